This design comes from an exercise in tuning for small area on the open sky130 flow, not from production work.
At most, simulation tests tie the RTL to the original design; equivalence was not proved.
The runs stand in the order in which they began. Some may have run side by side, so a run need not build on the results above it, and the first need not be the original design.
The series may have gaps, and a smaller design here may also do less where the tests do not look.
Function not checked in runs 20 and 21: the RTL went through the layout flow alone.
In runs 13 to 28 the design's own scripts or RTL, not TritonCTS, make the clock network.
The clock port is modelled as an ideal driver, which makes a skipped or thinned clock tree look cheaper than it is; a real chip needs a root buffer or a tree.
No activity file was given, so power comes from the tool's default toggle rates.

<file path="flow/config.mk">
export PLATFORM = sky130hd
export DESIGN_NAME = riscv8bit
export DESIGN_NICKNAME = riscv8bit
export VERILOG_FILES = /design/flow/design.v
export SDC_FILE = /design/flow/constraint.sdc
export NUM_CORES = 4
export LEC_CHECK = 0
export CAP_MARGIN = 20
export CORE_MARGIN = 2
export CORE_UTILIZATION = 40
export SLEW_MARGIN = 20
</file>
<file path="flow/constraint.sdc">
create_clock -name core_clock -period 5.0 [get_ports {clk}]
set_input_delay 1.0000 -clock core_clock [delete_from_list [all_inputs] [get_ports {clk}]]
set_output_delay 1.0000 -clock core_clock [all_outputs]
set_load 0.01 [all_outputs]
</file>
<file path="flow/design.v">
`timescale 1ns / 1ps
module pc(
	output reg [7:0] pc_increment_address,	 
	input wire clk,
	input wire rst
);
always@(posedge clk)begin
	if (rst) begin
		pc_increment_address <= 8'b0000_0000;
	end else begin
		pc_increment_address <= pc_increment_address + 8'b0000_0001;
	end
end
endmodule
`timescale 1ns / 1ps
module ifid(
	output reg [15:0] instruction_ifid_output,
	input wire [15:0] instruction_ifid_input,
	input wire rst,
	input wire clk
);
always@(posedge clk)begin
	if(rst)begin
		instruction_ifid_output <= 16'b0000_0000_0000_0000;
	end else begin
		instruction_ifid_output <= instruction_ifid_input;
	end
end
endmodule
`timescale 1ns / 1ps
module registerfile(
	output wire [7:0] read_data_1,	 
	output wire [7:0] read_data_2,	 
	input wire [2:0] rd,
	input wire [2:0] rs,  
	input wire [2:0] write_address,
	input wire [7:0] write_data,
	input wire regwrite,
	input wire clk,
	input wire rst
);
reg [7:0] register_memory [7:0];
assign read_data_1 = register_memory [rd];
assign read_data_2 = register_memory [rs];
always@(posedge clk)begin
	if(rst)begin
		register_memory[0] <= 8'b0000_0000;
		register_memory[1] <= 8'b0000_0000;
		register_memory[2] <= 8'b0000_0000;
		register_memory[3] <= 8'b0000_0000;
		register_memory[4] <= 8'b0000_0000;
		register_memory[5] <= 8'b0000_0000;
		register_memory[6] <= 8'b0000_0000;
		register_memory[7] <= 8'b0000_0000;
	end else if(regwrite)begin
		register_memory[write_address] <= write_data;
	end else begin
		register_memory[0] <= register_memory[0];
		register_memory[1] <= register_memory[1];
		register_memory[2] <= register_memory[2];
		register_memory[3] <= register_memory[3];
		register_memory[4] <= register_memory[4];
		register_memory[5] <= register_memory[5];
		register_memory[6] <= register_memory[6];
		register_memory[7] <= register_memory[7];
	end
end
endmodule	
`timescale 1ns / 1ps
module control(
	output reg regwrite,
	output reg mem_read,
	output reg mem_write,
	output reg mem_to_reg,
	output reg alu_src,
	input wire [4:0] instruction,
	input wire rst
);
always@(*) begin
	if(rst)begin
		{regwrite,mem_read} <= 2'b00;
		{mem_write,mem_to_reg,alu_src} <= 3'b000;
	end else begin
		case(instruction[4:3])
			2'b00:  
			if(instruction[2:0]==3'b101)begin		 
				{regwrite,mem_read} <= 2'b00;
				{mem_write,mem_to_reg,alu_src} <= 3'b000;
			end else begin
				{regwrite,mem_read} <= 2'b00;
				{mem_write,mem_to_reg,alu_src} <= 3'b001;
			end
			2'b01:  
				if(instruction[2:0]==3'b101)begin		 
					{regwrite,mem_read} <= 2'b11;
					{mem_write,mem_to_reg,alu_src} <= 3'b011;
				end else if(instruction[2:0]==3'b110) begin	 
					{regwrite,mem_read} <= 2'b00;
					{mem_write,mem_to_reg,alu_src} <= 3'b101;
				end else begin
					{regwrite,mem_read} <= 2'b10;
					{mem_write,mem_to_reg,alu_src} <= 3'b001;
				end
			2'b10:  
				begin
					{regwrite,mem_read} <= 2'b10;
					{mem_write,mem_to_reg,alu_src} <= 3'b000;
				end
			2'b11:  
				begin
					{regwrite,mem_read} <= 2'b10;
					{mem_write,mem_to_reg,alu_src} <= 3'b000;
				end
			default:  
				begin
					{regwrite,mem_read} <= 2'b00;
					{mem_write,mem_to_reg,alu_src} <= 3'b000;
				end
		endcase
	end	
end	
endmodule	
`timescale 1ns / 1ps
module idex(
	output reg regwrite_idex_output,
	output reg mem_read_idex_output,
	output reg mem_write_idex_output,
	output reg mem_to_reg_idex_output,
	output reg alu_src_idex_output,
	output reg [7:0] read_data_1_idex_output,
	output reg [7:0] read_data_2_idex_output,
	output reg [15:0] instruction_idex_output,
	input wire regwrite_idex_input,
	input wire mem_read_idex_input,
	input wire mem_write_idex_input,
	input wire mem_to_reg_idex_input,
	input wire alu_src_idex_input,
	input wire [7:0] read_data_1_idex_input,
	input wire [7:0] read_data_2_idex_input,
	input wire [15:0] instruction_idex_input,
	input wire rst,
	input wire clk
);
always@(posedge clk)begin
	if(rst)begin
		regwrite_idex_output <= 1'b0;
		mem_read_idex_output <= 1'b0;
		mem_write_idex_output <= 1'b0;
		mem_to_reg_idex_output <= 1'b0;
		alu_src_idex_output <= 1'b0;
		read_data_1_idex_output <= 8'b0000_0000;
		read_data_2_idex_output <= 8'b0000_0000;
		instruction_idex_output <= 16'b0000_0000_0000_0000;
	end else begin
		regwrite_idex_output <= regwrite_idex_input;
		mem_read_idex_output <= mem_read_idex_input;
		mem_write_idex_output <= mem_write_idex_input;
		mem_to_reg_idex_output <= mem_to_reg_idex_input;
		alu_src_idex_output <= alu_src_idex_input;
		read_data_1_idex_output <= read_data_1_idex_input;
		read_data_2_idex_output <= read_data_2_idex_input;
		instruction_idex_output <= instruction_idex_input;
	end
end
endmodule
`timescale 1ns / 1ps
module id(
	output wire regwrite_out,
	output wire mem_read,
	output wire mem_write,
	output wire mem_to_reg,
	output wire alu_src,
	output wire [7:0] rd_data,
	output wire [7:0] rs_data,
	output wire [15:0] instruction_output,
	input wire [15:0] instruction_input,
	input wire rst,
	input wire rst_registerfile,
	input wire regwrite,
	input wire [7:0] write_data,
	input wire [2:0] write_addr,
	input wire clk
);
wire [15:0] instruction_from_ifid; 
wire [7:0] rd, rs;
wire regwrite_from_control, 
	 mem_read_from_control, 
	 mem_write_from_control, 
	 mem_to_reg_from_control, 
	 alu_src_from_control;
ifid ifid1(instruction_from_ifid, 
		   instruction_input, 
		   rst,
		   clk
);
registerfile registerfile1(rd,
						   rs,
						   instruction_from_ifid [10:8],
						   instruction_from_ifid [7:5],
						   write_addr,	
						   write_data,						
						   regwrite,	
						   clk,					   
						   rst_registerfile
);
control control1(regwrite_from_control,
				 mem_read_from_control,
				 mem_write_from_control,
				 mem_to_reg_from_control,
				 alu_src_from_control,
				 instruction_from_ifid[15:11],
				 rst
);
idex idex1(regwrite_out,
		   mem_read,
		   mem_write,
		   mem_to_reg,
		   alu_src,
		   rd_data,
		   rs_data,
		   instruction_output,
		   regwrite_from_control,
		   mem_read_from_control,
		   mem_write_from_control,
		   mem_to_reg_from_control,
		   alu_src_from_control,
		   rd,
		   rs,
		   instruction_from_ifid,
		   rst,
		   clk
);
endmodule
`timescale 1ns / 1ps
module alu(
	output reg [7:0] alu_result,
	input wire [15:0] instruction,
	input wire alu_src,
	input wire [7:0] read_data_1,
	input wire [7:0] read_data_2,
	input wire rst
);
wire [7:0] alu_2nd_input;
wire [4:0] alu_op;
assign alu_op = instruction[15:11];
assign alu_2nd_input = alu_src ? instruction[7:0] : read_data_2;
parameter JMP = 5'b00000,
		  BRC = 5'b00001,
		  BRZ = 5'b00010,
		  BRV = 5'b00011,
		  JSR = 5'b00100,
		  NOP = 5'b00101,	 
		  ADDI = 5'b01000,	 
		  SUBI = 5'b01001,	 
		  ANDI = 5'b01010,	 
		  ORI = 5'b01011,	 
		  LDI = 5'b01100,	 
		  LDD = 5'b01101,	 
		  STD = 5'b01110,	 
		  ADD = 5'b10000,	 
		  SUB = 5'b10001,	 
		  AND = 5'b10010,	 
		  OR = 5'b10011,	 
		  EOR = 5'b10110,	 
		  NOT = 5'b11100,	 
		  SHL = 5'b11101,	 
		  SHR = 5'b11110;	 
always @(*) begin
	if(rst)begin
		alu_result = 8'b0000_0000;
	end else begin
		casez(alu_op)
			NOP: 
				begin
					alu_result = 8'b0000_0000;
				end
			ADDI: 
				begin	
					alu_result = read_data_1 + alu_2nd_input;
				end
			SUBI: 
				begin
					alu_result = read_data_1 - alu_2nd_input;
				end
			ANDI: 
				begin
					alu_result = read_data_1 & alu_2nd_input;
				end 
			ORI: 
				begin
					alu_result = read_data_1 | alu_2nd_input;
				end 
			LDI: 
				begin
					alu_result = alu_2nd_input;
				end
			LDD: 
				begin
					alu_result = alu_2nd_input;
				end 
			STD:
				begin
					alu_result = alu_2nd_input;
				end
			ADD: 
				begin
					alu_result = read_data_1 + alu_2nd_input;
				end
			SUB: 
				begin
					alu_result = read_data_1 - alu_2nd_input;
				end 
			AND: 
				begin
					alu_result = read_data_1 & alu_2nd_input;
				end 
			OR: 
				begin
					alu_result = read_data_1 | alu_2nd_input;
				end 
			EOR: 
				begin
					alu_result = read_data_1 ^ alu_2nd_input;
				end
			NOT: 
				begin
					alu_result = ~read_data_1;
				end
			SHL: 
				begin
					alu_result = read_data_1 << 1;
				end 
			SHR: 
				begin
					alu_result = read_data_1 >> 1;
				end
			default:	
				begin
					alu_result = 8'b0000_0000;
				end
		endcase
	end
end
endmodule
`timescale 1ns / 1ps
module exmem(
	output reg regwrite_exmem_output,
	output reg memread_exmem_output,
	output reg memwrite_exmem_output,
	output reg mem_to_reg_exmem_output,
	output reg [7:0] alu_result_exmem_output,
	output reg [7:0] write_data_exmem_output,
	output reg [2:0] rd_exmem_output,			 
	input wire regwrite_exmem_input,
	input wire memread_exmem_input,
	input wire memwrite_exmem_input,
	input wire mem_to_reg_exmem_input,
	input wire [7:0] alu_result_exmem_input,
	input wire [7:0] write_data_exmem_input,
	input wire [2:0] rd_exmem_input,			 
	input wire rst,
	input wire clk
);
always@(posedge clk)begin
	if(rst)begin
		alu_result_exmem_output <= 8'b0000_0000;
		rd_exmem_output <= 3'b000;
		write_data_exmem_output <= 8'b0000_0000;
		memwrite_exmem_output <= 1'b0;
		memread_exmem_output <= 1'b0;
		regwrite_exmem_output <= 1'b0;
		mem_to_reg_exmem_output <= 1'b0;
	end else begin
		alu_result_exmem_output <= alu_result_exmem_input;
		rd_exmem_output <= rd_exmem_input;
		write_data_exmem_output <= write_data_exmem_input;
		memwrite_exmem_output <= memwrite_exmem_input;
		memread_exmem_output <= memread_exmem_input;
		regwrite_exmem_output <= regwrite_exmem_input;
		mem_to_reg_exmem_output <= mem_to_reg_exmem_input;
	end
end
endmodule
`timescale 1ns / 1ps
module id_and_ex(
	output wire regwrite_out,
	output wire mem_read_out,
	output wire mem_write_out,
	output wire mem_to_reg_out,
	output wire [7:0] alu_result,
	output wire [7:0] write_data_to_memory,
	output wire [2:0] rd_address,	 
	input wire [15:0] instruction_input,
	input wire rst,
	input wire rst_registerfile,
	input wire regwrite,
	input wire [7:0] write_data,
	input wire [2:0] write_addr,
	input wire clk
);
wire [7:0] alu_result_from_alu;
wire regwrite_from_id;
wire mem_read_from_id;
wire mem_write_from_id;
wire mem_to_reg_from_id;
wire alu_src_from_id;
wire [7:0] rd_data_from_id;	 
wire [7:0] rs_data_from_id;
wire [15:0] instruction_from_id;
id id1(regwrite_from_id,
	   mem_read_from_id,
	   mem_write_from_id,
	   mem_to_reg_from_id,
	   alu_src_from_id,
	   rd_data_from_id,
	   rs_data_from_id,
	   instruction_from_id,
	   instruction_input,
	   rst,
	   rst_registerfile,
	   regwrite,
	   write_data,
	   write_addr,
	   clk
);
alu alu1(alu_result_from_alu,  
		 instruction_from_id, 
		 alu_src_from_id, 
		 rd_data_from_id,
		 rs_data_from_id,
		 rst
);
exmem exmem1(regwrite_out,
		   mem_read_out,
		   mem_write_out,
		   mem_to_reg_out,
		   alu_result,
		   write_data_to_memory,
		   rd_address,
		   regwrite_from_id,
		   mem_read_from_id,
		   mem_write_from_id,
		   mem_to_reg_from_id,
		   alu_result_from_alu,
		   rd_data_from_id,		 
		   instruction_from_id[10:8],
		   rst,
		   clk
);
endmodule
`timescale 1ns / 1ps
module memwb(	
	output reg regwire_memwb_output,
	output reg [2:0] rd_memwb_output,			 
	output wire [7:0] wb_data,		 
	input wire regwire_memwb_input,
	input wire mem_to_reg_memwb_input,
	input wire [7:0] read_ram_data_memwb_input,
	input wire [7:0] alu_result_memwb_input,
	input wire [2:0] rd_memwb_input,			 
	input wire rst,
	input wire clk
);
reg mem_to_reg_memwb_output;
reg [7:0] read_ram_data_memwb_output, alu_result_memwb_output;
assign wb_data =  mem_to_reg_memwb_output ? read_ram_data_memwb_output : alu_result_memwb_output;  
always@(posedge clk)begin
	if(rst)begin
		regwire_memwb_output <= 1'b0;
		read_ram_data_memwb_output <= 8'b0000_0000;
		alu_result_memwb_output <= 8'b0000_0000;
		rd_memwb_output <= 3'b000;
		mem_to_reg_memwb_output <= 1'b0;
	end else begin
		regwire_memwb_output <= regwire_memwb_input;
		read_ram_data_memwb_output <= read_ram_data_memwb_input;
		alu_result_memwb_output <= alu_result_memwb_input;
		rd_memwb_output <= rd_memwb_input;
		mem_to_reg_memwb_output <= mem_to_reg_memwb_input;
	end
end
endmodule
`timescale 1ns / 1ps
module id_to_wb(
	output wire [7:0] data_from_ram, 
	output wire mem_read_from_idandex,
	output wire mem_write_from_idandex,
	output wire [7:0] alu_result_from_idandex,		 
	output wire [7:0] write_data_to_memory,
	input wire [7:0] ram_data,
	input wire [15:0] instruction_input,
	input wire rst,
	input wire rst_registerfile,
	input wire clk
);
assign data_from_ram = ram_data;
wire regwrite_from_idandex;
wire mem_to_reg_from_idandex;
wire [2:0] instruction_from_idandex;
wire  regwrite_from_wb_mux_in;		 
wire  regwrite_from_wb;		 
wire [2:0] wb_address;		 
wire [7:0] wb_data;			 
id_and_ex id_and_ex1(regwrite_from_idandex,
					 mem_read_from_idandex,
					 mem_write_from_idandex,
					 mem_to_reg_from_idandex,
					 alu_result_from_idandex,
					 write_data_to_memory,
					 instruction_from_idandex,
					 instruction_input,
					 rst,
					 rst_registerfile,
					 regwrite_from_wb,		 
					 wb_data,				 
					 wb_address,			 
					 clk
);
memwb memwb1(regwrite_from_wb,
			 wb_address,
			 wb_data,
			 regwrite_from_idandex,
			 mem_to_reg_from_idandex,
			 ram_data,
			 alu_result_from_idandex,
			 instruction_from_idandex,
			 rst,
		     clk
);
endmodule
`timescale 1ns / 1ps
module riscv8bit(
	output wire [7:0] data_from_ram, 
	output wire mem_read_from_idandex,
	output wire mem_write_from_idandex,
	output wire [7:0] alu_result_from_idandex,		 
	output wire [7:0] write_data_to_memory,
	input wire [7:0] ram_data,
	output wire [7:0] pc_increment_address,
	input wire [15:0] instruction_input,
	input wire rst,
	input wire rst_registerfile,
	input wire clk 
);
id_to_wb id_to_wb1(data_from_ram,
				   mem_read_from_idandex,
				   mem_write_from_idandex,
				   alu_result_from_idandex,		
				   write_data_to_memory,
				   ram_data,
				   instruction_input,
				   rst,
				   rst_registerfile,
				   clk
);
pc pc1(pc_increment_address,	 
	   clk,
	   rst
);
endmodule
</file>
<file path="flow/run.sh">
#!/bin/bash
# synth_recipe.tcl (not shown) runs the flow's synth.tcl, then flattens the netlist and writes it again
# the make line also repeats each setting of config.mk as NAME=value (left out here)
make -C /OpenROAD-flow-scripts/flow DESIGN_CONFIG=/design/flow/config.mk WORK_HOME=/design/flow/orfs CLKGATE_MAP_FILE= SYNTH_SCRIPT=/design/flow/synth_recipe.tcl finish
</file>
==> flow_summary_export.csv, run 1 <==
group,metric,value,unit
detailed_routing,drt-initial-drc-count,393,
placed_design,finalWeightedCongestion,0.865,
finish,area_growth,17.4,%
detailed_routing,vias_per_cell,5.38,
finish,num-nets-final,726,
floorplanning,io_pins,61,
critical_path,cp_slowest_stage_delay,0.76,ns
floorplanning,core-area,0.0181,mm2
yosys,seq_area_frac_synth,53.6,%
critical_path,path_class,"reg -> reg",
critical_path,crit_fanout,16,
power,cellLeakagePower,3.13,nW
floorplanning,rows,49,
yosys,synthesis.area,0.00743,mm2
detailed_routing,drt-pass1-iter-count,5,
power,p_seq_share,48.9,%
run,cap_violations,0,
power,pwr-share-clk,41.1,%
global_route,first_global_vias,5023,
detailed_routing,vias,4915,
cts,cts_hold_buffers,0,
yosys,synth_top_area_share,27.8,%
yosys,synth-edff-count,64,
power,sw_frac_of_total,25.1,%
finish,drive_above_1_share,10.9,%
detailed_routing,detail-route-antenna-nets,0,
cts,cts_tree,"built",
timing,setup_tns,0,ns
yosys,synth_common_cells,"nor2_1 (107), dfxtp_1 (103), edfxtp_1 (64)",
placed_design,post-place-ws,1.85,ns
finish,postLayoutCoreUtil,48.2,%
floorplanning,die_w,140,um
global_route,track_usage,18.5,%
timing,maxSlewViolCount,0,
placed_design,hpwl,12.5,mm
yosys,synth_cell_types,56,
cts,clk_pin_slew,0.06,ns
outcome,status,"complete, no violations",
global_route,grt_pass1_wl,27.5,mm
power,power.density,357,mW/mm2
finish,fillCellCount,1587,
yosys,syn_area_per_cell,11.8,um2
yosys,yosysMostFrequentCell,"nor2_1",
cts,htreeDepth,4,
critical_path,rr_worst_depth,12,
timing,finalSetupViolations,0,
critical_path,worstPathArrival,3.57,ns
finish,n_antenna_cell,0,
cts,numCtsBuffers,17,
cts,clock_latency,0.43,ns
finish,stdcell_count,914,
global_route,antenna_found_initial,0,
floorplanning,fp.dieArea,0.0197,mm2
power,intPower,2.33,mW
worst_hold_path,min-delay-path-class,"reg -> reg",
timing,fin_skew,0.00855,ns
yosys,synth_largest_area_cell,"dfxtp_1",
yosys,yosysWarnings,8,
timing,fin_crit_sh,65.6,%
critical_path,worstSetupStartpointType,"register",
yosys,synth_seq_cells,167,
timing,worst_pin_slew,1.03,ns
detailed_routing,wire_per_inst,19.1,um
global_route,grt_max_degree,66,
critical_path,crit_cells,12,
timing,final_hold_viol_count,0,
timing,timing.final.ws_setup,1.72,ns
worst_hold_path,whs_path_depth,1,
global_route,grt_remaining_overflow,0,
yosys,netlist_instances,630,
detailed_routing,drt_wl_total,17.4,mm
critical_path,crit_required,5.29,ns
timing,fmax,305,MHz
cts,root_buffer,"clkbuf_16",
floorplanning,initial_core_util,41.1,%
timing,min_period,3.28,ns
timing,relSlewSlack,29.3,%
yosys,yosys-top-cells-area,"dfxtp_1 (28%), edfxtp_1 (26%), mux4_2 (9.7%)",
critical_path,cp-end-kind,"register",
cts,cts_setup_buffers,0,
placed_design,io_buffers,60,
cts,cts_buffer_depth,2,
yosys,ys_async_sr_fraction,0,%
cts,ctsResizeCount,0,
floorplanning,die_h,140,um
detailed_routing,drc,0,
critical_path,cp_num_buf_inv,1,
critical_path,crit_family,"compound AO/OA/AOI/OAI gates",
yosys,synthFlopType,"dfxtp_1",
timing,rsz0062_at_grt,"false",
critical_path,crit_slowest_cell,"dfxtp_1",
cts,clock-sinks,167,
power,power_switching,0.783,mW
power,p_comb_share,10.0,%
placed_design,dp_cells,882,
critical_path,crit_chain,"mux2i_1 > ha_1 > nand2_1 > o21ai_1 > inv_1 > ha_1 > nor2b_1 > o21ai_0 > o21ai_0 > o31a_1 > a31oi_1 > o41ai_1",
power,ir_drop,244,uV
-- power groups by stage --
stage                     sequential (mW)  clock (mW)  combinational [mW]
after floorplan                      1.52           0               0.236
after global placement               1.55           0               0.304
after detailed placement             1.55           0               0.306
after CTS                            1.52        1.31               0.311
after global routing                 1.53        1.36               0.338
final                                1.52        1.28               0.312
-- kinds of logic (layout without fill, tap and decap cells) --
logic type / count (synthesis) / count (layout) / share of synthesized area, %
adders and majority gates: 27 / 27 / 4.65
DFF: 167 / 167 / 53.6
xor gates and xnor gates: 19 / 19 / 2.34
buffers and inverters: 58 / 113 / 3.44
and+or+nand+nor: 235 / 235 / 16.0
AOI/OAI and AO/OA: 59 / 59 / 5.81
muxes: 65 / 65 / 14.2
-- metal layers --
metal | wire [um] | GRT usage, % | up-vias
met5 | 0 | 0 | -
met4 | 359 | 6.80 | 0
met3 | 1070 | 4.51 | 27
met2 | 8790 | 31.6 | 169
met1 | 7200 | 22.7 | 2418
li1 | - | - | 2301
-- path summary, 6_finish.rpt --
kind | to | slack, ns
max | register | 1.72
min | id_to_wb1.id_and_ex1.exmem1.memwrite_exmem_output | 0.44
max reg2reg | register | 1.72
min reg2reg | id_to_wb1.id_and_ex1.exmem1.memwrite_exmem_output | 0.44
-- through the flow --
step | power (mW) | area (um2) | hold WS [ns]
global placement | 1.86 | 8140 | 0.418
CTS | 3.15 | 8720 | 0.444
floorplan | 1.75 | 7430 | 0.401
global route | 3.23 | 8720 | 0.459
finish | 3.12 | 8720 | 0.438
detailed placement | 1.86 | 8140 | 0.425
-- sequential cells by signal, summed over array words and instances (netlist names), 3 cells and up --
signal / flops
id_to_wb1.id_and_ex1.id1.idex1.read_data_1_idex_output: 8
id_to_wb1.id_and_ex1.exmem1.alu_result_exmem_output: 8
id_to_wb1.memwb1.rd_memwb_output: 3
id_to_wb1.memwb1.alu_result_memwb_output: 8
id_to_wb1.id_and_ex1.exmem1.write_data_exmem_output: 8
id_to_wb1.id_and_ex1.id1.idex1.read_data_2_idex_output: 8
pc1.pc_increment_address: 8
id_to_wb1.id_and_ex1.exmem1.rd_exmem_output: 3
id_to_wb1.memwb1.read_ram_data_memwb_output: 8
id_to_wb1.id_and_ex1.id1.registerfile1.register_memory: 64
id_to_wb1.id_and_ex1.id1.idex1.instruction_idex_output: 16
id_to_wb1.id_and_ex1.id1.ifid1.instruction_ifid_output: 16
-- layout by cell type (no fill, tap or decap), types with 4 or more instances in the layout --
master | synthesis | routed
nor2b_1 | 63 | 63
xor2_1 | 7 | 7
clkbuf_16 | 0 | 19
nand3_1 | 7 | 7
edfxtp_1 | 64 | 64
dfxtp_1 | 103 | 101
mux2i_1 | 33 | 32
o21ai_0 | 4 | 4
nand2_1 | 19 | 19
nor3_1 | 5 | 5
mux4_2 | 32 | 32
nor2_1 | 107 | 107
inv_1 | 20 | 20
ha_1 | 26 | 26
clkdlybuf4s50_1 | 0 | 59
a31oi_1 | 8 | 8
xnor2_1 | 11 | 11
a21oi_1 | 12 | 12
nand2b_1 | 15 | 15
a221oi_1 | 5 | 5
inv_6 | 0 | 7
-- layout make-up --
class / count / area (um2) / area share [%]
clock buffers: 20 / 479 / 5.49
clock inverters: 12 / 98.8 / 1.13
inverters: 20 / 75.1 / 0.861
multi-input cells: 405 / 3190 / 36.6
flip-flops and latches: 167 / 3990 / 45.7
well taps: 229 / 287 / 3.29
repair buffers: 61 / 603 / 6.92
==> run 2, diff against run 1 <==
--- a/flow/config.mk
+++ b/flow/config.mk
@@ -5,7 +5,10 @@
 export SDC_FILE = /design/flow/constraint.sdc
 export NUM_CORES = 4
 export LEC_CHECK = 0
+export ABC_AREA = 1
 export CAP_MARGIN = 20
 export CORE_MARGIN = 2
 export CORE_UTILIZATION = 40
+export CTS_BUF_LIST = sky130_fd_sc_hd__clkbuf_2 sky130_fd_sc_hd__clkbuf_4 sky130_fd_sc_hd__clkbuf_8
+export CTS_CLUSTER_SIZE = 30
 export SLEW_MARGIN = 20
==> run 2 against run 1 <==
Core utilization shrank 1.1 points; highest routed layer unchanged; count of clock-buffer cells in the layout decreased by 2; cell count increased by 38%; still clean; synthesized cell count increased by 50%; sequential share of layout area shrank 0.83 points; worst setup slack better by 0.26 ns; synthesized area is 3.8% higher; hold slack lost 0.032 ns; register-to-register slack better by 0.49 ns.
==> flow_summary_export.csv, run 2 <==
group,metric,value,unit
critical_path,crit_slowest_cell,"clkdlybuf4s50_1",
critical_path,path_class,"in -> out",
critical_path,cp_num_buf_inv,2,
yosys,synthesis.area,0.00771,mm2
floorplanning,core-area,0.0188,mm2
cts,clk_pin_slew,0.09,ns
yosys,synth_seq_cells,167,
yosys,netlist_instances,944,
finish,fillCellCount,1813,
critical_path,crit_family,"buffers and inverters",
outcome,status,"complete, no violations",
critical_path,crit_required,4.00,ns
detailed_routing,drt_wl_total,19.1,mm
detailed_routing,vias,6194,
power,power.density,321,mW/mm2
yosys,synth_largest_area_cell,"dfxtp_1",
finish,largest_reg_flops,64,
cts,cts_tree,"built",
finish,drive_above_1_share,6.99,%
global_route,grt_max_degree,61,
cts,cts_buffer_depth,2,
placed_design,post-place-ws,1.98,ns
power,p_total,2.85,mW
yosys,yosysWarnings,8,
floorplanning,initial_core_util,40.9,%
cts,clock_latency,0.47,ns
timing,fmax,331,MHz
placed_design,hpwl,13.9,mm
yosys,synth_top_area_share,26.7,%
timing,holdWs,0.405,ns
yosys,synth_cell_types,44,
floorplanning,die_w,143,um
global_route,first_global_vias,5693,
timing,fin_skew,0.0184,ns
finish,largest_register,"id_to_wb1.id_and_ex1.id1.registerfile1.register_memory",
detailed_routing,drt-pass1-iter-count,5,
cts,clock-sinks,167,
placed_design,dp_cells,1228,
finish,design_area,0.00888,mm2
critical_path,cp_slowest_stage_delay,0.54,ns
floorplanning,rows,50,
floorplanning,fp.dieArea,0.0204,mm2
detailed_routing,wire_per_inst,15.2,um
yosys,yosys-top-cells-area,"dfxtp_1 (27%), edfxtp_1 (25%), nor2_1 (9.5%)",
yosys,synth_common_cells,"nor2_1 (196), inv_1 (128), nand2_1 (112)",
worst_hold_path,min-delay-path-class,"reg -> reg",
critical_path,cp-end-kind,"output port",
finish,stdcell_count,1261,
timing,finalSetupViolations,0,
cts,ctsResizeCount,0,
timing,worst_pin_slew,1.20,ns
finish,largestRegisters,"id_to_wb1.id_and_ex1.id1.registerfile1.register_memory (64), id_to_wb1.id_and_ex1.id1.idex1.instruction_idex_output (16), id_to_wb1.id_and_ex1.id1.ifid1.instruction_ifid_output (16)",
critical_path,crit_chain,"clkdlybuf4s50_1 > clkdlybuf4s50_1",
detailed_routing,drc,0,
floorplanning,io_pins,61,
finish,area_growth,15.1,%
detailed_routing,vias_per_cell,4.91,
finish,n_antenna_cell,0,
cts,htreeDepth,4,
power,cellLeakagePower,3.59,nW
detailed_routing,detail-route-antenna-nets,0,
yosys,syn_area_per_cell,8.17,um2
timing,setup_tns,0,ns
yosys,synth-edff-count,64,
cts,cts_hold_buffers,0,
timing,rsz0062_at_grt,"false",
global_route,grt_remaining_overflow,0,
timing,timing.final.ws_setup,1.98,ns
yosys,synthFlopType,"dfxtp_1",
cts,cts_setup_buffers,0,
floorplanning,die_h,143,um
timing,relSlewSlack,17.7,%
timing,maxSlewViolCount,0,
critical_path,worstPathArrival,2.02,ns
timing,fin_crit_sh,60.4,%
critical_path,crit_top_cell,"clkdlybuf4s50_1",
power,ir_drop,153,uV
critical_path,worstSetupStartpointType,"input port",
global_route,antenna_found_initial,0,
cts,root_buffer,"clkbuf_8",
placed_design,io_buffers,60,
critical_path,crit_fanout,2,
finish,layout_common_cells,"nor2_1 (196), inv_1 (128), nand2_1 (112)",
global_route,track_usage,19.5,%
detailed_routing,drt-initial-drc-count,474,
timing,min_period,3.02,ns
finish,mostFrequentLayoutCell,"nor2_1",
cts,numCtsBuffers,17,
yosys,yosysMostFrequentCell,"nor2_1",
timing,final_hold_viol_count,0,
critical_path,rrSetupSlack,2.21,ns
placed_design,finalWeightedCongestion,0.921,
yosys,seq_area_frac_synth,51.7,%
run,cap_violations,0,
yosys,ys_async_sr_fraction,0,%
finish,num-nets-final,1042,
finish,postLayoutCoreUtil,47.1,%
placed_design,placed_cell_area,0.00846,mm2
global_route,grt_pass1_wl,30.3,mm
## run 2: per-layer routing
metal	part of all wire, %	wire (um)	global-route usage [%]	vias to the layer above
li1	-	-	-	3110
met1	47	9040	27.2	2873
met2	46	8850	31.0	186
met3	4.9	945	3.76	25
met4	1.5	296	5.26	0
met5	0	0	0	-
## run 2: area by class of cell
class                   instances  area, um2  area share [%]
multi-input cells             598       3010            33.9
well taps                     260        325            3.67
clock buffers                  18        248            2.79
repair buffers                 64        623            7.02
clock inverters                14        156            1.76
flip-flops and latches        167       3980            44.9
inverters                     140        532            5.99
## run 2: path summary, 6_finish.rpt
path                                   from  cells after the start                                                 to
worst max-delay path            ram_data[5]                      2                                   data_from_ram[5]
worst min-delay path               register                      2  id_to_wb1.id_and_ex1.exmem1.memwrite_exmem_output
worst max register to register     register                     18                                           register
worst min register to register     register                      2  id_to_wb1.id_and_ex1.exmem1.memwrite_exmem_output
## run 2: cell families after synthesis
logic type      count (synthesis)  share of synthesized area (%)
xor+xnor                        6                          0.682
compound gates                182                           12.4
fa+ha+maj                      27                           4.48
mux                             8                           1.04
simple gates                  375                           20.3
buf+inv                       179                           9.41
flops                         167                           51.7
## run 2: where the power goes
part           switching, mW  total, mW  internal [mW]  leakage, nW
Sequential            0.0428       1.51           1.47         1.51
Clock                  0.553      0.984          0.431        0.200
Combinational          0.223      0.358          0.135         1.89
Total                  0.819       2.85           2.03         3.59
==> run 3, diff against run 2 <==
==> flow/design.v (replaced) <==
`timescale 1ns / 1ps
module riscv8bit(
	output wire [7:0] data_from_ram,
	output wire mem_read_from_idandex,
	output wire mem_write_from_idandex,
	output wire [7:0] alu_result_from_idandex,
	output wire [7:0] write_data_to_memory,
	input wire [7:0] ram_data,
	output wire [7:0] pc_increment_address,
	input wire [15:0] instruction_input,
	input wire rst,
	input wire rst_registerfile,
	input wire clk
);
assign data_from_ram = ram_data;
reg [7:0] pc;
always @(posedge clk)
	pc <= rst ? 8'd0 : pc + 8'd1;
assign pc_increment_address = pc;
reg [7:0] s1_res, s1_a;  reg [2:0] s1_rd;  reg s1_we, s1_m;
reg [7:0] s2_res, s2_a;  reg [2:0] s2_rd;  reg s2_we, s2_m;
reg       s2_v;
reg [7:0] s3_res, s3_a;  reg [2:0] s3_rd;  reg s3_we, s3_m;
wire s3_mr = s3_we & s3_m;
wire s3_mw = ~s3_we & s3_m;
reg [63:0] rf;
wire [7:0] wdata = s3_m ? ram_data : s3_res;
wire       wen   = s3_we & ~rst;
genvar gi;
generate
	for (gi = 0; gi < 8; gi = gi + 1) begin : g_rf
		wire sel  = wen & (s3_rd == gi);
		wire hold = ~sel & ~rst_registerfile;
		always @(posedge clk)
			rf[gi*8 +: 8] <= ({8{sel}} & wdata) | ({8{hold}} & rf[gi*8 +: 8]);
	end
endgenerate
wire [4:0] op = {instruction_input[15:14] & {2{~rst}}, instruction_input[13:11]};
wire [2:0] ra = instruction_input[10:8] & {3{~rst}};
wire [2:0] rb = instruction_input[7:5];
wire [7:0] k  = instruction_input[7:0];
reg [7:0] ra_q, rb_q;
integer i;
always @(*) begin
	ra_q = 8'd0;
	rb_q = 8'd0;
	for (i = 0; i < 8; i = i + 1) begin
		ra_q = ra_q | ({8{ra == i}} & rf[i*8 +: 8]);
		rb_q = rb_q | ({8{rb == i}} & rf[i*8 +: 8]);
	end
end
wire [7:0] a = ra_q & {8{~rst_registerfile}};
wire [7:0] b = op[4] ? (rb_q & {8{~rst_registerfile}}) : k;
wire is_i  = ~op[4] &  op[3];
wire is_r2 =  op[4] & ~op[3];
wire is_r1 =  op[4] &  op[3];
wire is_ir = is_i | is_r2;
wire f_arith = is_ir & (op[2:1] == 2'b00);
wire f_and   = is_ir & (op[2:0] == 3'b010);
wire f_or    = is_ir & (op[2:0] == 3'b011);
wire f_xor   = is_r2 & (op[2:0] == 3'b110);
wire f_b     = is_i  & op[2] & ~(op[1] & op[0]);
wire f_not   = is_r1 & (op[2:0] == 3'b100);
wire f_shl   = is_r1 & (op[2:0] == 3'b101);
wire f_shr   = is_r1 & (op[2:0] == 3'b110);
wire sub     = f_arith & op[0];
wire l0 = sub | f_not;                         
wire l1 = (f_arith & ~sub) | f_or | f_xor | f_b | f_not;  
wire l2 = (f_arith & ~sub) | f_or | f_xor;     
wire l3 = sub | f_and | f_or | f_b;            
wire [8:0] c;
wire [7:0] p;
assign c[0] = sub;
genvar gk;
generate
	for (gk = 0; gk < 8; gk = gk + 1) begin : g_alu
		assign p[gk]   = a[gk] ? (b[gk] ? l3 : l2) : (b[gk] ? l1 : l0);
		assign c[gk+1] = f_arith & (p[gk] ? c[gk] : a[gk]);
	end
endgenerate
wire [7:0] res = (p ^ c[7:0])
               | ({8{f_shl}} & {a[6:0], 1'b0})
               | ({8{f_shr}} & {1'b0, a[7:1]});
wire c_m  = is_i & op[2] & (op[1] ^ op[0]);    
wire c_we = (op[4] | op[3]) & ~(is_i & (op[2:0] == 3'b110));
always @(posedge clk) begin
	s1_res <= res;  s1_a <= a;  s1_rd <= ra;
	s1_we  <= c_we; s1_m <= c_m;
	s2_res <= s1_res; s2_a <= s1_a; s2_rd <= s1_rd;
	s2_we  <= s1_we;  s2_m <= s1_m;
	s2_v   <= ~rst;
	s3_rd  <= s2_rd;
	if (rst | ~s2_v) begin
		s3_res <= 8'd0; s3_a <= 8'd0;
		s3_we  <= 1'b0; s3_m <= 1'b0;
	end else begin
		s3_res <= s2_res; s3_a <= s2_a;
		s3_we  <= s2_we;  s3_m <= s2_m;
	end
end
assign alu_result_from_idandex = s3_res;
assign mem_read_from_idandex   = s3_mr;
assign mem_write_from_idandex  = s3_mw;
assign write_data_to_memory    = s3_a;
endmodule
--- a/flow/config.mk
+++ b/flow/config.mk
@@ -9,6 +9,4 @@
 export CAP_MARGIN = 20
 export CORE_MARGIN = 2
 export CORE_UTILIZATION = 40
-export CTS_BUF_LIST = sky130_fd_sc_hd__clkbuf_2 sky130_fd_sc_hd__clkbuf_4 sky130_fd_sc_hd__clkbuf_8
-export CTS_CLUSTER_SIZE = 30
 export SLEW_MARGIN = 20
==> run 3 against run 2 <==
Register-to-register slack improved by 0.45 ns; power fell by 12%; worst setup slack got worse by 1.0 ns; count of clock-buffer cells in the layout fell by 1; die area fell by 24%; critical path type is now in -> reg; global-route usage rose by 3.2 points; sequential power fell by 26%; non-clock buffer count fell by 1.
==> flow_summary_export.csv, run 3 <==
group,metric,value,unit
cts,root_buffer,"clkbuf_16",
yosys,syn_area_per_cell,7.73,um2
timing,finalSetupViolations,0,
run,cap_violations,0,
timing,final_hold_viol_count,0,
critical_path,cp_num_buf_inv,3,
detailed_routing,drt-pass1-iter-count,5,
power,power_switching,0.645,mW
cts,cts_buffer_depth,2,
global_route,grt_remaining_overflow,0,
critical_path,path_class,"in -> reg",
detailed_routing,drt_wl_total,17.2,mm
global_route,first_global_vias,5251,
finish,mostFrequentLayoutCell,"nand2_1",
power,intPower,1.87,mW
yosys,yosysWarnings,1,
cts,cts_hold_buffers,0,
finish,stdcell_count,1007,
placed_design,dp_cells,975,
yosys,synth-edff-count,0,
yosys,synth_largest_area_cell,"dfxtp_1",
detailed_routing,routed.top_layer,"met4",
critical_path,worstSetupStartpointType,"input port",
cts,clk_pin_slew,0.06,ns
floorplanning,core-area,0.0144,mm2
timing,fmax,247,MHz
detailed_routing,wl_met1,7.61,mm
finish,n_antenna_cell,0,
detailed_routing,vias_per_cell,5.36,
timing,fin_crit_sh,81.0,%
detailed_routing,drt-initial-drc-count,399,
power,power.density,353,mW/mm2
global_route,grt_pass1_wl,27.5,mm
placed_design,hpwl,12.9,mm
cts,htreeDepth,4,
detailed_routing,wire_per_inst,17.1,um
cts,clock_latency,0.43,ns
detailed_routing,wl_met3,1.11,mm
timing,fin_skew,0.00834,ns
critical_path,cp_slowest_stage_delay,0.43,ns
timing,worst_pin_slew,0.948,ns
floorplanning,io_pins,61,
cts,clock-sinks,136,
yosys,seq_area_frac_synth,46.8,%
worst_hold_path,min-delay-path-class,"reg -> reg",
placed_design,io_buffers,60,
finish,fillCellCount,1394,
yosys,synth_common_cells,"nand2_1 (139), dfxtp_1 (136), inv_1 (112)",
finish,largest_register,"rf",
power,p_seq_share,44.3,%
outcome,status,"complete, no violations",
timing,setup_tns,0,ns
global_route,track_usage,22.6,%
yosys,synth_cell_types,42,
finish,area_growth,22.3,%
floorplanning,fp.dieArea,0.0155,mm2
floorplanning,die_w,125,um
power,pwr-share-clk,49.2,%
timing,relSlewSlack,35.0,%
critical_path,crit_fanout,12,
cts,ctsResizeCount,0,
yosys,ys_async_sr_fraction,0,%
critical_path,crit_family,"simple AND/OR/NAND/NOR gates",
power,sw_frac_of_total,25.7,%
power,ir_drop,230,uV
detailed_routing,vias,5393,
detailed_routing,detail-route-antenna-nets,0,
yosys,synthesis.area,0.00582,mm2
yosys,yosysMostFrequentCell,"nand2_1",
finish,drive_above_1_share,8.63,%
cts,numCtsBuffers,17,
cts,cts_setup_buffers,0,
power,p_comb_share,6.5,%
floorplanning,rows,44,
detailed_routing,drc,0,
detailed_routing,met2_length,8.09,mm
placed_design,finalWeightedCongestion,0.959,
global_route,grt_max_degree,22,
yosys,netlist_instances,753,
finish,largest_reg_flops,64,
critical_path,worstPathArrival,4.36,ns
timing,rsz0062_at_grt,"false",
global_route,antenna_found_initial,0,
critical_path,crit_slowest_cell,"clkdlybuf4s50_1",
critical_path,crit_required,5.31,ns
yosys,synth_seq_cells,136,
floorplanning,initial_core_util,40.5,%
finish,layout_common_cells,"nand2_1 (139), dfxtp_1 (136), inv_1 (112)",
yosys,yosys-top-cells-area,"dfxtp_1 (47%), nand2_1 (9.0%), o22ai_1 (7.6%)",
critical_path,cp-end-kind,"register",
timing,min_period,4.05,ns
power,cellLeakagePower,2.82,nW
floorplanning,die_h,125,um
cts,cts_tree,"built",
timing,maxSlewViolCount,0,
yosys,synth_top_area_share,46.8,%
finish,num-nets-final,846,
yosys,synthFlopType,"dfxtp_1",
[run 3: per-layer routing]
metal | up-vias | track usage, %
li1 | 2647 | -
met1 | 2504 | 28.7
met2 | 208 | 36.6
met3 | 34 | 5.80
met4 | 0 | 9.58
met5 | - | 0
[run 3: layout make-up]
| cell class | instances | area [um2] | share of cell area (%) |
|---|---|---|---|
| Clock buffer | 17 | 425 | 5.97 |
| Multi-Input combinational cell | 473 | 2510 | 35.3 |
| Timing Repair Buffer | 63 | 623 | 8.75 |
| Inverter | 119 | 447 | 6.27 |
| Tap cell | 184 | 230 | 3.23 |
| Clock inverter | 15 | 158 | 2.21 |
| Sequential cell | 136 | 2720 | 38.2 |
[run 3: path summary, 6_finish.rpt]
kind | start | endpoint | slack, ns | depth (start not counted)
worst max-delay path | rst | s1_res[7] | 0.95 | 26
worst min-delay path | s1_res[5] | s2_res[5] | 0.33 | 0
worst max register to register | rf[14] | s1_res[7] | 2.66 | 14
worst min register to register | s1_res[5] | s2_res[5] | 0.33 | 0
[run 3: stage by stage]
stage / total power, mW / setup slack (ns) / area [um2] / hold WS (ns) / util, %
finish: 2.51 / 0.951 / 7120 / 0.325 / 49.6
global route: 2.60 / 0.606 / 7120 / 0.327 / 49.6
CTS: 2.54 / 0.966 / 7120 / 0.325 / 49.6
detailed placement: 1.30 / 0.510 / 6540 / 0.312 / 45.5
global placement: 1.30 / 0.663 / 6540 / 0.311 / 45.5
floorplan: 1.23 / 1.46 / 5820 / 0.310 / -
[run 3: power by group through the flow]
| stage | clock, mW | sequential [mW] | combinational, mW |
|---|---|---|---|
| after floorplan | 0 | 1.14 | 0.0942 |
| after global placement | 0 | 1.14 | 0.161 |
| after detailed placement | 0 | 1.14 | 0.162 |
| after CTS | 1.26 | 1.11 | 0.162 |
| after global routing | 1.30 | 1.11 | 0.181 |
| final | 1.24 | 1.11 | 0.164 |
[run 3: kinds of logic after synthesis]
| family | synth area share (%) |
|---|---|
| xor gates and xnor gates | 0.150 |
| buffers and inverters | 10.1 |
| DFF | 46.8 |
| muxes | 1.38 |
| and+or+nand+nor | 23.4 |
| AOI/OAI and AO/OA | 16.3 |
| adders and majority gates | 1.93 |
[run 3: worst reg2reg max path: stages (launching register included)]
cell and delay [ns]:
dfxtp_1 0.30, inv_1 0.10, o22ai_1 0.09, a2111oi_0 0.62
o21ai_0 0.24, nand2_1 0.13, inv_1 0.10, o211ai_1 0.11
nand2_1 0.10, inv_1 0.08, nand3_2 0.08, nand2_1 0.08
nand2_1 0.06, nand2_1 0.07, nand3_1 0.07
==> run 4, diff against run 3 <==
==> flow/flow/run.sh (new file) <==
#!/bin/bash
set -euo pipefail
W=$(pwd)
F=$W/flow

{
  echo 'proc abc {args} {'
  echo '  set i [lsearch $args -script]'
  echo "  if {\$i >= 0} { lset args [expr {\$i+1}] $F/area.abc }"
  echo '  yosys abc {*}$args'
  echo '}'
  cat "$W/synth_recipe.tcl"
} > "$W/own_synth.tcl"

export BUFFER_PORTS_ARGS="-buffer_cell sky130_fd_sc_hd__buf_1"
export CTS_ARGS="-sink_clustering_enable -repair_clock_nets -dont_use_dummy_load -buf_list {sky130_fd_sc_hd__clkbuf_2 sky130_fd_sc_hd__clkbuf_4 sky130_fd_sc_hd__clkbuf_8}"

make -C "$FLOW_HOME" DESIGN_CONFIG="$W/config.mk" WORK_HOME="$W/orfs" CLKGATE_MAP_FILE= \
  SYNTH_SCRIPT="$W/own_synth.tcl" finish > "$W/make.log" 2>&1

R=$W/orfs/results/sky130hd/riscv8bit/base
: # left out here: write the final layout as DEF
==> flow/flow/area.abc (new file) <==
strash
&get -n
&st
&dch
&nf -R 1000
&put
==> flow/standard.sh (new file) <==
#!/bin/bash
# synth_recipe.tcl (not shown) runs the flow's synth.tcl, then flattens the netlist and writes it again
# the make line also repeats each setting of config.mk as NAME=value (left out here)
make -C /OpenROAD-flow-scripts/flow DESIGN_CONFIG=/design/flow/config.mk WORK_HOME=/design/flow/orfs CLKGATE_MAP_FILE= SYNTH_SCRIPT=/design/flow/synth_recipe.tcl "${@:-finish}"
removed: flow/run.sh
==> run 4 against run 3 <==
Synthesized area decreased by 9.5%; sequential power about the same; highest routed layer unchanged; fmax decreased by 14%.
==> flow_summary_export.csv, run 4 <==
group,metric,value,unit
floorplanning,io_pins,61,
finish,layout_common_cells,"dfxtp_1 (136), nand2_1 (102), o21ai_0 (71)",
timing,final_hold_viol_count,0,
detailed_routing,detail-route-antenna-nets,0,
global_route,track_usage,23.3,%
critical_path,path_class,"in -> reg",
yosys,yosysWarnings,1,
floorplanning,fp.dieArea,0.0141,mm2
timing,fmax,212,MHz
yosys,netlist_instances,563,
finish,fillCellCount,1286,
critical_path,r2r-end,"s1_res[6]",
timing,timing.final.ws_setup,0.289,ns
finish,largest_register,"rf",
power,ir_drop,122,uV
yosys,synth_seq_cells,136,
yosys,ys_async_sr_fraction,0,%
finish,area_growth,19.7,%
worst_hold_path,whs_path_depth,0,
worst_hold_path,min_from,"s1_a[2]",
yosys,synth_top_area_share,51.6,%
finish,largest_reg_flops,64,
critical_path,cp-end-kind,"register",
finish,num-nets-final,724,
yosys,synth-edff-count,0,
finish,n_antenna_cell,0,
placed_design,io_buffers,60,
cts,clock-sinks,136,
floorplanning,die_h,119,um
placed_design,dp_cells,841,
critical_path,cp_num_buf_inv,4,
yosys,yosys-top-cells-area,"dfxtp_1 (52%), nand2_1 (7.3%), o21ai_0 (6.8%)",
timing,min_period,4.71,ns
timing,relSlewSlack,24.6,%
placed_design,post-place-ws,-0.104,ns
finish,mostFrequentLayoutCell,"dfxtp_1",
finish,stdcell_count,858,
placed_design,hpwl,12.2,mm
critical_path,rr_worst_depth,17,
timing,maxSlewViolCount,0,
power,power.density,304,mW/mm2
global_route,grt_pass1_wl,24.8,mm
finish,drive_above_1_share,11.1,%
worst_hold_path,hold_end,"s2_a[2]",
global_route,first_global_vias,4632,
yosys,synth_largest_area_cell,"dfxtp_1",
outcome,status,"complete, no violations",
detailed_routing,drt-initial-drc-count,483,
yosys,synthesis.area,0.00527,mm2
yosys,synthFlopType,"dfxtp_1",
yosys,synth_cell_types,37,
cts,clock_latency,0.46,ns
critical_path,crit_slowest_cell,"or3_1",
critical_path,crit_fanout,7,
critical_path,rrSetupSlack,1.08,ns
global_route,grt_remaining_overflow,0,
cts,cts_setup_buffers,0,
worst_hold_path,min-delay-path-class,"reg -> reg",
cts,root_buffer,"clkbuf_8",
timing,holdWs,0.316,ns
critical_path,cp_slowest_stage_delay,0.34,ns
timing,finalSetupViolations,0,
critical_path,crit_chain,"buf_1 > clkinv_1 > buf_4 > nand2_1 > ha_1 > nor2b_2 > nand2_1 > o21ai_0 > a31oi_2 > and3_1 > buf_4 > o21ai_0 > a21oi_1 > a21oi_1 > a21o_1 > o21a_1 > o31a_1 > nor3_1 > nor2b_1 > o31a_1 > or3_1 > xor2_1 > a221o_1",
timing,fin_skew,0.0346,ns
detailed_routing,vias_per_cell,5.71,
placed_design,finalWeightedCongestion,1.01,
timing,setup_tns,0,ns
cts,clk_pin_slew,0.08,ns
yosys,seq_area_frac_synth,51.6,%
floorplanning,initial_core_util,41.4,%
cts,cts_buffer_depth,2,
cts,cts_tree,"built",
critical_path,worstPathArrival,5.07,ns
cts,numCtsBuffers,17,
critical_path,crit_required,5.36,ns
critical_path,crit_family,"compound AO/OA/AOI/OAI gates",
detailed_routing,wire_per_inst,18.4,um
floorplanning,die_w,119,um
cts,htreeDepth,4,
detailed_routing,drt-pass1-iter-count,7,
yosys,syn_area_per_cell,9.36,um2
detailed_routing,drc,0,
run,cap_violations,0,
global_route,antenna_found_initial,0,
detailed_routing,vias,4903,
global_route,grt_max_degree,19,
critical_path,worstSetupStartpointType,"input port",
critical_path,r2r_start,"rf[0]",
floorplanning,core-area,0.0127,mm2
timing,worst_pin_slew,1.13,ns
detailed_routing,drt_wl_total,15.8,mm
floorplanning,rows,41,
yosys,synth_common_cells,"dfxtp_1 (136), nand2_1 (103), o21ai_0 (72)",
timing,fin_crit_sh,94.2,%
power,cellLeakagePower,2.31,nW
yosys,yosysMostFrequentCell,"dfxtp_1",
finish,postLayoutCoreUtil,49.6,%
## run 4: changes by cell type after synthesis, sizes merged, moves of 14 or more
cell    before  now
inv        119    0
o22ai       71    2
nand3       67   16
nand2      152  103
nor2        60   19
o21ai       44   72
and2         3   21
a222oi       0   14
## run 4: worst register-to-register path: stages (launching register included)
cell and delay [ns]:
dfxtp_1 0.34, a222oi_1 0.33, nand4_1 0.15, a221o_1 0.27, a22oi_1 0.30, nand2_1 0.09
o211ai_1 0.11, buf_4 0.14, o211ai_1 0.10, a21o_1 0.22, o21a_1 0.18, o31a_1 0.25
nor3_1 0.22, nor2b_1 0.10, o31a_1 0.25, or3_1 0.34, xor2_1 0.17, a221o_1 0.27
## run 4: layer usage
layer / up-vias / track usage [%] / share of wire, %
li1: 2295 / - / -
met1: 2341 / 31.9 / 46
met2: 228 / 34.6 / 44
met3: 39 / 5.45 / 7.3
met4: 0 / 10.7 / 2.7
met5: - / 0 / 0
## run 4: worst max-delay path by stage
| stage | start | endpoint | slack, ns | depth (start not counted) |
|---|---|---|---|---|
| 3_5_place_dp | rst | s1_res[6] | -0.10 | 20 |
| 5_1_grt | rst | s1_res[7] | -0.02 | 25 |
| 2_1_floorplan | rst | s1_res[6] | 0.02 | 20 |
| 3_3_place_gp | rst | s1_res[7] | -0.05 | 22 |
| 4_1_cts | rst | s1_res[6] | 0.37 | 20 |
| 6_report | rst | s1_res[6] | 0.29 | 23 |
## run 4: what timing repair did
action,CTS,global route
resized for setup,0,2
setup endpoints to repair,0,2
hold buffers,0,0
## run 4: layout make-up
class                      count  area [um2]  area share [%]
sequential                   136        2720            43.1
tap                          172         215            3.41
inverter                      10        37.5           0.595
multi-input combinational    409        2470            39.2
timing repair buffer         114         631            9.99
clock buffer                  17         234            3.71
## run 4: per-stage QoR
stage	instance area, um2	power, mW
global route	6310	2.00
global placement	6070	1.29
floorplan	5280	1.21
finish	6310	1.92
CTS	6300	1.93
detailed placement	6070	1.29
## run 4: cells by family (layout without fill, tap and decap cells)
group	Yosys count	in the layout	synth area share, %
AO/OA/AOI/OAI	171	171	21.4
buffers and inverters	18	141	1.85
AND/OR/NAND/NOR	200	200	17.6
multiplexers	18	18	3.54
adder cells (fa/ha/maj)	9	9	2.14
flip-flops	136	136	51.6
XOR/XNOR	11	11	1.83
## run 4: power by group
part	internal [mW]	switching, mW
Clock	0.298	0.347
Combinational	0.0611	0.0989
Sequential	1.10	0.00930
==> run 5, diff against run 4 <==
--- a/flow/config.mk
+++ b/flow/config.mk
@@ -9,4 +9,5 @@
 export CAP_MARGIN = 20
 export CORE_MARGIN = 2
 export CORE_UTILIZATION = 40
+export GPL_TIMING_DRIVEN = 0
 export SLEW_MARGIN = 20
==> run 5 against run 4 <==
Still clean on timing, DRC and antenna; wire length down 5.0%; combinational power down 7%; count of clock-buffer cells in the layout unchanged; power down 0.58%; synthesized cell count unchanged; global-route usage down 1.7 points; non-clock buffer count down 40; worst setup slack better by 0.0021 ns; fmax about the same; register-to-register slack worse by 0.13 ns; largest cell class unchanged; cell count down 4.7%; core utilization down 1.3 points.
==> flow_summary_export.csv, run 5 <==
group,metric,value,unit
yosys,syn_area_per_cell,9.36,um2
yosys,synth_largest_area_cell,"dfxtp_1",
floorplanning,core-area,0.0127,mm2
yosys,seq_area_frac_synth,51.6,%
detailed_routing,drt-pass1-iter-count,5,
yosys,synthesis.area,0.00527,mm2
critical_path,crit_start,"instruction_input[9]",
timing,final_hold_viol_count,0,
global_route,first_global_vias,4527,
global_route,grt_remaining_overflow,0,
power,cellLeakagePower,2.17,nW
placed_design,hpwl,10.9,mm
timing,fmax,212,MHz
power,ir_drop,135,uV
timing,rsz0062_at_grt,"false",
timing,fin_crit_sh,94.2,%
timing,worst_pin_slew,1.13,ns
critical_path,path_class,"in -> reg",
yosys,ys_async_sr_fraction,0,%
detailed_routing,drt_wl_total,15.0,mm
global_route,grt_pass1_wl,23.3,mm
critical_path,r2r_start,"rf[0]",
detailed_routing,detail-route-antenna-nets,0,
finish,layout_common_cells,"dfxtp_1 (136), nand2_1 (99), o21ai_0 (71)",
yosys,synth_common_cells,"dfxtp_1 (136), nand2_1 (103), o21ai_0 (72)",
outcome,status,"complete, no violations",
finish,largest_reg_flops,64,
cts,clock-sinks,136,
yosys,yosysMostFrequentCell,"dfxtp_1",
cts,numCtsBuffers,17,
global_route,met3_usage,5.50,%
critical_path,worstPathArrival,5.05,ns
critical_path,crit_required,5.34,ns
power,sw_frac_of_total,23.9,%
yosys,synth-edff-count,0,
finish,mostFrequentLayoutCell,"dfxtp_1",
placed_design,finalWeightedCongestion,0.931,
timing,holdWs,0.324,ns
cts,root_buffer,"clkbuf_8",
finish,drive_above_1_share,9.44,%
detailed_routing,drc,0,
yosys,synth_cell_types,37,
power,intPower,1.45,mW
finish,largest_register,"rf",
placed_design,io_buffers,60,
floorplanning,io_pins,61,
yosys,yosys-top-cells-area,"dfxtp_1 (52%), nand2_1 (7.3%), o21ai_0 (6.8%)",
floorplanning,initial_core_util,41.4,%
timing,fin_skew,0.0289,ns
global_route,track_usage,21.5,%
critical_path,crit_slowest_cell,"or3_1",
finish,multi_input_area,0.00259,mm2
power,p_seq_share,58.4,%
critical_path,crit_chain,"buf_1 > nor2b_4 > nor3_4 > a22o_1 > a221o_1 > a221oi_2 > a31o_1 > o211ai_1 > o21ai_1 > o211ai_1 > a21o_1 > o21a_1 > o31a_1 > nor3_2 > nor2b_1 > o31a_1 > or3_1 > xor2_1 > a221o_1",
finish,regArea,0.00272,mm2
timing,setup_tns,0,ns
worst_hold_path,min_from,"s1_a[2]",
finish,design_area,0.00614,mm2
timing,maxSlewViolCount,0,
timing,relSlewSlack,24.5,%
power,p_comb_share,7.8,%
power,p_total,1.91,mW
detailed_routing,vias_per_cell,5.76,
worst_hold_path,min-delay-path-class,"reg -> reg",
power,power_switching,0.455,mW
critical_path,crit_family,"compound AO/OA/AOI/OAI gates",
global_route,grt.busiest_layer,"met2",
critical_path,worstSetupStartpointType,"input port",
placed_design,placed_cell_area,0.00573,mm2
global_route,grt_util_met2,32.6,%
critical_path,crit_fanout,7,
cts,cts_tree,"built",
yosys,synth_top_area_share,51.6,%
finish,area_growth,16.6,%
finish,fillCellCount,1269,
floorplanning,fp.dieArea,0.0141,mm2
yosys,netlist_instances,563,
detailed_routing,wire_per_inst,18.4,um
finish,n_antenna_cell,0,
global_route,grt_max_degree,19,
placed_design,post-place-ws,-1.60,ns
yosys,synthFlopType,"dfxtp_1",
power,power.density,310,mW/mm2
timing,timing.final.ws_setup,0.291,ns
finish,num-nets-final,684,
critical_path,cp_num_buf_inv,1,
cts,cts_buffer_depth,2,
floorplanning,die_h,119,um
global_route,use_met1,28.9,%
cts,clock_latency,0.45,ns
run,cap_violations,0,
critical_path,cp_slowest_stage_delay,0.36,ns
critical_path,cp-end-kind,"register",
power,pwr-share-clk,33.8,%
cts,clk_pin_slew,0.07,ns
timing,finalSetupViolations,0,
yosys,yosysWarnings,1,
floorplanning,die_w,119,um
timing,min_period,4.71,ns
floorplanning,rows,41,
detailed_routing,drt-initial-drc-count,587,
yosys,synth_seq_cells,136,
global_route,antenna_found_initial,0,
cts,htreeDepth,4,
detailed_routing,vias,4714,
## run 5: cell count changes in the layout (fill, tap and decap cells not counted), sizes merged
cell	before	now
clkinv	10	9
clkbuf	17	20
inv	0	1
buf	114	71
## run 5: area by class of cell
class,count,area share [%]
Clock buffer,17,3.81
Tap cell,172,3.50
Inverter,10,0.692
Multi-Input combinational cell,409,42.1
Buffer,8,0.977
Sequential cell,136,44.3
Timing Repair Buffer,66,4.58
## run 5: layer usage
| layer | part of all wire [%] | routed length [um] |
|---|---|---|
| met3 | 8.3 | 1250 |
| met1 | 44 | 6670 |
| met2 | 45 | 6750 |
| met4 | 2.4 | 360 |
| met5 | 0 | 0 |
## run 5: cell families (layout without fill, tap and decap cells)
| logic type | after synthesis | in the layout | synth area share [%] |
|---|---|---|---|
| muxes | 18 | 18 | 3.54 |
| buffers and inverters | 18 | 101 | 1.85 |
| adders and majority gates | 9 | 9 | 2.14 |
| xor gates and xnor gates | 11 | 11 | 1.83 |
| AOI/OAI and AO/OA | 171 | 171 | 21.4 |
| DFF | 136 | 136 | 51.6 |
| and+or+nand+nor | 200 | 200 | 17.6 |
## run 5: timing repair
item                       in CTS  in global routing
setup buffers                   1                  5
pin swaps                       0                  4
gates resized for setup        15                 22
setup endpoints to repair       4                  2
hold buffers                    0                  0
## run 5: per-stage QoR
| stage | util [%] | instances |
|---|---|---|
| after floorplan | - | 563 |
| after global placement | 45.0 | 795 |
| after detailed placement | 45.0 | 795 |
| after CTS | 47.4 | 813 |
| after global routing | 48.3 | 818 |
| final | 48.3 | 818 |
## run 5: worst paths after layout
check / endpoint / slack, ns / depth (start not counted)
setup / recovery: s1_res[6] / 0.29 / 19
setup reg to reg: s1_res[6] / 0.95 / 16
hold / removal: s2_a[2] / 0.32 / 0
hold reg to reg: s2_a[2] / 0.32 / 0
## run 5: power groups by stage
stage / clock, mW / sequential, mW / combinational, mW
after global routing: 0.702 / 1.12 / 0.161
after detailed placement: 0 / 1.14 / 0.130
after CTS: 0.661 / 1.11 / 0.136
after global placement: 0 / 1.14 / 0.127
after floorplan: 0 / 1.14 / 0.0771
final: 0.644 / 1.11 / 0.149
==> run 6, diff against run 5 <==
--- a/flow/design.v
+++ b/flow/design.v
@@ -17,8 +17,8 @@
 always @(posedge clk)
 	pc <= rst ? 8'd0 : pc + 8'd1;
 assign pc_increment_address = pc;
-reg [7:0] s1_res, s1_a;  reg [2:0] s1_rd;  reg s1_we, s1_m;
-reg [7:0] s2_res, s2_a;  reg [2:0] s2_rd;  reg s2_we, s2_m;
+reg [7:0] s1_res_n, s1_a_n;  reg [2:0] s1_rd;  reg s1_we, s1_m;
+reg [7:0] s2_res_n, s2_a_n;  reg [2:0] s2_rd;  reg s2_we, s2_m;
 reg       s2_v;
 reg [7:0] s3_res, s3_a;  reg [2:0] s3_rd;  reg s3_we, s3_m;
 wire s3_mr = s3_we & s3_m;
@@ -75,7 +75,7 @@
 generate
 	for (gk = 0; gk < 8; gk = gk + 1) begin : g_alu
 		assign p[gk]   = a[gk] ? (b[gk] ? l3 : l2) : (b[gk] ? l1 : l0);
-		assign c[gk+1] = f_arith & (p[gk] ? c[gk] : a[gk]);
+		assign c[gk+1] = p[gk] ? c[gk] : (a[gk] & f_arith);
 	end
 endgenerate
 wire [7:0] res = (p ^ c[7:0])
@@ -84,9 +84,9 @@
 wire c_m  = is_i & op[2] & (op[1] ^ op[0]);    
 wire c_we = (op[4] | op[3]) & ~(is_i & (op[2:0] == 3'b110));
 always @(posedge clk) begin
-	s1_res <= res;  s1_a <= a;  s1_rd <= ra;
+	s1_res_n <= ~res;  s1_a_n <= ~a;  s1_rd <= ra;
 	s1_we  <= c_we; s1_m <= c_m;
-	s2_res <= s1_res; s2_a <= s1_a; s2_rd <= s1_rd;
+	s2_res_n <= s1_res_n; s2_a_n <= s1_a_n; s2_rd <= s1_rd;
 	s2_we  <= s1_we;  s2_m <= s1_m;
 	s2_v   <= ~rst;
 	s3_rd  <= s2_rd;
@@ -94,7 +94,7 @@
 		s3_res <= 8'd0; s3_a <= 8'd0;
 		s3_we  <= 1'b0; s3_m <= 1'b0;
 	end else begin
-		s3_res <= s2_res; s3_a <= s2_a;
+		s3_res <= ~s2_res_n; s3_a <= ~s2_a_n;
 		s3_we  <= s2_we;  s3_m <= s2_m;
 	end
 end
--- a/flow/flow/run.sh
+++ b/flow/flow/run.sh
@@ -13,7 +13,7 @@
 } > "$W/own_synth.tcl"
 
 export BUFFER_PORTS_ARGS="-buffer_cell sky130_fd_sc_hd__buf_1"
-export CTS_ARGS="-sink_clustering_enable -repair_clock_nets -dont_use_dummy_load -buf_list {sky130_fd_sc_hd__clkbuf_2 sky130_fd_sc_hd__clkbuf_4 sky130_fd_sc_hd__clkbuf_8}"
+export CTS_ARGS="-sink_clustering_enable -repair_clock_nets -dont_use_dummy_load -buf_list {sky130_fd_sc_hd__clkbuf_4}"
 
 make -C "$FLOW_HOME" DESIGN_CONFIG="$W/config.mk" WORK_HOME="$W/orfs" CLKGATE_MAP_FILE= \
   SYNTH_SCRIPT="$W/own_synth.tcl" finish > "$W/make.log" 2>&1
==> run 6 against run 5 <==
Still clean on timing, DRC and antenna; clock power decreased by 25%; power shrank 8.0%; first-iteration DRC count is 2.2% lower; register-to-register slack better by 0.21 ns; non-clock buffer count is 5 lower; largest cell class unchanged; highest routed layer unchanged.
==> flow_summary_export.csv, run 6 <==
group,metric,value,unit
outcome,status,"complete, no violations",
placed_design,io_buffers,60,
global_route,grt_remaining_overflow,0,
cts,numCtsBuffers,17,
critical_path,worstSetupStartpointType,"input port",
placed_design,finalWeightedCongestion,0.852,
critical_path,crit_required,5.50,ns
detailed_routing,wire_per_inst,18.4,um
critical_path,crit_slowest_cell,"nor3_2",
critical_path,worstPathArrival,5.11,ns
timing,fmax,217,MHz
detailed_routing,drt_wl_total,14.9,mm
finish,mostFrequentLayoutCell,"dfxtp_1",
power,pwr-share-clk,27.4,%
cts,root_buffer,"clkbuf_4",
cts,clock_latency,0.55,ns
yosys,synth-edff-count,0,
cts,cts_buffer_depth,2,
yosys,synth_top_area_share,52.0,%
floorplanning,die_w,118,um
timing,fin_skew,0.0326,ns
critical_path,cp-end-kind,"register",
floorplanning,initial_core_util,41.2,%
yosys,yosys-top-cells-area,"dfxtp_1 (52%), o21ai_0 (7.2%), nand2_1 (6.7%)",
timing,holdWs,0.319,ns
global_route,grt_pass1_wl,23.3,mm
finish,n_antenna_cell,0,
yosys,syn_area_per_cell,9.39,um2
power,cellLeakagePower,2.12,nW
finish,num-nets-final,674,
placed_design,placed_cell_area,0.00569,mm2
run,cap_violations,0,
worst_hold_path,min-delay-path-class,"reg -> reg",
floorplanning,die_h,118,um
yosys,synthesis.area,0.00524,mm2
cts,clock-sinks,136,
critical_path,cp_num_buf_inv,3,
power,power.density,298,mW/mm2
timing,setup_tns,0,ns
detailed_routing,drt-pass1-iter-count,6,
timing,maxSlewViolCount,0,
yosys,netlist_instances,558,
yosys,yosysMostFrequentCell,"dfxtp_1",
global_route,track_usage,21.7,%
critical_path,crit_family,"simple AND/OR/NAND/NOR gates",
timing,final_hold_viol_count,0,
power,intPower,1.31,mW
yosys,seq_area_frac_synth,52.0,%
global_route,first_global_vias,4220,
floorplanning,fp.dieArea,0.0140,mm2
critical_path,crit_fanout,11,
floorplanning,rows,41,
yosys,synth_seq_cells,136,
detailed_routing,drc,0,
power,sw_frac_of_total,25.1,%
yosys,synth_common_cells,"dfxtp_1 (136), nand2_1 (94), o21ai_0 (75)",
detailed_routing,wl_met1,6.60,mm
cts,htreeDepth,4,
global_route,antenna_found_initial,0,
detailed_routing,met2_length,6.67,mm
yosys,synth_cell_types,32,
global_route,grt_max_degree,18,
timing,min_period,4.61,ns
finish,area_growth,12.3,%
detailed_routing,drt-initial-drc-count,574,
finish,design_area,0.00589,mm2
finish,largest_register,"rf",
timing,finalSetupViolations,0,
timing,rsz0062_at_grt,"false",
timing,worst_pin_slew,1.09,ns
yosys,yosysWarnings,1,
critical_path,path_class,"in -> reg",
finish,layout_common_cells,"dfxtp_1 (136), nand2_1 (92), o21ai_0 (74)",
critical_path,cp_slowest_stage_delay,0.63,ns
power,p_seq_share,64.0,%
power,p_comb_share,8.6,%
yosys,synthFlopType,"dfxtp_1",
detailed_routing,vias,4604,
cts,cts_tree,"built",
cts,clk_pin_slew,0.11,ns
yosys,synth_largest_area_cell,"dfxtp_1",
floorplanning,core-area,0.0127,mm2
power,power_switching,0.441,mW
detailed_routing,routed.top_layer,"met4",
detailed_routing,wl_met3,1.33,mm
yosys,ys_async_sr_fraction,0,%
finish,drive_above_1_share,6.60,%
critical_path,crit_top_cell,"nand2_1",
power,ir_drop,121,uV
detailed_routing,vias_per_cell,5.70,
floorplanning,io_pins,61,
critical_path,crit_chain,"buf_2 > inv_4 > nand2_1 > clkinv_1 > nor3_2 > a221oi_1 > a21o_1 > o22ai_2 > nand2_1 > o21ai_1 > nor2_1 > nor2_1 > nand2_1 > o21ai_0 > nand2b_1 > o31a_1 > nand2_1 > o21ai_0 > nand2b_1 > o31a_1 > nand2_1 > o21a_1 > xor2_1 > nor2_1",
finish,largest_reg_flops,64,
placed_design,hpwl,11.0,mm
timing,fin_crit_sh,92.2,%
detailed_routing,detail-route-antenna-nets,0,
timing,relSlewSlack,27.1,%
## run 6: cell count changes in the layout (fill, tap and decap cells not counted), sizes merged, moves of 5 or more
cell / change
nor2: +25
and2: -20
a21oi: -12
mux2i: +11
nand2: -9
mux2: -5
o22ai: +5
## run 6: layout make-up
cell class	count	area [um2]
Fill cell	1273	6840
Sequential cell	136	2720
Multi-Input combinational cell	407	2500
Timing Repair Buffer	61	235
Tap cell	172	215
Clock buffer	17	128
Buffer	8	60.1
Inverter	7	28.8
## run 6: per-stage QoR
stage	worst slack, ns	total power [mW]	util [%]	std cells
CTS	0.00951	1.76	45.8	807
global route	0.0392	1.83	46.3	808
global placement	-1.06	1.29	44.6	790
finish	0.388	1.75	46.3	808
floorplan	0.358	1.23	-	558
detailed placement	-1.28	1.29	44.7	790
## run 6: cells by family (layout without fill, tap and decap cells)
logic type	Yosys count	count (layout)	share of synthesized area [%]
and+or+nand+nor	195	195	16.3
AOI/OAI and AO/OA	168	168	21.5
DFF	136	136	52.0
muxes	24	24	4.58
buffers and inverters	15	93	1.65
xor gates and xnor gates	11	11	1.84
adders and majority gates	9	9	2.15
## run 6: repair_timing
item	4_1_cts	5_1_grt
setup endpoints to repair	3	3
gates resized for setup	4	12
hold buffers	0	0
hold endpoints to repair	0	0
setup buffers	0	1
## run 6: path summary, 6_finish.rpt
path              startpoint     endpoint  slack [ns]  depth (start not counted)
hold reg to reg        s1_we        s2_we        0.32                          0
setup reg to reg      rf[16]  s1_res_n[7]        1.16                         21
hold / removal         s1_we        s2_we        0.32                          0
setup / recovery         rst  s1_res_n[7]        0.39                         24
## run 6: power groups by stage
stage          clock (mW)  combinational (mW)  sequential [mW]
6_report            0.481               0.151             1.12
2_1_floorplan           0              0.0854             1.15
4_1_cts             0.496               0.144             1.12
5_1_grt             0.543               0.164             1.13
3_5_place_dp            0               0.142             1.15
3_3_place_gp            0               0.139             1.15
## run 6: routing by layer
metal | GRT usage, % | up-vias
met2 | 31.8 | 239
li1 | - | 2199
met3 | 6.76 | 23
met5 | 0 | -
met4 | 9.08 | 0
met1 | 29.4 | 2143
==> run 7, diff against run 6 <==
--- a/flow/flow/run.sh
+++ b/flow/flow/run.sh
@@ -12,7 +12,9 @@
   cat "$W/synth_recipe.tcl"
 } > "$W/own_synth.tcl"
 
+export REMOVE_ABC_BUFFERS=1
 export BUFFER_PORTS_ARGS="-buffer_cell sky130_fd_sc_hd__buf_1"
+export POST_CTS_TCL="$F/post_cts.tcl"
 export CTS_ARGS="-sink_clustering_enable -repair_clock_nets -dont_use_dummy_load -buf_list {sky130_fd_sc_hd__clkbuf_4}"
 
 make -C "$FLOW_HOME" DESIGN_CONFIG="$W/config.mk" WORK_HOME="$W/orfs" CLKGATE_MAP_FILE= \
==> flow/flow/area.abc (replaced) <==
strash
dc2
&get -n
&st
&dch -f
&nf -R 1000
&put
==> flow/flow/post_cts.tcl (new file) <==
set target [expr {[info exists ::env(MY_CLK_SLEW_TARGET)] ? $::env(MY_CLK_SLEW_TARGET) : 0.105}]
set_propagated_clock [all_clocks]
estimate_parasitics -placement
set changed 0
foreach inst [get_cells clkbuf_*] {
  set cell [get_name [get_lib_cells -of_objects $inst]]
  set bigger [dict create sky130_fd_sc_hd__clkbuf_1 sky130_fd_sc_hd__clkbuf_2 sky130_fd_sc_hd__clkbuf_2 sky130_fd_sc_hd__clkbuf_4 sky130_fd_sc_hd__clkbuf_4 sky130_fd_sc_hd__clkbuf_8 sky130_fd_sc_hd__clkbuf_8 sky130_fd_sc_hd__clkbuf_16]
  if {![dict exists $bigger $cell]} { continue }
  set worst 0
  foreach out [get_pins -of_objects $inst -filter "direction==output"] {
    foreach p [get_pins -of_objects [get_nets -of_objects $out] -filter "direction==input"] {
      set s [get_property $p slew_max]
      if {$s > $worst} { set worst $s }
    }
  }
  if {$worst > $target} {
    puts "clock buffer [get_name $inst]: load slew $worst > $target, $cell -> [dict get $bigger $cell]"
    replace_cell $inst [dict get $bigger $cell]
    incr changed
  }
}
if {$changed > 0} {
  detailed_placement
  estimate_parasitics -placement
}
==> run 7 against run 6 <==
Still clean; fmax fell by 0.70%; sequential power hardly changed; global-route usage up 2.3 points; via count increased by 6.5%; hold slack got worse by 0.020 ns; clock skew barely moved; critical endpoint unchanged; largest cell class unchanged; largest power group unchanged.
==> flow_summary_export.csv, run 7 <==
group,metric,value,unit
finish,mostFrequentLayoutCell,"dfxtp_1",
timing,holdWs,0.299,ns
yosys,synth-edff-count,0,
global_route,antenna_found_initial,0,
detailed_routing,drc,0,
floorplanning,die_h,118,um
global_route,grt.busiest_layer,"met2",
floorplanning,rows,41,
finish,largest_register,"rf",
floorplanning,core-area,0.0126,mm2
timing,relSlewSlack,18.5,%
detailed_routing,drt_wl_total,16.5,mm
placed_design,post-place-ws,-1.66,ns
detailed_routing,drt-pass1-iter-count,6,
run,cap_violations,0,
worst_hold_path,min-delay-path-class,"reg -> reg",
global_route,use_met1,33.0,%
critical_path,worstPathArrival,4.98,ns
finish,area_growth,16.7,%
finish,layout_common_cells,"dfxtp_1 (136), nand2_1 (99), o21ai_0 (77)",
yosys,ys_async_sr_fraction,0,%
timing,fin_crit_sh,92.9,%
yosys,syn_area_per_cell,9.28,um2
yosys,synth_largest_area_cell,"dfxtp_1",
yosys,synth_cell_types,34,
timing,fin_skew,0.0330,ns
power,cellLeakagePower,2.11,nW
placed_design,io_buffers,60,
yosys,yosys-top-cells-area,"dfxtp_1 (53%), o21ai_0 (7.5%), nand2_1 (7.3%)",
timing,finalSetupViolations,0,
yosys,netlist_instances,557,
detailed_routing,wire_per_inst,20.3,um
yosys,synth_seq_cells,136,
floorplanning,initial_core_util,41.0,%
floorplanning,fp.dieArea,0.0139,mm2
cts,clk_pin_slew,0.10,ns
global_route,grt_util_met2,33.8,%
global_route,first_global_vias,4467,
cts,clock_latency,0.42,ns
detailed_routing,vias_per_cell,6.01,
yosys,synthFlopType,"dfxtp_1",
finish,n_antenna_cell,0,
placed_design,finalWeightedCongestion,0.913,
timing,final_hold_viol_count,0,
outcome,status,"complete, no violations",
yosys,synth_top_area_share,52.6,%
yosys,yosysMostFrequentCell,"dfxtp_1",
placed_design,hpwl,10.9,mm
power,power.density,293,mW/mm2
finish,fillCellCount,1275,
critical_path,worstSetupStartpointType,"input port",
timing,rsz0062_at_grt,"false",
critical_path,crit_required,5.34,ns
placed_design,dp_cells,781,
floorplanning,die_w,118,um
detailed_routing,detail-route-antenna-nets,0,
global_route,grt_remaining_overflow,0,
yosys,synthesis.area,0.00517,mm2
detailed_routing,drt-initial-drc-count,816,
yosys,yosysWarnings,1,
global_route,track_usage,23.9,%
finish,stdcell_count,815,
finish,drive_above_1_share,11.0,%
power,ir_drop,150,uV
timing,maxSlewViolCount,0,
floorplanning,io_pins,61,
yosys,seq_area_frac_synth,52.6,%
critical_path,cp-end-kind,"register",
global_route,met3_usage,7.46,%
critical_path,path_class,"in -> reg",
critical_path,crit_fanout,13,
timing,worst_pin_slew,1.22,ns
global_route,grt_pass1_wl,25.1,mm
finish,largest_reg_flops,64,
cts,cts_tree,"built",
cts,clock-sinks,136,
detailed_routing,vias,4901,
timing,timing.final.ws_setup,0.356,ns
global_route,grt_max_degree,18,
finish,postLayoutCoreUtil,47.8,%
finish,num-nets-final,681,
timing,setup_tns,0,ns
timing,min_period,4.64,ns
timing,fmax,215,MHz
yosys,synth_common_cells,"dfxtp_1 (136), nand2_1 (101), o21ai_0 (78)",
run 7: cell types whose count changed in the layout (fill, tap and decap cells not counted), sizes merged, moves of 5 or more:
cell    before  now
a22o        17    6
a31oi        6   18
nor2        44   30
nand2       94  101
o22ai        7    1
clkbuf      18   23
mux2i       24   11
a21oi        7   30
a222oi      13   25
xnor2        7    1
clkinv       6   12
a31o         6    0
nand3       18    5
run 7: report_power, final:
group,total (mW),switching [mW],internal [mW]
combinational,0.160,0.112,0.0477
sequential,1.12,0.0103,1.10
clock,0.492,0.318,0.175
run 7: area by class of cell:
class / count / area (um2) / area share [%]
Timing Repair Buffer: 77 / 363 / 6.01
Clock buffer: 17 / 140 / 2.32
Inverter: 13 / 51.3 / 0.850
Sequential cell: 136 / 2720 / 45.1
Tap cell: 172 / 215 / 3.57
Multi-Input combinational cell: 400 / 2540 / 42.1
run 7: final timing paths:
kind | from | end | slack [ns] | depth (start not counted)
worst max-delay path | rst | s1_res_n[7] | 0.36 | 22
worst min-delay path | s1_res_n[4] | s2_res_n[4] | 0.30 | 0
worst max register to register | rf[16] | s1_res_n[7] | 1.24 | 18
worst min register to register | s1_res_n[4] | s2_res_n[4] | 0.30 | 0
run 7: metal layers:
metal  wire length (um)  up-vias
li1                   -     2234
met1               6890     2280
met2               6950      332
met3               2050       55
met4                637        0
met5                  0        -
run 7: critical path, cell delays in order:
cell and delay (ns):
clkbuf_4 0.23, inv_4 0.10, nand2_4 0.18, clkinv_1 0.13, ha_1 0.36, nor2_1 0.11
o21ai_0 0.15, nand3_1 0.21, mux2_1 0.36, a21oi_2 0.21, nor2_1 0.06, a31oi_1 0.22
nor2b_1 0.08, a21o_1 0.18, a22oi_1 0.24, o22ai_1 0.16, a22o_1 0.24, nor2b_1 0.14
a31oi_2 0.20, mux2i_1 0.12, xor2_1 0.17, a21oi_1 0.11
run 7: cells by family after synthesis:
family                   Yosys count  synth area share, %
flip-flops                       136                 52.6
adder cells (fa/ha/maj)            9                 2.18
AND/OR/NAND/NOR                  181                 15.8
multiplexers                      12                 2.35
buffers and inverters             21                 2.11
XOR/XNOR                           8                 1.36
AO/OA/AOI/OAI                    190                 23.6
run 7: metrics by stage:
step	instance area (um2)	power (mW)
5_1_grt	6040	1.85
6_report	6040	1.77
3_3_place_gp	5550	1.27
3_5_place_dp	5590	1.27
2_1_floorplan	5110	1.21
==> run 8, diff against run 7 <==
--- a/flow/design.v
+++ b/flow/design.v
@@ -17,7 +17,7 @@
 always @(posedge clk)
 	pc <= rst ? 8'd0 : pc + 8'd1;
 assign pc_increment_address = pc;
-reg [7:0] s1_res_n, s1_a_n;  reg [2:0] s1_rd;  reg s1_we, s1_m;
+reg [7:0] s1_p, s1_a_n;  reg s1_c1, s1_ar;  reg [2:0] s1_rd;  reg s1_we, s1_m;
 reg [7:0] s2_res_n, s2_a_n;  reg [2:0] s2_rd;  reg s2_we, s2_m;
 reg       s2_v;
 reg [7:0] s3_res, s3_a;  reg [2:0] s3_rd;  reg s3_we, s3_m;
@@ -68,25 +68,32 @@
 wire l1 = (f_arith & ~sub) | f_or | f_xor | f_b | f_not;  
 wire l2 = (f_arith & ~sub) | f_or | f_xor;     
 wire l3 = sub | f_and | f_or | f_b;            
-wire [8:0] c;
 wire [7:0] p;
-assign c[0] = sub;
 genvar gk;
 generate
 	for (gk = 0; gk < 8; gk = gk + 1) begin : g_alu
-		assign p[gk]   = a[gk] ? (b[gk] ? l3 : l2) : (b[gk] ? l1 : l0);
-		assign c[gk+1] = p[gk] ? c[gk] : (a[gk] & f_arith);
+		assign p[gk] = a[gk] ? (b[gk] ? l3 : l2) : (b[gk] ? l1 : l0);
 	end
 endgenerate
-wire [7:0] res = (p ^ c[7:0])
-               | ({8{f_shl}} & {a[6:0], 1'b0})
-               | ({8{f_shr}} & {1'b0, a[7:1]});
+wire [7:0] pp = p | ({8{f_shl}} & {a[6:0], 1'b0})
+                  | ({8{f_shr}} & {1'b0, a[7:1]});
+wire       c1 = p[0] ? sub : (a[0] & f_arith);
+wire [7:0] s1_a = ~s1_a_n;
+wire [8:1] c;
+assign c[1] = s1_c1;
+generate
+	for (gk = 1; gk < 8; gk = gk + 1) begin : g_carry
+		assign c[gk+1] = s1_p[gk] ? c[gk] : (s1_a[gk] & s1_ar);
+	end
+endgenerate
+wire [7:0] res = {s1_p[7:1] ^ c[7:1], s1_p[0]};
 wire c_m  = is_i & op[2] & (op[1] ^ op[0]);    
 wire c_we = (op[4] | op[3]) & ~(is_i & (op[2:0] == 3'b110));
 always @(posedge clk) begin
-	s1_res_n <= ~res;  s1_a_n <= ~a;  s1_rd <= ra;
+	s1_p <= {pp[7:1], pp[0] ^ sub};  s1_c1 <= c1;  s1_ar <= f_arith;
+	s1_a_n <= ~a;  s1_rd <= ra;
 	s1_we  <= c_we; s1_m <= c_m;
-	s2_res_n <= s1_res_n; s2_a_n <= s1_a_n; s2_rd <= s1_rd;
+	s2_res_n <= ~res; s2_a_n <= s1_a_n; s2_rd <= s1_rd;
 	s2_we  <= s1_we;  s2_m <= s1_m;
 	s2_v   <= ~rst;
 	s3_rd  <= s2_rd;
==> flow/flow/area.abc (replaced) <==
strash
&get -n
&st
&dch
&nf -R 1000
&put
--- a/flow/config.mk
+++ b/flow/config.mk
@@ -8,6 +8,6 @@
 export ABC_AREA = 1
 export CAP_MARGIN = 20
 export CORE_MARGIN = 2
-export CORE_UTILIZATION = 40
+export CORE_UTILIZATION = 65
 export GPL_TIMING_DRIVEN = 0
 export SLEW_MARGIN = 20
==> run 8 against run 7 <==
Via count fell by 2.3%; clock power grew 7.1%; die area is 36% lower; clock skew decreased by 0.0014 ns; critical endpoint is now s1_p[0]; sequential share of layout area up 2.7 points; combinational power is 22% lower; sequential cell count increased by 2; wire length is 12% lower.
==> flow_summary_export.csv, run 8 <==
group,metric,value,unit
worst_hold_path,min_from,"s1_a_n[2]",
timing,min_period,4.75,ns
global_route,track_usage,34.1,%
finish,num-nets-final,676,
yosys,synth_seq_cells,138,
timing,timing.final.ws_setup,0.254,ns
run,cap_violations,0,
timing,fin_skew,0.0315,ns
finish,regArea,0.00276,mm2
floorplanning,core-area,0.00785,mm2
placed_design,post-place-ws,-0.0407,ns
finish,fillCellCount,626,
finish,design_area,0.00578,mm2
worst_hold_path,min-delay-path-class,"reg -> reg",
power,power.density,309,mW/mm2
yosys,yosys-top-cells-area,"dfxtp_1 (52%), o21ai_0 (7.1%), nand2_1 (6.8%)",
finish,layout_common_cells,"dfxtp_1 (138), nand2_1 (97), o21ai_0 (76)",
timing,maxSlewViolCount,0,
yosys,yosysWarnings,1,
cts,cts_tree,"built",
critical_path,path_class,"in -> reg",
detailed_routing,drt-pass1-iter-count,6,
yosys,synth_cell_types,35,
floorplanning,initial_core_util,67.8,%
floorplanning,die_w,94.5,um
timing,fin_crit_sh,94.9,%
global_route,grt_remaining_overflow,0,
critical_path,crit_start,"rst",
yosys,synth_top_area_share,51.9,%
critical_path,r2r-end,"s1_p[0]",
yosys,syn_area_per_cell,9.35,um2
critical_path,worstPathArrival,5.07,ns
yosys,ys_async_sr_fraction,0,%
finish,drive_above_1_share,2.98,%
floorplanning,rows,32,
placed_design,io_buffers,60,
critical_path,rrSetupSlack,2.51,ns
detailed_routing,vias_per_cell,6.47,
floorplanning,fp.dieArea,0.00892,mm2
timing,fmax,211,MHz
placed_design,finalWeightedCongestion,0.964,
global_route,first_global_vias,4351,
detailed_routing,drc,0,
finish,multi_input_area,0.00246,mm2
yosys,netlist_instances,569,
critical_path,cp-end-kind,"register",
finish,largest_register,"rf",
power,cellLeakagePower,2.02,nW
worst_hold_path,hold_end,"s2_a_n[2]",
cts,clk_pin_slew,0.10,ns
critical_path,crit_fanout,12,
detailed_routing,wire_per_inst,19.6,um
critical_path,crit_required,5.32,ns
global_route,antenna_found_initial,0,
detailed_routing,detail-route-antenna-nets,0,
global_route,grt_max_degree,18,
timing,worst_pin_slew,1.20,ns
yosys,synth-edff-count,0,
floorplanning,io_pins,61,
cts,clock-sinks,138,
detailed_routing,vias,4789,
timing,relSlewSlack,19.8,%
yosys,synthFlopType,"dfxtp_1",
global_route,grt_pass1_wl,22.5,mm
timing,rsz0062_at_grt,"false",
critical_path,worstSetupStartpointType,"input port",
cts,clock_latency,0.42,ns
finish,largest_reg_flops,64,
detailed_routing,drt-initial-drc-count,647,
yosys,synth_largest_area_cell,"dfxtp_1",
yosys,seq_area_frac_synth,51.9,%
yosys,synthesis.area,0.00532,mm2
placed_design,placed_cell_area,0.00561,mm2
yosys,yosysMostFrequentCell,"dfxtp_1",
finish,mostFrequentLayoutCell,"dfxtp_1",
detailed_routing,drt_wl_total,14.5,mm
yosys,synth_common_cells,"dfxtp_1 (138), nand2_1 (97), o21ai_0 (76)",
floorplanning,die_h,94.5,um
power,ir_drop,186,uV
timing,finalSetupViolations,0,
timing,final_hold_viol_count,0,
finish,area_growth,8.56,%
outcome,status,"complete, no violations",
placed_design,hpwl,10.3,mm
finish,n_antenna_cell,0,
critical_path,rr_worst_depth,9,
worst_hold_path,whs_path_depth,0,
critical_path,r2r_start,"rf[16]",
## run 8: cells by family (layout without fill, tap and decap cells)
group / after synthesis / in the layout / synth area share (%)
and+or+nand+nor: 192 / 192 / 16.1
buffers and inverters: 21 / 90 / 2.05
muxes: 23 / 23 / 4.40
AOI/OAI and AO/OA: 172 / 172 / 21.1
adders and majority gates: 9 / 9 / 2.12
xor gates and xnor gates: 14 / 14 / 2.30
DFF: 138 / 138 / 51.9
## run 8: layout make-up
cell class	instances	area share, %
well taps	102	2.21
flip-flops and latches	138	47.8
inverters	13	0.845
multi-input cells	410	42.6
repair buffers	60	3.90
clock buffers	17	2.64
## run 8: critical path, cell delays in order
cell	delay (ns)
buf_1	0.40
clkinv_1	0.44
nand2_1	0.47
ha_1	0.31
nor2b_1	0.15
and2_0	0.22
clkinv_1	0.08
o21ai_0	0.34
a311oi_1	1.00
mux2_1	0.25
a21oi_1	0.07
a21oi_1	0.19
xnor2_1	0.14
## run 8: power breakdown
part | switching [mW] | internal [mW]
registers | 0.0135 | 1.12
clock network | 0.336 | 0.192
logic | 0.0879 | 0.0369
total | 0.437 | 1.35
## run 8: routing by layer
layer | track usage [%] | share of wire, % | up-vias
met3 | 8.86 | 13 | 40
met5 | 0 | 0 | -
met4 | 12.3 | 2.9 | 0
li1 | - | - | 2209
met1 | 46.9 | 40 | 2207
met2 | 52.0 | 44 | 333
## run 8: worst max path at each step
stage,slack [ns],cells past startpoint,end
after floorplan,1.47,12,s1_c1
after global placement,0.18,13,s1_c1
after detailed placement,-0.04,13,s1_c1
after global routing,0.07,13,s1_p[0]
final,0.25,13,s1_p[0]
## run 8: per-stage QoR
stage | TNS [ns] | hold slack [ns] | power (mW) | util [%] | std cells
floorplan | 0 | 0.310 | 1.22 | - | 561
detailed placement | -0.0761 | 0.313 | 1.28 | 71.5 | 723
global route | 0 | 0.314 | 1.85 | 73.6 | 740
finish | 0 | 0.312 | 1.79 | 73.6 | 740
global placement | 0 | 0.310 | 1.27 | 71.5 | 723
==> run 9, diff against run 8 <==
==> flow/flow/area.abc (replaced) <==
strash
dc2
&get -n
&st
&dch -f
&nf -R 1000
&put
==> run 9 against run 8 <==
Still clean on timing, DRC and antenna; wire length is 2.9% higher; first-iteration DRC count rose by 53%; cell count fell by 1.8%; synthesized area shrank 2.0%; count of clock-buffer cells in the layout did not move; clock power is essentially flat; global-route usage is 0.68 points higher; sequential share of layout area up 0.60 points; sequential power hardly changed; critical path type unchanged; largest cell class unchanged.
==> flow_summary_export.csv, run 9 <==
group,metric,value,unit
placed_design,placed_cell_area,0.00553,mm2
cts,clk_pin_slew,0.07,ns
yosys,ys_async_sr_fraction,0,%
timing,fin_skew,0.0306,ns
run,cap_violations,0,
power,power.density,314,mW/mm2
floorplanning,io_pins,61,
yosys,synth_cell_types,31,
timing,final_hold_viol_count,0,
critical_path,worstSetupStartpointType,"input port",
timing,timing.final.ws_setup,0.625,ns
finish,drive_above_1_share,4.00,%
yosys,synth_common_cells,"dfxtp_1 (138), nand2_1 (92), o21ai_0 (86)",
placed_design,hpwl,10.3,mm
detailed_routing,drt_wl_total,14.9,mm
critical_path,path_class,"in -> reg",
yosys,synth_largest_area_cell,"dfxtp_1",
floorplanning,fp.dieArea,0.00875,mm2
yosys,yosysWarnings,1,
finish,stdcell_count,727,
timing,rsz0062_at_grt,"false",
power,cellLeakagePower,1.92,nW
critical_path,cp-end-kind,"register",
detailed_routing,detail-route-antenna-nets,0,
finish,fillCellCount,616,
critical_path,rr_worst_depth,10,
timing,min_period,4.37,ns
floorplanning,initial_core_util,67.1,%
detailed_routing,drt-pass1-iter-count,11,
yosys,synth_seq_cells,138,
timing,worst_pin_slew,1.09,ns
yosys,synthesis.area,0.00521,mm2
floorplanning,die_w,93.6,um
power,ir_drop,201,uV
cts,clock_latency,0.42,ns
floorplanning,core-area,0.00777,mm2
timing,fin_crit_sh,87.5,%
global_route,first_global_vias,4504,
detailed_routing,drc,0,
timing,maxSlewViolCount,0,
finish,layout_common_cells,"dfxtp_1 (138), nand2_1 (92), o21ai_0 (86)",
detailed_routing,wire_per_inst,20.5,um
cts,clock-sinks,138,
finish,area_growth,9.43,%
finish,n_antenna_cell,0,
global_route,track_usage,34.7,%
yosys,yosysMostFrequentCell,"dfxtp_1",
yosys,yosys-top-cells-area,"dfxtp_1 (53%), o21ai_0 (8.3%), nand2_1 (6.6%)",
worst_hold_path,whs_path_depth,0,
critical_path,crit_required,5.28,ns
finish,num-nets-final,663,
global_route,grt_pass1_wl,23.0,mm
finish,mostFrequentLayoutCell,"dfxtp_1",
floorplanning,die_h,93.6,um
timing,finalSetupViolations,0,
critical_path,worstPathArrival,4.66,ns
yosys,seq_area_frac_synth,53.0,%
global_route,grt_max_degree,18,
global_route,antenna_found_initial,0,
timing,fmax,229,MHz
cts,cts_tree,"built",
worst_hold_path,min-delay-path-class,"reg -> reg",
yosys,syn_area_per_cell,9.37,um2
finish,design_area,0.00570,mm2
floorplanning,rows,32,
placed_design,io_buffers,60,
placed_design,finalWeightedCongestion,0.947,
detailed_routing,vias_per_cell,6.71,
detailed_routing,vias,4881,
timing,relSlewSlack,26.9,%
yosys,netlist_instances,556,
placed_design,dp_cells,710,
yosys,synthFlopType,"dfxtp_1",
yosys,synth_top_area_share,53.0,%
timing,setup_tns,0,ns
detailed_routing,drt-initial-drc-count,992,
finish,largest_reg_flops,64,
finish,largest_register,"rf",
power,p_total,1.79,mW
placed_design,post-place-ws,0.357,ns
yosys,synth-edff-count,0,
critical_path,rrSetupSlack,2.70,ns
global_route,grt_remaining_overflow,0,
critical_path,crit_fanout,13,
outcome,status,"complete, no violations",
==> run 9: worst paths after layout <==
| check | startpoint | end |
|---|---|---|
| worst max-delay path | rst | s1_p[0] |
| worst min-delay path | s2_rd[1] | s3_rd[1] |
| worst max register to register | s1_ar | s2_res_n[7] |
| worst min register to register | s2_rd[1] | s3_rd[1] |
==> run 9: power breakdown <==
part           switching (mW)  leakage, nW  internal, mW
Sequential             0.0139         1.12          1.12
Combinational          0.0926        0.708        0.0335
Clock                   0.330       0.0912         0.200
Total                   0.436         1.92          1.36
==> run 9: layout make-up <==
| class | instances | area, um2 | share of cell area [%] |
|---|---|---|---|
| tap | 102 | 128 | 2.24 |
| multi-input combinational | 395 | 2370 | 41.6 |
| clock buffer | 17 | 159 | 2.79 |
| timing repair buffer | 60 | 225 | 3.95 |
| inverter | 15 | 56.3 | 0.987 |
| sequential | 138 | 2760 | 48.4 |
==> run 9: critical path, cell delays in order <==
cell      delay [ns]
buf_1           0.51
clkinv_1        0.40
nand2_1         0.48
ha_1            0.32
nor2b_1         0.16
nand2_1         0.13
clkinv_1        0.12
a21oi_1         0.70
and3_1          0.33
mux2i_1         0.10
o21ai_0         0.18
nand2_1         0.09
xnor2_1         0.13
==> run 9: cell families after synthesis <==
group                      share of synthesized area (%)
adders and majority gates                           2.16
AOI/OAI and AO/OA                                   23.9
DFF                                                 53.0
buffers and inverters                               2.23
and+or+nand+nor                                     15.2
xor gates and xnor gates                            1.18
muxes                                               2.35
==> run 9: through the flow <==
| step | utilization, % | hold slack (ns) |
|---|---|---|
| 2_1_floorplan | - | 0.310 |
| 3_3_place_gp | 70.9 | 0.310 |
| 3_5_place_dp | 71.1 | 0.315 |
| 5_1_grt | 73.4 | 0.338 |
| 6_report | 73.4 | 0.330 |
==> run 9: layer usage <==
layer | vias up | global-route usage, % | wire [um] | part of all wire, %
met2 | 393 | 54.3 | 6720 | 45
met1 | 2206 | 44.9 | 5740 | 38
met3 | 76 | 8.30 | 1780 | 12
met5 | - | 0 | 0 | 0
met4 | 0 | 17.9 | 677 | 4.5
li1 | 2206 | - | - | -
==> run 10, diff against run 9 <==
--- a/flow/design.v
+++ b/flow/design.v
@@ -17,7 +17,7 @@
 always @(posedge clk)
 	pc <= rst ? 8'd0 : pc + 8'd1;
 assign pc_increment_address = pc;
-reg [7:0] s1_p, s1_a_n;  reg s1_c1, s1_ar;  reg [2:0] s1_rd;  reg s1_we, s1_m;
+reg [7:0] s1_res_n, s1_a_n;  reg [2:0] s1_rd;  reg s1_we, s1_m;
 reg [7:0] s2_res_n, s2_a_n;  reg [2:0] s2_rd;  reg s2_we, s2_m;
 reg       s2_v;
 reg [7:0] s3_res, s3_a;  reg [2:0] s3_rd;  reg s3_we, s3_m;
@@ -68,32 +68,25 @@
 wire l1 = (f_arith & ~sub) | f_or | f_xor | f_b | f_not;  
 wire l2 = (f_arith & ~sub) | f_or | f_xor;     
 wire l3 = sub | f_and | f_or | f_b;            
+wire [8:0] c;
 wire [7:0] p;
+assign c[0] = sub;
 genvar gk;
 generate
 	for (gk = 0; gk < 8; gk = gk + 1) begin : g_alu
-		assign p[gk] = a[gk] ? (b[gk] ? l3 : l2) : (b[gk] ? l1 : l0);
+		assign p[gk]   = a[gk] ? (b[gk] ? l3 : l2) : (b[gk] ? l1 : l0);
+		assign c[gk+1] = p[gk] ? c[gk] : (a[gk] & f_arith);
 	end
 endgenerate
-wire [7:0] pp = p | ({8{f_shl}} & {a[6:0], 1'b0})
-                  | ({8{f_shr}} & {1'b0, a[7:1]});
-wire       c1 = p[0] ? sub : (a[0] & f_arith);
-wire [7:0] s1_a = ~s1_a_n;
-wire [8:1] c;
-assign c[1] = s1_c1;
-generate
-	for (gk = 1; gk < 8; gk = gk + 1) begin : g_carry
-		assign c[gk+1] = s1_p[gk] ? c[gk] : (s1_a[gk] & s1_ar);
-	end
-endgenerate
-wire [7:0] res = {s1_p[7:1] ^ c[7:1], s1_p[0]};
+wire [7:0] res = (p ^ c[7:0])
+               | ({8{f_shl}} & {a[6:0], 1'b0})
+               | ({8{f_shr}} & {1'b0, a[7:1]});
 wire c_m  = is_i & op[2] & (op[1] ^ op[0]);    
 wire c_we = (op[4] | op[3]) & ~(is_i & (op[2:0] == 3'b110));
 always @(posedge clk) begin
-	s1_p <= {pp[7:1], pp[0] ^ sub};  s1_c1 <= c1;  s1_ar <= f_arith;
-	s1_a_n <= ~a;  s1_rd <= ra;
+	s1_res_n <= ~res;  s1_a_n <= ~a;  s1_rd <= ra;
 	s1_we  <= c_we; s1_m <= c_m;
-	s2_res_n <= ~res; s2_a_n <= s1_a_n; s2_rd <= s1_rd;
+	s2_res_n <= s1_res_n; s2_a_n <= s1_a_n; s2_rd <= s1_rd;
 	s2_we  <= s1_we;  s2_m <= s1_m;
 	s2_v   <= ~rst;
 	s3_rd  <= s2_rd;
--- a/flow/flow/run.sh
+++ b/flow/flow/run.sh
@@ -14,7 +14,6 @@
 
 export REMOVE_ABC_BUFFERS=1
 export BUFFER_PORTS_ARGS="-buffer_cell sky130_fd_sc_hd__buf_1"
-export POST_CTS_TCL="$F/post_cts.tcl"
 export CTS_ARGS="-sink_clustering_enable -repair_clock_nets -dont_use_dummy_load -buf_list {sky130_fd_sc_hd__clkbuf_4}"
 
 make -C "$FLOW_HOME" DESIGN_CONFIG="$W/config.mk" WORK_HOME="$W/orfs" CLKGATE_MAP_FILE= \
==> flow/flow/area.abc (replaced) <==
strash
&get -n
&st
&dch
&nf -R 1000
&put
removed: flow/flow/post_cts.tcl
==> run 10 against run 9 <==
Sequential power is essentially flat; register-to-register slack worse by 1.7 ns; core utilization rose by 0.43 points; critical path depth is 11 higher; design area increased by 0.59%; count of clock-buffer cells in the layout is the same; synthesized area up 0.53%; wire length fell by 4.4%; worst setup slack lost 0.40 ns; fmax shrank 8.4%; largest power group unchanged.
==> flow_summary_export.csv, run 10 <==
group,metric,value,unit
yosys,yosysWarnings,1,
timing,maxSlewViolCount,0,
power,ir_drop,240,uV
floorplanning,core-area,0.00777,mm2
floorplanning,fp.dieArea,0.00880,mm2
critical_path,cp_slowest_stage_delay,0.89,ns
power,cellLeakagePower,2.08,nW
detailed_routing,drt-pass1-iter-count,9,
cts,htreeDepth,4,
floorplanning,initial_core_util,67.5,%
power,power.density,304,mW/mm2
yosys,synth_largest_area_cell,"dfxtp_1",
detailed_routing,wire_per_inst,19.5,um
yosys,netlist_instances,558,
floorplanning,rows,32,
power,p_total,1.74,mW
global_route,track_usage,33.1,%
critical_path,cp-end-kind,"register",
detailed_routing,drc,0,
detailed_routing,vias_per_cell,6.48,
yosys,yosysMostFrequentCell,"dfxtp_1",
power,p_seq_share,64.4,%
finish,num-nets-final,666,
yosys,syn_area_per_cell,9.39,um2
global_route,grt_pass1_wl,21.9,mm
global_route,grt_max_degree,18,
finish,layout_common_cells,"dfxtp_1 (136), nand2_1 (92), o21ai_0 (74)",
timing,relSlewSlack,29.6,%
timing,finalSetupViolations,0,
floorplanning,io_pins,61,
global_route,first_global_vias,4208,
critical_path,worstPathArrival,5.16,ns
cts,clock_latency,0.52,ns
cts,cts_tree,"built",
cts,cts_hold_buffers,0,
critical_path,crit_fanout,9,
critical_path,path_class,"in -> reg",
finish,mostFrequentLayoutCell,"dfxtp_1",
timing,fmax,209,MHz
placed_design,hpwl,10.3,mm
timing,fin_crit_sh,95.5,%
outcome,status,"complete, no violations",
power,intPower,1.31,mW
timing,min_period,4.77,ns
placed_design,finalWeightedCongestion,0.993,
placed_design,io_buffers,60,
floorplanning,die_h,93.8,um
power,sw_frac_of_total,24.8,%
timing,worst_pin_slew,1.05,ns
critical_path,crit_required,5.39,ns
finish,drive_above_1_share,5.41,%
critical_path,crit_chain,"buf_1 > nor3_1 > a222oi_1 > nand4_1 > a221o_1 > a22oi_1 > mux2i_1 > o22ai_2 > nand2_1 > o21ai_1 > nor2_1 > nor2_2 > nand2_1 > o21ai_0 > nand2b_1 > o31a_1 > nand2_1 > o21ai_0 > nand2b_1 > o31a_1 > nand2_1 > o21a_1 > xor2_1 > nor2_1",
finish,largest_register,"rf",
yosys,yosys-top-cells-area,"dfxtp_1 (52%), o21ai_0 (7.2%), nand2_1 (6.7%)",
finish,n_antenna_cell,0,
yosys,ys_async_sr_fraction,0,%
cts,root_buffer,"clkbuf_4",
global_route,grt_remaining_overflow,0,
power,pwr-share-clk,27.3,%
detailed_routing,vias,4727,
critical_path,crit_top_cell,"nand2_1",
worst_hold_path,min-delay-path-class,"reg -> reg",
floorplanning,die_w,93.8,um
yosys,synth_common_cells,"dfxtp_1 (136), nand2_1 (94), o21ai_0 (75)",
critical_path,cp_num_buf_inv,1,
cts,numCtsBuffers,17,
timing,final_hold_viol_count,0,
detailed_routing,drt_wl_total,14.2,mm
global_route,antenna_found_initial,0,
power,power_switching,0.434,mW
critical_path,worstSetupStartpointType,"input port",
finish,largest_reg_flops,64,
timing,fin_skew,0.0468,ns
run,cap_violations,0,
yosys,synthesis.area,0.00524,mm2
cts,cts_buffer_depth,2,
yosys,synth_top_area_share,52.0,%
finish,postLayoutCoreUtil,73.9,%
yosys,synth-edff-count,0,
critical_path,crit_slowest_cell,"nor3_1",
critical_path,crit_family,"simple AND/OR/NAND/NOR gates",
cts,clock-sinks,136,
yosys,synth_cell_types,32,
yosys,synth_seq_cells,136,
power,p_comb_share,8.3,%
detailed_routing,drt-initial-drc-count,689,
detailed_routing,detail-route-antenna-nets,0,
yosys,seq_area_frac_synth,52.0,%
timing,setup_tns,0,ns
finish,area_growth,9.50,%
yosys,synthFlopType,"dfxtp_1",
cts,clk_pin_slew,0.12,ns
==> run 10: path summary, 6_finish.rpt <==
path / start / end / slack, ns / cells after the start
max: instruction_input[5] / s1_res_n[7] / 0.23 / 24
min: s1_a_n[5] / s2_a_n[5] / 0.30 / 0
max reg2reg: rf[16] / s1_res_n[7] / 0.98 / 21
min reg2reg: s1_a_n[5] / s2_a_n[5] / 0.30 / 0
==> run 10: kinds of logic after synthesis <==
group | share of synthesized area [%]
mux | 4.58
simple gates | 16.3
xor+xnor | 1.84
compound gates | 21.5
fa+ha+maj | 2.15
flops | 52.0
buf+inv | 1.65
==> run 10: cell type report <==
| class | count | area, um2 |
|---|---|---|
| well taps | 102 | 128 |
| fillers | 603 | 2030 |
| inverters | 7 | 28.8 |
| multi-input cells | 407 | 2500 |
| flip-flops and latches | 136 | 2720 |
| clock buffers | 17 | 128 |
| repair buffers | 61 | 234 |
==> run 10: routing by layer <==
metal / up-vias / wire length, um / track usage, %
met5: - / 0 / 0
met3: 44 / 1610 / 8.35
met1: 2191 / 5990 / 45.8
met2: 313 / 6210 / 49.9
li1: 2179 / - / -
met4: 0 / 438 / 13.0
==> run 10: what timing repair did <==
action / 4_1_cts / 5_1_grt
setup buffers: 1 / 0
setup endpoints to repair: 3 / 2
gates resized for setup: 4 / 16
==> run 10: power groups by stage <==
stage	clock network [mW]	logic, mW	registers [mW]
after floorplan	0	0.0788	1.15
after global placement	0	0.129	1.15
after detailed placement	0	0.134	1.15
after CTS	0.479	0.136	1.12
after global routing	0.523	0.158	1.13
final	0.476	0.145	1.12
==> run 10: through the flow <==
stage	hold WS [ns]	instances	area (um2)	setup WS, ns
6_report	0.301	730	5740	0.226
5_1_grt	0.300	730	5740	-0.0110
4_1_cts	0.295	730	5680	0.0882
3_5_place_dp	0.312	712	5530	-1.26
3_3_place_gp	0.310	712	5530	-0.933
2_1_floorplan	0.310	550	5180	0.358
==> run 11, diff against run 10 <==
--- a/flow/flow/run.sh
+++ b/flow/flow/run.sh
@@ -14,6 +14,7 @@
 
 export REMOVE_ABC_BUFFERS=1
 export BUFFER_PORTS_ARGS="-buffer_cell sky130_fd_sc_hd__buf_1"
+export POST_CTS_TCL="$F/post_cts.tcl"
 export CTS_ARGS="-sink_clustering_enable -repair_clock_nets -dont_use_dummy_load -buf_list {sky130_fd_sc_hd__clkbuf_4}"
 
 make -C "$FLOW_HOME" DESIGN_CONFIG="$W/config.mk" WORK_HOME="$W/orfs" CLKGATE_MAP_FILE= \
==> flow/flow/post_cts.tcl (new file) <==
set target [expr {[info exists ::env(MY_CLK_SLEW_TARGET)] ? $::env(MY_CLK_SLEW_TARGET) : 0.115}]
set_propagated_clock [all_clocks]
estimate_parasitics -placement
set changed 0
foreach inst [get_cells clkbuf_*] {
  set cell [get_name [get_lib_cells -of_objects $inst]]
  set bigger [dict create sky130_fd_sc_hd__clkbuf_1 sky130_fd_sc_hd__clkbuf_2 sky130_fd_sc_hd__clkbuf_2 sky130_fd_sc_hd__clkbuf_4 sky130_fd_sc_hd__clkbuf_4 sky130_fd_sc_hd__clkbuf_8 sky130_fd_sc_hd__clkbuf_8 sky130_fd_sc_hd__clkbuf_16]
  if {![dict exists $bigger $cell]} { continue }
  set worst 0
  foreach out [get_pins -of_objects $inst -filter "direction==output"] {
    foreach p [get_pins -of_objects [get_nets -of_objects $out] -filter "direction==input"] {
      set s [get_property $p slew_max]
      if {$s > $worst} { set worst $s }
    }
  }
  if {$worst > $target} {
    puts "clock buffer [get_name $inst]: load slew $worst > $target, $cell -> [dict get $bigger $cell]"
    replace_cell $inst [dict get $bigger $cell]
    incr changed
  }
}
if {$changed > 0} {
  detailed_placement
  estimate_parasitics -placement
}
--- a/flow/config.mk
+++ b/flow/config.mk
@@ -8,6 +8,6 @@
 export ABC_AREA = 1
 export CAP_MARGIN = 20
 export CORE_MARGIN = 2
-export CORE_UTILIZATION = 65
+export CORE_UTILIZATION = 55
 export GPL_TIMING_DRIVEN = 0
 export SLEW_MARGIN = 20
==> run 11 against run 10 <==
Still clean on timing, DRC and antenna; worst setup slack better by 0.065 ns; clock skew down 0.010 ns; combinational power about the same; sequential share of layout area down 0.57 points; count of clock-buffer cells in the layout unchanged; critical path type unchanged; largest power group unchanged.
==> flow_summary_export.csv, run 11 <==
group,metric,value,unit
cts,clock_latency,0.41,ns
yosys,synth-simple-area-share,16.3,%
finish,regArea,0.00272,mm2
finish,layout_common_cells,"dfxtp_1 (136), nand2_1 (92), o21ai_0 (74)",
critical_path,r2r_start,"rf[8]",
global_route,grt_max_degree,18,
yosys,synth-edff-count,0,
floorplanning,die_h,102,um
floorplanning,die_w,102,um
critical_path,crit_cells,23,
yosys,synthFlopType,"dfxtp_1",
power,ir_drop,183,uV
detailed_routing,wire_per_inst,18.6,um
timing,maxSlewViolCount,0,
yosys,synth_common_cells,"dfxtp_1 (136), nand2_1 (94), o21ai_0 (75)",
timing,relSlewSlack,29.3,%
outcome,status,"complete, no violations",
yosys,yosys-top-cells-area,"dfxtp_1 (52%), o21ai_0 (7.2%), nand2_1 (6.7%)",
timing,holdWs,0.296,ns
finish,n_antenna_cell,0,
timing,finalSetupViolations,0,
finish,multi_input_area,0.00251,mm2
yosys,yosysMostFrequentCell,"dfxtp_1",
global_route,track_usage,28.4,%
power,pwr-share-clk,28.9,%
detailed_routing,drt-pass1-iter-count,8,
yosys,synth_cell_types,32,
detailed_routing,vias,4599,
power,p_comb_share,8.1,%
floorplanning,core-area,0.00924,mm2
yosys,synthMuxAreaShare,4.58,%
global_route,antenna_found_initial,0,
placed_design,dp_cells,739,
finish,area_growth,10.8,%
critical_path,cp_slowest_stage_delay,0.43,ns
power,power_switching,0.437,mW
finish,fillCellCount,847,
critical_path,rr_worst_depth,21,
critical_path,cp-end-kind,"register",
yosys,synth_largest_area_cell,"dfxtp_1",
worst_hold_path,min-delay-path-class,"reg -> reg",
floorplanning,fp.dieArea,0.0103,mm2
timing,fin_crit_sh,94.2,%
finish,largest_reg_flops,64,
power,sw_frac_of_total,24.5,%
timing,fin_skew,0.0366,ns
global_route,grt_remaining_overflow,0,
critical_path,worstSetupStartpointType,"input port",
finish,largest_register,"rf",
critical_path,crit_chain,"buf_1 > nor3b_2 > a222oi_1 > nand4_1 > a221o_1 > a22oi_1 > mux2i_1 > o22ai_2 > o21ai_1 > nor2_1 > nor2_1 > nand2_1 > o21ai_0 > nand2b_1 > o31a_1 > nand2_1 > o21ai_0 > nand2b_1 > o31a_1 > nand2_1 > o21a_1 > xor2_1 > nor2_1",
detailed_routing,drt-initial-drc-count,610,
cts,cts_tree,"built",
cts,clk_pin_slew,0.11,ns
critical_path,r2r-end,"s1_res_n[7]",
finish,stdcell_count,757,
critical_path,crit_family,"compound AO/OA/AOI/OAI gates",
placed_design,hpwl,10.3,mm
yosys,synth_top_family_by_area,"compound AO/OA/AOI/OAI gates",
timing,final_hold_viol_count,0,
run,cap_violations,0,
yosys,synth-xor-area-share,1.84,%
critical_path,cp_num_buf_inv,1,
yosys,synth_seq_cells,136,
yosys,netlist_instances,558,
finish,mostFrequentLayoutCell,"dfxtp_1",
yosys,synth_top_area_share,52.0,%
placed_design,finalWeightedCongestion,0.982,
yosys,synthesis.area,0.00524,mm2
placed_design,io_buffers,60,
critical_path,crit_start,"instruction_input[5]",
floorplanning,io_pins,61,
power,intPower,1.35,mW
floorplanning,initial_core_util,56.7,%
global_route,first_global_vias,4120,
critical_path,rrSetupSlack,1.14,ns
timing,min_period,4.71,ns
power,p_total,1.79,mW
critical_path,crit_slowest_cell,"a222oi_1",
finish,drive_above_1_share,5.89,%
yosys,syn_area_per_cell,9.39,um2
global_route,grt_pass1_wl,22.0,mm
yosys,seq_area_frac_synth,52.0,%
power,power.density,307,mW/mm2
timing,worst_pin_slew,1.05,ns
yosys,synth_compound_area_share,21.5,%
yosys,yosysWarnings,1,
detailed_routing,drc,0,
timing,fmax,212,MHz
detailed_routing,drt_wl_total,14.1,mm
power,p_seq_share,62.9,%
yosys,synth_fa_ha_area_share,2.15,%
detailed_routing,vias_per_cell,6.08,
cts,clock-sinks,136,
power,cellLeakagePower,2.09,nW
critical_path,crit_required,5.28,ns
floorplanning,rows,35,
worst_hold_path,min_from,"s1_a_n[5]",
critical_path,crit_fanout,9,
yosys,ys_async_sr_fraction,0,%
detailed_routing,detail-route-antenna-nets,0,
worst_hold_path,whs_path_depth,0,
critical_path,path_class,"in -> reg",
critical_path,worstPathArrival,4.99,ns
finish,num-nets-final,666,
worst_hold_path,hold_end,"s2_a_n[5]",
## run 11: power by group through the flow
stage | logic (mW) | clock network, mW | registers, mW
6_report | 0.145 | 0.516 | 1.12
5_1_grt | 0.160 | 0.564 | 1.13
3_5_place_dp | 0.134 | 0 | 1.15
3_3_place_gp | 0.131 | 0 | 1.15
2_1_floorplan | 0.0788 | 0 | 1.15
## run 11: metal layers
metal / global-route usage (%) / vias up / part of all wire (%)
met2: 41.5 / 269 / 42
met3: 9.80 / 22 / 11
met4: 9.36 / 0 / 2.3
li1: - / 2181 / -
met1: 39.4 / 2127 / 44
met5: 0 / - / 0
## run 11: layout make-up
| type | instances | share of cell area, % |
|---|---|---|
| Timing Repair Buffer | 61 | 4.05 |
| Multi-Input combinational cell | 407 | 43.2 |
| Sequential cell | 136 | 46.9 |
| Clock buffer | 17 | 2.63 |
| Tap cell | 129 | 2.78 |
| Inverter | 7 | 0.495 |
## run 11: worst max-delay path by stage
stage / end / slack (ns)
after global routing: s1_res_n[7] / -0.03
after floorplan: s1_res_n[7] / 0.36
final: s1_res_n[7] / 0.29
after global placement: s1_res_n[7] / -1.04
after detailed placement: s1_res_n[7] / -1.15
## run 11: per-stage QoR
step           setup WS, ns  setup TNS (ns)  cell area [um2]  util (%)
6_report              0.291               0             5810      62.9
5_1_grt             -0.0269         -0.0269             5810      62.9
2_1_floorplan         0.358               0             5180         -
3_5_place_dp          -1.15           -3.43             5570      60.2
3_3_place_gp          -1.04           -2.91             5570      60.2
## run 11: kinds of logic (layout without fill, tap and decap cells)
group,Yosys count,in the layout
muxes,24,24
buffers and inverters,15,85
adders and majority gates,9,9
DFF,136,136
xor gates and xnor gates,11,11
AOI/OAI and AO/OA,168,168
and+or+nand+nor,195,195
==> run 12, diff against run 11 <==
--- a/flow/design.v
+++ b/flow/design.v
@@ -17,7 +17,7 @@
 always @(posedge clk)
 	pc <= rst ? 8'd0 : pc + 8'd1;
 assign pc_increment_address = pc;
-reg [7:0] s1_res_n, s1_a_n;  reg [2:0] s1_rd;  reg s1_we, s1_m;
+reg [7:0] s1_p, s1_a_n;  reg s1_c1, s1_ar;  reg [2:0] s1_rd;  reg s1_we, s1_m;
 reg [7:0] s2_res_n, s2_a_n;  reg [2:0] s2_rd;  reg s2_we, s2_m;
 reg       s2_v;
 reg [7:0] s3_res, s3_a;  reg [2:0] s3_rd;  reg s3_we, s3_m;
@@ -68,25 +68,32 @@
 wire l1 = (f_arith & ~sub) | f_or | f_xor | f_b | f_not;  
 wire l2 = (f_arith & ~sub) | f_or | f_xor;     
 wire l3 = sub | f_and | f_or | f_b;            
-wire [8:0] c;
 wire [7:0] p;
-assign c[0] = sub;
 genvar gk;
 generate
 	for (gk = 0; gk < 8; gk = gk + 1) begin : g_alu
-		assign p[gk]   = a[gk] ? (b[gk] ? l3 : l2) : (b[gk] ? l1 : l0);
-		assign c[gk+1] = p[gk] ? c[gk] : (a[gk] & f_arith);
+		assign p[gk] = a[gk] ? (b[gk] ? l3 : l2) : (b[gk] ? l1 : l0);
 	end
 endgenerate
-wire [7:0] res = (p ^ c[7:0])
-               | ({8{f_shl}} & {a[6:0], 1'b0})
-               | ({8{f_shr}} & {1'b0, a[7:1]});
+wire [7:0] pp = p | ({8{f_shl}} & {a[6:0], 1'b0})
+                  | ({8{f_shr}} & {1'b0, a[7:1]});
+wire       c1 = p[0] ? sub : (a[0] & f_arith);
+wire [7:0] s1_a = ~s1_a_n;
+wire [8:1] c;
+assign c[1] = s1_c1;
+generate
+	for (gk = 1; gk < 8; gk = gk + 1) begin : g_carry
+		assign c[gk+1] = s1_p[gk] ? c[gk] : (s1_a[gk] & s1_ar);
+	end
+endgenerate
+wire [7:0] res = {s1_p[7:1] ^ c[7:1], s1_p[0]};
 wire c_m  = is_i & op[2] & (op[1] ^ op[0]);    
 wire c_we = (op[4] | op[3]) & ~(is_i & (op[2:0] == 3'b110));
 always @(posedge clk) begin
-	s1_res_n <= ~res;  s1_a_n <= ~a;  s1_rd <= ra;
+	s1_p <= {pp[7:1], pp[0] ^ sub};  s1_c1 <= c1;  s1_ar <= f_arith;
+	s1_a_n <= ~a;  s1_rd <= ra;
 	s1_we  <= c_we; s1_m <= c_m;
-	s2_res_n <= s1_res_n; s2_a_n <= s1_a_n; s2_rd <= s1_rd;
+	s2_res_n <= ~res; s2_a_n <= s1_a_n; s2_rd <= s1_rd;
 	s2_we  <= s1_we;  s2_m <= s1_m;
 	s2_v   <= ~rst;
 	s3_rd  <= s2_rd;
--- a/flow/flow/run.sh
+++ b/flow/flow/run.sh
@@ -1,4 +1,10 @@
 #!/bin/bash
+# Own layout flow: the standard ORFS flow with these changes.
+#  2. Port buffers are the smallest buffer (buf_1) instead of the default.
+#  4. Buffers that synthesis put on pass-through wires are removed at
+#     floorplan (REMOVE_ABC_BUFFERS); port buffering adds the port buffers.
+# Every tool's full output goes to orfs/logs (ORFS's own per-step logs) and
+# to make.log / def.log in this folder.
 set -euo pipefail
 W=$(pwd)
 F=$W/flow
==> flow/flow/area.abc (replaced) <==
strash
dc2
&get -n
&st
&dch -f
&nf -R 1000
&put
--- a/flow/flow/post_cts.tcl
+++ b/flow/flow/post_cts.tcl
@@ -1,4 +1,4 @@
-set target [expr {[info exists ::env(MY_CLK_SLEW_TARGET)] ? $::env(MY_CLK_SLEW_TARGET) : 0.115}]
+set target [expr {[info exists ::env(MY_CLK_SLEW_TARGET)] ? $::env(MY_CLK_SLEW_TARGET) : 0.105}]
 set_propagated_clock [all_clocks]
 estimate_parasitics -placement
 set changed 0
--- a/flow/config.mk
+++ b/flow/config.mk
@@ -8,6 +8,6 @@
 export ABC_AREA = 1
 export CAP_MARGIN = 20
 export CORE_MARGIN = 2
-export CORE_UTILIZATION = 55
+export CORE_UTILIZATION = 65
 export GPL_TIMING_DRIVEN = 0
 export SLEW_MARGIN = 20
==> run 12 against run 11 <==
First-iteration DRC count up 63%; sequential power about the same; synthesized cell count down 0.36%; fmax up 7.7%; sequential share of layout area up 1.6 points; highest routed layer unchanged.
==> flow_summary_export.csv, run 12 <==
group,metric,value,unit
critical_path,cp-end-kind,"register",
timing,fin_skew,0.0306,ns
outcome,status,"complete, no violations",
yosys,synth_seq_cells,138,
timing,rsz0062_at_grt,"false",
global_route,antenna_found_initial,0,
critical_path,worstSetupStartpointType,"input port",
placed_design,dp_cells,710,
placed_design,hpwl,10.3,mm
placed_design,post-place-ws,0.357,ns
detailed_routing,detail-route-antenna-nets,0,
timing,maxSlewViolCount,0,
finish,layout_common_cells,"dfxtp_1 (138), nand2_1 (92), o21ai_0 (86)",
critical_path,crit_required,5.28,ns
floorplanning,io_pins,61,
global_route,grt_pass1_wl,23.0,mm
detailed_routing,vias,4881,
critical_path,r2r_start,"s1_ar",
detailed_routing,vias_per_cell,6.71,
worst_hold_path,min-delay-path-class,"reg -> reg",
yosys,synth_largest_area_cell,"dfxtp_1",
floorplanning,core-area,0.00777,mm2
finish,mostFrequentLayoutCell,"dfxtp_1",
finish,stdcell_count,727,
placed_design,io_buffers,60,
cts,clock-sinks,138,
timing,holdWs,0.330,ns
finish,design_area,0.00570,mm2
timing,finalSetupViolations,0,
critical_path,rrSetupSlack,2.70,ns
timing,worst_pin_slew,1.09,ns
yosys,synthFlopType,"dfxtp_1",
floorplanning,die_h,93.6,um
power,cellLeakagePower,1.92,nW
detailed_routing,drc,0,
global_route,track_usage,34.7,%
floorplanning,fp.dieArea,0.00875,mm2
timing,fmax,229,MHz
yosys,seq_area_frac_synth,53.0,%
detailed_routing,wire_per_inst,20.5,um
power,p_total,1.79,mW
timing,min_period,4.37,ns
finish,postLayoutCoreUtil,73.4,%
floorplanning,initial_core_util,67.1,%
critical_path,crit_fanout,13,
critical_path,path_class,"in -> reg",
floorplanning,die_w,93.6,um
global_route,first_global_vias,4504,
global_route,grt_max_degree,18,
yosys,netlist_instances,556,
yosys,synthesis.area,0.00521,mm2
finish,largest_reg_flops,64,
critical_path,r2r-end,"s2_res_n[7]",
global_route,grt_remaining_overflow,0,
detailed_routing,drt-pass1-iter-count,11,
timing,timing.final.ws_setup,0.625,ns
timing,fin_crit_sh,87.5,%
timing,relSlewSlack,26.9,%
timing,setup_tns,0,ns
detailed_routing,drt-initial-drc-count,992,
yosys,synth_top_area_share,53.0,%
worst_hold_path,whs_path_depth,0,
worst_hold_path,min_from,"s2_rd[1]",
yosys,syn_area_per_cell,9.37,um2
critical_path,worstPathArrival,4.66,ns
yosys,yosys-top-cells-area,"dfxtp_1 (53%), o21ai_0 (8.3%), nand2_1 (6.6%)",
placed_design,finalWeightedCongestion,0.947,
power,ir_drop,201,uV
finish,largest_register,"rf",
critical_path,rr_worst_depth,10,
finish,drive_above_1_share,4.00,%
run,cap_violations,0,
finish,n_antenna_cell,0,
worst_hold_path,hold_end,"s3_rd[1]",
timing,final_hold_viol_count,0,
yosys,synth-edff-count,0,
cts,clock_latency,0.42,ns
yosys,yosysMostFrequentCell,"dfxtp_1",
detailed_routing,drt_wl_total,14.9,mm
yosys,ys_async_sr_fraction,0,%
cts,cts_tree,"built",
yosys,synth_cell_types,31,
yosys,yosysWarnings,1,
cts,clk_pin_slew,0.07,ns
finish,area_growth,9.43,%
yosys,synth_common_cells,"dfxtp_1 (138), nand2_1 (92), o21ai_0 (86)",
finish,num-nets-final,663,
power,power.density,314,mW/mm2
floorplanning,rows,32,
placed_design,placed_cell_area,0.00553,mm2
==> run 12: changes by cell type in the layout (fill, tap and decap cells not counted), moves of 12 or more <==
cell	before	now
mux2i_1	24	10
o21ai_0	74	86
a31oi_1	6	19
a21oi_1	7	36
nor2_1	43	20
nand3_1	17	5
a222oi_1	13	29
a22o_1	17	2
==> run 12: cells by family after synthesis <==
logic type,share of synthesized area [%]
AOI/OAI and AO/OA,23.9
xor gates and xnor gates,1.18
adders and majority gates,2.16
DFF,53.0
and+or+nand+nor,15.2
buffers and inverters,2.23
muxes,2.35
==> run 12: area by class of cell <==
cell class / count / area [um2]
Clock buffer: 17 / 159
Sequential cell: 138 / 2760
Timing Repair Buffer: 60 / 225
Tap cell: 102 / 128
Inverter: 15 / 56.3
Fill cell: 616 / 2060
Multi-Input combinational cell: 395 / 2370
==> run 12: routing by layer <==
metal | wire [um] | share of wire (%) | vias to the layer above | GRT usage [%]
met2 | 6720 | 45 | 393 | 54.3
met5 | 0 | 0 | - | 0
met1 | 5740 | 38 | 2206 | 44.9
met4 | 677 | 4.5 | 0 | 17.9
li1 | - | - | 2206 | -
met3 | 1780 | 12 | 76 | 8.30
==> run 12: worst max-delay path by stage <==
stage                     start       to  slack [ns]  depth (start not counted)
after global routing        rst  s1_p[0]        0.43                         13
after global placement      rst  s1_p[0]        0.51                         13
after detailed placement    rst  s1_p[0]        0.36                         13
after floorplan             rst  s1_p[0]        1.89                         11
final                       rst  s1_p[0]        0.63                         13
==> run 12: worst max-delay path: stages <==
cell      delay, ns
buf_1          0.51
clkinv_1       0.40
nand2_1        0.48
ha_1           0.32
nor2b_1        0.16
nand2_1        0.13
clkinv_1       0.12
a21oi_1        0.70
and3_1         0.33
mux2i_1        0.10
o21ai_0        0.18
nand2_1        0.09
xnor2_1        0.13
==> run 12: report_power, final <==
group / internal [mW] / switching, mW / leakage [nW]
clock: 0.200 / 0.330 / 0.0912
sequential: 1.12 / 0.0139 / 1.12
combinational: 0.0335 / 0.0926 / 0.708
==> run 13, diff against run 12 <==
--- a/flow/flow/run.sh
+++ b/flow/flow/run.sh
@@ -20,6 +20,9 @@
 
 export REMOVE_ABC_BUFFERS=1
 export BUFFER_PORTS_ARGS="-buffer_cell sky130_fd_sc_hd__buf_1"
+export PRE_CTS_TCL="$F/pre_cts.tcl"
+export MY_CLKLEAVES=8 MY_CLKROOTS=1
+export MY_CLKBUF=sky130_fd_sc_hd__clkbuf_8 MY_CLKROOTBUF=sky130_fd_sc_hd__clkbuf_8
 export POST_CTS_TCL="$F/post_cts.tcl"
 export CTS_ARGS="-sink_clustering_enable -repair_clock_nets -dont_use_dummy_load -buf_list {sky130_fd_sc_hd__clkbuf_4}"
 
--- a/flow/flow/post_cts.tcl
+++ b/flow/flow/post_cts.tcl
@@ -1,4 +1,4 @@
-set target [expr {[info exists ::env(MY_CLK_SLEW_TARGET)] ? $::env(MY_CLK_SLEW_TARGET) : 0.105}]
+set target [expr {[info exists ::env(MY_CLK_SLEW_TARGET)] ? $::env(MY_CLK_SLEW_TARGET) : 0.115}]
 set_propagated_clock [all_clocks]
 estimate_parasitics -placement
 set changed 0
==> flow/flow/pre_cts.tcl (new file) <==
proc mcts_env {name default} {
  if {[info exists ::env($name)]} { return $::env($name) }
  return $default
}
set mcts_leaf_cell [mcts_env MY_CLKBUF sky130_fd_sc_hd__clkbuf_4]
set mcts_root_cell [mcts_env MY_CLKROOTBUF sky130_fd_sc_hd__clkbuf_4]
set mcts_leaves [mcts_env MY_CLKLEAVES 8]
set mcts_roots [mcts_env MY_CLKROOTS 2]

set block [ord::get_db_block]
set clknet [$block findNet clk]
set sinks {}
foreach it [$clknet getITerms] {
  set bb [[$it getInst] getBBox]
  lappend sinks [list $it [expr {([$bb xMin] + [$bb xMax]) / 2}] [expr {([$bb yMin] + [$bb yMax]) / 2}]]
}
proc mcts_halves {lst axis} {
  set s [lsort -integer -index [expr {$axis + 1}] $lst]
  set h [expr {[llength $s] / 2}]
  return [list [lrange $s 0 [expr {$h - 1}]] [lrange $s $h end]]
}
set groups [list $sinks]
set axis 1
while {[llength $groups] < $mcts_leaves} {
  set axis [expr {1 - $axis}]
  set ng {}
  foreach g $groups { foreach h [mcts_halves $g $axis] { lappend ng $h } }
  set groups $ng
}
proc mcts_buffer {block master name innet pins} {
  # pins: list of {iterm x y}; returns {x y} of the new buffer
  set buf [odb::dbInst_create $block $master $name]
  set net [odb::dbNet_create $block "${name}_net"]
  $net setSigType CLOCK
  [$buf findITerm A] connect $innet
  [$buf findITerm X] connect $net
  set sx 0; set sy 0
  foreach s $pins {
    set it [lindex $s 0]
    $it disconnect
    $it connect $net
    incr sx [lindex $s 1]; incr sy [lindex $s 2]
  }
  set n [llength $pins]
  set x [expr {$sx / $n}]; set y [expr {$sy / $n}]
  $buf setLocation $x $y
  $buf setPlacementStatus PLACED
  puts "manual clock tree: $name ([$master getName]) drives $n pins"
  return [list [$buf findITerm A] $x $y]
}
set leaf_master [[ord::get_db] findMaster $mcts_leaf_cell]
set root_master [[ord::get_db] findMaster $mcts_root_cell]
set leafpins {}
set i 0
foreach g $groups {
  lappend leafpins [mcts_buffer $block $leaf_master "clkbuf_leaf$i" $clknet $g]
  incr i
}
if {$mcts_roots > 0} {
  set per [expr {[llength $leafpins] / $mcts_roots}]
  for {set r 0} {$r < $mcts_roots} {incr r} {
    mcts_buffer $block $root_master "clkbuf_root$r" $clknet [lrange $leafpins [expr {$r * $per}] [expr {($r + 1) * $per - 1}]]
  }
}
global_connect
rename clock_tree_synthesis mcts_unused_clock_tree_synthesis
proc clock_tree_synthesis {args} { puts "clock_tree_synthesis skipped: manual clock tree in place" }
==> run 13 against run 12 <==
Sequential power hardly changed; hold slack worse by 0.0045 ns; critical path depth stayed put; register-to-register slack improved by 0.02 ns; sequential cell count stayed put; sequential share of layout area grew 0.20 points; clock skew decreased by 0.013 ns; core utilization down 0.31 points; synthesized cell count did not move.
==> flow_summary_export.csv, run 13 <==
group,metric,value,unit
placed_design,io_buffers,60,
global_route,track_usage,33.3,%
floorplanning,die_h,93.6,um
yosys,synth_cell_types,31,
finish,area_growth,8.98,%
detailed_routing,wire_per_inst,20.5,um
yosys,syn_area_per_cell,9.37,um2
yosys,synthFlopType,"dfxtp_1",
detailed_routing,drt-pass1-iter-count,7,
critical_path,rr_worst_depth,10,
timing,fin_crit_sh,89.0,%
critical_path,crit_family,"simple AND/OR/NAND/NOR gates",
yosys,seq_area_frac_synth,53.0,%
timing,rsz0062_at_grt,"false",
floorplanning,die_w,93.6,um
detailed_routing,vias,4790,
yosys,synth_largest_area_cell,"dfxtp_1",
power,p_comb_share,7.2,%
critical_path,r2r-end,"s2_res_n[7]",
worst_hold_path,hold_end,"s3_rd[0]",
timing,final_hold_viol_count,0,
power,power_switching,0.414,mW
floorplanning,io_pins,61,
floorplanning,initial_core_util,67.1,%
critical_path,path_class,"in -> reg",
detailed_routing,drt_wl_total,14.7,mm
floorplanning,fp.dieArea,0.00875,mm2
finish,drive_above_1_share,2.76,%
detailed_routing,drc,0,
timing,finalSetupViolations,0,
timing,fin_skew,0.0180,ns
floorplanning,rows,32,
global_route,grt_remaining_overflow,0,
power,pwr-share-clk,28.0,%
power,p_seq_share,64.9,%
yosys,netlist_instances,556,
critical_path,cp_num_buf_inv,3,
yosys,synth_top_area_share,53.0,%
timing,worst_pin_slew,1.10,ns
finish,num-nets-final,655,
power,ir_drop,310,uV
global_route,antenna_found_initial,0,
timing,fmax,225,MHz
finish,layout_common_cells,"dfxtp_1 (138), nand2_1 (92), o21ai_0 (86)",
global_route,grt_pass1_wl,22.8,mm
worst_hold_path,min_from,"s2_rd[0]",
finish,mostFrequentLayoutCell,"dfxtp_1",
worst_hold_path,whs_path_depth,0,
finish,n_antenna_cell,0,
power,sw_frac_of_total,23.6,%
global_route,grt_max_degree,19,
power,cellLeakagePower,1.90,nW
power,power.density,308,mW/mm2
timing,setup_tns,0,ns
placed_design,hpwl,10.3,mm
critical_path,crit_fanout,13,
yosys,yosys-top-cells-area,"dfxtp_1 (53%), o21ai_0 (8.3%), nand2_1 (6.6%)",
timing,maxSlewViolCount,0,
critical_path,crit_top_cell,"nand2_1",
yosys,synth_common_cells,"dfxtp_1 (138), nand2_1 (92), o21ai_0 (86)",
critical_path,crit_slowest_cell,"a21oi_1",
floorplanning,core-area,0.00777,mm2
global_route,first_global_vias,4455,
cts,clock_latency,0.35,ns
yosys,synth_seq_cells,138,
detailed_routing,vias_per_cell,6.66,
detailed_routing,detail-route-antenna-nets,0,
finish,largest_reg_flops,64,
timing,relSlewSlack,26.4,%
critical_path,crit_chain,"buf_1 > clkinv_1 > nand2_1 > ha_1 > nor2b_1 > nand2_1 > clkinv_1 > a21oi_1 > and3_1 > mux2i_1 > o21ai_0 > nand2_1 > xnor2_1",
placed_design,finalWeightedCongestion,0.947,
finish,largest_register,"rf",
detailed_routing,drt-initial-drc-count,806,
cts,clk_pin_slew,0.11,ns
critical_path,worstPathArrival,4.68,ns
finish,postLayoutCoreUtil,73.1,%
yosys,synth-edff-count,0,
run,cap_violations,0,
critical_path,crit_cells,13,
yosys,synthesis.area,0.00521,mm2
yosys,yosysWarnings,1,
yosys,yosysMostFrequentCell,"dfxtp_1",
power,intPower,1.34,mW
critical_path,worstSetupStartpointType,"input port",
timing,min_period,4.45,ns
yosys,ys_async_sr_fraction,0,%
outcome,status,"complete, no violations",
critical_path,crit_required,5.23,ns
finish,fillCellCount,616,
critical_path,cp-end-kind,"register",
critical_path,r2r_start,"s1_ar",
critical_path,rrSetupSlack,2.72,ns
worst_hold_path,min-delay-path-class,"reg -> reg",
critical_path,cp_slowest_stage_delay,0.72,ns
==> run 13: stage by stage <==
step	hold slack [ns]	power (mW)	cell area, um2	setup WS (ns)	cells
6_report	0.325	1.75	5680	0.549	719
5_1_grt	0.338	1.81	5680	0.362	719
3_5_place_dp	0.315	1.28	5530	0.357	710
3_3_place_gp	0.310	1.27	5510	0.505	710
2_1_floorplan	0.310	1.22	5150	1.89	548
==> run 13: worst reg2reg max path, cell delays in order, from the launching register on <==
cell and delay, ns:
dfxtp_1 0.37, nor3b_1 0.16, a21oi_1 0.23, mux2i_1 0.16
nand2_1 0.09, o21ai_0 0.13, and2_0 0.20, o21ai_0 0.20
o21ai_0 0.17, mux2_1 0.33, xnor2_1 0.13
==> run 13: worst max path at each step <==
stage	startpoint	to	slack, ns
3_3_place_gp	rst	s1_p[0]	0.51
5_1_grt	rst	s1_p[0]	0.36
6_report	rst	s1_p[0]	0.55
2_1_floorplan	rst	s1_p[0]	1.89
3_5_place_dp	rst	s1_p[0]	0.36
==> run 13: cell type report <==
type | count | area (um2) | share of cell area (%)
well taps | 102 | 128 | 2.25
inverters | 15 | 56.3 | 0.991
repair buffers | 60 | 225 | 3.96
multi-input cells | 395 | 2370 | 41.8
plain buffers | 9 | 135 | 2.38
flip-flops and latches | 138 | 2760 | 48.6
==> run 13: metal layers <==
metal / up-vias / share of wire (%) / track usage [%]
met1: 2159 / 38 / 44.4
met2: 363 / 45 / 54.3
met3: 77 / 12 / 5.24
li1: 2191 / - / -
met4: 0 / 4.6 / 13.5
met5: - / 0 / 0
==> run 13: kinds of logic (layout without fill, tap and decap cells) <==
kind of cell | after synthesis | count (layout) | synth area share, %
AO/OA/AOI/OAI | 198 | 198 | 23.9
XOR/XNOR | 7 | 7 | 1.18
buffers and inverters | 23 | 84 | 2.23
AND/OR/NAND/NOR | 169 | 169 | 15.2
flip-flops | 138 | 138 | 53.0
adder cells (fa/ha/maj) | 9 | 9 | 2.16
multiplexers | 12 | 12 | 2.35
==> run 13: power groups by stage <==
| stage | combinational [mW] | sequential (mW) | clock, mW |
|---|---|---|---|
| final | 0.125 | 1.14 | 0.490 |
| after global routing | 0.135 | 1.14 | 0.534 |
| after detailed placement | 0.119 | 1.16 | 0 |
| after global placement | 0.114 | 1.16 | 0 |
| after floorplan | 0.0614 | 1.16 | 0 |
==> run 14, diff against run 13 <==
==> flow/flow/post_cts.tcl (replaced) <==
set target [expr {[info exists ::env(MY_CLK_SLEW_TARGET)] ? $::env(MY_CLK_SLEW_TARGET) : 0.115}]
set root_target [expr {[info exists ::env(MY_CLK_ROOT_SLEW_TARGET)] ? $::env(MY_CLK_ROOT_SLEW_TARGET) : 0.300}]
set_propagated_clock [all_clocks]
estimate_parasitics -placement
set changed 0
foreach inst [get_cells clkbuf_*] {
  set cell [get_name [get_lib_cells -of_objects $inst]]
  set bigger [dict create sky130_fd_sc_hd__clkbuf_1 sky130_fd_sc_hd__clkbuf_2 sky130_fd_sc_hd__clkbuf_2 sky130_fd_sc_hd__clkbuf_4 sky130_fd_sc_hd__clkbuf_4 sky130_fd_sc_hd__clkbuf_8 sky130_fd_sc_hd__clkbuf_8 sky130_fd_sc_hd__clkbuf_16]
  if {![dict exists $bigger $cell]} { continue }
  set worst 0
  set limit $target
  foreach out [get_pins -of_objects $inst -filter "direction==output"] {
    foreach p [get_pins -of_objects [get_nets -of_objects $out] -filter "direction==input"] {
      if {[get_property $p lib_pin_name] != "CLK"} { set limit $root_target }
      set s [get_property $p slew_max]
      if {$s > $worst} { set worst $s }
    }
  }
  if {$worst > $limit} {
    puts "clock buffer [get_name $inst]: load slew $worst > $limit, $cell -> [dict get $bigger $cell]"
    replace_cell $inst [dict get $bigger $cell]
    incr changed
  }
}
if {$changed > 0} {
  detailed_placement
  estimate_parasitics -placement
}
==> run 14 against run 13 <==
Via count about the same; synthesized area did not move; global-route usage about the same; hold slack got worse by 0.0020 ns; clock skew decreased by 0.00092 ns; critical path depth unchanged; combinational power barely moved; highest routed layer unchanged; die area unchanged; critical endpoint unchanged; wire length up 0.18%; cell count did not move; worst setup slack better by 0.078 ns; core utilization fell by 0.14 points.
==> flow_summary_export.csv, run 14 <==
group,metric,value,unit
outcome,status,"complete, no violations",
finish,largest_reg_flops,64,
placed_design,io_buffers,60,
yosys,yosysMostFrequentCell,"dfxtp_1",
cts,clock_latency,0.40,ns
timing,fin_skew,0.0171,ns
global_route,grt_pass1_wl,22.8,mm
finish,largest_register,"rf",
yosys,yosysWarnings,1,
critical_path,cp-end-kind,"register",
yosys,synth_cell_types,31,
floorplanning,fp.dieArea,0.00875,mm2
timing,rsz0062_at_grt,"false",
yosys,synthFlopType,"dfxtp_1",
global_route,first_global_vias,4460,
finish,layout_common_cells,"dfxtp_1 (138), nand2_1 (92), o21ai_0 (86)",
critical_path,worstPathArrival,4.65,ns
power,p_total,1.74,mW
global_route,track_usage,33.3,%
finish,mostFrequentLayoutCell,"dfxtp_1",
yosys,ys_async_sr_fraction,0,%
detailed_routing,drc,0,
global_route,antenna_found_initial,0,
placed_design,finalWeightedCongestion,0.947,
floorplanning,rows,32,
timing,setup_tns,0,ns
cts,clk_pin_slew,0.11,ns
detailed_routing,wl_met1,5.72,mm
global_route,grt_remaining_overflow,0,
yosys,yosys-top-cells-area,"dfxtp_1 (53%), o21ai_0 (8.3%), nand2_1 (6.6%)",
finish,drive_above_1_share,2.76,%
detailed_routing,drt_wl_total,14.7,mm
yosys,synth_seq_cells,138,
power,power.density,306,mW/mm2
timing,relSlewSlack,23.3,%
timing,maxSlewViolCount,0,
timing,worst_pin_slew,1.15,ns
detailed_routing,wl_met3,1.68,mm
power,cellLeakagePower,1.89,nW
finish,postLayoutCoreUtil,73.0,%
detailed_routing,wire_per_inst,20.5,um
floorplanning,core-area,0.00777,mm2
placed_design,hpwl,10.3,mm
detailed_routing,routed.top_layer,"met4",
detailed_routing,drt-pass1-iter-count,10,
floorplanning,die_h,93.6,um
floorplanning,io_pins,61,
critical_path,path_class,"in -> reg",
yosys,synth_top_area_share,53.0,%
worst_hold_path,min-delay-path-class,"reg -> reg",
finish,stdcell_count,719,
finish,area_growth,8.76,%
detailed_routing,vias_per_cell,6.66,
floorplanning,die_w,93.6,um
floorplanning,initial_core_util,67.1,%
yosys,synth-edff-count,0,
timing,finalSetupViolations,0,
detailed_routing,vias,4792,
timing,fin_crit_sh,87.5,%
power,ir_drop,305,uV
critical_path,worstSetupStartpointType,"input port",
yosys,netlist_instances,556,
global_route,grt_max_degree,19,
detailed_routing,detail-route-antenna-nets,0,
placed_design,dp_cells,710,
critical_path,crit_required,5.28,ns
timing,holdWs,0.323,ns
finish,n_antenna_cell,0,
run,cap_violations,0,
yosys,syn_area_per_cell,9.37,um2
yosys,synth_common_cells,"dfxtp_1 (138), nand2_1 (92), o21ai_0 (86)",
detailed_routing,drt-initial-drc-count,875,
yosys,synthesis.area,0.00521,mm2
critical_path,crit_fanout,13,
yosys,seq_area_frac_synth,53.0,%
timing,fmax,229,MHz
timing,final_hold_viol_count,0,
timing,min_period,4.37,ns
yosys,synth_largest_area_cell,"dfxtp_1",
detailed_routing,met2_length,6.64,mm
finish,num-nets-final,655,
run 14: area by class of cell:
cell class | count | area, um2
fill | 617 | 2100
sequential | 138 | 2760
tap | 102 | 128
buffer | 9 | 124
timing repair buffer | 60 | 225
multi-input combinational | 395 | 2370
inverter | 15 | 56.3
run 14: cells by family after synthesis:
family | share of synthesized area, %
fa+ha+maj | 2.16
simple gates | 15.2
buf+inv | 2.23
flops | 53.0
compound gates | 23.9
mux | 2.35
xor+xnor | 1.18
run 14: worst paths after layout:
| check | from | endpoint | slack [ns] | cells past startpoint |
|---|---|---|---|---|
| max | rst | s1_p[0] | 0.63 | 13 |
| min | s2_rd[0] | s3_rd[0] | 0.32 | 0 |
| max reg2reg | s1_ar | s2_res_n[7] | 2.72 | 10 |
| min reg2reg | s2_rd[0] | s3_rd[0] | 0.32 | 0 |
run 14: report_power, final:
part	total (mW)	switching [mW]	leakage, nW	internal (mW)
clock network	0.473	0.310	0.0647	0.163
registers	1.14	0.0138	1.12	1.12
logic	0.126	0.0924	0.708	0.0335
total	1.74	0.416	1.89	1.32
run 14: critical path, cell delays in order:
cell and delay, ns:
buf_1 0.50, clkinv_1 0.41, nand2_1 0.48, ha_1 0.32, nor2b_1 0.16, nand2_1 0.12
clkinv_1 0.12, a21oi_1 0.69, and3_1 0.32, mux2i_1 0.11, o21ai_0 0.18, nand2_1 0.09
xnor2_1 0.13
run 14: stage by stage:
step                cell area (um2)  worst slack (ns)
floorplan                      5150              1.89
global placement               5510             0.505
detailed placement             5530             0.357
global route                   5670             0.409
finish                         5670             0.627
run 14: routing by layer:
layer,track usage (%),vias to the layer above
met4,13.5,0
met5,0,-
met2,54.1,342
met1,44.5,2189
met3,5.24,73
li1,-,2188
==> run 15, diff against run 14 <==
==> flow/flow/area.abc (replaced) <==
strash
dc2
&get -n
&st
&dch -f
&nf -R 2000 -C 30
&put
--- a/flow/config.mk
+++ b/flow/config.mk
@@ -8,6 +8,6 @@
 export ABC_AREA = 1
 export CAP_MARGIN = 20
 export CORE_MARGIN = 2
-export CORE_UTILIZATION = 65
+export CORE_UTILIZATION = 60
 export GPL_TIMING_DRIVEN = 0
 export SLEW_MARGIN = 20
==> run 15 against run 14 <==
First-iteration DRC count is 9.3% higher; worst setup slack worse by 0.12 ns; clock skew is 0.00058 ns higher; synthesized cell count is 0.54% lower; hold slack better by 0.016 ns; design area is 0.13% lower; synthesized area is 0.12% lower; sequential power hardly changed; cell count stayed put.
==> flow_summary_export.csv, run 15 <==
group,metric,value,unit
outcome,status,"complete, no violations",
finish,fillCellCount,694,
yosys,synth_cell_types,32,
detailed_routing,vias_per_cell,6.57,
finish,num-nets-final,652,
critical_path,worstSetupStartpointType,"input port",
yosys,synth_top_area_share,53.1,%
finish,n_antenna_cell,0,
yosys,netlist_instances,553,
yosys,yosysMostFrequentCell,"dfxtp_1",
yosys,synth_seq_cells,138,
critical_path,cp-end-kind,"register",
timing,fin_skew,0.0176,ns
yosys,synth_common_cells,"dfxtp_1 (138), nand2_1 (92), o21ai_0 (85)",
finish,largest_register,"rf",
floorplanning,fp.dieArea,0.00944,mm2
floorplanning,initial_core_util,62.7,%
worst_hold_path,whs_path_depth,0,
yosys,synthFlopType,"dfxtp_1",
global_route,grt_max_degree,19,
worst_hold_path,min_from,"s1_rd[1]",
detailed_routing,drt_wl_total,14.6,mm
power,power.density,307,mW/mm2
timing,fin_crit_sh,89.9,%
critical_path,r2r_start,"s1_ar",
timing,worst_pin_slew,1.22,ns
yosys,synth_largest_area_cell,"dfxtp_1",
global_route,antenna_found_initial,0,
worst_hold_path,hold_end,"s2_rd[1]",
finish,area_growth,8.75,%
detailed_routing,wire_per_inst,20.3,um
detailed_routing,drc,0,
timing,final_hold_viol_count,0,
timing,holdWs,0.340,ns
yosys,yosysWarnings,1,
timing,finalSetupViolations,0,
timing,fmax,222,MHz
floorplanning,core-area,0.00830,mm2
finish,largest_reg_flops,64,
detailed_routing,detail-route-antenna-nets,0,
detailed_routing,drt-pass1-iter-count,10,
critical_path,crit_required,5.32,ns
timing,relSlewSlack,18.1,%
yosys,syn_area_per_cell,9.41,um2
cts,clock_latency,0.41,ns
cts,clk_pin_slew,0.11,ns
run,cap_violations,0,
yosys,synth-edff-count,0,
floorplanning,rows,33,
placed_design,finalWeightedCongestion,0.953,
global_route,grt_pass1_wl,23.1,mm
floorplanning,die_w,97.2,um
critical_path,r2r-end,"s2_res_n[7]",
timing,maxSlewViolCount,0,
worst_hold_path,min-delay-path-class,"reg -> reg",
floorplanning,die_h,97.2,um
timing,setup_tns,0,ns
power,cellLeakagePower,1.90,nW
timing,rsz0062_at_grt,"false",
global_route,grt_remaining_overflow,0,
yosys,synthesis.area,0.00521,mm2
power,ir_drop,283,uV
critical_path,rrSetupSlack,2.69,ns
detailed_routing,vias,4722,
finish,drive_above_1_share,2.61,%
finish,multi_input_area,0.00236,mm2
critical_path,path_class,"in -> reg",
critical_path,rr_worst_depth,10,
floorplanning,io_pins,61,
global_route,first_global_vias,4392,
global_route,track_usage,30.2,%
yosys,seq_area_frac_synth,53.1,%
timing,min_period,4.50,ns
finish,mostFrequentLayoutCell,"dfxtp_1",
placed_design,hpwl,10.0,mm
placed_design,io_buffers,60,
detailed_routing,drt-initial-drc-count,956,
yosys,ys_async_sr_fraction,0,%
yosys,yosys-top-cells-area,"dfxtp_1 (53%), o21ai_0 (8.2%), nand2_1 (6.6%)",
critical_path,worstPathArrival,4.82,ns
finish,layout_common_cells,"dfxtp_1 (138), nand2_1 (92), o21ai_0 (85)",
critical_path,crit_fanout,13,
finish,regArea,0.00276,mm2
run 15: area by class of cell:
class,instances,share of cell area (%)
Sequential cell,138,48.8
Multi-Input combinational cell,392,41.7
Timing Repair Buffer,60,3.98
Tap cell,105,2.32
Buffer,9,2.19
Inverter,15,0.994
run 15: kinds of logic (layout without fill, tap and decap cells):
family,count (synthesis),count (layout),synth area share (%)
mux,12,12,2.33
xor+xnor,7,7,1.18
flops,138,138,53.1
buf+inv,23,84,2.24
simple gates,167,167,14.9
fa+ha+maj,9,9,2.16
compound gates,197,197,24.1
run 15: worst max-delay path: stages:
cell	delay, ns
buf_1	0.43
clkinv_1	0.43
nand2_1	0.46
ha_1	0.31
nor2b_1	0.16
nand2_1	0.11
clkinv_1	0.11
a21oi_1	0.67
nand3_1	0.42
mux2i_1	0.24
nand2_1	0.09
a22oi_1	0.20
xor2_1	0.20
run 15: power breakdown:
part | leakage, nW | switching, mW | total, mW | internal (mW)
Clock | 0.0647 | 0.314 | 0.477 | 0.163
Combinational | 0.713 | 0.0900 | 0.123 | 0.0330
Sequential | 1.12 | 0.0140 | 1.14 | 1.12
run 15: layer usage:
| layer | track usage (%) | part of all wire, % |
|---|---|---|
| met1 | 42.5 | 40 |
| met2 | 48.1 | 43 |
| met3 | 4.89 | 13 |
| met4 | 9.43 | 3.4 |
| met5 | 0 | 0 |
run 15: metrics by stage:
step / total power [mW] / util (%) / cells / instance area (um2) / setup WS, ns
6_report: 1.74 / 68.2 / 719 / 5660 / 0.503
5_1_grt: 1.80 / 68.2 / 719 / 5660 / 0.242
3_5_place_dp: 1.28 / 66.6 / 710 / 5530 / 0.208
3_3_place_gp: 1.28 / 66.3 / 710 / 5500 / 0.307
2_1_floorplan: 1.22 / - / 545 / 5150 / 1.76
run 15: worst max-delay path by stage:
stage / startpoint / to
floorplan: rst / s1_p[0]
finish: rst / s1_p[0]
global route: rst / s1_p[0]
global placement: rst / s1_p[0]
detailed placement: rst / s1_p[0]
==> run 16, diff against run 15 <==
--- a/flow/config.mk
+++ b/flow/config.mk
@@ -8,6 +8,6 @@
 export ABC_AREA = 1
 export CAP_MARGIN = 20
 export CORE_MARGIN = 2
-export CORE_UTILIZATION = 60
+export CORE_UTILIZATION = 72
 export GPL_TIMING_DRIVEN = 0
 export SLEW_MARGIN = 20
==> run 16 against run 15 <==
Synthesized area unchanged; critical path depth did not move; combinational power is 3% higher; sequential power about the same; worst setup slack improved by 0.0086 ns; clock skew fell by 0.00097 ns; sequential share of layout area grew 0.054 points; cell count shrank 1.3%; first-iteration DRC count grew 8.6%; wire length grew 3.2%; die area is 16% lower; critical path type unchanged; highest routed layer unchanged.
==> flow_summary_export.csv, run 16 <==
group,metric,value,unit
yosys,synth-xor-area-share,1.18,%
finish,num-nets-final,652,
critical_path,cp-end-kind,"register",
yosys,seq_area_frac_synth,53.1,%
yosys,yosys-top-cells-area,"dfxtp_1 (53%), o21ai_0 (8.2%), nand2_1 (6.6%)",
detailed_routing,vias,4888,
floorplanning,rows,30,
detailed_routing,drt-initial-drc-count,1038,
critical_path,path_class,"in -> reg",
placed_design,hpwl,10.2,mm
yosys,synthesis.area,0.00521,mm2
critical_path,crit_required,5.34,ns
yosys,synth_top_family_by_area,"compound AO/OA/AOI/OAI gates",
detailed_routing,vias_per_cell,6.88,
critical_path,worstPathArrival,4.82,ns
yosys,syn_area_per_cell,9.41,um2
finish,mostFrequentLayoutCell,"dfxtp_1",
timing,setup_tns,0,ns
yosys,netlist_instances,553,
yosys,synth-edff-count,0,
finish,stdcell_count,710,
floorplanning,die_h,89.0,um
floorplanning,initial_core_util,75.4,%
power,power_switching,0.427,mW
timing,min_period,4.49,ns
detailed_routing,drt-pass1-iter-count,9,
power,p_comb_share,7.3,%
power,sw_frac_of_total,24.4,%
timing,relSlewSlack,19.2,%
timing,final_hold_viol_count,0,
finish,area_growth,8.63,%
outcome,status,"complete, no violations",
yosys,synth_cell_types,32,
finish,fillCellCount,469,
yosys,synthFlopType,"dfxtp_1",
detailed_routing,detail-route-antenna-nets,0,
power,p_total,1.75,mW
floorplanning,die_w,89.0,um
detailed_routing,wire_per_inst,21.2,um
power,intPower,1.32,mW
timing,fin_skew,0.0167,ns
finish,postLayoutCoreUtil,81.9,%
critical_path,worstSetupStartpointType,"input port",
global_route,grt_max_degree,19,
timing,fin_crit_sh,89.8,%
placed_design,finalWeightedCongestion,0.959,
finish,multi_input_area,0.00237,mm2
placed_design,io_buffers,60,
detailed_routing,drc,0,
finish,drive_above_1_share,2.77,%
power,cellLeakagePower,1.90,nW
timing,holdWs,0.335,ns
global_route,grt_pass1_wl,22.8,mm
yosys,synth_compound_area_share,24.1,%
finish,regArea,0.00276,mm2
floorplanning,core-area,0.00691,mm2
yosys,synth_fa_ha_area_share,2.16,%
yosys,synth_largest_area_cell,"dfxtp_1",
yosys,synth_top_area_share,53.1,%
finish,n_antenna_cell,0,
yosys,synth_seq_cells,138,
global_route,grt_remaining_overflow,0,
placed_design,placed_cell_area,0.00553,mm2
timing,timing.final.ws_setup,0.512,ns
timing,finalSetupViolations,0,
yosys,yosysMostFrequentCell,"dfxtp_1",
power,ir_drop,285,uV
yosys,synthMuxAreaShare,2.33,%
critical_path,crit_fanout,13,
timing,worst_pin_slew,1.21,ns
timing,rsz0062_at_grt,"false",
power,power.density,309,mW/mm2
cts,clock_latency,0.41,ns
finish,largest_reg_flops,64,
global_route,track_usage,37.8,%
yosys,synth-simple-area-share,14.9,%
placed_design,dp_cells,701,
timing,fmax,223,MHz
yosys,synth_common_cells,"dfxtp_1 (138), nand2_1 (92), o21ai_0 (85)",
global_route,antenna_found_initial,0,
global_route,first_global_vias,4508,
detailed_routing,drt_wl_total,15.0,mm
finish,largest_register,"rf",
worst_hold_path,min-delay-path-class,"reg -> reg",
power,pwr-share-clk,27.6,%
power,p_seq_share,65.2,%
yosys,yosysWarnings,1,
yosys,ys_async_sr_fraction,0,%
timing,maxSlewViolCount,0,
finish,design_area,0.00566,mm2
placed_design,post-place-ws,0.291,ns
floorplanning,io_pins,61,
cts,clk_pin_slew,0.10,ns
run,cap_violations,0,
finish,layout_common_cells,"dfxtp_1 (138), nand2_1 (92), o21ai_0 (85)",
floorplanning,fp.dieArea,0.00793,mm2
-- run 16: cell counts after synthesis --
Identical to the previous run, type by type.
-- run 16: final timing paths --
kind / start / end / slack, ns / cells past startpoint
max: rst / s1_p[0] / 0.51 / 13
min: s1_rd[1] / s2_rd[1] / 0.34 / 0
max reg2reg: s1_ar / s2_res_n[7] / 2.62 / 10
min reg2reg: s1_rd[1] / s2_rd[1] / 0.34 / 0
-- run 16: per-layer routing --
metal	wire (um)	track usage [%]	part of all wire [%]	vias up
li1	-	-	-	2178
met1	5310	48.0	35	2183
met2	6660	61.3	44	430
met3	2250	9.70	15	97
met4	828	16.6	5.5	0
met5	0	0	0	-
-- run 16: logic make-up after synthesis --
logic type,after synthesis
AOI/OAI and AO/OA,197
xor gates and xnor gates,7
adders and majority gates,9
buffers and inverters,23
DFF,138
muxes,12
and+or+nand+nor,167
-- run 16: power by group through the flow --
stage / combinational, mW / clock [mW] / sequential [mW]
final: 0.127 / 0.482 / 1.14
after global routing: 0.134 / 0.512 / 1.14
after detailed placement: 0.119 / 0 / 1.16
after global placement: 0.113 / 0 / 1.16
after floorplan: 0.0613 / 0 / 1.16
-- run 16: worst max-delay path, stage by stage --
cell	delay, ns
buf_1	0.42
clkinv_1	0.44
nand2_1	0.48
ha_1	0.32
nor2b_1	0.16
nand2_1	0.11
clkinv_1	0.11
a21oi_1	0.63
nand3_1	0.41
mux2i_1	0.24
nand2_1	0.09
a22oi_1	0.22
xor2_1	0.17
-- run 16: area by class of cell --
type	count	area share, %
Sequential cell	138	48.8
Multi-Input combinational cell	392	41.9
Timing Repair Buffer	60	3.98
Buffer	9	2.19
Tap cell	96	2.12
Inverter	15	0.996
==> run 17, diff against run 16 <==
--- a/flow/config.mk
+++ b/flow/config.mk
@@ -8,6 +8,6 @@
 export ABC_AREA = 1
 export CAP_MARGIN = 20
 export CORE_MARGIN = 2
-export CORE_UTILIZATION = 72
+export CORE_UTILIZATION = 65
 export GPL_TIMING_DRIVEN = 0
 export SLEW_MARGIN = 20
==> run 17 against run 16 <==
Die area grew 10%; critical path type unchanged; synthesized cell count is the same; core utilization decreased by 8.7 points; worst setup slack worse by 0.068 ns; combinational power hardly changed; sequential power is essentially flat; power is 0.29% lower; largest cell class unchanged; critical endpoint unchanged; sequential share of layout area about the same; cell count grew 0.85%; fmax shrank 1.5%; first-iteration DRC count fell by 27%.
==> flow_summary_export.csv, run 17 <==
group,metric,value,unit
outcome,status,"complete, no violations",
worst_hold_path,hold_end,"s3_rd[2]",
critical_path,worstPathArrival,4.88,ns
yosys,synth-xor-area-share,1.18,%
power,p_total,1.74,mW
critical_path,worstSetupStartpointType,"input port",
critical_path,rrSetupSlack,2.67,ns
placed_design,placed_cell_area,0.00551,mm2
timing,timing.final.ws_setup,0.443,ns
global_route,grt_max_degree,19,
global_route,grt_pass1_wl,22.9,mm
cts,clock_latency,0.40,ns
power,power.density,308,mW/mm2
yosys,synth-simple-area-share,14.9,%
detailed_routing,vias_per_cell,6.65,
floorplanning,initial_core_util,67.4,%
yosys,yosysMostFrequentCell,"dfxtp_1",
global_route,antenna_found_initial,0,
timing,relSlewSlack,22.8,%
yosys,synth_cell_types,32,
detailed_routing,vias,4763,
detailed_routing,drt-initial-drc-count,754,
critical_path,crit_family,"simple AND/OR/NAND/NOR gates",
yosys,synth_fa_ha_area_share,2.16,%
yosys,syn_area_per_cell,9.41,um2
cts,clk_pin_slew,0.11,ns
critical_path,crit_fanout,13,
timing,min_period,4.56,ns
critical_path,cp-end-kind,"register",
yosys,synth_largest_area_cell,"dfxtp_1",
finish,drive_above_1_share,2.61,%
worst_hold_path,whs_path_depth,0,
critical_path,crit_chain,"buf_1 > clkinv_1 > nand2_1 > ha_1 > nor2b_1 > nand2_1 > clkinv_1 > a21oi_1 > nand3_1 > mux2i_1 > nand2_1 > a22oi_1 > xor2_1",
finish,n_antenna_cell,0,
yosys,synth-edff-count,0,
yosys,yosysWarnings,1,
detailed_routing,drt-pass1-iter-count,8,
detailed_routing,detail-route-antenna-nets,0,
global_route,track_usage,33.2,%
critical_path,crit_required,5.32,ns
finish,mostFrequentLayoutCell,"dfxtp_1",
finish,area_growth,8.68,%
timing,fmax,219,MHz
yosys,synthMuxAreaShare,2.33,%
timing,finalSetupViolations,0,
placed_design,post-place-ws,0.219,ns
power,cellLeakagePower,1.90,nW
worst_hold_path,min_from,"s2_rd[2]",
timing,maxSlewViolCount,0,
detailed_routing,drc,0,
yosys,ys_async_sr_fraction,0,%
detailed_routing,wire_per_inst,20.8,um
detailed_routing,drt_wl_total,14.9,mm
critical_path,path_class,"in -> reg",
global_route,first_global_vias,4371,
critical_path,cp_slowest_stage_delay,0.65,ns
floorplanning,rows,32,
timing,fin_skew,0.0202,ns
timing,fin_crit_sh,91.1,%
finish,num-nets-final,652,
worst_hold_path,min-delay-path-class,"reg -> reg",
placed_design,dp_cells,707,
timing,rsz0062_at_grt,"false",
critical_path,rr_worst_depth,10,
floorplanning,io_pins,61,
finish,layout_common_cells,"dfxtp_1 (138), nand2_1 (92), o21ai_0 (85)",
critical_path,r2r-end,"s2_res_n[7]",
global_route,grt_remaining_overflow,0,
yosys,synth_compound_area_share,24.1,%
yosys,synthesis.area,0.00521,mm2
run,cap_violations,0,
yosys,seq_area_frac_synth,53.1,%
critical_path,cp_num_buf_inv,3,
yosys,synthFlopType,"dfxtp_1",
timing,setup_tns,0,ns
finish,design_area,0.00566,mm2
power,ir_drop,286,uV
timing,final_hold_viol_count,0,
timing,worst_pin_slew,1.15,ns
floorplanning,die_w,93.5,um
yosys,synth_common_cells,"dfxtp_1 (138), nand2_1 (92), o21ai_0 (85)",
critical_path,crit_slowest_cell,"a21oi_1",
timing,holdWs,0.327,ns
placed_design,finalWeightedCongestion,0.973,
floorplanning,core-area,0.00773,mm2
yosys,yosys-top-cells-area,"dfxtp_1 (53%), o21ai_0 (8.2%), nand2_1 (6.6%)",
finish,largest_reg_flops,64,
critical_path,crit_top_cell,"nand2_1",
finish,postLayoutCoreUtil,73.2,%
floorplanning,fp.dieArea,0.00874,mm2
finish,stdcell_count,716,
placed_design,io_buffers,60,
yosys,synth_top_area_share,53.1,%
placed_design,hpwl,10.2,mm
yosys,netlist_instances,553,
finish,largest_register,"rf",
yosys,synth_seq_cells,138,
yosys,synth_top_family_by_area,"compound AO/OA/AOI/OAI gates",
floorplanning,die_h,93.5,um
critical_path,r2r_start,"s1_ar",
[run 17: area by class of cell]
class                           instances  area (um2)
Tap cell                              102         128
Multi-Input combinational cell        392        2360
Timing Repair Buffer                   60         225
Inverter                               15        56.3
Sequential cell                       138        2760
Fill cell                             603        2070
Buffer                                  9         124
[run 17: kinds of logic after synthesis]
| logic type | count (synthesis) |
|---|---|
| fa+ha+maj | 9 |
| simple gates | 167 |
| buf+inv | 23 |
| compound gates | 197 |
| mux | 12 |
| xor+xnor | 7 |
| flops | 138 |
[run 17: worst max-delay path by stage]
stage                     start  endpoint  cells after the start
final                       rst   s1_p[0]                     13
after floorplan             rst   s1_p[0]                     12
after global routing        rst   s1_p[0]                     13
after global placement      rst   s1_p[0]                     13
after detailed placement    rst   s1_p[0]                     13
[run 17: power breakdown]
part           internal, mW  total [mW]  switching, mW
registers              1.12        1.14         0.0142
logic                0.0330       0.124         0.0907
clock network         0.164       0.481          0.317
total                  1.32        1.74          0.422
[run 17: routing by layer]
metal / share of wire [%] / GRT usage, %
met4: 4.6 / 15.6
met1: 38 / 43.4
met5: 0 / 0
met3: 12 / 6.93
met2: 45 / 52.6
==> run 18, diff against run 17 <==
--- a/flow/design.v
+++ b/flow/design.v
@@ -39,18 +39,17 @@
 wire [2:0] ra = instruction_input[10:8] & {3{~rst}};
 wire [2:0] rb = instruction_input[7:5];
 wire [7:0] k  = instruction_input[7:0];
-reg [7:0] ra_q, rb_q;
-integer i;
-always @(*) begin
-	ra_q = 8'd0;
-	rb_q = 8'd0;
-	for (i = 0; i < 8; i = i + 1) begin
-		ra_q = ra_q | ({8{ra == i}} & rf[i*8 +: 8]);
-		rb_q = rb_q | ({8{rb == i}} & rf[i*8 +: 8]);
+wire [7:0] sa, sb;
+genvar gs;
+generate
+	for (gs = 0; gs < 8; gs = gs + 1) begin : g_sel
+		assign sa[gs] = (ra == gs) & ~rst_registerfile;
+		assign sb[gs] = (rb == gs) & ~rst_registerfile & op[4];
 	end
-end
-wire [7:0] a = ra_q & {8{~rst_registerfile}};
-wire [7:0] b = op[4] ? (rb_q & {8{~rst_registerfile}}) : k;
+endgenerate
+wire [7:0] a, b;
+rf_sel_a u_sel_a(.rf(rf), .s(sa), .y(a));
+rf_sel u_sel_b(.rf(rf), .s(sb), .ks(~op[4]), .k(k), .y(b));
 wire is_i  = ~op[4] &  op[3];
 wire is_r2 =  op[4] & ~op[3];
 wire is_r1 =  op[4] &  op[3];
@@ -110,3 +109,29 @@
 assign mem_write_from_idandex  = s3_mw;
 assign write_data_to_memory    = s3_a;
 endmodule
+module rf_sel(
+	input wire [63:0] rf,
+	input wire [7:0] s,
+	input wire ks,
+	input wire [7:0] k,
+	output reg [7:0] y
+);
+integer i;
+always @(*) begin
+	y = {8{ks}} & k;
+	for (i = 0; i < 8; i = i + 1)
+		y = y | ({8{s[i]}} & rf[i*8 +: 8]);
+end
+endmodule
+module rf_sel_a(
+	input wire [63:0] rf,
+	input wire [7:0] s,
+	output reg [7:0] y
+);
+integer i;
+always @(*) begin
+	y = 8'd0;
+	for (i = 0; i < 8; i = i + 1)
+		y = y | ({8{s[i]}} & rf[i*8 +: 8]);
+end
+endmodule
--- a/flow/flow/run.sh
+++ b/flow/flow/run.sh
@@ -18,6 +18,7 @@
   cat "$W/synth_recipe.tcl"
 } > "$W/own_synth.tcl"
 
+export ADDER_MAP_FILE=
 export REMOVE_ABC_BUFFERS=1
 export BUFFER_PORTS_ARGS="-buffer_cell sky130_fd_sc_hd__buf_1"
 export PRE_CTS_TCL="$F/pre_cts.tcl"
--- a/flow/config.mk
+++ b/flow/config.mk
@@ -11,3 +11,5 @@
 export CORE_UTILIZATION = 65
 export GPL_TIMING_DRIVEN = 0
 export SLEW_MARGIN = 20
+export SYNTH_HIERARCHICAL = 1
+export SYNTH_MINIMUM_KEEP_SIZE = 0
==> run 18 against run 17 <==
Still clean on timing, DRC and antenna; clock power about the same; worst setup slack improved by 0.40 ns; global-route usage increased by 0.95 points; fmax up 9.6%; sequential share of layout area increased by 1.3 points; critical endpoint unchanged.
==> flow_summary_export.csv, run 18 <==
group,metric,value,unit
worst_hold_path,whs_path_depth,0,
timing,setup_tns,0,ns
yosys,yosys-top-cells-area,"dfxtp_1 (55%), o21ai_0 (7.9%), a222oi_1 (7.1%)",
finish,design_area,0.00551,mm2
power,power.density,309,mW/mm2
finish,num-nets-final,639,
detailed_routing,vias,4630,
power,ir_drop,257,uV
global_route,grt_pass1_wl,22.6,mm
detailed_routing,drt-pass1-iter-count,11,
placed_design,placed_cell_area,0.00538,mm2
yosys,synthesis.area,0.00505,mm2
critical_path,path_class,"in -> reg",
floorplanning,initial_core_util,66.4,%
timing,worst_pin_slew,1.04,ns
yosys,synth_seq_cells,138,
yosys,seq_area_frac_synth,54.7,%
placed_design,finalWeightedCongestion,0.991,
finish,stdcell_count,712,
detailed_routing,detail-route-antenna-nets,0,
detailed_routing,vias_per_cell,6.50,
finish,postLayoutCoreUtil,72.4,%
timing,fmax,240,MHz
finish,area_growth,9.04,%
yosys,synthFlopType,"dfxtp_1",
global_route,antenna_found_initial,0,
critical_path,crit_chain,"buf_1 > nor2b_1 > clkinv_1 > or3_1 > nor2_1 > a222oi_1 > nand3_1 > o21ai_0 > a22oi_1 > xor2_1",
timing,relSlewSlack,30.5,%
timing,final_hold_viol_count,0,
critical_path,cp_slowest_stage_delay,0.66,ns
placed_design,hpwl,10.3,mm
finish,largest_register,"rf",
yosys,yosysWarnings,9,
timing,min_period,4.16,ns
critical_path,worstSetupStartpointType,"input port",
outcome,status,"complete, no violations",
critical_path,rr_worst_depth,10,
floorplanning,core-area,0.00761,mm2
global_route,grt_max_degree,19,
detailed_routing,drt-initial-drc-count,750,
finish,drive_above_1_share,2.79,%
floorplanning,fp.dieArea,0.00849,mm2
critical_path,crit_slowest_cell,"nor2_1",
yosys,synth-edff-count,0,
finish,multi_input_area,0.00221,mm2
finish,mostFrequentLayoutCell,"dfxtp_1",
power,cellLeakagePower,1.82,nW
critical_path,crit_fanout,11,
finish,regArea,0.00276,mm2
timing,maxSlewViolCount,0,
yosys,synth_common_cells,"dfxtp_1 (138), nand2_1 (94), o21ai_0 (80)",
cts,clock_latency,0.40,ns
power,p_total,1.70,mW
critical_path,crit_required,5.33,ns
global_route,track_usage,34.1,%
floorplanning,io_pins,61,
yosys,syn_area_per_cell,9.22,um2
detailed_routing,drc,0,
finish,largest_reg_flops,64,
timing,rsz0062_at_grt,"false",
timing,finalSetupViolations,0,
yosys,synth_largest_area_cell,"dfxtp_1",
timing,fin_skew,0.0189,ns
finish,layout_common_cells,"dfxtp_1 (138), nand2_1 (94), o21ai_0 (80)",
placed_design,dp_cells,703,
floorplanning,die_w,92.2,um
finish,n_antenna_cell,0,
timing,fin_crit_sh,83.2,%
critical_path,cp-end-kind,"register",
global_route,first_global_vias,4429,
yosys,netlist_instances,548,
run,cap_violations,0,
cts,clk_pin_slew,0.11,ns
floorplanning,die_h,92.2,um
detailed_routing,wire_per_inst,20.5,um
finish,fillCellCount,616,
global_route,grt_remaining_overflow,0,
worst_hold_path,min-delay-path-class,"reg -> reg",
yosys,yosysMostFrequentCell,"dfxtp_1",
floorplanning,rows,32,
detailed_routing,drt_wl_total,14.6,mm
yosys,ys_async_sr_fraction,0,%
yosys,synth_top_area_share,54.7,%
placed_design,io_buffers,60,
critical_path,worstPathArrival,4.49,ns
yosys,synth_cell_types,31,
run 18: cell types whose count changed in the layout (fill, tap and decap cells not counted), moves of 6 or more:
cell / delta
a221oi_1: -9
a222oi_1: +7
a31oi_1: -23
ha_1: -9
nand3_1: +17
nor2_1: +13
nor3_2: +6
nor3b_2: -6
o211ai_1: +6
run 18: report_power, final:
group	leakage (nW)	internal (mW)	switching, mW
combinational	0.633	0.0282	0.0716
clock	0.0647	0.164	0.316
sequential	1.12	1.12	0.0101
total	1.82	1.31	0.397
run 18: final timing paths:
kind	slack (ns)	end	startpoint
setup reg to reg	2.79	s2_res_n[7]	s1_ar
hold reg to reg	0.32	s3_rd[1]	s2_rd[1]
hold / removal	0.32	s3_rd[1]	s2_rd[1]
setup / recovery	0.84	s1_p[0]	rst
run 18: per-layer routing:
metal	global-route usage, %	vias up	part of all wire (%)	routed length (um)
met5	0	-	0	0
met4	12.7	0	5.1	746
met3	6.33	72	13	1830
met2	57.7	302	45	6580
met1	43.6	2115	37	5420
li1	-	2141	-	-
run 18: worst max-delay path, delay by kind of cell:
family | cells | cell delay (ns)
simple gates | 4 | 1.88
xor+xnor | 1 | 0.18
compound gates | 3 | 0.68
buf+inv | 2 | 0.73
run 18: final cells by class:
class / count / area share [%]
plain buffers: 9 / 2.25
inverters: 14 / 0.954
multi-input cells: 388 / 40.1
flip-flops and latches: 138 / 50.2
well taps: 102 / 2.32
repair buffers: 61 / 4.18
run 18: Yosys stat by module (local to each module, per instance):
module,area [um2],cells,copies in the design,flip-flops and latches
riscv8bit,4500,480,1,138
rf_sel,280,32,1,0
rf_sel_a,270,36,1,0
run 18: stage by stage:
stage,worst slack (ns),hold WS (ns)
3_5_place_dp,0.690,0.313
6_report,0.842,0.321
2_1_floorplan,1.81,0.310
5_1_grt,0.796,0.335
3_3_place_gp,0.518,0.310
run 18: cell families (layout without fill, tap and decap cells):
family / after synthesis / in the layout / synth area share, %
buffers and inverters: 22 / 84 / 2.23
AND/OR/NAND/NOR: 199 / 199 / 17.7
flip-flops: 138 / 138 / 54.7
XOR/XNOR: 7 / 7 / 1.21
AO/OA/AOI/OAI: 172 / 172 / 22.2
multiplexers: 10 / 10 / 2.01
==> run 19, diff against run 18 <==
==> flow/flow/area.abc (replaced) <==
strash
dc2
&get -n
&st
&dch -f
&nf -R 1000
&put
==> run 19 against run 18 <==
Hold slack better by 0.014 ns; largest cell class unchanged; still clean; critical endpoint unchanged; via count is 2.9% lower; clock power down 2%; global-route usage down 3.4 points.
==> flow_summary_export.csv, run 19 <==
group,metric,value,unit
outcome,status,"complete, no violations",
floorplanning,core-area,0.00765,mm2
floorplanning,die_w,92.2,um
placed_design,finalWeightedCongestion,0.897,
cts,clock_latency,0.39,ns
yosys,yosysMostFrequentCell,"dfxtp_1",
critical_path,crit_fanout,11,
worst_hold_path,min-delay-path-class,"reg -> reg",
placed_design,io_buffers,60,
yosys,yosysWarnings,9,
finish,layout_common_cells,"dfxtp_1 (138), nand2_1 (94), o21ai_0 (80)",
critical_path,crit_required,5.32,ns
detailed_routing,detail-route-antenna-nets,0,
finish,area_growth,8.53,%
finish,mostFrequentLayoutCell,"dfxtp_1",
timing,worst_pin_slew,1.15,ns
yosys,synth_top_area_share,54.6,%
floorplanning,fp.dieArea,0.00851,mm2
yosys,synthFlopType,"dfxtp_1",
timing,fin_skew,0.0197,ns
timing,fin_crit_sh,84.4,%
placed_design,dp_cells,703,
detailed_routing,drt-pass1-iter-count,8,
timing,maxSlewViolCount,0,
detailed_routing,vias_per_cell,6.31,
yosys,synth_cell_types,33,
detailed_routing,drc,0,
critical_path,cp-end-kind,"register",
detailed_routing,drt_wl_total,13.2,mm
yosys,synth_largest_area_cell,"dfxtp_1",
global_route,grt_max_degree,19,
global_route,first_global_vias,4194,
yosys,synth_common_cells,"dfxtp_1 (138), nand2_1 (94), o21ai_0 (80)",
yosys,ys_async_sr_fraction,0,%
finish,design_area,0.00549,mm2
timing,fmax,237,MHz
cts,clk_pin_slew,0.10,ns
yosys,synth-edff-count,0,
power,ir_drop,216,uV
yosys,syn_area_per_cell,9.22,um2
power,p_total,1.69,mW
timing,relSlewSlack,22.4,%
finish,postLayoutCoreUtil,71.8,%
finish,stdcell_count,712,
yosys,synth_seq_cells,138,
placed_design,placed_cell_area,0.00536,mm2
floorplanning,io_pins,61,
floorplanning,initial_core_util,66.2,%
yosys,yosys-top-cells-area,"dfxtp_1 (55%), o21ai_0 (7.9%), nand2_1 (7.0%)",
power,cellLeakagePower,1.82,nW
critical_path,worstSetupStartpointType,"input port",
power,power.density,307,mW/mm2
critical_path,path_class,"in -> reg",
finish,fillCellCount,599,
finish,multi_input_area,0.00220,mm2
global_route,track_usage,30.7,%
yosys,netlist_instances,549,
finish,largest_reg_flops,64,
global_route,grt_pass1_wl,21.0,mm
yosys,seq_area_frac_synth,54.6,%
finish,n_antenna_cell,0,
run,cap_violations,0,
critical_path,worstPathArrival,4.54,ns
finish,num-nets-final,639,
timing,min_period,4.22,ns
floorplanning,rows,32,
finish,largest_register,"rf",
floorplanning,die_h,92.2,um
finish,regArea,0.00276,mm2
detailed_routing,vias,4495,
global_route,antenna_found_initial,0,
detailed_routing,drt-initial-drc-count,534,
detailed_routing,wire_per_inst,18.5,um
timing,finalSetupViolations,0,
yosys,synthesis.area,0.00506,mm2
finish,drive_above_1_share,1.97,%
global_route,grt_remaining_overflow,0,
timing,rsz0062_at_grt,"false",
placed_design,hpwl,9.83,mm
worst_hold_path,whs_path_depth,0,
timing,final_hold_viol_count,0,
critical_path,rr_worst_depth,10,
timing,setup_tns,0,ns
-- run 19: changes by cell type after synthesis, sizes merged --
cell    delta
nand4      -3
a22oi      -5
a221oi     +4
nand3      +3
a22o       +4
a222oi     -2
-- run 19: path summary, 6_finish.rpt --
| kind | start | to | slack [ns] |
|---|---|---|---|
| max reg2reg | s1_ar | s2_res_n[7] | 2.65 |
| max | rst | s1_p[0] | 0.78 |
| min | s1_rd[0] | s2_rd[0] | 0.33 |
| min reg2reg | s1_rd[0] | s2_rd[0] | 0.33 |
-- run 19: kinds of logic (layout without fill, tap and decap cells) --
logic type      after synthesis  after routing  share of synthesized area, %
compound gates              173            173                          22.4
xor+xnor                      7              7                          1.21
buf+inv                      22             83                          2.23
flops                       138            138                          54.6
mux                          10             10                          2.00
simple gates                199            199                          17.6
-- run 19: report_power, final --
part,total [mW],switching (mW),internal [mW]
clock network,0.468,0.305,0.163
logic,0.0935,0.0655,0.0280
registers,1.13,0.00997,1.12
total,1.69,0.380,1.31
-- run 19: critical path: stages --
cell and delay [ns]:
buf_1 0.20, nor2b_1 0.45, clkinv_1 0.48, or3_1 0.51, nor3_1 0.90, a222oi_1 0.16
nand3_1 0.22, o21ai_0 0.18, a22oi_1 0.26, xor2_1 0.17
-- run 19: cell type report --
type	instances	share of cell area, %
buffer	9	2.26
multi-input combinational	389	40.1
inverter	14	0.957
sequential	138	50.3
tap	102	2.32
timing repair buffer	60	4.10
-- run 19: Yosys stat by module (local to each module, per instance) --
| module | flip-flops and latches | cells inside | area, um2 |
|---|---|---|---|
| riscv8bit | 138 | 480 | 4500 |
| rf_sel | 0 | 32 | 280 |
| rf_sel_a | 0 | 37 | 279 |
-- run 19: per-layer routing --
layer | track usage (%) | wire length (um)
met3 | 3.45 | 1210
met5 | 0 | 0
met4 | 7.21 | 243
met2 | 54.0 | 6310
met1 | 40.7 | 5380
-- run 19: per-stage QoR --
stage / hold slack [ns] / worst slack [ns]
final: 0.335 / 0.779
after global routing: 0.342 / 0.623
after detailed placement: 0.312 / 0.595
after global placement: 0.311 / 0.626
after floorplan: 0.310 / 1.81
==> run 20, diff against run 19 <==
--- a/flow/design.v
+++ b/flow/design.v
@@ -17,7 +17,7 @@
 always @(posedge clk)
 	pc <= rst ? 8'd0 : pc + 8'd1;
 assign pc_increment_address = pc;
-reg [7:0] s1_p, s1_a_n;  reg s1_c1, s1_ar;  reg [2:0] s1_rd;  reg s1_we, s1_m;
+reg [7:0] s1_res_n, s1_a_n;  reg [2:0] s1_rd;  reg s1_we, s1_m;
 reg [7:0] s2_res_n, s2_a_n;  reg [2:0] s2_rd;  reg s2_we, s2_m;
 reg       s2_v;
 reg [7:0] s3_res, s3_a;  reg [2:0] s3_rd;  reg s3_we, s3_m;
@@ -67,32 +67,25 @@
 wire l1 = (f_arith & ~sub) | f_or | f_xor | f_b | f_not;  
 wire l2 = (f_arith & ~sub) | f_or | f_xor;     
 wire l3 = sub | f_and | f_or | f_b;            
+wire [8:0] c;
 wire [7:0] p;
+assign c[0] = sub;
 genvar gk;
 generate
 	for (gk = 0; gk < 8; gk = gk + 1) begin : g_alu
-		assign p[gk] = a[gk] ? (b[gk] ? l3 : l2) : (b[gk] ? l1 : l0);
+		assign p[gk]   = a[gk] ? (b[gk] ? l3 : l2) : (b[gk] ? l1 : l0);
+		assign c[gk+1] = p[gk] ? c[gk] : (a[gk] & f_arith);
 	end
 endgenerate
-wire [7:0] pp = p | ({8{f_shl}} & {a[6:0], 1'b0})
-                  | ({8{f_shr}} & {1'b0, a[7:1]});
-wire       c1 = p[0] ? sub : (a[0] & f_arith);
-wire [7:0] s1_a = ~s1_a_n;
-wire [8:1] c;
-assign c[1] = s1_c1;
-generate
-	for (gk = 1; gk < 8; gk = gk + 1) begin : g_carry
-		assign c[gk+1] = s1_p[gk] ? c[gk] : (s1_a[gk] & s1_ar);
-	end
-endgenerate
-wire [7:0] res = {s1_p[7:1] ^ c[7:1], s1_p[0]};
+wire [7:0] res = (p ^ c[7:0])
+               | ({8{f_shl}} & {a[6:0], 1'b0})
+               | ({8{f_shr}} & {1'b0, a[7:1]});
 wire c_m  = is_i & op[2] & (op[1] ^ op[0]);    
 wire c_we = (op[4] | op[3]) & ~(is_i & (op[2:0] == 3'b110));
 always @(posedge clk) begin
-	s1_p <= {pp[7:1], pp[0] ^ sub};  s1_c1 <= c1;  s1_ar <= f_arith;
-	s1_a_n <= ~a;  s1_rd <= ra;
+	s1_res_n <= ~res;  s1_a_n <= ~a;  s1_rd <= ra;
 	s1_we  <= c_we; s1_m <= c_m;
-	s2_res_n <= ~res; s2_a_n <= s1_a_n; s2_rd <= s1_rd;
+	s2_res_n <= s1_res_n; s2_a_n <= s1_a_n; s2_rd <= s1_rd;
 	s2_we  <= s1_we;  s2_m <= s1_m;
 	s2_v   <= ~rst;
 	s3_rd  <= s2_rd;
==> run 20 against run 19 <==
Via count grew 2.3%; critical path type unchanged; fmax shrank 9.3%; combinational power grew 24%; sequential cell count shrank 2; die area shrank 0.83%; wire length grew 1.5%; core utilization grew 1.1 points; register-to-register slack lost 1.1 ns; design area grew 1.0%; hold slack lost 0.0016 ns; synthesized cell count is the same; clock skew grew 0.0050 ns.
==> flow_summary_export.csv, run 20 <==
group,metric,value,unit
global_route,grt_max_degree,18,
yosys,synth_cell_types,31,
yosys,synth_seq_cells,136,
yosys,yosysMostFrequentCell,"dfxtp_1",
timing,holdWs,0.333,ns
timing,min_period,4.66,ns
yosys,synth-edff-count,0,
placed_design,dp_cells,703,
finish,n_antenna_cell,0,
global_route,first_global_vias,4393,
yosys,yosys-top-cells-area,"dfxtp_1 (54%), o21ai_0 (9.1%), nand2_1 (7.6%)",
critical_path,crit_fanout,10,
cts,clock_latency,0.41,ns
cts,clk_pin_slew,0.09,ns
yosys,syn_area_per_cell,9.14,um2
critical_path,worstSetupStartpointType,"input port",
critical_path,worstPathArrival,4.92,ns
timing,relSlewSlack,21.0,%
power,p_total,1.70,mW
floorplanning,die_w,91.8,um
critical_path,crit_required,5.27,ns
run,cap_violations,0,
detailed_routing,drc,0,
yosys,synth_largest_area_cell,"dfxtp_1",
timing,maxSlewViolCount,0,
yosys,netlist_instances,549,
timing,final_hold_viol_count,0,
yosys,synthesis.area,0.00502,mm2
global_route,antenna_found_initial,0,
detailed_routing,detail-route-antenna-nets,0,
critical_path,cp-end-kind,"register",
finish,largest_register,"rf",
outcome,status,"complete, no violations",
timing,fmax,215,MHz
timing,rsz0062_at_grt,"false",
floorplanning,fp.dieArea,0.00844,mm2
finish,largest_reg_flops,64,
global_route,grt_remaining_overflow,0,
floorplanning,die_h,91.8,um
floorplanning,rows,32,
finish,stdcell_count,715,
finish,layout_common_cells,"dfxtp_1 (136), nand2_1 (101), o21ai_0 (90)",
timing,finalSetupViolations,0,
detailed_routing,wire_per_inst,18.7,um
power,ir_drop,307,uV
global_route,track_usage,31.8,%
finish,area_growth,10.6,%
floorplanning,core-area,0.00761,mm2
detailed_routing,vias_per_cell,6.43,
detailed_routing,vias,4600,
placed_design,finalWeightedCongestion,0.913,
finish,num-nets-final,642,
critical_path,path_class,"in -> reg",
worst_hold_path,min-delay-path-class,"reg -> reg",
floorplanning,io_pins,61,
timing,worst_pin_slew,1.18,ns
timing,fin_skew,0.0247,ns
yosys,synthFlopType,"dfxtp_1",
detailed_routing,drt-initial-drc-count,624,
floorplanning,initial_core_util,65.9,%
finish,mostFrequentLayoutCell,"dfxtp_1",
yosys,yosysWarnings,9,
yosys,synth_top_area_share,54.3,%
power,power.density,306,mW/mm2
power,cellLeakagePower,1.86,nW
finish,drive_above_1_share,5.06,%
yosys,synth_common_cells,"dfxtp_1 (136), nand2_1 (101), o21ai_0 (91)",
timing,fin_crit_sh,93.1,%
detailed_routing,drt_wl_total,13.4,mm
placed_design,io_buffers,60,
placed_design,hpwl,9.55,mm
global_route,grt_pass1_wl,21.9,mm
yosys,seq_area_frac_synth,54.3,%
detailed_routing,drt-pass1-iter-count,8,
yosys,ys_async_sr_fraction,0,%
## run 20: changes by cell type after synthesis, sizes merged, moves of 3 or more
cell    change
o21ai      +11
and2        +3
a22oi       -5
nand3       -7
nand2       +7
a221oi      +6
nor2        +3
o211ai      -6
nor3b       -3
a21oi       -7
## run 20: per-stage QoR
| stage | setup WS [ns] | TNS [ns] | utilization, % | area, um2 |
|---|---|---|---|---|
| 3_3_place_gp | -0.726 | -2.12 | 69.8 | 5310 |
| 5_1_grt | 0.0203 | 0 | 72.9 | 5550 |
| 2_1_floorplan | 0.406 | 0 | - | 4960 |
| 6_report | 0.345 | 0 | 72.9 | 5550 |
| 3_5_place_dp | -0.859 | -2.66 | 69.8 | 5310 |
## run 20: area by class of cell
cell class | instances | area (um2)
Sequential cell | 136 | 2720
Timing Repair Buffer | 63 | 250
Fill cell | 644 | 2060
Buffer | 9 | 124
Inverter | 14 | 58.8
Multi-Input combinational cell | 391 | 2260
Tap cell | 102 | 128
## run 20: kinds of logic after synthesis
kind of cell              Yosys count  synth area share, %
and+or+nand+nor                   201                 17.6
xor gates and xnor gates            9                 1.57
AOI/OAI and AO/OA                 172                 22.2
DFF                               136                 54.3
buffers and inverters              22                 2.24
muxes                               9                 2.05
## run 20: Yosys stat by module, one instance, submodules excluded
| module | area, um2 | flip-flops and latches |
|---|---|---|
| rf_sel_a | 279 | 0 |
| rf_sel | 280 | 0 |
| riscv8bit | 4460 | 136 |
## run 20: power by group
group          total (mW)  switching [mW]  internal, mW
Sequential           1.11         0.00945          1.10
Clock               0.471           0.308         0.163
Combinational       0.116          0.0809        0.0350
## run 20: worst max-delay path, stage by stage
cell      delay [ns]
buf_2           0.17
nor2b_2         0.27
nand3b_1        0.23
nor2_1          0.61
a222oi_1        0.22
nand3_1         0.19
o21ai_0         0.12
a21oi_1         0.14
a21o_1          0.13
nor2_1          0.05
a31oi_1         0.25
o22ai_1         0.16
nand2b_1        0.09
o21ai_0         0.13
nand2b_1        0.10
o21ai_0         0.15
nand2b_1        0.12
o21ai_0         0.14
nand2b_1        0.11
o21ai_0         0.14
o21ai_1         0.20
xnor2_1         0.13
a21oi_1         0.05
## run 20: per-layer routing
| layer | GRT usage (%) | up-vias | share of wire, % |
|---|---|---|---|
| met4 | 9.45 | 0 | 3.3 |
| met5 | 0 | - | 0 |
| met2 | 52.9 | 312 | 46 |
| li1 | - | 2137 | - |
| met3 | 4.77 | 55 | 11 |
| met1 | 43.1 | 2096 | 39 |
## run 20: final timing paths
path	from	endpoint	slack [ns]	cells past startpoint
max	rst	s1_res_n[7]	0.34	23
min	s1_a_n[7]	s2_a_n[7]	0.33	0
max reg2reg	rf[0]	s1_res_n[7]	1.53	21
min reg2reg	s1_a_n[7]	s2_a_n[7]	0.33	0
==> run 21, diff against run 20 <==
==> flow/flow/area.abc (replaced) <==
strash
dc2
&get -n
&st
&dch -f
&nf -R 2000 -C 30
&put
==> run 21 against run 20 <==
Synthesized area is 0.27% lower; die area is 0.26% lower; critical path type unchanged; cell count is 0.56% higher; register-to-register slack worse by 0.02 ns; sequential cell count stayed put; wire length is 15% higher; fmax is 1.5% lower.
==> flow_summary_export.csv, run 21 <==
group,metric,value,unit
outcome,status,"complete, no violations",
critical_path,crit_chain,"clkbuf_4 > nor2b_4 > clkinv_4 > or3_4 > nor2_4 > a222oi_1 > nand3_1 > o21ai_0 > a21oi_1 > nand3_1 > a21oi_1 > a31oi_1 > or2_0 > a21oi_1 > a31oi_1 > or2_0 > a21oi_1 > a31oi_1 > mux2i_1 > xnor2_1 > a21oi_1",
placed_design,post-place-ws,-1.09,ns
critical_path,path_class,"in -> reg",
yosys,yosysMostFrequentCell,"dfxtp_1",
critical_path,cp-end-kind,"register",
critical_path,worstPathArrival,5.04,ns
finish,area_growth,14.6,%
placed_design,io_buffers,60,
finish,layout_common_cells,"dfxtp_1 (136), nand2_1 (94), o21ai_0 (82)",
timing,setup_tns,0,ns
detailed_routing,drt-pass1-iter-count,12,
yosys,synth_largest_area_cell,"dfxtp_1",
yosys,netlist_instances,544,
critical_path,rr_worst_depth,17,
detailed_routing,drt_wl_total,15.4,mm
timing,fin_skew,0.0203,ns
worst_hold_path,min-delay-path-class,"reg -> reg",
global_route,grt_remaining_overflow,0,
floorplanning,die_w,91.7,um
yosys,synth_cell_types,32,
critical_path,cp_slowest_stage_delay,0.42,ns
finish,largest_reg_flops,64,
yosys,synth-xor-area-share,0.350,%
detailed_routing,detail-route-antenna-nets,0,
floorplanning,initial_core_util,67.9,%
timing,finalSetupViolations,0,
critical_path,worstSetupStartpointType,"input port",
critical_path,cp_num_buf_inv,2,
yosys,synth_common_cells,"dfxtp_1 (136), nand2_1 (96), o21ai_0 (83)",
timing,final_hold_viol_count,0,
floorplanning,die_h,91.7,um
global_route,grt_max_degree,18,
yosys,synth_compound_area_share,22.6,%
timing,fin_crit_sh,94.5,%
floorplanning,fp.dieArea,0.00841,mm2
yosys,synth-simple-area-share,17.8,%
timing,timing.final.ws_setup,0.275,ns
timing,fmax,212,MHz
critical_path,crit_slowest_cell,"or3_4",
floorplanning,io_pins,61,
worst_hold_path,whs_path_depth,0,
global_route,grt_pass1_wl,24.2,mm
yosys,synthFlopType,"dfxtp_1",
floorplanning,rows,31,
power,cellLeakagePower,1.96,nW
critical_path,r2r-end,"s1_res_n[7]",
critical_path,crit_family,"simple AND/OR/NAND/NOR gates",
yosys,synth_fa_ha_area_share,0,%
critical_path,rrSetupSlack,1.51,ns
global_route,track_usage,36.5,%
yosys,synthMuxAreaShare,2.70,%
placed_design,finalWeightedCongestion,0.986,
yosys,seq_area_frac_synth,54.4,%
finish,num-nets-final,649,
finish,mostFrequentLayoutCell,"dfxtp_1",
global_route,antenna_found_initial,0,
floorplanning,core-area,0.00737,mm2
timing,maxSlewViolCount,0,
detailed_routing,drt-initial-drc-count,820,
yosys,yosysWarnings,9,
timing,rsz0062_at_grt,"false",
critical_path,crit_required,5.31,ns
yosys,synth_top_area_share,54.4,%
power,ir_drop,262,uV
yosys,yosys-top-cells-area,"dfxtp_1 (54%), o21ai_0 (8.3%), a222oi_1 (7.2%)",
cts,clk_pin_slew,0.10,ns
critical_path,r2r_start,"rf[8]",
worst_hold_path,hold_end,"s2_res_n[6]",
critical_path,crit_top_cell,"a21oi_1",
timing,min_period,4.73,ns
critical_path,crit_fanout,10,
detailed_routing,vias,4907,
worst_hold_path,min_from,"s1_res_n[6]",
run,cap_violations,0,
yosys,ys_async_sr_fraction,0,%
placed_design,hpwl,9.92,mm
detailed_routing,drc,0,
yosys,synth-edff-count,0,
global_route,first_global_vias,4679,
power,power.density,300,mW/mm2
detailed_routing,wire_per_inst,21.4,um
finish,drive_above_1_share,8.87,%
yosys,synth_seq_cells,136,
finish,largest_register,"rf",
power,p_total,1.72,mW
timing,relSlewSlack,21.1,%
finish,postLayoutCoreUtil,77.8,%
timing,worst_pin_slew,1.18,ns
yosys,synth_top_family_by_area,"compound AO/OA/AOI/OAI gates",
cts,clock_latency,0.41,ns
yosys,syn_area_per_cell,9.20,um2
detailed_routing,vias_per_cell,6.82,
yosys,synthesis.area,0.00500,mm2
finish,n_antenna_cell,0,
## run 21: metal layers
layer	GRT usage (%)	wire length [um]	up-vias
met2	58.3	6710	397
met3	9.37	2200	99
li1	-	-	2167
met5	0	0	-
met4	14.8	863	0
met1	47.4	5610	2244
## run 21: layout make-up
cell class                 instances  area [um2]
sequential                       136        2720
timing repair buffer              75         355
tap                               99         124
multi-input combinational        388        2350
fill                             513        1640
buffer                             9         124
inverter                          12        56.3
## run 21: Yosys stat by module (local to each module, per instance)
module	cells inside	cell area (um2)
rf_sel	32	280
riscv8bit	476	4450
rf_sel_a	36	270
## run 21: where the power goes
part           switching, mW  leakage, nW  internal, mW  total [mW]
clock                  0.312       0.0647         0.163       0.476
combinational         0.0920        0.792        0.0377       0.130
sequential           0.00980         1.10          1.10        1.11
total                  0.414         1.96          1.30        1.72
## run 21: how the worst max path moves through the flow
stage,start,to,cells past startpoint
floorplan,instruction_input[15],s1_res_n[7],20
global placement,rst,s1_res_n[7],21
detailed placement,rst,s1_res_n[7],23
global route,rst,s1_res_n[7],22
finish,rst,s1_res_n[7],21
## run 21: cells by family after synthesis
| family | after synthesis |
|---|---|
| simple gates | 200 |
| compound gates | 175 |
| flops | 136 |
| buf+inv | 20 |
| mux | 11 |
| xor+xnor | 2 |
## run 21: through the flow
step | hold WS [ns] | cell area (um2) | cells
2_1_floorplan | 0.310 | 4940 | 536
3_3_place_gp | 0.311 | 5290 | 695
3_5_place_dp | 0.313 | 5310 | 695
5_1_grt | 0.341 | 5730 | 719
6_report | 0.334 | 5730 | 719
==> run 22, diff against run 21 <==
--- a/flow/design.v
+++ b/flow/design.v
@@ -17,7 +17,7 @@
 always @(posedge clk)
 	pc <= rst ? 8'd0 : pc + 8'd1;
 assign pc_increment_address = pc;
-reg [7:0] s1_res_n, s1_a_n;  reg [2:0] s1_rd;  reg s1_we, s1_m;
+reg [7:0] s1_p, s1_a_n;  reg s1_c1, s1_ar;  reg [2:0] s1_rd;  reg s1_we, s1_m;
 reg [7:0] s2_res_n, s2_a_n;  reg [2:0] s2_rd;  reg s2_we, s2_m;
 reg       s2_v;
 reg [7:0] s3_res, s3_a;  reg [2:0] s3_rd;  reg s3_we, s3_m;
@@ -67,25 +67,32 @@
 wire l1 = (f_arith & ~sub) | f_or | f_xor | f_b | f_not;  
 wire l2 = (f_arith & ~sub) | f_or | f_xor;     
 wire l3 = sub | f_and | f_or | f_b;            
-wire [8:0] c;
 wire [7:0] p;
-assign c[0] = sub;
 genvar gk;
 generate
 	for (gk = 0; gk < 8; gk = gk + 1) begin : g_alu
-		assign p[gk]   = a[gk] ? (b[gk] ? l3 : l2) : (b[gk] ? l1 : l0);
-		assign c[gk+1] = p[gk] ? c[gk] : (a[gk] & f_arith);
+		assign p[gk] = a[gk] ? (b[gk] ? l3 : l2) : (b[gk] ? l1 : l0);
 	end
 endgenerate
-wire [7:0] res = (p ^ c[7:0])
-               | ({8{f_shl}} & {a[6:0], 1'b0})
-               | ({8{f_shr}} & {1'b0, a[7:1]});
+wire [7:0] pp = p | ({8{f_shl}} & {a[6:0], 1'b0})
+                  | ({8{f_shr}} & {1'b0, a[7:1]});
+wire       c1 = p[0] ? sub : (a[0] & f_arith);
+wire [7:0] s1_a = ~s1_a_n;
+wire [8:1] c;
+assign c[1] = s1_c1;
+generate
+	for (gk = 1; gk < 8; gk = gk + 1) begin : g_carry
+		assign c[gk+1] = s1_p[gk] ? c[gk] : (s1_a[gk] & s1_ar);
+	end
+endgenerate
+wire [7:0] res = {s1_p[7:1] ^ c[7:1], s1_p[0]};
 wire c_m  = is_i & op[2] & (op[1] ^ op[0]);    
 wire c_we = (op[4] | op[3]) & ~(is_i & (op[2:0] == 3'b110));
 always @(posedge clk) begin
-	s1_res_n <= ~res;  s1_a_n <= ~a;  s1_rd <= ra;
+	s1_p <= {pp[7:1], pp[0] ^ sub};  s1_c1 <= c1;  s1_ar <= f_arith;
+	s1_a_n <= ~a;  s1_rd <= ra;
 	s1_we  <= c_we; s1_m <= c_m;
-	s2_res_n <= s1_res_n; s2_a_n <= s1_a_n; s2_rd <= s1_rd;
+	s2_res_n <= ~res; s2_a_n <= s1_a_n; s2_rd <= s1_rd;
 	s2_we  <= s1_we;  s2_m <= s1_m;
 	s2_v   <= ~rst;
 	s3_rd  <= s2_rd;
--- a/flow/flow/run.sh
+++ b/flow/flow/run.sh
@@ -23,9 +23,8 @@
 export BUFFER_PORTS_ARGS="-buffer_cell sky130_fd_sc_hd__buf_1"
 export PRE_CTS_TCL="$F/pre_cts.tcl"
 export MY_CLKLEAVES=8 MY_CLKROOTS=1
-export MY_CLKBUF=sky130_fd_sc_hd__clkbuf_8 MY_CLKROOTBUF=sky130_fd_sc_hd__clkbuf_8
+export MY_CLKBUF=sky130_fd_sc_hd__clkbuf_8 MY_CLKROOTBUF=sky130_fd_sc_hd__clkbuf_4
 export POST_CTS_TCL="$F/post_cts.tcl"
-export CTS_ARGS="-sink_clustering_enable -repair_clock_nets -dont_use_dummy_load -buf_list {sky130_fd_sc_hd__clkbuf_4}"
 
 make -C "$FLOW_HOME" DESIGN_CONFIG="$W/config.mk" WORK_HOME="$W/orfs" CLKGATE_MAP_FILE= \
   SYNTH_SCRIPT="$W/own_synth.tcl" finish > "$W/make.log" 2>&1
==> flow/flow/area.abc (replaced) <==
strash
dc2
&get -n
&st
&dch -f
&nf -R 1000
&put
==> run 22 against run 21 <==
Still clean on timing, DRC and antenna; synthesized area rose by 1.2%; hold slack improved by 0.0017 ns; wire length fell by 14%; critical path depth fell by 11; power fell by 1.1%; sequential share of layout area rose by 2.8 points; clock skew fell by 0.0037 ns; sequential cell count rose by 2; clock power barely moved; cell count fell by 0.97%; design area fell by 4.1%; critical endpoint is now s1_p[0]; highest routed layer unchanged.
==> flow_summary_export.csv, run 22 <==
group,metric,value,unit
detailed_routing,routed.top_layer,"met4",
global_route,grt_remaining_overflow,0,
finish,drive_above_1_share,1.97,%
power,cellLeakagePower,1.82,nW
floorplanning,initial_core_util,66.2,%
yosys,syn_area_per_cell,9.22,um2
power,power.density,309,mW/mm2
finish,multi_input_area,0.00220,mm2
yosys,synth-simple-area-share,17.6,%
placed_design,hpwl,9.83,mm
power,ir_drop,216,uV
yosys,yosysWarnings,9,
yosys,yosys-top-cells-area,"dfxtp_1 (55%), o21ai_0 (7.9%), nand2_1 (7.0%)",
yosys,synth_compound_area_share,22.4,%
timing,fmax,242,MHz
worst_hold_path,min-delay-path-class,"reg -> reg",
critical_path,crit_required,5.42,ns
timing,setup_tns,0,ns
cts,clk_pin_slew,0.10,ns
detailed_routing,drc,0,
yosys,synth_seq_cells,138,
timing,fin_skew,0.0165,ns
global_route,track_usage,30.7,%
floorplanning,core-area,0.00765,mm2
detailed_routing,drt-pass1-iter-count,8,
yosys,synth-edff-count,0,
yosys,synth_top_area_share,54.6,%
yosys,synthFlopType,"dfxtp_1",
finish,num-nets-final,639,
global_route,grt_pass1_wl,21.0,mm
finish,postLayoutCoreUtil,71.9,%
floorplanning,io_pins,61,
finish,n_antenna_cell,0,
detailed_routing,vias,4498,
yosys,seq_area_frac_synth,54.6,%
critical_path,worstPathArrival,4.55,ns
detailed_routing,wire_per_inst,18.5,um
timing,relSlewSlack,21.2,%
global_route,antenna_found_initial,0,
floorplanning,die_w,92.2,um
finish,regArea,0.00276,mm2
finish,area_growth,8.63,%
critical_path,cp_slowest_stage_delay,0.89,ns
yosys,synth_common_cells,"dfxtp_1 (138), nand2_1 (94), o21ai_0 (80)",
yosys,netlist_instances,549,
critical_path,crit_chain,"buf_1 > nor2b_1 > clkinv_1 > or3_1 > nor3_1 > a222oi_1 > nand3_1 > o21ai_0 > a22oi_1 > xor2_1",
placed_design,finalWeightedCongestion,0.897,
yosys,synth_top_family_by_area,"compound AO/OA/AOI/OAI gates",
critical_path,worstSetupStartpointType,"input port",
detailed_routing,detail-route-antenna-nets,0,
finish,fillCellCount,598,
detailed_routing,wl_met3,1.20,mm
finish,stdcell_count,712,
detailed_routing,vias_per_cell,6.32,
floorplanning,rows,32,
finish,largest_register,"rf",
critical_path,cp-end-kind,"register",
yosys,ys_async_sr_fraction,0,%
yosys,synth_cell_types,33,
critical_path,cp_num_buf_inv,2,
critical_path,crit_slowest_cell,"nor3_1",
timing,rsz0062_at_grt,"false",
critical_path,crit_fanout,11,
yosys,synthMuxAreaShare,2.00,%
timing,maxSlewViolCount,0,
yosys,yosysMostFrequentCell,"dfxtp_1",
yosys,synth_fa_ha_area_share,0,%
timing,finalSetupViolations,0,
detailed_routing,wl_met1,5.36,mm
critical_path,path_class,"in -> reg",
timing,min_period,4.13,ns
cts,clock_latency,0.48,ns
timing,final_hold_viol_count,0,
finish,layout_common_cells,"dfxtp_1 (138), nand2_1 (94), o21ai_0 (80)",
run,cap_violations,0,
floorplanning,die_h,92.2,um
floorplanning,fp.dieArea,0.00851,mm2
detailed_routing,drt-initial-drc-count,488,
finish,mostFrequentLayoutCell,"dfxtp_1",
finish,largest_reg_flops,64,
global_route,grt_max_degree,19,
yosys,synth_largest_area_cell,"dfxtp_1",
detailed_routing,drt_wl_total,13.2,mm
detailed_routing,met2_length,6.32,mm
timing,fin_crit_sh,82.7,%
placed_design,dp_cells,703,
power,p_total,1.70,mW
yosys,synthesis.area,0.00506,mm2
critical_path,crit_family,"simple AND/OR/NAND/NOR gates",
timing,worst_pin_slew,1.17,ns
yosys,synth-xor-area-share,1.21,%
outcome,status,"complete, no violations",
global_route,first_global_vias,4193,
placed_design,io_buffers,60,
==> run 22: cell types whose count changed after synthesis, moves of 3 or more <==
cell	previous run	this run
o21ai_0	83	80
nor2_1	36	33
nor3b_1	1	4
xnor2_1	1	5
and3_1	10	6
nand2b_1	3	7
a31oi_1	5	2
nand3_1	19	26
o211ai_1	0	6
==> run 22: per-layer routing <==
layer / up-vias / global-route usage (%)
met3: 29 / 3.45
li1: 2146 / -
met2: 260 / 54.0
met1: 2063 / 40.6
met5: - / 0
met4: 0 / 7.21
==> run 22: cell families after synthesis <==
logic type | count (synthesis)
simple gates | 199
buf+inv | 22
flops | 138
mux | 10
xor+xnor | 7
compound gates | 173
==> run 22: worst paths after layout <==
path	from	to	slack (ns)	cells after the start
max	rst	s1_p[0]	0.87	10
min	s1_rd[0]	s2_rd[0]	0.34	0
max reg2reg	s1_ar	s2_res_n[7]	2.64	10
min reg2reg	s1_rd[0]	s2_rd[0]	0.34	0
==> run 22: through the flow <==
step	hold WS [ns]	worst slack, ns	area [um2]
6_report	0.335	0.866	5500
5_1_grt	0.342	0.726	5500
3_5_place_dp	0.312	0.595	5360
3_3_place_gp	0.311	0.626	5350
2_1_floorplan	0.310	1.81	5000
==> run 22: power breakdown <==
part | internal (mW) | switching, mW
sequential | 1.12 | 0.00990
clock | 0.169 | 0.309
combinational | 0.0280 | 0.0660
==> run 22: Yosys stat by module, one instance, submodules excluded <==
module	cells inside	copies in the design	cell area (um2)
riscv8bit	480	1	4500
rf_sel_a	37	1	279
rf_sel	32	1	280
==> run 22: cell type report <==
class                      instances  area share, %
sequential                       138           50.3
multi-input combinational        389           40.0
timing repair buffer              60           4.10
inverter                          14          0.956
tap                              102           2.32
buffer                             9           2.34
==> run 23, diff against run 22 <==
--- a/flow/flow/run.sh
+++ b/flow/flow/run.sh
@@ -23,7 +23,7 @@
 export BUFFER_PORTS_ARGS="-buffer_cell sky130_fd_sc_hd__buf_1"
 export PRE_CTS_TCL="$F/pre_cts.tcl"
 export MY_CLKLEAVES=8 MY_CLKROOTS=1
-export MY_CLKBUF=sky130_fd_sc_hd__clkbuf_8 MY_CLKROOTBUF=sky130_fd_sc_hd__clkbuf_4
+export MY_CLKBUF=sky130_fd_sc_hd__clkbuf_8 MY_CLKROOTBUF=sky130_fd_sc_hd__clkbuf_8
 export POST_CTS_TCL="$F/post_cts.tcl"
 
 make -C "$FLOW_HOME" DESIGN_CONFIG="$W/config.mk" WORK_HOME="$W/orfs" CLKGATE_MAP_FILE= \
--- a/flow/config.mk
+++ b/flow/config.mk
@@ -8,7 +8,7 @@
 export ABC_AREA = 1
 export CAP_MARGIN = 20
 export CORE_MARGIN = 2
-export CORE_UTILIZATION = 65
+export CORE_UTILIZATION = 60
 export GPL_TIMING_DRIVEN = 0
 export SLEW_MARGIN = 20
 export SYNTH_HIERARCHICAL = 1
==> run 23 against run 22 <==
Synthesized area is the same; sequential power about the same; largest power group unchanged; design area is essentially flat; power shrank 0.12%; largest cell class unchanged; hold slack worse by 0.00081 ns; die area rose by 8.0%; fmax is 0.82% higher.
==> flow_summary_export.csv, run 23 <==
group,metric,value,unit
timing,fin_crit_sh,82.0,%
timing,fin_skew,0.0169,ns
yosys,yosysWarnings,9,
floorplanning,core-area,0.00818,mm2
placed_design,finalWeightedCongestion,0.898,
power,pwr-share-clk,28.2,%
detailed_routing,vias_per_cell,6.25,
yosys,synth_largest_area_cell,"dfxtp_1",
finish,fillCellCount,723,
finish,regArea,0.00276,mm2
timing,relSlewSlack,23.5,%
critical_path,worstPathArrival,4.38,ns
detailed_routing,drt-pass1-iter-count,6,
yosys,synth_cell_types,33,
detailed_routing,drt-initial-drc-count,465,
detailed_routing,wire_per_inst,17.8,um
finish,area_growth,8.61,%
placed_design,post-place-ws,0.677,ns
cts,clock_latency,0.40,ns
finish,mostFrequentLayoutCell,"dfxtp_1",
critical_path,path_class,"in -> reg",
yosys,synth_seq_cells,138,
run,cap_violations,0,
detailed_routing,drt_wl_total,12.7,mm
power,intPower,1.31,mW
timing,rsz0062_at_grt,"false",
yosys,netlist_instances,549,
power,sw_frac_of_total,22.9,%
yosys,yosys-top-cells-area,"dfxtp_1 (55%), o21ai_0 (7.9%), nand2_1 (7.0%)",
critical_path,crit_required,5.28,ns
power,power_switching,0.389,mW
floorplanning,die_w,95.8,um
timing,timing.final.ws_setup,0.900,ns
power,p_comb_share,5.5,%
timing,setup_tns,0,ns
cts,clk_pin_slew,0.10,ns
finish,num-nets-final,639,
critical_path,cp-end-kind,"register",
finish,layout_common_cells,"dfxtp_1 (138), nand2_1 (94), o21ai_0 (80)",
critical_path,worstSetupStartpointType,"input port",
timing,final_hold_viol_count,0,
power,ir_drop,275,uV
critical_path,rrSetupSlack,2.74,ns
floorplanning,initial_core_util,61.9,%
detailed_routing,drc,0,
critical_path,crit_fanout,11,
finish,drive_above_1_share,1.97,%
outcome,status,"complete, no violations",
timing,fmax,244,MHz
yosys,seq_area_frac_synth,54.6,%
floorplanning,io_pins,61,
worst_hold_path,min-delay-path-class,"reg -> reg",
global_route,first_global_vias,4105,
timing,maxSlewViolCount,0,
power,cellLeakagePower,1.82,nW
finish,largest_register,"rf",
yosys,ys_async_sr_fraction,0,%
yosys,yosysMostFrequentCell,"dfxtp_1",
placed_design,hpwl,9.51,mm
placed_design,io_buffers,60,
timing,min_period,4.10,ns
detailed_routing,vias,4471,
global_route,grt_remaining_overflow,0,
finish,multi_input_area,0.00220,mm2
global_route,grt_max_degree,19,
global_route,track_usage,27.9,%
floorplanning,die_h,95.8,um
power,p_seq_share,66.4,%
yosys,synth_top_area_share,54.6,%
timing,finalSetupViolations,0,
power,power.density,309,mW/mm2
detailed_routing,detail-route-antenna-nets,0,
global_route,antenna_found_initial,0,
global_route,grt_pass1_wl,20.4,mm
yosys,synthesis.area,0.00506,mm2
yosys,synth_common_cells,"dfxtp_1 (138), nand2_1 (94), o21ai_0 (80)",
floorplanning,fp.dieArea,0.00918,mm2
yosys,syn_area_per_cell,9.22,um2
finish,largest_reg_flops,64,
floorplanning,rows,33,
yosys,synth-edff-count,0,
yosys,synthFlopType,"dfxtp_1",
finish,n_antenna_cell,0,
timing,worst_pin_slew,1.14,ns
[run 23: cell count changes in the layout (fill, tap and decap cells not counted)]
cell       before  now
clkbuf_4        1    0
clkbuf_16       1    0
clkbuf_8        7    9
[run 23: power groups by stage]
stage	combinational [mW]	clock (mW)	sequential, mW
3_5_place_dp	0.0901	0	1.15
2_1_floorplan	0.0494	0	1.15
5_1_grt	0.102	0.523	1.13
6_report	0.0929	0.478	1.13
3_3_place_gp	0.0876	0	1.15
[run 23: path summary, 6_finish.rpt]
| check | startpoint | end | cells after the start |
|---|---|---|---|
| worst max-delay path | rst | s1_p[0] | 11 |
| worst max register to register | s1_ar | s2_res_n[7] | 10 |
| worst min register to register | s2_rd[0] | s3_rd[0] | 0 |
| worst min-delay path | s2_rd[0] | s3_rd[0] | 0 |
[run 23: cells by family after synthesis]
| family | synth area share (%) |
|---|---|
| flip-flops | 54.6 |
| multiplexers | 2.00 |
| XOR/XNOR | 1.21 |
| buffers and inverters | 2.23 |
| AND/OR/NAND/NOR | 17.6 |
| AO/OA/AOI/OAI | 22.4 |
[run 23: Yosys stat by module, one instance, submodules excluded]
module	flops+latches	cell area, um2	copies in the design
rf_sel	0	280	1
rf_sel_a	0	279	1
riscv8bit	138	4500	1
[run 23: layout make-up]
cell class / instances / area share [%]
Sequential cell: 138 / 50.3
Multi-Input combinational cell: 389 / 40.0
Timing Repair Buffer: 60 / 4.10
Tap cell: 105 / 2.39
Buffer: 9 / 2.25
Inverter: 14 / 0.956
[run 23: metrics by stage]
step           area, um2  utilization, %  total power [mW]  cells  hold slack [ns]
3_5_place_dp        5360            65.6              1.24    706            0.312
6_report            5500            67.2              1.70    715            0.334
3_3_place_gp        5360            65.5              1.24    706            0.310
2_1_floorplan       5000               -              1.20    541            0.310
5_1_grt             5500            67.2              1.75    715            0.338
[run 23: worst max-delay path, cell delays in order]
cell	delay, ns
buf_1	0.22
nor2b_1	0.41
clkinv_1	0.45
or3_1	0.51
nor3_1	0.86
a222oi_1	0.20
nand3_1	0.25
a21oi_1	0.08
o21ai_0	0.11
a22oi_1	0.12
xor2_1	0.16
[run 23: layer usage]
layer	global-route usage, %	wire (um)	vias up
li1	-	-	2145
met2	47.6	5870	232
met5	0	0	-
met4	7.98	350	0
met1	36.8	5300	2051
met3	4.31	1180	43
==> run 24, diff against run 23 <==
--- a/flow/config.mk
+++ b/flow/config.mk
@@ -8,7 +8,7 @@
 export ABC_AREA = 1
 export CAP_MARGIN = 20
 export CORE_MARGIN = 2
-export CORE_UTILIZATION = 60
+export CORE_UTILIZATION = 70
 export GPL_TIMING_DRIVEN = 0
 export SLEW_MARGIN = 20
 export SYNTH_HIERARCHICAL = 1
==> run 24 against run 23 <==
Critical path depth unchanged; synthesized area is the same; synthesized cell count unchanged; via count rose by 5.4%; global-route usage up 6.8 points; core utilization is 12 points higher; clock power barely moved; power up 0.14%; fmax down 3.5%; combinational power grew 2.9%.
==> flow_summary_export.csv, run 24 <==
group,metric,value,unit
yosys,synth_common_cells,"dfxtp_1 (138), nand2_1 (94), o21ai_0 (80)",
floorplanning,rows,30,
cts,clock_latency,0.39,ns
yosys,synthFlopType,"dfxtp_1",
timing,final_hold_viol_count,0,
finish,n_antenna_cell,0,
yosys,yosysMostFrequentCell,"dfxtp_1",
yosys,syn_area_per_cell,9.22,um2
detailed_routing,wire_per_inst,19.7,um
power,pwr-share-clk,28.0,%
finish,mostFrequentLayoutCell,"dfxtp_1",
timing,finalSetupViolations,0,
global_route,track_usage,34.7,%
global_route,grt_pass1_wl,21.6,mm
yosys,netlist_instances,549,
critical_path,worstSetupStartpointType,"input port",
power,p_comb_share,5.6,%
timing,fin_crit_sh,85.0,%
power,intPower,1.31,mW
yosys,synthesis.area,0.00506,mm2
finish,design_area,0.00548,mm2
critical_path,path_class,"in -> reg",
floorplanning,die_h,89.0,um
critical_path,cp-end-kind,"register",
critical_path,worstPathArrival,4.52,ns
yosys,synth_cell_types,33,
timing,fmax,235,MHz
critical_path,crit_required,5.28,ns
yosys,synth_seq_cells,138,
power,power_switching,0.391,mW
global_route,first_global_vias,4362,
timing,min_period,4.25,ns
floorplanning,die_w,89.0,um
yosys,seq_area_frac_synth,54.6,%
cts,clk_pin_slew,0.10,ns
timing,timing.final.ws_setup,0.751,ns
timing,fin_skew,0.0141,ns
worst_hold_path,min-delay-path-class,"reg -> reg",
finish,drive_above_1_share,1.80,%
critical_path,crit_chain,"buf_1 > nor2b_1 > clkinv_1 > or3_1 > nor3_1 > a222oi_1 > nand3_1 > a21oi_1 > o21ai_0 > a22oi_1 > xor2_1",
detailed_routing,detail-route-antenna-nets,0,
finish,num-nets-final,639,
yosys,synth_top_area_share,54.6,%
placed_design,finalWeightedCongestion,0.991,
timing,worst_pin_slew,1.25,ns
floorplanning,core-area,0.00691,mm2
global_route,grt_remaining_overflow,0,
yosys,synth-edff-count,0,
detailed_routing,drc,0,
timing,rsz0062_at_grt,"false",
power,power.density,310,mW/mm2
placed_design,hpwl,9.96,mm
placed_design,post-place-ws,0.639,ns
detailed_routing,drt-pass1-iter-count,10,
yosys,synth_largest_area_cell,"dfxtp_1",
global_route,grt_max_degree,19,
global_route,antenna_found_initial,0,
outcome,status,"complete, no violations",
yosys,yosys-top-cells-area,"dfxtp_1 (55%), o21ai_0 (7.9%), nand2_1 (7.0%)",
floorplanning,fp.dieArea,0.00792,mm2
finish,largest_register,"rf",
detailed_routing,drt-initial-drc-count,744,
timing,setup_tns,0,ns
placed_design,placed_cell_area,0.00535,mm2
power,cellLeakagePower,1.82,nW
yosys,ys_async_sr_fraction,0,%
yosys,yosysWarnings,9,
floorplanning,io_pins,61,
detailed_routing,vias,4711,
power,p_seq_share,66.3,%
finish,largest_reg_flops,64,
floorplanning,initial_core_util,73.3,%
timing,maxSlewViolCount,0,
finish,area_growth,8.28,%
power,sw_frac_of_total,23.0,%
finish,layout_common_cells,"dfxtp_1 (138), nand2_1 (94), o21ai_0 (80)",
placed_design,io_buffers,60,
run,cap_violations,0,
power,ir_drop,285,uV
detailed_routing,vias_per_cell,6.67,
finish,postLayoutCoreUtil,79.3,%
detailed_routing,drt_wl_total,13.9,mm
critical_path,cp_slowest_stage_delay,0.97,ns
critical_path,crit_slowest_cell,"nor3_1",
critical_path,crit_fanout,11,
timing,relSlewSlack,16.0,%
-- run 24: cell counts after synthesis --
No cell type changed its count.
-- run 24: area by class of cell --
type / count / area [um2]
multi-input cells: 389 / 2190
plain buffers: 9 / 124
repair buffers: 60 / 225
well taps: 96 / 120
flip-flops and latches: 138 / 2760
inverters: 14 / 52.6
fillers: 489 / 1430
-- run 24: logic make-up after synthesis --
logic type,count (synthesis),share of synthesized area [%]
flops,138,54.6
compound gates,173,22.4
xor+xnor,7,1.21
simple gates,199,17.6
buf+inv,22,2.23
mux,10,2.00
-- run 24: worst max-delay path, delay by kind of cell --
| family | cells | cell delay (ns) |
|---|---|---|
| buffers and inverters | 2 | 0.69 |
| AO/OA/AOI/OAI | 4 | 0.51 |
| XOR/XNOR | 1 | 0.16 |
| AND/OR/NAND/NOR | 4 | 2.15 |
-- run 24: worst paths after layout --
path              startpoint     endpoint  slack (ns)  cells after the start
hold / removal     s1_a_n[0]    s2_a_n[0]        0.34                      0
hold reg to reg    s1_a_n[0]    s2_a_n[0]        0.34                      0
setup / recovery         rst      s1_p[0]        0.75                     11
setup reg to reg       s1_ar  s2_res_n[7]        2.58                     10
-- run 24: metal layers --
metal | vias to the layer above | share of wire (%) | track usage [%]
met2 | 362 | 46 | 58.3
met5 | - | 0 | 0
li1 | 2139 | - | -
met3 | 56 | 12 | 7.20
met1 | 2154 | 38 | 44.8
met4 | 0 | 3.8 | 11.9
-- run 24: power by group through the flow --
stage                     Sequential [mW]  Clock (mW)  Combinational, mW
final                                1.13       0.476             0.0956
after global routing                 1.13       0.511              0.103
after detailed placement             1.15           0             0.0914
after global placement               1.15           0             0.0878
after floorplan                      1.15           0             0.0494
-- run 24: Yosys stat by module (local to each module, per instance) --
module	flip-flops and latches	cells	area [um2]	times used
rf_sel	0	32	280	1
rf_sel_a	0	37	279	1
riscv8bit	138	480	4500	1
-- run 24: per-stage QoR --
step | hold slack [ns] | total power, mW | instances
6_report | 0.335 | 1.70 | 706
5_1_grt | 0.343 | 1.74 | 706
3_5_place_dp | 0.312 | 1.24 | 697
3_3_place_gp | 0.310 | 1.24 | 697
2_1_floorplan | 0.310 | 1.20 | 541
==> run 25, diff against run 24 <==
--- a/flow/design.v
+++ b/flow/design.v
@@ -90,7 +90,7 @@
 wire c_we = (op[4] | op[3]) & ~(is_i & (op[2:0] == 3'b110));
 always @(posedge clk) begin
 	s1_p <= {pp[7:1], pp[0] ^ sub};  s1_c1 <= c1;  s1_ar <= f_arith;
-	s1_a_n <= ~a;  s1_rd <= ra;
+	s1_a_n <= ~a;  s1_rd <= instruction_input[10:8];    
 	s1_we  <= c_we; s1_m <= c_m;
 	s2_res_n <= ~res; s2_a_n <= s1_a_n; s2_rd <= s1_rd;
 	s2_we  <= s1_we;  s2_m <= s1_m;
--- a/flow/config.mk
+++ b/flow/config.mk
@@ -8,7 +8,7 @@
 export ABC_AREA = 1
 export CAP_MARGIN = 20
 export CORE_MARGIN = 2
-export CORE_UTILIZATION = 70
+export CORE_UTILIZATION = 65
 export GPL_TIMING_DRIVEN = 0
 export SLEW_MARGIN = 20
 export SYNTH_HIERARCHICAL = 1
==> run 25 against run 24 <==
Die area increased by 7.1%; clock power about the same; core utilization decreased by 7.5 points; wire length decreased by 10%.
==> flow_summary_export.csv, run 25 <==
group,metric,value,unit
finish,area_growth,8.25,%
global_route,grt_pass1_wl,20.2,mm
finish,largest_reg_flops,64,
critical_path,crit_chain,"buf_1 > nor2b_1 > clkinv_1 > or3_1 > nor3_1 > a222oi_1 > nand3_1 > o21ai_0 > a21oi_1 > o21ai_0 > xnor2_1",
timing,rsz0062_at_grt,"false",
yosys,synthFlopType,"dfxtp_1",
detailed_routing,drc,0,
worst_hold_path,min-delay-path-class,"reg -> reg",
cts,clock_latency,0.40,ns
finish,mostFrequentLayoutCell,"dfxtp_1",
critical_path,cp_slowest_stage_delay,0.78,ns
power,cellLeakagePower,1.83,nW
critical_path,crit_slowest_cell,"nor3_1",
detailed_routing,drt-initial-drc-count,521,
placed_design,placed_cell_area,0.00534,mm2
detailed_routing,detail-route-antenna-nets,0,
timing,fin_crit_sh,79.6,%
timing,setup_tns,0,ns
placed_design,finalWeightedCongestion,1.01,
global_route,grt_max_degree,19,
timing,worst_pin_slew,1.10,ns
critical_path,crit_required,5.28,ns
yosys,synth_common_cells,"dfxtp_1 (138), nand2_1 (95), o21ai_0 (82)",
floorplanning,die_w,92.1,um
detailed_routing,wl_met1,5.09,mm
timing,finalSetupViolations,0,
yosys,seq_area_frac_synth,54.7,%
finish,largest_register,"rf",
yosys,synth_top_area_share,54.7,%
timing,final_hold_viol_count,0,
outcome,status,"complete, no violations",
timing,fin_skew,0.0173,ns
placed_design,dp_cells,703,
critical_path,worstPathArrival,4.26,ns
finish,drive_above_1_share,1.48,%
finish,design_area,0.00546,mm2
critical_path,worstSetupStartpointType,"input port",
yosys,synthesis.area,0.00505,mm2
floorplanning,die_h,92.1,um
yosys,synth-edff-count,0,
power,ir_drop,255,uV
global_route,track_usage,29.3,%
timing,maxSlewViolCount,0,
power,p_total,1.69,mW
floorplanning,rows,32,
timing,relSlewSlack,26.0,%
placed_design,hpwl,9.54,mm
floorplanning,fp.dieArea,0.00849,mm2
yosys,synth_cell_types,33,
placed_design,io_buffers,60,
finish,stdcell_count,712,
detailed_routing,drt-pass1-iter-count,7,
detailed_routing,vias_per_cell,6.26,
finish,layout_common_cells,"dfxtp_1 (138), nand2_1 (95), o21ai_0 (82)",
yosys,yosys-top-cells-area,"dfxtp_1 (55%), o21ai_0 (8.1%), nand2_1 (7.1%)",
critical_path,path_class,"in -> reg",
detailed_routing,drt_wl_total,12.5,mm
detailed_routing,met2_length,5.87,mm
yosys,netlist_instances,549,
detailed_routing,wl_met3,1.16,mm
global_route,antenna_found_initial,0,
critical_path,crit_top_cell,"o21ai_0",
yosys,yosysWarnings,9,
timing,fmax,251,MHz
global_route,first_global_vias,4131,
power,power.density,309,mW/mm2
timing,min_period,3.98,ns
detailed_routing,routed.top_layer,"met4",
yosys,ys_async_sr_fraction,0,%
yosys,yosysMostFrequentCell,"dfxtp_1",
finish,fillCellCount,609,
global_route,grt_remaining_overflow,0,
critical_path,crit_fanout,11,
critical_path,cp-end-kind,"register",
finish,n_antenna_cell,0,
floorplanning,core-area,0.00761,mm2
finish,num-nets-final,639,
detailed_routing,vias,4456,
yosys,synth_largest_area_cell,"dfxtp_1",
run,cap_violations,0,
cts,clk_pin_slew,0.09,ns
floorplanning,initial_core_util,66.3,%
detailed_routing,wire_per_inst,17.5,um
floorplanning,io_pins,61,
yosys,synth_seq_cells,138,
yosys,syn_area_per_cell,9.19,um2
==> run 25: worst max-delay path, delay by kind of cell <==
| kind | cells | cell delay (ns) |
|---|---|---|
| compound gates | 4 | 0.63 |
| xor+xnor | 1 | 0.14 |
| buf+inv | 2 | 0.60 |
| simple gates | 4 | 1.90 |
==> run 25: logic make-up (layout without fill, tap and decap cells) <==
group | count (synthesis) | after routing | synth area share (%)
buffers and inverters | 21 | 82 | 2.16
xor gates and xnor gates | 7 | 7 | 1.21
DFF | 138 | 138 | 54.7
and+or+nand+nor | 198 | 198 | 17.3
muxes | 10 | 10 | 2.01
AOI/OAI and AO/OA | 175 | 175 | 22.6
==> run 25: worst paths after layout <==
check,start,endpoint,slack (ns),depth (start not counted)
hold / removal,s2_rd[0],s3_rd[0],0.33,0
setup / recovery,rst,s1_p[0],1.02,11
setup reg to reg,s1_ar,s2_res_n[7],2.79,10
hold reg to reg,s2_rd[0],s3_rd[0],0.33,0
==> run 25: layout make-up <==
cell class / instances / area (um2) / area share (%)
multi-input combinational: 390 / 2180 / 39.8
buffer: 9 / 124 / 2.27
tap: 102 / 128 / 2.34
timing repair buffer: 60 / 225 / 4.12
sequential: 138 / 2760 / 50.6
inverter: 13 / 48.8 / 0.893
==> run 25: where the power goes <==
group	internal, mW	leakage [nW]	total, mW	switching [mW]
logic	0.0274	0.642	0.0905	0.0632
registers	1.12	1.12	1.13	0.0104
clock network	0.163	0.0647	0.475	0.312
==> run 25: metrics by stage <==
step,setup WS [ns],utilization [%],hold slack (ns)
3_3_place_gp,0.730,70.2,0.310
6_report,1.02,71.8,0.333
5_1_grt,0.722,71.8,0.343
3_5_place_dp,0.727,70.2,0.313
2_1_floorplan,1.70,-,0.310
==> run 25: metal layers <==
metal / track usage (%) / vias up
met5: 0 / -
met4: 9.20 / 0
met3: 5.09 / 35
met2: 50.7 / 244
met1: 37.4 / 2032
li1: - / 2145
==> run 25: Yosys stat by module, one instance, submodules excluded <==
module | cells inside | area, um2
riscv8bit | 480 | 4490
rf_sel | 32 | 280
rf_sel_a | 37 | 279
==> run 26, diff against run 25 <==
==> flow/flow/area.abc (replaced) <==
strash
dc2
&get -n
&st
&dch -f
&nf -R 2000 -C 30 -p
&put
==> run 26 against run 25 <==
Wire length rose by 7.4%; fmax fell by 2.6%; hold slack barely moved; synthesized cell count shrank 0.55%; clock skew fell by 0.0014 ns; via count up 1.9%; critical path type unchanged; critical endpoint unchanged; largest power group unchanged.
==> flow_summary_export.csv, run 26 <==
group,metric,value,unit
timing,finalSetupViolations,0,
floorplanning,die_w,92.0,um
finish,mostFrequentLayoutCell,"dfxtp_1",
critical_path,path_class,"in -> reg",
global_route,track_usage,31.9,%
finish,stdcell_count,710,
critical_path,rrSetupSlack,2.71,ns
global_route,antenna_found_initial,0,
power,pwr-share-clk,28.9,%
timing,setup_tns,0,ns
timing,relSlewSlack,24.8,%
power,power_switching,0.389,mW
floorplanning,rows,32,
worst_hold_path,hold_end,"s3_rd[1]",
critical_path,worstPathArrival,4.37,ns
detailed_routing,drt-initial-drc-count,722,
critical_path,r2r-end,"s2_res_n[7]",
critical_path,crit_chain,"buf_1 > nor2b_1 > clkinv_1 > or3_1 > nor3_1 > a222oi_1 > nand3_1 > a21oi_1 > a211oi_1 > o21ai_0 > xnor2_1",
critical_path,cp-end-kind,"register",
floorplanning,initial_core_util,66.2,%
critical_path,rr_worst_depth,10,
detailed_routing,vias,4542,
yosys,yosysMostFrequentCell,"dfxtp_1",
critical_path,r2r_start,"s1_ar",
cts,clock_latency,0.40,ns
detailed_routing,drt_wl_total,13.4,mm
detailed_routing,vias_per_cell,6.40,
global_route,grt_max_degree,19,
power,sw_frac_of_total,22.7,%
finish,n_antenna_cell,0,
timing,fin_skew,0.0159,ns
finish,layout_common_cells,"dfxtp_1 (138), nand2_1 (95), o21ai_0 (82)",
outcome,status,"complete, no violations",
detailed_routing,detail-route-antenna-nets,0,
power,cellLeakagePower,1.82,nW
worst_hold_path,min_from,"s2_rd[1]",
finish,design_area,0.00548,mm2
power,p_seq_share,65.7,%
yosys,synth_largest_area_cell,"dfxtp_1",
placed_design,io_buffers,60,
cts,clk_pin_slew,0.09,ns
power,p_comb_share,5.4,%
power,intPower,1.32,mW
global_route,grt_remaining_overflow,0,
run,cap_violations,0,
power,power.density,313,mW/mm2
finish,largest_register,"rf",
floorplanning,core-area,0.00761,mm2
yosys,synth-edff-count,0,
yosys,syn_area_per_cell,9.23,um2
power,ir_drop,271,uV
yosys,ys_async_sr_fraction,0,%
worst_hold_path,whs_path_depth,0,
yosys,yosys-top-cells-area,"dfxtp_1 (55%), o21ai_0 (8.1%), a222oi_1 (7.2%)",
placed_design,placed_cell_area,0.00533,mm2
critical_path,worstSetupStartpointType,"input port",
yosys,netlist_instances,546,
floorplanning,io_pins,61,
critical_path,crit_fanout,11,
yosys,synth_common_cells,"dfxtp_1 (138), nand2_1 (95), o21ai_0 (82)",
yosys,synth_top_area_share,54.8,%
yosys,yosysWarnings,9,
timing,min_period,4.09,ns
finish,postLayoutCoreUtil,72.0,%
finish,fillCellCount,597,
yosys,synthesis.area,0.00504,mm2
placed_design,hpwl,10.2,mm
detailed_routing,drt-pass1-iter-count,8,
finish,area_growth,8.72,%
global_route,first_global_vias,4304,
yosys,seq_area_frac_synth,54.8,%
finish,num-nets-final,637,
floorplanning,die_h,92.0,um
finish,drive_above_1_share,1.81,%
yosys,synthFlopType,"dfxtp_1",
finish,largest_reg_flops,64,
worst_hold_path,min-delay-path-class,"reg -> reg",
timing,fin_crit_sh,81.7,%
placed_design,dp_cells,700,
timing,fmax,245,MHz
critical_path,cp_slowest_stage_delay,0.72,ns
placed_design,finalWeightedCongestion,0.950,
yosys,synth_cell_types,32,
critical_path,crit_required,5.29,ns
timing,rsz0062_at_grt,"false",
timing,worst_pin_slew,1.12,ns
timing,maxSlewViolCount,0,
detailed_routing,wire_per_inst,18.9,um
timing,final_hold_viol_count,0,
critical_path,crit_slowest_cell,"nor3_1",
floorplanning,fp.dieArea,0.00847,mm2
yosys,synth_seq_cells,138,
global_route,grt_pass1_wl,22.1,mm
detailed_routing,drc,0,
## run 26: worst max path at each step
stage	startpoint	end	slack (ns)	cells past startpoint
after floorplan	instruction_input[15]	s1_p[0]	1.70	10
after global placement	rst	s1_p[0]	0.72	11
after detailed placement	rst	s1_p[0]	0.62	11
after global routing	rst	s1_p[0]	0.60	11
final	rst	s1_p[0]	0.91	11
## run 26: logic make-up after synthesis
family	after synthesis	synth area share [%]
compound gates	174	22.4
xor+xnor	7	1.22
buf+inv	20	2.09
flops	138	54.8
mux	10	2.01
simple gates	197	17.5
## run 26: power by group through the flow
stage                     Clock [mW]  Combinational (mW)  Sequential [mW]
after floorplan                    0              0.0486             1.15
after global placement             0              0.0876             1.15
after detailed placement           0              0.0896             1.15
after global routing           0.546               0.101             1.13
final                          0.494              0.0923             1.13
## run 26: critical path, delay by kind of cell
kind            cells  cell delay, ns
xor+xnor            1            0.13
buf+inv             2            0.66
compound gates      4            0.65
simple gates        4            1.93
## run 26: modules after synthesis, one instance, submodules excluded
module     cells  flops+latches
rf_sel        32              0
rf_sel_a      36              0
riscv8bit    478            138
## run 26: layout make-up
| cell class | instances | area [um2] | share of cell area (%) |
|---|---|---|---|
| inverters | 12 | 45.0 | 0.822 |
| repair buffers | 61 | 230 | 4.20 |
| flip-flops and latches | 138 | 2760 | 50.4 |
| plain buffers | 9 | 135 | 2.47 |
| well taps | 102 | 128 | 2.33 |
| multi-input cells | 388 | 2180 | 39.7 |
## run 26: per-stage QoR
stage	power [mW]	setup slack (ns)	hold WS, ns
floorplan	1.20	1.70	0.310
global placement	1.24	0.718	0.311
detailed placement	1.24	0.622	0.312
global route	1.77	0.605	0.341
finish	1.71	0.913	0.334
## run 26: per-layer routing
metal	wire (um)	vias to the layer above	part of all wire, %	track usage [%]
li1	-	2149	-	-
met1	5450	2079	41	43.8
met2	6350	270	47	53.9
met3	1310	44	9.8	4.52
met4	286	0	2.1	7.09
met5	0	-	0	0
==> run 27, diff against run 26 <==
==> flow/flow/area.abc (replaced) <==
strash
dc2
&get -n
&st
&dch -f
&nf -R 2000 -C 30
&put
==> run 27 against run 26 <==
Largest cell class unchanged; first-iteration DRC count up 6.9%; synthesized area unchanged; critical path type unchanged; still clean; highest routed layer unchanged; sequential share of layout area about the same; largest power group unchanged; register-to-register slack worse by 0.14 ns.
==> flow_summary_export.csv, run 27 <==
group,metric,value,unit
outcome,status,"complete, no violations",
timing,maxSlewViolCount,0,
timing,worst_pin_slew,1.17,ns
detailed_routing,drt-initial-drc-count,772,
global_route,grt_pass1_wl,22.5,mm
critical_path,worstSetupStartpointType,"input port",
floorplanning,rows,32,
global_route,grt_util_met2,57.5,%
power,power.density,310,mW/mm2
floorplanning,die_w,92.0,um
power,ir_drop,239,uV
global_route,grt.busiest_layer,"met2",
timing,fin_crit_sh,82.7,%
floorplanning,io_pins,61,
detailed_routing,detail-route-antenna-nets,0,
critical_path,crit_chain,"buf_1 > nor2b_1 > clkinv_1 > or3_1 > nor2_1 > a222oi_1 > nand3_1 > a21oi_1 > a211oi_1 > o21ai_0 > xnor2_1",
timing,min_period,4.13,ns
timing,fin_skew,0.0189,ns
placed_design,finalWeightedCongestion,0.952,
timing,setup_tns,0,ns
cts,clock_latency,0.40,ns
yosys,synthesis.area,0.00504,mm2
global_route,antenna_found_initial,0,
finish,largest_register,"rf",
floorplanning,fp.dieArea,0.00847,mm2
detailed_routing,vias,4668,
worst_hold_path,min-delay-path-class,"reg -> reg",
finish,num-nets-final,638,
global_route,track_usage,34.0,%
floorplanning,core-area,0.00761,mm2
placed_design,hpwl,10.1,mm
finish,fillCellCount,603,
detailed_routing,vias_per_cell,6.57,
finish,drive_above_1_share,2.30,%
power,cellLeakagePower,1.82,nW
finish,area_growth,8.77,%
placed_design,dp_cells,702,
global_route,use_met1,45.4,%
yosys,synthFlopType,"dfxtp_1",
detailed_routing,drc,0,
detailed_routing,drt-pass1-iter-count,7,
yosys,yosysWarnings,9,
critical_path,worstPathArrival,4.42,ns
cts,clk_pin_slew,0.10,ns
detailed_routing,drt_wl_total,14.5,mm
yosys,synth_top_area_share,54.8,%
global_route,first_global_vias,4192,
timing,fmax,242,MHz
finish,n_antenna_cell,0,
yosys,synth_seq_cells,138,
timing,rsz0062_at_grt,"false",
critical_path,crit_fanout,11,
critical_path,cp-end-kind,"register",
timing,final_hold_viol_count,0,
floorplanning,initial_core_util,66.2,%
yosys,netlist_instances,548,
yosys,ys_async_sr_fraction,0,%
floorplanning,die_h,92.0,um
critical_path,crit_required,5.28,ns
finish,regArea,0.00276,mm2
run,cap_violations,0,
detailed_routing,wire_per_inst,20.5,um
global_route,grt_max_degree,19,
yosys,synth_cell_types,31,
global_route,met3_usage,5.18,%
critical_path,path_class,"in -> reg",
finish,layout_common_cells,"dfxtp_1 (138), nand2_1 (95), o21ai_0 (82)",
yosys,seq_area_frac_synth,54.8,%
critical_path,cp_slowest_stage_delay,0.66,ns
finish,stdcell_count,711,
finish,largest_reg_flops,64,
finish,multi_input_area,0.00219,mm2
finish,mostFrequentLayoutCell,"dfxtp_1",
timing,finalSetupViolations,0,
critical_path,crit_slowest_cell,"nor2_1",
yosys,syn_area_per_cell,9.19,um2
yosys,synth_largest_area_cell,"dfxtp_1",
yosys,yosys-top-cells-area,"dfxtp_1 (55%), o21ai_0 (8.1%), a222oi_1 (7.2%)",
timing,relSlewSlack,21.3,%
global_route,grt_remaining_overflow,0,
yosys,synth_common_cells,"dfxtp_1 (138), nand2_1 (95), o21ai_0 (82)",
yosys,synth-edff-count,0,
placed_design,io_buffers,60,
yosys,yosysMostFrequentCell,"dfxtp_1",
[run 27: worst paths after layout]
kind / from / endpoint / slack (ns) / cells after the start
setup / recovery: rst / s1_p[0] / 0.87 / 11
hold / removal: s1_a_n[0] / s2_a_n[0] / 0.33 / 0
setup reg to reg: s1_ar / s2_res_n[7] / 2.57 / 10
hold reg to reg: s1_a_n[0] / s2_a_n[0] / 0.33 / 0
[run 27: per-stage QoR]
stage	worst slack [ns]	area, um2	utilization, %	power (mW)	hold slack [ns]
5_1_grt	0.771	5480	72.0	1.75	0.340
3_5_place_dp	0.670	5350	70.3	1.24	0.313
3_3_place_gp	0.473	5330	70.1	1.24	0.310
6_report	0.866	5480	72.0	1.70	0.335
2_1_floorplan	1.70	4980	-	1.20	0.310
[run 27: layer usage]
metal / share of wire [%] / vias up
met5: 0 / -
met4: 3.9 / 0
met3: 12 / 63
met2: 46 / 324
met1: 38 / 2141
li1: - / 2140
[run 27: critical path: cells and delay by family]
family          cells  cell delay [ns]
simple gates        4             1.80
xor+xnor            1             0.15
compound gates      4             0.77
buf+inv             2             0.68
[run 27: cells by family (layout without fill, tap and decap cells)]
group | count (synthesis) | after routing | share of synthesized area [%]
AND/OR/NAND/NOR | 198 | 198 | 17.4
AO/OA/AOI/OAI | 174 | 174 | 22.4
flip-flops | 138 | 138 | 54.8
buffers and inverters | 21 | 82 | 2.16
multiplexers | 10 | 10 | 2.01
XOR/XNOR | 7 | 7 | 1.22
[run 27: layout make-up]
class | instances | area share, %
multi-input combinational | 389 | 40.0
inverter | 13 | 0.890
buffer | 9 | 2.26
timing repair buffer | 60 | 4.11
tap | 102 | 2.33
sequential | 138 | 50.4
[run 27: per-module statistics from Yosys, one instance, submodules excluded]
| module | cell area, um2 | cells |
|---|---|---|
| rf_sel_a | 270 | 36 |
| rf_sel | 280 | 32 |
| riscv8bit | 4490 | 480 |
[run 27: power by group]
group,switching [mW],internal (mW),leakage [nW]
combinational,0.0706,0.0275,0.632
sequential,0.0104,1.12,1.12
clock,0.310,0.163,0.0647
==> run 28, diff against run 27 <==
--- a/flow/flow/run.sh
+++ b/flow/flow/run.sh
@@ -22,8 +22,8 @@
 export REMOVE_ABC_BUFFERS=1
 export BUFFER_PORTS_ARGS="-buffer_cell sky130_fd_sc_hd__buf_1"
 export PRE_CTS_TCL="$F/pre_cts.tcl"
-export MY_CLKLEAVES=8 MY_CLKROOTS=1
-export MY_CLKBUF=sky130_fd_sc_hd__clkbuf_8 MY_CLKROOTBUF=sky130_fd_sc_hd__clkbuf_8
+export MY_CLKLEAVES=4 MY_CLKROOTS=0
+export MY_CLKBUF=sky130_fd_sc_hd__clkbuf_16
 export POST_CTS_TCL="$F/post_cts.tcl"
 
 make -C "$FLOW_HOME" DESIGN_CONFIG="$W/config.mk" WORK_HOME="$W/orfs" CLKGATE_MAP_FILE= \
==> flow/flow/area.abc (replaced) <==
strash
dc2
&get -n
&st
&dch -f
&nf -R 1000
&put
==> run 28 against run 27 <==
Fmax shrank 1.7%; cell count shrank 0.56%; hold slack better by 0.0063 ns; global-route usage down 5.2 points; design area decreased by 0.73%; still clean; largest power group unchanged; clock skew is 0.0043 ns lower; clock power is 14% lower; via count is 4.2% lower.
==> flow_summary_export.csv, run 28 <==
group,metric,value,unit
yosys,seq_area_frac_synth,54.7,%
placed_design,finalWeightedCongestion,1.01,
detailed_routing,drt_wl_total,12.4,mm
yosys,synth_cell_types,33,
yosys,netlist_instances,549,
placed_design,hpwl,9.54,mm
global_route,grt_pass1_wl,19.9,mm
timing,relSlewSlack,27.1,%
timing,finalSetupViolations,0,
detailed_routing,drt-initial-drc-count,571,
yosys,yosysMostFrequentCell,"dfxtp_1",
outcome,status,"complete, no violations",
global_route,track_usage,28.8,%
timing,holdWs,0.341,ns
finish,drive_above_1_share,0.661,%
power,ir_drop,250,uV
finish,largest_reg_flops,64,
finish,layout_common_cells,"dfxtp_1 (138), nand2_1 (95), o21ai_0 (82)",
timing,worst_pin_slew,1.08,ns
critical_path,critPathCapture,"s1_p[0]",
timing,final_hold_viol_count,0,
placed_design,dp_cells,703,
global_route,first_global_vias,4039,
power,power.density,299,mW/mm2
yosys,synth_top_area_share,54.7,%
power,p_total,1.63,mW
yosys,synthesis.area,0.00505,mm2
finish,design_area,0.00544,mm2
finish,largest_register,"rf",
finish,stdcell_count,707,
floorplanning,fp.dieArea,0.00849,mm2
yosys,synth-simple-area-share,17.3,%
critical_path,crit_required,5.08,ns
global_route,grt_remaining_overflow,0,
yosys,synth_seq_cells,138,
yosys,synth_fa_ha_area_share,0,%
finish,n_antenna_cell,0,
global_route,antenna_found_initial,0,
timing,fmax,238,MHz
critical_path,r2r_start,"s1_ar",
yosys,synth_compound_area_share,22.6,%
detailed_routing,detail-route-antenna-nets,0,
yosys,synthFlopType,"dfxtp_1",
yosys,ys_async_sr_fraction,0,%
timing,min_period,4.20,ns
yosys,synth_top_family_by_area,"compound AO/OA/AOI/OAI gates",
timing,rsz0062_at_grt,"false",
global_route,grt_max_degree,36,
cts,clock_latency,0.18,ns
yosys,syn_area_per_cell,9.19,um2
finish,mostFrequentLayoutCell,"dfxtp_1",
worst_hold_path,min-delay-path-class,"reg -> reg",
yosys,synth-xor-area-share,1.21,%
yosys,yosysWarnings,9,
critical_path,r2r-end,"s2_res_n[7]",
detailed_routing,wire_per_inst,17.5,um
floorplanning,die_h,92.1,um
yosys,synthMuxAreaShare,2.01,%
detailed_routing,vias_per_cell,6.32,
critical_path,rr_worst_depth,10,
floorplanning,initial_core_util,66.3,%
yosys,yosys-top-cells-area,"dfxtp_1 (55%), o21ai_0 (8.1%), nand2_1 (7.1%)",
placed_design,placed_cell_area,0.00534,mm2
worst_hold_path,whs_path_depth,0,
floorplanning,core-area,0.00761,mm2
yosys,synth_largest_area_cell,"dfxtp_1",
timing,setup_tns,0,ns
detailed_routing,vias,4470,
cts,clk_pin_slew,0.12,ns
floorplanning,io_pins,61,
finish,num-nets-final,634,
finish,area_growth,7.78,%
timing,fin_skew,0.0146,ns
critical_path,cp-end-kind,"register",
placed_design,post-place-ws,0.727,ns
critical_path,path_class,"in -> reg",
critical_path,crit_fanout,11,
floorplanning,rows,32,
floorplanning,die_w,92.1,um
run,cap_violations,0,
critical_path,worstSetupStartpointType,"input port",
detailed_routing,drc,0,
critical_path,crit_start,"rst",
finish,postLayoutCoreUtil,71.5,%
yosys,synth_common_cells,"dfxtp_1 (138), nand2_1 (95), o21ai_0 (82)",
timing,fin_crit_sh,84.1,%
detailed_routing,drt-pass1-iter-count,9,
power,cellLeakagePower,1.81,nW
yosys,synth-edff-count,0,
timing,maxSlewViolCount,0,
timing,timing.final.ws_setup,0.796,ns
placed_design,io_buffers,60,
critical_path,rrSetupSlack,2.72,ns
critical_path,worstPathArrival,4.28,ns
==> run 28: report_power, final <==
| part | leakage [nW] | internal, mW | switching [mW] |
|---|---|---|---|
| Sequential | 1.12 | 1.12 | 0.0102 |
| Combinational | 0.642 | 0.0274 | 0.0632 |
| Clock | 0.0493 | 0.150 | 0.261 |
==> run 28: worst min-delay path by stage <==
stage / start / to / slack (ns)
floorplan: s1_a_n[0] / s2_a_n[0] / 0.31
detailed placement: s1_m / s2_m / 0.31
global placement: s2_rd[0] / s3_rd[0] / 0.31
finish: s2_rd[0] / s3_rd[0] / 0.34
global route: s1_rd[0] / s2_rd[0] / 0.35
==> run 28: logic make-up after synthesis <==
kind of cell	Yosys count
muxes	10
AOI/OAI and AO/OA	175
xor gates and xnor gates	7
buffers and inverters	21
DFF	138
and+or+nand+nor	198
==> run 28: cell type report <==
class | count | area [um2]
multi-input combinational | 390 | 2180
sequential | 138 | 2760
tap | 102 | 128
inverter | 13 | 48.8
fill | 604 | 2170
buffer | 4 | 100
timing repair buffer | 60 | 225
==> run 28: worst max-delay path, stage by stage <==
cell	delay, ns
buf_1	0.19
nor2b_1	0.38
clkinv_1	0.41
or3_1	0.51
nor3_1	0.78
a222oi_1	0.17
nand3_1	0.23
o21ai_0	0.12
a21oi_1	0.20
o21ai_0	0.15
xnor2_1	0.14
==> run 28: modules after synthesis, one instance, submodules excluded <==
module,cell area [um2],cells
rf_sel,280,32
rf_sel_a,279,37
riscv8bit,4490,480
==> run 28: metal layers <==
layer	part of all wire, %	up-vias	global-route usage (%)
li1	-	2131	-
met1	41	2067	37.8
met2	48	239	50.1
met3	8.1	33	3.70
met4	2.9	0	8.08
met5	0	-	0

[afterwards: timing with drivers on the ports]
No port has a modelled driver above. Below, the same layouts with a new extraction and two added sets of constraints. Step 1, drivers: a clkbuf_16 drives clk and a buf_2 each remaining input, both assumed. Step 2 moves the port delays by t, midway between the first and last clock arrival at a register: inputs arrive t later, outputs are due t later. That takes back most of the time a late clock gives input paths. a / b / c = ideal / step 1 / step 2; a / b = the first two.
run | shift t [ns] | slack for setup (ns) | hold slack, ns
run 1 | 0.465 | 1.718 / 1.718 / 1.718 | 0.438 / 0.438 / 0.438
run 2 | 0.500 | 1.982 / 1.959 / 1.959 | 0.405 / 0.405 / 0.405
run 3 | 0.470 | 0.951 / 0.972 / 0.503 | 0.325 / 0.325 / 0.325
run 4 | 0.481 | 0.289 / 0.298 / -0.183 | 0.316 / 0.316 / 0.316
run 5 | 0.475 | 0.291 / 0.303 / -0.172 | 0.324 / 0.324 / 0.324
run 6 | 0.570 | 0.388 / 0.404 / -0.166 | 0.319 / 0.319 / 0.319
run 7 | 0.438 | 0.356 / 0.364 / -0.074 | 0.299 / 0.299 / 0.299
run 8 | 0.439 | 0.254 / 0.262 / -0.177 | 0.312 / 0.312 / 0.312
run 9 | 0.438 | 0.625 / 0.636 / 0.198 | 0.330 / 0.330 / 0.330
run 10 | 0.526 | 0.226 / 0.238 / -0.289 | 0.301 / 0.301 / 0.301
run 11 | 0.425 | 0.291 / 0.302 / -0.123 | 0.296 / 0.296 / 0.296
run 12 | 0.438 | 0.625 / 0.636 / 0.198 | 0.330 / 0.330 / 0.330
run 13 | 0.376 | 0.549 / 0.561 / 0.185 | 0.325 / 0.325 / 0.325
run 14 | 0.420 | 0.627 / 0.635 / 0.214 | 0.323 / 0.323 / 0.323
run 15 | 0.436 | 0.503 / 0.512 / 0.076 | 0.340 / 0.340 / 0.340
run 16 | 0.432 | 0.512 / 0.521 / 0.089 | 0.335 / 0.335 / 0.335
run 17 | 0.423 | 0.443 / 0.447 / 0.024 | 0.327 / 0.327 / 0.327
run 18 | 0.424 | 0.842 / 0.852 / 0.427 | 0.321 / 0.321 / 0.321
run 19 | 0.414 | 0.779 / 0.795 / 0.381 | 0.335 / 0.335 / 0.335
run 20 | 0.425 | 0.345 / 0.358 / -0.068 | 0.333 / 0.333 / 0.333
run 21 | 0.428 | 0.275 / 0.285 / -0.143 | 0.334 / 0.334 / 0.334
run 22 | 0.506 | 0.866 / 0.880 / 0.374 | 0.335 / 0.335 / 0.335
run 23 | 0.424 | 0.900 / 0.913 / 0.489 | 0.334 / 0.334 / 0.334
run 24 | 0.416 | 0.751 / 0.763 / 0.346 | 0.335 / 0.335 / 0.335
run 25 | 0.425 | 1.021 / 1.031 / 0.606 | 0.333 / 0.333 / 0.333
run 26 | 0.426 | 0.913 / 0.929 / 0.503 | 0.334 / 0.334 / 0.334
run 27 | 0.424 | 0.866 / 0.878 / 0.454 | 0.335 / 0.335 / 0.335
run 28 | 0.263 | 0.796 / 0.861 / 0.599 | 0.341 / 0.341 / 0.341
Met with ideal ports but missed after step 2: setup timing in 9 of these runs. For run 6, which loses most, drivers alone change the setup slack by +0.016 ns; drivers and shift together by -0.554 ns.
